Source: an optimization exercise on an open RTL-to-GDS flow (aim: small area). Production flows keep margins and buffers that such runs may drop. The RTL was checked by simulation tests, not by an equivalence proof against the original design. Order is by start time. A run may have started before the one above it ended, and the first run may already hold edits. The series may have gaps, and a smaller design here may also do less where the tests do not look. Power and IR drop assume default switching activity.

## flow/config.mk

```make
export PLATFORM = sky130hd
export DESIGN_NAME = accel
export DESIGN_NICKNAME = accel
export VERILOG_FILES = /design/flow/design.v
export SDC_FILE = /design/flow/constraint.sdc
export NUM_CORES = 4
export LEC_CHECK = 0
export CAP_MARGIN = 20
export CORE_MARGIN = 2
export CORE_UTILIZATION = 40
export SLEW_MARGIN = 20
```

## flow/constraint.sdc

```tcl
create_clock -name core_clock -period 32.0 [get_ports {clk}]
set_input_delay 6.4000 -clock core_clock [delete_from_list [all_inputs] [get_ports {clk}]]
set_output_delay 6.4000 -clock core_clock [all_outputs]
set_load 0.01 [all_outputs]
```

## flow/design.v

```verilog
module fa(
input a,input b,input ci, output s, output co
);
reg s_out,c_out;
always @(*)
begin
s_out=a^b^ci;
c_out=a&b|a&ci|b&ci;
end
assign s=s_out;
assign co=c_out;
endmodule
module add20bit_2sComp(
   input 		     [19:0]		A,
	input 		     [19:0]		B,
	input 		         		ci,
	output		     [19:0]		calculate_out
);
wire [19:0] s;
wire [19:0] co;
fa fa0(A[0],B[0],ci,s[0],co[0]);
fa fa1(A[1],B[1],co[0],s[1],co[1]);
fa fa2(A[2],B[2],co[1],s[2],co[2]);
fa fa3(A[3],B[3],co[2],s[3],co[3]);
fa fa4(A[4],B[4],co[3],s[4],co[4]);
fa fa5(A[5],B[5],co[4],s[5],co[5]);
fa fa6(A[6],B[6],co[5],s[6],co[6]);
fa fa7(A[7],B[7],co[6],s[7],co[7]);
fa fa8(A[8],B[8],co[7],s[8],co[8]);
fa fa9(A[9],B[9],co[8],s[9],co[9]);
fa fa10(A[10],B[10],co[9],s[10],co[10]);
fa fa11(A[11],B[11],co[10],s[11],co[11]);
fa fa12(A[12],B[12],co[11],s[12],co[12]);
fa fa13(A[13],B[13],co[12],s[13],co[13]);
fa fa14(A[14],B[14],co[13],s[14],co[14]);
fa fa15(A[15],B[15],co[14],s[15],co[15]);
fa fa16(A[16],B[16],co[15],s[16],co[16]);
fa fa17(A[17],B[17],co[16],s[17],co[17]);
fa fa18(A[18],B[18],co[17],s[18],co[18]);
fa fa19(A[19],B[19],co[18],s[19],co[19]);
assign calculate_out[19:0]=s;
endmodule 
module add_12plus1bit(
   input 		     [11:0]		A,
	input 		     [11:0]		B,
	input 		         		ci,
	output		     [12:0]		calculate_out
);
wire [11:0] s;
wire [11:0] co;
fa fa0(A[0],B[0],ci,s[0],co[0]);
fa fa1(A[1],B[1],co[0],s[1],co[1]);
fa fa2(A[2],B[2],co[1],s[2],co[2]);
fa fa3(A[3],B[3],co[2],s[3],co[3]);
fa fa4(A[4],B[4],co[3],s[4],co[4]);
fa fa5(A[5],B[5],co[4],s[5],co[5]);
fa fa6(A[6],B[6],co[5],s[6],co[6]);
fa fa7(A[7],B[7],co[6],s[7],co[7]);
fa fa8(A[8],B[8],co[7],s[8],co[8]);
fa fa9(A[9],B[9],co[8],s[9],co[9]);
fa fa10(A[10],B[10],co[9],s[10],co[10]);
fa fa11(A[11],B[11],co[10],s[11],co[11]);
assign calculate_out[12:0]={co[11],s};
endmodule 
module edge_detection ( 
input clock, 
input rst_n,
input input_signal, 
output reg rising_transition
);
reg n; 
wire rising_transition_c;
assign rising_transition_c = ~n & input_signal;
always @(posedge clock) begin 
if (!rst_n) begin
n                 <= 1'b0;
rising_transition <= 1'b0;
end
else begin
n                 <= input_signal; 
rising_transition <= rising_transition_c; 
end
end
endmodule
module resolution_count(
input reset_timer,
input clk,
input rst_n,
output res0point01_en
);
localparam RES_CYCLES = 25;
reg [4:0] count, count_c;
always @(reset_timer or count) begin
	if (reset_timer == 1'b1 || count == RES_CYCLES - 1) begin
		count_c = 5'd0;
	end
	else begin
		count_c = count + 5'd1;
	end
end
always @ (posedge clk) begin
	if (!rst_n)
		count <= 5'd0;
	else
		count <= count_c;
end
assign res0point01_en = (count == RES_CYCLES - 1);
endmodule
module ring_counter(
input clk,
input rst_n,
input ring_reset,
input ring_en,
output [9:0] mole_posit
);
reg r1, r2, r3, r4, r5, r6, r7, r8, r9, r10;
wire [9:0] content;
always @ (posedge clk) begin
	if (!rst_n) begin
		{r10, r9, r8, r7, r6, r5, r4, r3, r2, r1} <= 10'b0;
	end
	else begin
	if (ring_en == 1'b1) begin
		r1 <= r10;
		r2 <= r1;
		r3 <= r2;
		r4 <= r3;
		r5 <= r4;
		r6 <= r5;
		r7 <= r6;
		r8 <= r7;
		r9 <= r8;
		r10 <= r9;
	end
	if (ring_reset == 1'b1) begin
	   r1 <= 1'b1;
		r2 <= 1'b0;
		r3 <= 1'b0;
		r4 <= 1'b0;
		r5 <= 1'b0;
		r6 <= 1'b0;
		r7 <= 1'b0;
		r8 <= 1'b0;
		r9 <= 1'b0;
		r10 <= 1'b0;
	end
	end
end
assign content = {r10, r9, r8, r7, r6, r5, r4, r3, r2, r1};
assign mole_posit = content;
endmodule
module small_mem (
input clk,
input [9:0] data_in,
input write_enable,
input [1:0] addr_wr,
input [1:0] addr_rd,
output [9:0] data_out
);
reg [9:0]    mem [0:3];
always @(posedge clk) begin
  if (write_enable == 1'b1) begin 
   mem[addr_wr] <= data_in;
  end 
end
assign data_out = mem[addr_rd];
endmodule 
module timers (
input reset_timer,
input clk,
input rst_n,
input whack,
output [9:0] display_timer,
output reg [9:0] timer_stop,
output timer_0point2_edge,
output timer_1_edge,
output timer_3_edge,
output timer_9point99_edge
);
reg [9:0] count_c, count;
wire res0point01_en;
always @ (*) begin
   count_c = count + 10'd00_01;
	timer_stop = count;
	if (count == 10'd09_99 || whack == 1'b1) begin
		count_c = count;
	end	
end
always @ (posedge clk) begin
   if (!rst_n) begin
		count <= 10'd00_00;
	end
	else begin
   if (res0point01_en == 1'b1) begin
		count <= count_c;
	end
	if (reset_timer == 1'b1) begin
		count <= 10'd00_00;
	end
	end
end
wire timer_0point2, timer_1, timer_3, timer_9point99;
assign timer_0point2 = (count == 10'd00_20);
assign timer_1 = (count == 10'd01_00);
assign timer_3 = (count == 10'd03_00);
assign timer_9point99 = (count == 10'd09_99);
assign display_timer = count;
resolution_count my_res(.reset_timer(reset_timer),.clk(clk),.rst_n(rst_n),.res0point01_en(res0point01_en));
edge_detection edge1(.clock(clk),.rst_n(rst_n),.input_signal(timer_0point2),.rising_transition(timer_0point2_edge));
edge_detection edge2(.clock(clk),.rst_n(rst_n),.input_signal(timer_1),.rising_transition(timer_1_edge));
edge_detection edge3(.clock(clk),.rst_n(rst_n),.input_signal(timer_3),.rising_transition(timer_3_edge));
edge_detection edge4(.clock(clk),.rst_n(rst_n),.input_signal(timer_9point99),.rising_transition(timer_9point99_edge));
endmodule
module remapper(
input [15:0] in,
output reg [9:0] board_posit
);
reg [15:0] abs_in;
reg neg;
always @(*) begin
   board_posit = 10'b00_0000_0000;
	if (in[15] == 1'b1) begin 
		abs_in = (~in) + 16'b0000_0000_0000_0001;
		neg = 1'b1;
	end
	else begin
		abs_in = in;
		neg = 1'b0;
	end
	if (neg == 1'b1 && abs_in >= 16'd00_080) begin
		board_posit = 10'b00_0000_0001;
	end
	if (neg == 1'b1 && abs_in >= 16'd00_060 && abs_in < 16'd00_080) begin
		board_posit = 10'b00_0000_0010;
	end
	if (neg == 1'b1 && abs_in >= 16'd00_040 && abs_in < 16'd00_060) begin
		board_posit = 10'b00_0000_0100;
	end
	if (neg == 1'b1 && abs_in >= 16'd00_020 && abs_in < 16'd00_040) begin
		board_posit = 10'b00_0000_1000;
	end
	if (neg == 1'b1 && abs_in > 16'd00_000 && abs_in < 16'd00_020) begin
		board_posit = 10'b00_0001_0000;
	end
	if (neg == 1'b0 && abs_in >= 16'd00_000 && abs_in <= 16'd00_020) begin
		board_posit = 10'b00_0010_0000;
	end
	if (neg == 1'b0 && abs_in > 16'd00_020 && abs_in <= 16'd00_040) begin
		board_posit = 10'b00_0100_0000;
	end
	if (neg == 1'b0 && abs_in > 16'd00_040 && abs_in <= 16'd00_060) begin
		board_posit = 10'b00_1000_0000;
	end
	if (neg == 1'b0 && abs_in > 16'd00_060 && abs_in <= 16'd00_080) begin
		board_posit = 10'b01_0000_0000;
	end
	if (neg == 1'b0 && abs_in > 16'd00_080) begin
		board_posit = 10'b10_0000_0000;
	end
end
endmodule 
module control7(
input clk,
input rst_n,
input [1:0] KEY,
input [15:0] smooth_out,
output reg init,
output [9:0] LEDR,
output reg [3:0] FSM_state,  
output reg [3:0] game_number,  
output reg [9:0] BCD_in
);
reg [9:0] source1, source2, source3, source4;
reg [9:0] source1_q, source2_q, source3_q, source4_q;
reg [9:0] target_q;
wire [11:0] num1, num2, num3, num4;
reg [12:0] sum;
wire [12:0] calculate_out1, calculate_out2, calculate_out3;
wire [9:0] mole_posit;
reg ring_reset, ring_en;
reg reset_timer;
wire whack;
wire [9:0] time_of_game;
wire timer_0point2, timer_1, timer_3, timer_9point99;
wire [9:0] data_out;
reg [9:0] data_in;
reg [1:0] addr_rd, addr_wr;
reg write_enable;
wire [9:0] board_posit;
wire [9:0] display_timer;
wire reset, bang; 
wire reset_edge, bang_edge;
reg [9:0] LED;
assign reset = ~KEY[1];
assign bang = ~KEY[0];
assign LEDR = LED;
edge_detection my_edge1(.clock(clk),.rst_n(rst_n),.input_signal(reset),.rising_transition(reset_edge));
edge_detection my_edge2(.clock(clk),.rst_n(rst_n),.input_signal(bang),.rising_transition(bang_edge));
reg [3:0] state_c, state;
reg [1:0] count_c, count;  
reg [9:0] target;  
parameter start = 4'h0;
parameter mole = 4'h1;
parameter hammer = 4'h2;
parameter game_ends = 4'h3;
parameter A = 4'h4;
parameter B = 4'h5;
parameter C = 4'h6;
parameter D = 4'h7;
parameter E = 4'h8;
always @(*) begin
	state_c = state;
	count_c  = count;
	reset_timer = 1'b0;
	ring_reset = 1'b0;
	LED = 10'b00_0000_0000;
	init = 1'b0;
	ring_en = 1'b1;
	write_enable = 1'b0;
	game_number = {2'b00, count};
	FSM_state = state;
	target = target_q;
	addr_wr = count;
	addr_rd = count;
	data_in = time_of_game;
	source1 = source1_q;
	source2 = source2_q;
	source3 = source3_q;
	source4 = source4_q;
	BCD_in = display_timer;
	case (state)
		start: begin
			LED = 10'b00_0000_0000;
			init = 1'b1;
			FSM_state = start;
			game_number = count;
			BCD_in = display_timer;
			if (timer_3 == 1'b1) begin
				state_c = mole;
				reset_timer = 1'b1;
			end
		end
		mole: begin
		   ring_en = 1'b0;
			LED = mole_posit[9:0];
			target = mole_posit[9:0];
			FSM_state = mole;
			game_number = count;
			BCD_in = display_timer;
			if (timer_0point2 == 1'b1) begin
				state_c = hammer;
			end		
		end
		hammer: begin
			LED = board_posit;
			FSM_state = hammer;
			game_number = count;
			BCD_in = display_timer;
			if (timer_9point99 == 1'b1 || whack == 1'b1) begin
			   write_enable = 1'b1;
				addr_wr = count;
				data_in = time_of_game;
				state_c = game_ends;
				reset_timer = 1'b1;
			end
		end
		game_ends: begin
			LED = 10'b00_0000_0000;
			FSM_state = game_ends;
			game_number = count;
         addr_rd = count;
         BCD_in = data_out;
			if (timer_3 == 1'b1) begin
				count_c = count + 2'b01;
				reset_timer = 1'b1;
			   if (count == 2'b11) begin
					state_c = A;
				end
				else begin
					state_c = start;
			   end
			end
		end
		A: begin
		   addr_rd = 2'b00;
         game_number = A;
			BCD_in = data_out;
			source1 = data_out;
			FSM_state = A;
			if (timer_3 == 1'b1) begin
				state_c = B;
				reset_timer = 1'b1;
			end		 
		end
		B: begin
			addr_rd = 2'b01;
			game_number = B;
			BCD_in = data_out;
			source2 = data_out;
			FSM_state = B;
			if (timer_3 == 1'b1) begin
				state_c = C;
				reset_timer = 1'b1;
			end
		end
		C: begin
			addr_rd = 2'b10;
			game_number = C;
			BCD_in = data_out;
			source3 = data_out;
			FSM_state = C;
			if (timer_3 == 1'b1) begin
				state_c = D;
				reset_timer = 1'b1;
			end
		end
		D: begin
			addr_rd = 2'b11;
			game_number = D;
			BCD_in = data_out;
			source4 = data_out;
			FSM_state = D;
			if (timer_3 == 1'b1) begin
            state_c = E;
				reset_timer = 1'b1;
			end
		end
		E: begin
			game_number = E;
			BCD_in = sum[9:0];
			FSM_state = E;
			if (timer_3 == 1'b1) begin
				state_c = A;
				reset_timer = 1'b1;
			end		
		end
	endcase
	if (reset == 1'b1) begin
		state_c = start;
		count_c = 2'b00;
		reset_timer = 1'b1;
		ring_reset = 1'b1;
	end
end
assign whack = ((target == board_posit[9:0]) && (bang_edge == 1'b1) );
always @(posedge clk) begin
	if (!rst_n) begin
		state <= start;
		count <= 2'b00;
		target_q <= 10'd0;
		source1_q <= 10'd0;
		source2_q <= 10'd0;
		source3_q <= 10'd0;
		source4_q <= 10'd0;
	end
	else begin
		state <= state_c;
		count <= count_c;
		target_q <= target;
		source1_q <= source1;
		source2_q <= source2;
		source3_q <= source3;
		source4_q <= source4;
	end
end
assign num1 = {{2{1'b0}},source1};
assign num2 = {{2{1'b0}},source2};
assign num3 = {{2{1'b0}},source3};
assign num4 = {{2{1'b0}},source4};
add_12plus1bit my_add1(.A(num1), .B(num2), .ci(1'b0), .calculate_out(calculate_out1));
add_12plus1bit my_add2(.A(calculate_out1), .B(num3), .ci(1'b0), .calculate_out(calculate_out2));
add_12plus1bit my_add3(.A(calculate_out2), .B(num4), .ci(1'b0), .calculate_out(calculate_out3));
always @(*) begin
sum = calculate_out3;
sum = sum >> 2;
end
ring_counter my_ring (.clk(clk),.rst_n(rst_n),.ring_reset(ring_reset),.ring_en(ring_en),.mole_posit(mole_posit));
timers my_timers(.reset_timer(reset_timer),.clk(clk),.rst_n(rst_n),.whack(whack),
.display_timer(display_timer),.timer_stop(time_of_game),.timer_0point2_edge(timer_0point2),
.timer_1_edge(timer_1),.timer_3_edge(timer_3),.timer_9point99_edge(timer_9point99));
small_mem my_mem(.clk(clk),.data_in(data_in),.write_enable(write_enable),.addr_wr(addr_wr),.addr_rd(addr_rd),.data_out(data_out));
remapper my_remapper(.in(smooth_out),.board_posit(board_posit));
endmodule 
module bin2bcd
(
	input wire [9:0] bin,
	output wire [3:0] bcd2,bcd1,bcd0
);
reg [9:0] rem, ones;
reg [3:0] tens, honds;
always @ (*) begin
	if (bin >= 10'd0999)
		begin
		honds = 4'h9;
		rem = 10'd0099; 
		end
	else if (bin >= 10'd0900 && bin < 10'd0999)
	   begin
		honds = 4'h9;
		rem = bin - 10'd0900;
		end
	else if (bin >= 10'd0800 && bin < 10'd0900)
	   begin
		honds = 4'h8;
		rem = bin - 10'd0800;
		end
	else if (bin >= 10'd0700 && bin < 10'd0800)
	   begin
		honds = 4'h7;
		rem = bin - 10'd0700;
		end
	else if (bin >= 10'd0600 && bin < 10'd0700)
	   begin
		honds = 4'h6;
		rem = bin - 10'd0600;
		end
	else if (bin >= 10'd0500 && bin < 10'd0600)
	   begin
		honds = 4'h5;
		rem = bin - 10'd0500;
		end	
	else if (bin >= 10'd0400 && bin < 10'd0500)
	   begin
		honds = 4'h4;
		rem = bin - 10'd0400;
		end
	else if (bin >= 10'd0300 && bin < 10'd0400)
	   begin
		honds = 4'h3;
		rem = bin - 10'd0300;
		end
	else if (bin >= 10'd0200 && bin < 10'd0300)
	   begin
		honds = 4'h2;
		rem = bin - 10'd0200;
		end
	else if (bin >= 10'd0100 && bin < 10'd0200)
	   begin
		honds = 4'h1;
		rem = bin - 10'd0100;
		end
	else 
	   begin
		honds = 4'h0;
		rem = bin;
		end
	if (rem >= 10'd0090)
		begin
		tens = 4'h9;
		ones = rem - 10'd0090;
		end
	else if (rem >= 10'd0080 && rem < 10'd0090)
		begin
		tens = 4'h8;
		ones = rem - 10'd0080;
		end
	else if (rem >= 10'd0070 && rem < 10'd0080)
		begin
		tens = 4'h7;
		ones = rem - 10'd0070;
		end
	else if (rem >= 10'd0060 && rem < 10'd0070)
		begin
		tens = 4'h6;
		ones = rem - 10'd0060;
		end
	else if (rem >= 10'd0050 && rem < 10'd0060)
		begin
		tens = 4'h5;
		ones = rem - 10'd0050;
		end
	else if (rem >= 10'd0040 && rem < 10'd0050)
		begin
		tens = 4'h4;
		ones = rem - 10'd0040;
		end
	else if (rem >= 10'd0030 && rem < 10'd0040)
		begin
		tens = 4'h3;
		ones = rem - 10'd0030;
		end
	else if (rem >= 10'd0020 && rem < 10'd0030)
		begin
		tens = 4'h2;
		ones = rem - 10'd0020;
		end
	else if (rem >= 10'd0010 && rem < 10'd0020)
		begin
		tens = 4'h1;
		ones = rem - 10'd0010;
		end
	else 
		begin
		tens = 4'h0;
		ones = rem;
		end
end
assign bcd0 = ones [3:0];
assign bcd1 = tens;
assign bcd2 = honds;
endmodule 
module seg7(
	output		     [7:0]		HEX0,
	output		     [7:0]		HEX1,
	output		     [7:0]		HEX2,
	output		     [7:0]		HEX3,
	output		     [7:0]		HEX4,
	output		     [7:0]		HEX5,
	input            [9:0]     SW,
	input                      clk,
	input                      init,
	input            [3:0]     FSM_state,  
	input            [3:0]     game_number,  
   input 		     [11:0]		display
);
reg [47:0] out;   
always @(*) begin
	 out [31:24]= 8'b11111111; 
	 case (display [3:0])  
	 4'b0000: begin 
	 out [7:0] = 8'b11000000; 
	 end 
	 4'b0001: begin 
	 out [7:0] = 8'b11111001; 
	 end 
	 4'b0010: begin 
	 out [7:0] = 8'b10100100; 
	 end 
	 4'b0011: begin 
	 out [7:0] = 8'b10110000; 
	 end 
	 4'b0100: begin 
	 out [7:0] = 8'b10011001; 
	 end 
	 4'b0101: begin 
	 out [7:0]= 8'b10010010; 
	 end 
	 4'b0110: begin 
	 out [7:0]= 8'b10000010; 
	 end 
	 4'b0111: begin 
	 out [7:0]= 8'b11111000; 
	 end
	 4'b1000: begin 
	 out [7:0]= 8'b10000000; 
	 end 
	 4'b1001: begin 
	 out [7:0]= 8'b10010000; 
	 end 
	 4'b1010: begin 
	 out [7:0]= 8'b10001000; 
	 end 
	 4'b1011: begin 
	 out [7:0]= 8'b10000011; 
	 end
	 4'b1100: begin 
	 out [7:0]= 8'b11000110; 
	 end 
	 4'b1101: begin 
	 out [7:0]= 8'b10100001; 
	 end 
	 4'b1110: begin 
	 out [7:0]= 8'b10000110; 
	 end 
	 4'b1111: begin 
	 out [7:0]= 8'b10001110; 
	 end
	 default: begin 
	 out [7:0]= 8'b11111111; 
	 end 
	 endcase 
	 case (display [7:4])  
	 4'b0000: begin 
	 out [15:8]= 8'b11000000; 
	 end 
	 4'b0001: begin 
	 out [15:8]= 8'b11111001; 
	 end 
	 4'b0010: begin 
	 out [15:8]= 8'b10100100; 
	 end 
	 4'b0011: begin 
	 out [15:8]= 8'b10110000; 
	 end 
	 4'b0100: begin 
	 out [15:8]= 8'b10011001; 
	 end 
	 4'b0101: begin 
	 out [15:8]= 8'b10010010; 
	 end 
	 4'b0110: begin 
	 out [15:8]= 8'b10000010; 
	 end 
	 4'b0111: begin 
	 out [15:8]= 8'b11111000; 
	 end
	 4'b1000: begin 
	 out [15:8]= 8'b10000000; 
	 end 
	 4'b1001: begin 
	 out [15:8]= 8'b10010000; 
	 end 
	 4'b1010: begin 
	 out [15:8]= 8'b10001000; 
	 end 
	 4'b1011: begin 
	 out [15:8]= 8'b10000011; 
	 end
	 4'b1100: begin 
	 out [15:8]= 8'b11000110; 
	 end 
	 4'b1101: begin 
	 out [15:8]= 8'b10100001; 
	 end 
	 4'b1110: begin 
	 out [15:8]= 8'b10000110; 
	 end 
	 4'b1111: begin 
	 out [15:8]= 8'b10001110; 
	 end
	 default: begin 
	 out [15:8]= 8'b11111111; 
	 end 
	 endcase 
	 case (display [11:8])  
	 4'b0000: begin 
	 out [23:16]= 8'b01000000; 
	 end 
	 4'b0001: begin 
	 out [23:16]= 8'b01111001; 
	 end 
	 4'b0010: begin 
	 out [23:16]= 8'b00100100; 
	 end 
	 4'b0011: begin 
	 out [23:16]= 8'b00110000; 
	 end 
	 4'b0100: begin 
	 out [23:16]= 8'b00011001; 
	 end 
	 4'b0101: begin 
	 out [23:16]= 8'b00010010; 
	 end 
	 4'b0110: begin 
	 out [23:16]= 8'b00000010; 
	 end 
	 4'b0111: begin 
	 out [23:16]= 8'b01111000; 
	 end
	 4'b1000: begin 
	 out [23:16]= 8'b00000000; 
	 end 
	 4'b1001: begin 
	 out [23:16]= 8'b00010000; 
	 end 
	 4'b1010: begin 
	 out [23:16]= 8'b00001000; 
	 end 
	 4'b1011: begin 
	 out [23:16]= 8'b00000011; 
	 end
	 4'b1100: begin 
	 out [23:16]= 8'b01000110; 
	 end 
	 4'b1101: begin 
	 out [23:16]= 8'b00100001; 
	 end 
	 4'b1110: begin 
	 out [23:16]= 8'b00000110; 
	 end 
	 4'b1111: begin 
	 out [23:16]= 8'b00001110; 
	 end
	 default: begin 
	 out [23:16]= 8'b11111111; 
	 end 
	 endcase 
	 case (FSM_state)
	 4'h0: begin out[47:40] = 8'b1111_1001; end
	 4'h1: begin out[47:40] = 8'b1010_0100; end
	 4'h2: begin out[47:40] = 8'b1011_0000; end
	 4'h3: begin out[47:40] = 8'b1001_1001; end
	 4'h4: begin out[47:40] = 8'b1000_1000; end
	 4'h5: begin out[47:40] = 8'b1000_0011; end
	 4'h6: begin out[47:40] = 8'b1100_0110; end
	 4'h7: begin out[47:40] = 8'b1010_0001; end
	 4'h8: begin out[47:40] = 8'b1000_0110; end
	 default: begin out[47:40] = 8'b1111_1111; end
	 endcase
	 case (game_number)
	 4'h0: begin out[39:32] = 8'b1111_1001; end
	 4'h1: begin out[39:32] = 8'b1010_0100; end
	 4'h2: begin out[39:32] = 8'b1011_0000; end
	 4'h3: begin out[39:32] = 8'b1001_1001; end
	 4'h4: begin out[39:32] = 8'b1000_1000; end
	 4'h5: begin out[39:32] = 8'b1000_0011; end
	 4'h6: begin out[39:32] = 8'b1100_0110; end
	 4'h7: begin out[39:32] = 8'b1010_0001; end
	 4'h8: begin out[39:32] = 8'b1000_0110; end
	 default: begin out[39:32] = 8'b1111_1111; end
	 endcase
    if (init == 1'b1) begin 
	 out [7:0] = 8'b1011_1111;
	 out[15:8] = 8'b1011_1111;
	 out[23:16] = 8'b0011_1111;
	 out[31:24] = 8'b1111_1111; 
	 end 	 
	 if (SW[9] == 1'b1) begin
	 out[47:40] = 8'b1111_1111;
	 end
 end 
assign HEX0[7:0]=out[7:0];
assign HEX1[7:0]=out[15:8];
assign HEX2[7:0]=out[23:16];
assign HEX3[7:0]=out[31:24];
assign HEX5[7:0]= out[39:32];
assign HEX4[7:0]= out[47:40];
endmodule
module smooth_filter(
input clk,
input rst_n,
input reset,
input [15:0] in,
input [1:0] SW,
output [15:0] out
);
localparam FILTER_CYCLES = 50;
reg [5:0] count, count_c;
wire en;
always @(reset or count) begin
	if (reset == 1'b1 || count == FILTER_CYCLES - 1) begin
		count_c = 6'd0;
	end
	else begin
		count_c = count + 6'd1;
	end
end
assign en = (count == FILTER_CYCLES - 1);
reg [15:0] r1, r2, r3, r4, r5, r6, r7, r8, r9, r10, r11, r12, r13, r14, r15, r16;
always @ (posedge clk) begin
	if (!rst_n) begin
		count <= 6'd0;
		{r1, r2, r3, r4, r5, r6, r7, r8} <= 128'd0;
		{r9, r10, r11, r12, r13, r14, r15, r16} <= 128'd0;
	end
	else begin
	count <= count_c;
	if (en == 1'b1) begin
		r1 <= in;
		r2 <= r1;
		r3 <= r2;
		r4 <= r3;
		r5 <= r4;
		r6 <= r5;
		r7 <= r6;
		r8 <= r7;
		r9 <= r8;
		r10 <= r9;
		r11 <= r10;
		r12 <= r11;
		r13 <= r12;
		r14 <= r13;
		r15 <= r14;
		r16 <= r15;
	end
	end
end
reg [19:0] sum;
wire [19:0] num1, num2, num3, num4, num5, num6, num7, num8;
wire [19:0] num9, num10, num11, num12, num13, num14, num15, num16;
wire ci=1'b0;
wire [19:0] calculate_out1, calculate_out2, calculate_out3, calculate_out4,
            calculate_out5, calculate_out6, calculate_out7, calculate_out8,
				calculate_out9, calculate_out10, calculate_out11, calculate_out12,
				calculate_out13, calculate_out14, calculate_out15;
assign num1 = {{4{r1[15]}},r1};
assign num2 = {{4{r2[15]}},r2};
assign num3 = {{4{r3[15]}},r3};
assign num4 = {{4{r4[15]}},r4};
assign num5 = {{4{r5[15]}},r5};
assign num6 = {{4{r6[15]}},r6};
assign num7 = {{4{r7[15]}},r7};
assign num8 = {{4{r8[15]}},r8};
assign num9 = {{4{r9[15]}},r9};
assign num10 = {{4{r10[15]}},r10};
assign num11 = {{4{r11[15]}},r11};
assign num12 = {{4{r12[15]}},r12};
assign num13 = {{4{r13[15]}},r13};
assign num14 = {{4{r14[15]}},r14};
assign num15 = {{4{r15[15]}},r15};
assign num16 = {{4{r16[15]}},r16};
always @(*) begin
	sum = num1;
	case (SW[1:0]) 
	2'b00:begin 
		sum = num1;
	end
	2'b01:begin
		sum = calculate_out1;
		sum = sum >> 1; 
	end
	2'b10:begin
		sum = calculate_out3;
		sum = sum >> 2;  
	end
	2'b11:begin
		sum = calculate_out15;
		sum = sum >> 4;  
	end
	endcase 
end
assign out = sum[15:0];
add20bit_2sComp my_adder1 (.A(num1),.B(num2),.ci(ci),.calculate_out(calculate_out1));
add20bit_2sComp my_adder2 (.A(calculate_out1),.B(num3),.ci(ci),.calculate_out(calculate_out2));
add20bit_2sComp my_adder3(.A(calculate_out2),.B(num4),.ci(ci),.calculate_out(calculate_out3));
add20bit_2sComp my_adder4(.A(calculate_out3),.B(num5),.ci(ci),.calculate_out(calculate_out4));
add20bit_2sComp my_adder5 (.A(calculate_out4),.B(num6),.ci(ci),.calculate_out(calculate_out5));
add20bit_2sComp my_adder6(.A(calculate_out5),.B(num7),.ci(ci),.calculate_out(calculate_out6));
add20bit_2sComp my_adder7(.A(calculate_out6),.B(num8),.ci(ci),.calculate_out(calculate_out7));
add20bit_2sComp my_adder8 (.A(calculate_out7),.B(num9),.ci(ci),.calculate_out(calculate_out8));
add20bit_2sComp my_adder9(.A(calculate_out8),.B(num10),.ci(ci),.calculate_out(calculate_out9));
add20bit_2sComp my_adder10(.A(calculate_out9),.B(num11),.ci(ci),.calculate_out(calculate_out10));
add20bit_2sComp my_adder11(.A(calculate_out10),.B(num12),.ci(ci),.calculate_out(calculate_out11));
add20bit_2sComp my_adder12(.A(calculate_out11),.B(num13),.ci(ci),.calculate_out(calculate_out12));
add20bit_2sComp my_adder13(.A(calculate_out12),.B(num14),.ci(ci),.calculate_out(calculate_out13));
add20bit_2sComp my_adder14(.A(calculate_out13),.B(num15),.ci(ci),.calculate_out(calculate_out14));
add20bit_2sComp my_adder15(.A(calculate_out14),.B(num16),.ci(ci),.calculate_out(calculate_out15));
endmodule 
module spi_serdes(
        input                       rst_n,
        input                       reset_n,
        input                       spi_clk,
        input                       spi_clk_out,
        input       [15:0]          data_tx,
        input                       start,
        output                      done,
        output reg  [7:0]           data_rx,
        output                      SPI_SDI,
        input                       SPI_SDO,
        output                      SPI_CSN,
        output                      SPI_CLK
    );
localparam  IDLE = 0;  
localparam WRITE = 1;  
localparam  READ = 2;  
localparam STALL = 3;  
reg [1:0]  state;
reg [3:0]  count;
reg [15:0] data_tx_reg;
reg read;
wire spi_active;
assign spi_active = (state == READ || state == WRITE);
assign SPI_CSN = ~(spi_active || start);
assign SPI_CLK = spi_active ? spi_clk_out : 1'b1;
assign SPI_SDI = (state == WRITE) ? data_tx_reg[count] : 1'b1;
assign done    = (state == STALL);
always @(posedge spi_clk) begin
    if (rst_n == 1'b0) begin
        state       <= IDLE;
        count       <= 4'h0;
        data_tx_reg <= 16'h0;
        read        <= 1'b0;
        data_rx     <= 8'h0;
    end else if (reset_n == 1'b0) begin
        state <= IDLE;
    end else begin
        case (state)
            IDLE : begin
                count <= 4'hf;
                if (start) begin
                    read        <= data_tx[15];
                    data_tx_reg <= data_tx;
                    state       <= WRITE;
                end
            end
            WRITE : begin
                count <= count - 4'b0001;
                if (read && (count == 8)) begin
                    state <= READ;
                end else if (count == 0) begin
                    state <= STALL;
                end
            end
            READ : begin
                count <= count - 4'b0001;
                data_rx <= {data_rx[6:0],SPI_SDO};
                if (count == 0) begin
                    state <= STALL;
                end
            end
            STALL: state <= IDLE;
        endcase
    end
end
endmodule
module spi_control#(
        parameter SPI_CLK_FREQ  = 2_000_000,
        parameter UPDATE_FREQ   = 50
    )(
        input                   rst_n,
        input                   reset_n,
        input                   clk,
        input                   spi_clk,  
        input                   spi_clk_out,
        output                  data_update,
        output [15:0]           data_x,
        output [15:0]           data_y,
        output                  SPI_SDI,
        input                   SPI_SDO,
        output                  SPI_CSN,
        output                  SPI_CLK,
        input [1:0]             interrupt  
    );
localparam TIMECOUNT = SPI_CLK_FREQ / UPDATE_FREQ;
localparam SDI_WIDTH = 16;
localparam SDO_WIDTH = 8;
localparam WRITE_MODE      = 2'b00;
localparam READ_MODE       = 2'b10;
localparam INI_NUMBER      = 4'd11;
localparam   IDLE            = 0;
localparam   TRANSFER        = 1;
localparam   INTERACT        = 2;
localparam   BW_RATE         = 6'h2c;
localparam   POWER_CONTROL   = 6'h2d;
localparam   DATA_FORMAT     = 6'h31;
localparam   INT_ENABLE      = 6'h2E;
localparam   INT_MAP         = 6'h2F;
localparam   THRESH_ACT      = 6'h24;
localparam   THRESH_INACT    = 6'h25;
localparam   TIME_INACT      = 6'h26;
localparam   ACT_INACT_CTL   = 6'h27;
localparam   THRESH_FF       = 6'h28;
localparam   TIME_FF         = 6'h29;
localparam   INT_SOURCE      = 6'h30;  
localparam   X_LB            = 6'h32;  
localparam   X_HB            = 6'h33;  
localparam   Y_LB            = 6'h34;  
localparam   Y_HB            = 6'h35;  
localparam   Z_LB            = 6'h36;  
localparam   Z_HB            = 6'h37;  
reg  [3:0]              init_index;
reg  [SDI_WIDTH-3:0]    write_data;
reg  [SDI_WIDTH-1:0]    data_tx;
reg                     start;
wire                    done;
wire [SDO_WIDTH-1:0]    data_rx;
reg  [1:0]              spi_state;
reg data_update_internal;
reg [1:0] data_update_shift;
reg  [$clog2(TIMECOUNT)-1:0]   sample_count;  
wire sample;
reg [2:0] read_index;
reg [7:0] read_command;
localparam LAST_READ_COMMAND = 4;
reg [7:0] data_storage [3:0];
assign data_x = {data_storage[1], data_storage[0]};
assign data_y = {data_storage[3], data_storage[2]};
spi_serdes serdes (
        .rst_n          (rst_n),
        .reset_n        (reset_n),
        .spi_clk        (spi_clk),
        .spi_clk_out    (spi_clk_out),
        .data_tx        (data_tx),
        .start          (start),
        .done           (done),
        .data_rx        (data_rx),
        .SPI_SDI        (SPI_SDI),
        .SPI_SDO        (SPI_SDO),
        .SPI_CSN        (SPI_CSN),
        .SPI_CLK        (SPI_CLK)
    );
always @ (*) begin
    case (init_index)
        0       : write_data = {THRESH_ACT,     8'h20};
        1       : write_data = {THRESH_INACT,   8'h03};
        2       : write_data = {TIME_INACT,     8'h01};
        3       : write_data = {ACT_INACT_CTL,  8'h7f};
        4       : write_data = {THRESH_FF,      8'h09};
        5       : write_data = {TIME_FF,        8'h46};
        6       : write_data = {BW_RATE,        8'h09};
        7       : write_data = {INT_ENABLE,     8'h10};
        8       : write_data = {INT_MAP,        8'h10};
        9       : write_data = {DATA_FORMAT,    8'h00};
        default : write_data = {POWER_CONTROL,  8'h08};
    endcase
end
always @(*) begin
    case (read_index)
        0 : read_command = {READ_MODE, X_LB};
        1 : read_command = {READ_MODE, X_HB};
        2 : read_command = {READ_MODE, Y_LB};
        3 : read_command = {READ_MODE, Y_HB};
        default : read_command = {READ_MODE, INT_SOURCE};
    endcase
end
assign sample = (sample_count == TIMECOUNT - 1);
always @(posedge spi_clk) begin
    if (!rst_n || !reset_n) begin
        sample_count <= 0;
    end else begin
        if (sample) begin
            sample_count <= 0;
        end else begin
            sample_count <= sample_count + 1'b1;
        end
    end 
end
always@(posedge spi_clk) begin
    if(!rst_n) begin
        init_index              <= 4'b0;
        start                   <= 1'b0;
        spi_state               <= IDLE;
        read_index              <= 0;
        data_update_internal    <= 1'b0;
        data_tx                 <= 16'h0;
        data_storage[0]         <= 8'h0;
        data_storage[1]         <= 8'h0;
        data_storage[2]         <= 8'h0;
        data_storage[3]         <= 8'h0;
    end else if(!reset_n) begin
        init_index              <= 4'b0;
        start                   <= 1'b0;
        spi_state               <= IDLE;
        read_index              <= 0;
        data_update_internal    <= 1'b0;
    end else if(init_index < INI_NUMBER) begin
        case(spi_state)
            IDLE : begin
                data_tx   <= {WRITE_MODE, write_data};
                start     <= 1'b1;
                spi_state <= TRANSFER;
            end
            TRANSFER : begin
                if (done) begin
                    init_index  <= init_index + 4'b1;
                    start       <= 1'b0;
                    spi_state   <= IDLE;
                end
            end
        endcase
     end else begin
        case(spi_state)
            IDLE : begin
                data_update_internal    <= 1'b0;
                read_index              <= 0;
                start                   <= 1'b0;
                if (sample) begin
                    spi_state <= INTERACT;
                end
            end
            INTERACT : begin
                data_tx[15:8] <= read_command;
                if (read_index > 0) begin
                    data_storage[read_index - 1'b1] <= data_rx;
                end
                start <= 1'b1;
                spi_state <= TRANSFER;
            end
            TRANSFER : begin
                if (done) begin
                    start <= 1'b0;
                    if (read_index == LAST_READ_COMMAND) begin
                        data_update_internal <= 1'b1;
                        spi_state   <= IDLE;
                    end else begin
                        read_index  <= read_index + 1'b1;
                        spi_state   <= INTERACT;
                    end
                end
            end
            default: begin
                spi_state <= IDLE;
            end
        endcase
    end
end
always @(posedge clk) begin
    if (!rst_n)
        data_update_shift <= 2'b00;
    else
        data_update_shift <= {data_update_shift[0], data_update_internal};
end
assign data_update = data_update_shift == 2'b01;
endmodule
module accel (
   input                      clk,
   input                      rst_n,
   input                      spi_clk_out,
   output           [7:0]     HEX0,
   output           [7:0]     HEX1,
   output           [7:0]     HEX2,
   output           [7:0]     HEX3,
   output           [7:0]     HEX4,
   output           [7:0]     HEX5,
   input            [1:0]     KEY,
   output           [9:0]     LEDR,
   input            [9:0]     SW,
   output                     GSENSOR_CS_N,
   output                     GSENSOR_SCLK,
   output                     GSENSOR_SDI,
   input                      GSENSOR_SDO
   );
   localparam SPI_CLK_FREQ  = 200;   
   localparam UPDATE_FREQ   = 1;     
   wire reset_n;
   wire data_update;
   wire [15:0] data_x, data_y;
spi_control #(      
      .SPI_CLK_FREQ   (SPI_CLK_FREQ),
      .UPDATE_FREQ    (UPDATE_FREQ))
   spi_ctrl (       
      .rst_n      (rst_n),
      .reset_n    (reset_n),
      .clk        (clk),
      .spi_clk    (clk),
      .spi_clk_out(spi_clk_out),
      .data_update(data_update),
      .data_x     (data_x),
      .data_y     (data_y),
      .SPI_SDI    (GSENSOR_SDI),
      .SPI_SDO    (GSENSOR_SDO),
      .SPI_CSN    (GSENSOR_CS_N),
      .SPI_CLK    (GSENSOR_SCLK),
      .interrupt  (2'b00)
   );
assign reset_n = KEY[0];
wire [3:0] bcd2,bcd1,bcd0;
wire [15:0] smooth_out;
wire res = 1'b0;
wire init;
wire [9:0] BCD_in;
wire [3:0] FSM_state;  
wire [3:0] game_number;  
smooth_filter my_filter(.clk(clk),.rst_n(rst_n),.reset(res),.in(data_x[15:0]),.SW(SW[1:0]),.out(smooth_out));
bin2bcd my_bin2bcd (.bin(BCD_in),.bcd2(bcd2),.bcd1(bcd1),.bcd0(bcd0));
seg7 my_seg7 (.HEX0(HEX0),.HEX1(HEX1),.HEX2(HEX2),.HEX3(HEX3),.HEX4(HEX4),.HEX5(HEX5),.SW(SW),.clk(clk),.init(init),.FSM_state(FSM_state),.game_number(game_number),.display({bcd2,bcd1,bcd0}));
control7 my_control7(.clk(clk),.rst_n(rst_n),.KEY(KEY),.smooth_out(smooth_out),.init(init),.LEDR(LEDR),.FSM_state(FSM_state),.game_number(game_number),.BCD_in(BCD_in));
endmodule
```

## flow/run.sh

```bash
#!/bin/bash
# synth_recipe.tcl (not shown) runs the flow's synth.tcl, then flattens the netlist and writes it again
# the make line also repeats each setting of config.mk as NAME=value (left out here)
make -C /OpenROAD-flow-scripts/flow DESIGN_CONFIG=/design/flow/config.mk WORK_HOME=/design/flow/orfs CLKGATE_MAP_FILE= SYNTH_SCRIPT=/design/flow/synth_recipe.tcl finish
```

==> flow_summary_export.csv, run 1 <==
group,metric,value,unit
layout,drive_above_1_share,0.05974,
synthesis,synth-edff-count,56,
routing,number_of_iterations_in_the_first_detailed_routing_pass,5,
routing,detail-route-antenna-nets,0,
clock_tree,postCtsSetupBuffers,0,
power_and_ir_drop,power_frac_seq,0.480,
setup_path,critical_path.slowest_cell,"sky130_fd_sc_hd__o21ai_0",
routing,drc,0,
power_and_ir_drop,power.leakage,13.45,nW
clock_tree,htreeDepth,2,
placement,dp.final_hpwl,47920,um
clock_tree,ctsLongestPathBuffers,3,
setup_path,worst_setup_path_start_kind,"flop",
power_and_ir_drop,cellPowerDensity,38.10,nW/um2
routing,drt-total-wl,68400,um
synthesis,yosysTopAreaCell,"sky130_fd_sc_hd__dfxtp_1",
power_and_ir_drop,total_power,1.267,mW
routing,drt-initial-drc-count,1515,
setup_path,critPathArrivalTime,21090,ps
floorplan,io-pin-count,77,
setup_path,critical-path-max-stage-delay,690,ps
setup_path,type_of_element_capturing_the_critical_path,"output port",
synthesis,synth_flop_cell,"sky130_fd_sc_hd__dfxtp_1",
setup_path,critical_path.top_delay_family,"adder cells",
run_status,result_of_the_run,"complete, no violations",
synthesis,synth.top_cells.by_count,"sky130_fd_sc_hd__nand2_1 (717), sky130_fd_sc_hd__dfxtp_1 (420), sky130_fd_sc_hd__a21oi_1 (373)",
placement,place_congestion,0.9363,
global_route,global_route.overflow_total,0,
power_and_ir_drop,sw_frac_of_total,0.2195,
setup_path,cp_num_buf_inv,4,
synthesis,synth-seq-area-share,0.3337,
layout,area_growth,9.992,%
synthesis,synth_largest_type_area_fraction,0.2780,
sta,maxSlewHeadroom,0.2788,
floorplan,die_outline_width,279.0,um
clock_tree,post_cts_hold_buffers,0,
layout,antenna_cells,0,
layout,largest_register_ffs,40,
routing,drt-vias-per-instance,5.239,
sta,timing_max_transition_violations_final,0,
sta,max_freq,0.03638,GHz
power_and_ir_drop,clockPowerShare,0.499,
clock_tree,cts-root-buf,"sky130_fd_sc_hd__clkbuf_16",
sta,skew,38.61,ps
sta,fin_crit_sh,0.8590,
floorplan,design.core.area,74700,um2
sta,period_minus_slack,27490,ps
synthesis,syn_inst,3279,
clock_tree,clock_latency,620,ps
setup_path,critical_path.max_fanout,15,
floorplan,die_y,279.0,um
run,maxCapViolCount,0,
floorplan,row_count,100,
routing,num_vias,22270,
power_and_ir_drop,cell_internal_power,0.9890,mW
sta,fin_tns_setup,0,ps
power_and_ir_drop,pwr-share-comb,0.021,
power_and_ir_drop,net-switching-power,0.2782,mW
synthesis,yosysWarnings,15,
synthesis,synth_top_cells_by_area,"sky130_fd_sc_hd__dfxtp_1 (28%), sky130_fd_sc_hd__fa_1 (20%), sky130_fd_sc_hd__nand2_1 (8.9%)",
synthesis,synthArstFlopShare,0,
sta,hold_viol_final,0,
setup_path,worst-setup-path-type,"reg2out",
routing,per_cell_routed_wire_length,16.09,um
clock_tree,cts-buffers-inserted,55,
synthesis,synth_area_per_cell,9.222,um2
placement,placement.io_buffers,56,
floorplan,start_util,0.4048,
clock_tree,cts.clk_slew.worst_paths,60,ps
layout,layout.filler_cells,7257,
synthesis,ys_ff_latch,476,
sta,rsz0062_at_grt,"false",
sta,timing_worst_slew_pin_value,1068,ps
setup_path,critPathRequiredTime,25600,ps
hold_path,class_of_the_tightest_hold_or_removal_check,"reg2reg",
clock_tree,cts_tree,"done",
power_and_ir_drop,vdd_ir_drop_max,0.03833,mV
floorplan,floorplan.die_area,77820,um2
setup_path,most_repeated_library_cell_on_the_critical_path,"sky130_fd_sc_hd__fa_1",
synthesis,netlist-cell-type-count,110,
global_route,grt_max_degree,241,
global_route,grt_util_all_layers,0.1790,
layout,postLayoutCellArea,33260,um2
synthesis,synth.most_common_cell,"sky130_fd_sc_hd__nand2_1",
sta,setup_violating_endpoint_count_in_the_final_report,0,
layout,final_net_count,3658,
placement,postPlaceCellArea,31400,um2
global_route,grt_pass1_vias,22160,
synthesis,cell_area_after_synthesis,30240,um2
global_route,grt_antenna_before_repair,2,
clock_tree,postCtsResizedCells,0,
clock_tree,cts_sinks,476,
setup_path,regToRegSetupSlack,10350,ps
global_route,global_route_wire_length_before_repair,115700,um
layout,largest_register,"my_control7.my_mem.mem",
metal layers:
metal / vias to the layer above / wire (um) / track usage
met4: 4 / 1193 / 0.04425
met1: 10750 / 31420 / 0.2484
met3: 86 / 3379 / 0.02594
met2: 463 / 32380 / 0.2945
li1: 10970 / - / -
met5: - / 26 / 0
logic make-up after synthesis:
kind of cell | count (synthesis) | share of synthesized area
DFF | 476 | 0.3337
and+or+nand+nor | 1175 | 0.1693
other | 2 | 0.0002483
AOI/OAI and AO/OA | 691 | 0.1404
muxes | 103 | 0.04324
adders and majority gates | 408 | 0.2424
buffers and inverters | 349 | 0.04721
xor gates and xnor gates | 75 | 0.02358
worst paths after layout:
path	endpoint	startpoint	depth (start not counted)
hold reg to reg	my_control7.my_timers.edge4.rising_transition	my_control7.my_timers.edge4.n	1
setup reg to reg	my_control7.my_mem.mem[2][8]	my_filter.r1[0]	52
setup / recovery	LEDR[6]	my_filter.r1[0]	47
hold / removal	my_control7.my_timers.edge4.rising_transition	my_control7.my_timers.edge4.n	1
power groups by stage:
| stage | Clock [mW] | Combinational [mW] | Sequential, mW |
|---|---|---|---|
| after floorplan | 0 | 0.0204 | 0.620 |
| after global placement | 0 | 0.0261 | 0.621 |
| after detailed placement | 0 | 0.0262 | 0.621 |
| after CTS | 0.651 | 0.0263 | 0.608 |
| after global routing | 0.674 | 0.0295 | 0.608 |
| final | 0.633 | 0.0265 | 0.608 |
cell type report:
| class | instances | area (um2) | area share |
|---|---|---|---|
| Clock inverter | 20 | 207.7 | 0.006244 |
| Clock buffer | 82 | 1623 | 0.04879 |
| Tap cell | 969 | 1212 | 0.03645 |
| Inverter | 162 | 615.6 | 0.01851 |
| Sequential cell | 476 | 10090 | 0.3033 |
| Timing Repair Buffer | 76 | 743.2 | 0.02234 |
| Multi-Input combinational cell | 2465 | 18770 | 0.5643 |
cells in the final DEF (no fill, tap or decap), drive strengths merged, types with 19 or more instances in the layout:
cell type	count
nor2	180
xnor2	57
nand2b	19
clkbuf	82
mux2i	63
clkdlybuf4s50	56
edfxtp	56
fa	297
buf	20
inv	164
mux2	21
nand3	50
nand2	719
o211ai	21
mux4	19
dfxtp	420
a211oi	23
a21oi	377
and3	33
and2	40
o21ai	86
nand4	24
nor3	27
a31oi	20
ha	109
stage by stage:
| stage | util | instances | hold WS [ps] | setup WS [ps] |
|---|---|---|---|---|
| finish | 0.4453 | 4250 | 379.2 | 4510 |
| global route | 0.4453 | 4250 | 396.8 | 3621 |
| global placement | 0.4204 | 4147 | 371.5 | 5185 |
| CTS | 0.4449 | 4249 | 387.2 | 4348 |
| floorplan | - | 3290 | 367.3 | 6961 |
| detailed placement | 0.4204 | 4147 | 371.4 | 5013 |
==> inputs of run 2 (changes only) <==
==> flow/design.v (replaced) <==
module rca #(parameter W = 16) (
   input  [W-1:0] a,
   input  [W-1:0] b,
   input          ci,
   output [W-1:0] s,
   output         co
);
wire [W:0] c;
assign c[0] = ci;
genvar i;
generate
   for (i = 0; i < W; i = i + 1) begin : bit_
      assign s[i]   = a[i] ^ b[i] ^ c[i];
      assign c[i+1] = (a[i] & b[i]) | (a[i] & c[i]) | (b[i] & c[i]);
   end
endgenerate
assign co = c[W];
endmodule
module remapper (
   input      [15:0] in,
   output reg [3:0]  board_idx
);
wire signed [15:0] s = in;
always @(*) begin
   if (s <= -16'sd80)      board_idx = 4'd0;
   else if (s <= -16'sd60) board_idx = 4'd1;
   else if (s <= -16'sd40) board_idx = 4'd2;
   else if (s <= -16'sd20) board_idx = 4'd3;
   else if (s < 16'sd0)    board_idx = 4'd4;
   else if (s <= 16'sd20)  board_idx = 4'd5;
   else if (s <= 16'sd40)  board_idx = 4'd6;
   else if (s <= 16'sd60)  board_idx = 4'd7;
   else if (s <= 16'sd80)  board_idx = 4'd8;
   else                    board_idx = 4'd9;
end
endmodule
module control7 (
   input            clk,
   input            rst_n,
   input      [1:0] KEY,
   input      [3:0] board_idx,
   output           init,
   output     [9:0] LEDR,
   output     [3:0] FSM_state,
   output     [3:0] game_number,
   output reg [9:0] BCD_in
);
localparam START = 4'd0, MOLE = 4'd1, HAMMER = 4'd2, GAME_ENDS = 4'd3,
           A = 4'd4, B = 4'd5, C = 4'd6, D = 4'd7, E = 4'd8;
localparam RES_CYCLES = 25;
wire reset = ~KEY[1];
wire bang  = ~KEY[0];
reg [3:0] state, state_c;
reg [1:0] count, count_c;
reg       reset_timer, write_enable;
reg bang_n, bang_edge;
always @(posedge clk) begin
   if (!rst_n) begin
      bang_n    <= 1'b0;
      bang_edge <= 1'b0;
   end else begin
      bang_n    <= bang;
      bang_edge <= bang & ~bang_n;
   end
end
reg [3:0] ring;
always @(posedge clk) begin
   if (!rst_n)
      ring <= 4'd15;
   else if (reset)
      ring <= 4'd0;
   else if (state != MOLE && ring != 4'd15)
      ring <= (ring == 4'd9) ? 4'd0 : ring + 4'd1;
end
reg [3:0] target_q;
always @(posedge clk) begin
   if (!rst_n)
      target_q <= 4'd15;
   else if (state == MOLE)
      target_q <= ring;
end
wire [3:0] target = (state == MOLE) ? ring : target_q;
wire whack = bang_edge & ~(target[3] & target[2]) & (target == board_idx);
reg [4:0] res;
reg [9:0] tcount;
reg inc_q, t0p2, t3, t9p99;
wire tick   = (res == RES_CYCLES - 1);
wire frozen = (tcount == 10'd999) | whack;
always @(posedge clk) begin
   if (!rst_n) begin
      res    <= 5'd0;
      tcount <= 10'd0;
      inc_q  <= 1'b0;
      t0p2   <= 1'b0;
      t3     <= 1'b0;
      t9p99  <= 1'b0;
   end else begin
      res <= (reset_timer | tick) ? 5'd0 : res + 5'd1;
      if (reset_timer)
         tcount <= 10'd0;
      else if (tick & ~frozen)
         tcount <= tcount + 10'd1;
      inc_q <= tick & ~frozen & ~reset_timer;
      t0p2  <= inc_q & (tcount == 10'd20);
      t3    <= inc_q & (tcount == 10'd300);
      t9p99 <= inc_q & (tcount == 10'd999);
   end
end
always @(*) begin
   state_c = state;
   count_c = count;
   reset_timer = 1'b0;
   write_enable = 1'b0;
   case (state)
      START: if (t3) begin state_c = MOLE; reset_timer = 1'b1; end
      MOLE: if (t0p2) state_c = HAMMER;
      HAMMER: if (t9p99 | whack) begin
         write_enable = 1'b1;
         state_c = GAME_ENDS;
         reset_timer = 1'b1;
      end
      GAME_ENDS: if (t3) begin
         count_c = count + 2'd1;
         reset_timer = 1'b1;
         state_c = (count == 2'd3) ? A : START;
      end
      A, B, C, D: if (t3) begin state_c = state + 4'd1; reset_timer = 1'b1; end
      E: if (t3) begin state_c = A; reset_timer = 1'b1; end
      default: ;
   endcase
   if (reset) begin
      state_c = START;
      count_c = 2'd0;
      reset_timer = 1'b1;
   end
end
always @(posedge clk) begin
   if (!rst_n) begin
      state <= START;
      count <= 2'd0;
   end else begin
      state <= state_c;
      count <= count_c;
   end
end
reg [9:0] mem [0:3];
always @(posedge clk) begin
   if (write_enable)
      mem[count] <= tcount;
end
wire [1:0] addr_rd = (state == GAME_ENDS) ? count : state[1:0];
wire [9:0] data_out = mem[addr_rd];
wire [10:0] t01, t23;
wire [11:0] total;
rca #(10) add_01 (.a(mem[0]), .b(mem[1]), .ci(1'b0), .s(t01[9:0]), .co(t01[10]));
rca #(10) add_23 (.a(mem[2]), .b(mem[3]), .ci(1'b0), .s(t23[9:0]), .co(t23[10]));
rca #(11) add_all (.a(t01), .b(t23), .ci(1'b0), .s(total[10:0]), .co(total[11]));
always @(*) begin
   if (state == START || state == MOLE || state == HAMMER)
      BCD_in = tcount;
   else if (state == E)
      BCD_in = total[11:2];
   else
      BCD_in = data_out;
end
assign init = (state == START);
assign FSM_state = state;
assign game_number = (state >= A) ? state : {2'b00, count};
wire [3:0] led_idx = (state == MOLE) ? ring : board_idx;
wire led_on = (state == MOLE) | (state == HAMMER);
genvar g;
generate
   for (g = 0; g < 10; g = g + 1) begin : led
      assign LEDR[g] = led_on & (led_idx == g);
   end
endgenerate
endmodule
module bin2bcd (
   input  [9:0] bin,
   output [3:0] bcd2, bcd1, bcd0
);
wire [11:0] st [0:10];
assign st[0] = 12'd0;
genvar i;
generate
   for (i = 0; i < 10; i = i + 1) begin : stage
      wire [3:0] a0, a1, a2;
      add3 u0 (.d(st[i][3:0]),  .q(a0));
      add3 u1 (.d(st[i][7:4]),  .q(a1));
      add3 u2 (.d(st[i][11:8]), .q(a2));
      assign st[i+1] = {a2[2:0], a1, a0, bin[9-i]};
   end
endgenerate
assign bcd0 = st[10][3:0];
assign bcd1 = st[10][7:4];
assign bcd2 = st[10][11:8];
endmodule
module add3 (
   input  [3:0] d,
   output [3:0] q
);
assign q[3] = d[3] | (d[2] & d[0]) | (d[2] & d[1]);
assign q[2] = (d[3] & d[0]) | (d[2] & ~d[1] & ~d[0]);
assign q[1] = (d[3] & ~d[0]) | (~d[2] & d[1]) | (d[1] & d[0]);
assign q[0] = (d[3] & ~d[0]) | (~d[3] & ~d[2] & d[0]) | (d[2] & d[1] & ~d[0]);
endmodule
module seg7 (
   output [7:0]  HEX0,
   output [7:0]  HEX1,
   output [7:0]  HEX2,
   output [7:0]  HEX3,
   output [7:0]  HEX4,
   output [7:0]  HEX5,
   input         SW9,
   input         init,
   input  [3:0]  FSM_state,
   input  [3:0]  game_number,
   input  [11:0] display
);
wire [6:0] d0, d1, d2;
wire [7:0] s4, s5;
digit7 u_d0 (.d(display[3:0]),  .seg(d0));
digit7 u_d1 (.d(display[7:4]),  .seg(d1));
digit7 u_d2 (.d(display[11:8]), .seg(d2));
code8  u_s4 (.s(FSM_state),     .seg(s4));
code8  u_s5 (.s(game_number),   .seg(s5));
assign HEX0 = init ? 8'b1011_1111 : {1'b1, d0};
assign HEX1 = init ? 8'b1011_1111 : {1'b1, d1};
assign HEX2 = init ? 8'b0011_1111 : {1'b0, d2};
assign HEX3 = 8'b1111_1111;
assign HEX4 = SW9 ? 8'b1111_1111 : s4;
assign HEX5 = s5;
endmodule
module digit7 (
   input  [3:0] d,
   output [6:0] seg
);
assign seg = (d == 4'd0) ? 7'b1000000 :
             (d == 4'd1) ? 7'b1111001 :
             (d == 4'd2) ? 7'b0100100 :
             (d == 4'd3) ? 7'b0110000 :
             (d == 4'd4) ? 7'b0011001 :
             (d == 4'd5) ? 7'b0010010 :
             (d == 4'd6) ? 7'b0000010 :
             (d == 4'd7) ? 7'b1111000 :
             (d == 4'd8) ? 7'b0000000 : 7'b0010000;
endmodule
module code8 (
   input  [3:0] s,
   output [7:0] seg
);
assign seg = (s == 4'h0) ? 8'b1111_1001 :
             (s == 4'h1) ? 8'b1010_0100 :
             (s == 4'h2) ? 8'b1011_0000 :
             (s == 4'h3) ? 8'b1001_1001 :
             (s == 4'h4) ? 8'b1000_1000 :
             (s == 4'h5) ? 8'b1000_0011 :
             (s == 4'h6) ? 8'b1100_0110 :
             (s == 4'h7) ? 8'b1010_0001 :
             (s == 4'h8) ? 8'b1000_0110 : 8'b1111_1111;
endmodule
module smooth_filter (
   input         clk,
   input         rst_n,
   input  [15:0] in,
   input  [1:0]  SW,
   output [15:0] out
);
localparam FILTER_CYCLES = 50;
localparam RING = 196;
localparam [127:0] POS = {8'd188, 8'd176, 8'd164, 8'd152, 8'd149, 8'd140, 8'd137, 8'd128,
                          8'd125, 8'd113, 8'd101, 8'd89,  8'd77,  8'd65,  8'd16,  8'd4};
reg [5:0] count;
wire en = (count == FILTER_CYCLES - 1);
reg [15:0] r1, r2, r3, r4;
reg [RING-1:0] ring;
reg [4:0]  nsamp;            
reg [19:0] sum16;
wire [RING-1:0] moved = {ring[RING-2:0], ring[RING-1]};
reg  [RING-1:0] ring_next;
wire [15:0] h16;
integer j;
always @(*) begin
   ring_next = moved;
   for (j = 0; j < 16; j = j + 1)
      if (en) ring_next[POS[8*j +: 8]] = r4[j];
end
genvar b;
generate
   for (b = 0; b < 16; b = b + 1) begin : rd
      assign h16[b] = ring[(POS[8*b +: 8] + 599) % RING];
   end
endgenerate
always @(posedge clk) begin
   ring <= ring_next;
end
always @(posedge clk) begin
   if (en) begin
      r1 <= in;
      r2 <= r1;
      r3 <= r2;
      r4 <= r3;
   end
end
wire [15:0] oldest_n = ~(h16 & {16{nsamp[4]}});
always @(posedge clk) begin
   if (!rst_n) begin
      count <= 6'd0;
      nsamp <= 5'd0;
      sum16 <= 20'd0;
   end else begin
      count <= en ? 6'd0 : count + 6'd1;
      if (en) begin
         if (!nsamp[4]) nsamp <= nsamp + 5'd1;
         sum16 <= sum16_next;
      end
   end
end
wire [15:0] d_lo;
wire        d_co;
rca #(16) sub_d (.a(in), .b(oldest_n), .ci(1'b1), .s(d_lo), .co(d_co));
wire [16:0] d = {in[15] ^ oldest_n[15] ^ d_co, d_lo};
wire [19:0] sum16_next;
wire        unused_co16;
rca #(20) add_s (.a(sum16), .b({{3{d[16]}}, d}), .ci(1'b0), .s(sum16_next), .co(unused_co16));
wire [16:0] sum2, sum34;
wire [17:0] sum4;
wire        co2, co34, co4;
rca #(16) add_12 (.a(r1), .b(r2), .ci(1'b0), .s(sum2[15:0]), .co(co2));
assign sum2[16] = r1[15] ^ r2[15] ^ co2;
rca #(16) add_34 (.a(r3), .b(r4), .ci(1'b0), .s(sum34[15:0]), .co(co34));
assign sum34[16] = r3[15] ^ r4[15] ^ co34;
rca #(17) add_4 (.a(sum2), .b(sum34), .ci(1'b0), .s(sum4[16:0]), .co(co4));
assign sum4[17] = sum2[16] ^ sum34[16] ^ co4;
assign out = (SW == 2'd0) ? r1 :
             (SW == 2'd1) ? sum2[16:1] :
             (SW == 2'd2) ? sum4[17:2] : sum16[19:4];
endmodule
module spi_control (
   input             clk,
   input             rst_n,
   input             reset_n,
   input             spi_clk_out,
   output reg [15:0] data_x,
   output            SPI_SDI,
   input             SPI_SDO,
   output            SPI_CSN,
   output            SPI_CLK
);
reg [4:0] ph;
reg [3:0] idx;
reg [7:0] sample_count;
reg [7:0] data_rx;
wire rd_mode = (idx > 4'd10);
wire sample  = (sample_count == 8'd199);
wire bitph   = ph[4];
wire [3:0] k = ph[3:0];
wire rx_bit  = bitph & rd_mode & ~k[3];
wire [15:0] word =
   (idx == 4'd0)  ? {2'b00, 6'h24, 8'h20} :
   (idx == 4'd1)  ? {2'b00, 6'h25, 8'h03} :
   (idx == 4'd2)  ? {2'b00, 6'h26, 8'h01} :
   (idx == 4'd3)  ? {2'b00, 6'h27, 8'h7f} :
   (idx == 4'd4)  ? {2'b00, 6'h28, 8'h09} :
   (idx == 4'd5)  ? {2'b00, 6'h29, 8'h46} :
   (idx == 4'd6)  ? {2'b00, 6'h2c, 8'h09} :
   (idx == 4'd7)  ? {2'b00, 6'h2e, 8'h10} :
   (idx == 4'd8)  ? {2'b00, 6'h2f, 8'h10} :
   (idx == 4'd9)  ? {2'b00, 6'h31, 8'h00} :
   (idx == 4'd10) ? {2'b00, 6'h2d, 8'h08} :
   (idx == 4'd11) ? {2'b10, 6'h32, 8'h00} :
   (idx == 4'd12) ? {2'b10, 6'h33, 8'h00} :
   (idx == 4'd13) ? {2'b10, 6'h34, 8'h00} :
   (idx == 4'd14) ? {2'b10, 6'h35, 8'h00} :
                    {2'b10, 6'h30, 8'h00};
assign SPI_CSN = ~(bitph | ph[1]);
assign SPI_CLK = bitph ? spi_clk_out : 1'b1;
assign SPI_SDI = (bitph & ~rx_bit) ? word[k] : 1'b1;
always @(posedge clk) begin
   if (!rst_n || !reset_n)
      sample_count <= 8'd0;
   else if (sample)
      sample_count <= 8'd0;
   else
      sample_count <= sample_count + 8'd1;
end
always @(posedge clk) begin
   if (!rst_n || !reset_n) begin
      ph  <= 5'd0;
      idx <= 4'd0;
   end else if (bitph) begin
      ph <= (k == 4'd0) ? 5'd3 : ph - 5'd1;
   end else begin
      case (ph[1:0])
         2'd0: if (!rd_mode) ph <= 5'd2; else if (sample) ph <= 5'd1;
         2'd1: ph <= 5'd2;
         2'd2: ph <= 5'd31;
         2'd3: begin
            if (idx == 4'd10 || idx == 4'd15) ph <= 5'd0;
            else if (rd_mode) ph <= 5'd1;
            else ph <= 5'd0;
            idx <= (idx == 4'd15) ? 4'd11 : idx + 4'd1;
         end
      endcase
   end
end
always @(posedge clk) begin
   if (rx_bit)
      data_rx <= {data_rx[6:0], SPI_SDO};
end
always @(posedge clk) begin
   if (!rst_n)
      data_x <= 16'd0;
   else if (reset_n && ph == 5'd1 && idx == 4'd12)
      data_x[7:0] <= data_rx;
   else if (reset_n && ph == 5'd1 && idx == 4'd13)
      data_x[15:8] <= data_rx;
end
endmodule
module accel (
   input                      clk,
   input                      rst_n,
   input                      spi_clk_out,
   output           [7:0]     HEX0,
   output           [7:0]     HEX1,
   output           [7:0]     HEX2,
   output           [7:0]     HEX3,
   output           [7:0]     HEX4,
   output           [7:0]     HEX5,
   input            [1:0]     KEY,
   output           [9:0]     LEDR,
   input            [9:0]     SW,
   output                     GSENSOR_CS_N,
   output                     GSENSOR_SCLK,
   output                     GSENSOR_SDI,
   input                      GSENSOR_SDO
   );
wire [15:0] data_x;
wire [15:0] smooth_out;
wire [3:0]  board_idx;
wire        init;
wire [3:0]  FSM_state;
wire [3:0]  game_number;
wire [9:0]  BCD_in;
wire [3:0]  bcd2, bcd1, bcd0;
spi_control spi_ctrl (
   .clk        (clk),
   .rst_n      (rst_n),
   .reset_n    (KEY[0]),
   .spi_clk_out(spi_clk_out),
   .data_x     (data_x),
   .SPI_SDI    (GSENSOR_SDI),
   .SPI_SDO    (GSENSOR_SDO),
   .SPI_CSN    (GSENSOR_CS_N),
   .SPI_CLK    (GSENSOR_SCLK)
);
smooth_filter my_filter (.clk(clk), .rst_n(rst_n), .in(data_x), .SW(SW[1:0]), .out(smooth_out));
remapper my_remapper (.in(smooth_out), .board_idx(board_idx));
control7 my_control7 (.clk(clk), .rst_n(rst_n), .KEY(KEY), .board_idx(board_idx), .init(init),
   .LEDR(LEDR), .FSM_state(FSM_state), .game_number(game_number), .BCD_in(BCD_in));
bin2bcd my_bin2bcd (.bin(BCD_in), .bcd2(bcd2), .bcd1(bcd1), .bcd0(bcd0));
seg7 my_seg7 (.HEX0(HEX0), .HEX1(HEX1), .HEX2(HEX2), .HEX3(HEX3), .HEX4(HEX4), .HEX5(HEX5),
   .SW9(SW[9]), .init(init), .FSM_state(FSM_state), .game_number(game_number),
   .display({bcd2, bcd1, bcd0}));
endmodule
--- a/flow/config.mk
+++ b/flow/config.mk
@@ -7,2 +7,3 @@
 export LEC_CHECK = 0
+export ABC_AREA = 1
 export CAP_MARGIN = 20
==> run 2 against run 1 <==
Against the previous run:
- maximum frequency grew 55%
- combinational power grew 6%
- area after synthesis shrank 39%
- critical path type is now in2out
- register-to-register slack gained 11000 ps
- synthesized cell count shrank 39%
- largest cell class is now registers
- clock power shrank 23%
==> flow_summary_export.csv, run 2 <==
group,metric,value,unit
floorplan,floorplan.die_area,47860,um2
synthesis,cell_area_after_synthesis,18450,um2
sta,maxSlewHeadroom,0.3060,
floorplan,row_count,78,
sta,fin_tns_setup,0,ps
setup_path,type_of_element_capturing_the_critical_path,"output port",
sta,fin_crit_sh,0.5547,
layout,layout.area.seq,9269,um2
setup_path,worst-setup-path-type,"in2out",
clock_tree,cts-buffers-inserted,43,
synthesis,yosysWarnings,5,
synthesis,synth-edff-count,112,
run,maxCapViolCount,0,
sta,skew,29.48,ps
routing,detail-route-antenna-nets,0,
sta,setup_violating_endpoint_count_in_the_final_report,0,
layout,layout.filler_cells,4375,
setup_path,worst_setup_path_start_kind,"input port",
hold_path,class_of_the_tightest_hold_or_removal_check,"reg2reg",
placement,dp.final_hpwl,27520,um
synthesis,syn_inst,1994,
routing,drc,0,
setup_path,critPathArrivalTime,11350,ps
layout,largestRegisters,"my_filter.ring x196, my_control7.mem x40, my_filter.sum16 x20",
layout,layout_common_cells,"sky130_fd_sc_hd__nand2_1 (338), sky130_fd_sc_hd__inv_1 (300), sky130_fd_sc_hd__dfxtp_1 (295), sky130_fd_sc_hd__nor2_1 (186), sky130_fd_sc_hd__o21ai_0 (138)",
setup_path,critical_path.slowest_cell,"sky130_fd_sc_hd__clkdlybuf4s50_1",
clock_tree,cts_tree,"done",
setup_path,most_repeated_library_cell_on_the_critical_path,"sky130_fd_sc_hd__inv_1",
synthesis,ys_ff_latch,407,
layout,antenna_cells,0,
floorplan,die_y,218.8,um
setup_path,critPathRequiredTime,25600,ps
sta,max_freq,0.05634,GHz
synthesis,synth.most_common_cell,"sky130_fd_sc_hd__nand2_1",
routing,number_of_iterations_in_the_first_detailed_routing_pass,5,
clock_tree,clock_latency,580,ps
sta,timing_worst_slew_pin_value,1037,ps
clock_tree,cts-root-buf,"sky130_fd_sc_hd__clkbuf_16",
synthesis,synth.top_cells.by_count,"sky130_fd_sc_hd__nand2_1 (338), sky130_fd_sc_hd__inv_1 (300), sky130_fd_sc_hd__dfxtp_1 (295)",
setup_path,critical_path.max_fanout,16,
clock_tree,htreeDepth,2,
global_route,global_route_wire_length_before_repair,63470,um
sta,rsz0062_at_grt,"false",
global_route,grt_util_all_layers,0.1634,
floorplan,die_outline_width,218.8,um
routing,drt-vias-per-instance,4.873,
synthesis,synth_mux_area_frac,0,
power_and_ir_drop,power.leakage,8.540,nW
layout,multi_input_gate_area_in_the_final_layout,7820,um2
setup_path,worstPathCellList,"clkdlybuf4s50_1, inv_1, nor2_2, inv_1, nand2_1, a22oi_1, o21ai_0, inv_1, nor3_1, nand3_1, o41ai_1, inv_1, nand3_1, nand2_1, inv_1, nand2_1, nor2_1, clkdlybuf4s50_1",
routing,num_vias,13180,
power_and_ir_drop,vdd_ir_drop_max,0.04377,mV
setup_path,critical-path-max-stage-delay,670,ps
synthesis,synth_largest_type_area_fraction,0.3201,
floorplan,start_util,0.4057,
placement,placement.io_buffers,56,
layout,largest_register,"my_filter.ring",
global_route,global_route.overflow_total,0,
synthesis,synth_compound_gate_area_share,0.09209,
layout,largest_register_ffs,196,
floorplan,io-pin-count,77,
layout,drive_above_1_share,0.07842,
clock_tree,postCtsResizedCells,0,
synthesis,synth-seq-area-share,0.5024,
global_route,grt_pass1_vias,12850,
placement,place_congestion,0.8590,
clock_tree,post_cts_hold_buffers,0,
sta,timing_max_transition_violations_final,0,
setup_path,cp_num_buf_inv,7,
synthesis,synth_area_per_cell,9.253,um2
synthesis,yosysTopAreaCell,"sky130_fd_sc_hd__dfxtp_1",
clock_tree,cts.clk_slew.worst_paths,60,ps
synthesis,adder_and_majority_gate_portion_of_the_synthesized_area,0.1345,
global_route,grt_antenna_before_repair,0,
run_status,result_of_the_run,"complete, no violations",
layout,mostFrequentLayoutCell,"sky130_fd_sc_hd__nand2_1",
setup_path,critical_path.top_delay_family,"buffers and inverters",
routing,drt-initial-drc-count,788,
clock_tree,ctsLongestPathBuffers,3,
synthesis,synthArstFlopShare,0,
synthesis,synth_flop_cell,"sky130_fd_sc_hd__dfxtp_1",
clock_tree,postCtsSetupBuffers,0,
synthesis,main_combinational_cell_family_by_area_after_synthesis,"simple AND/OR/NAND/NOR gates",
synthesis,synth-simple-area-share,0.1853,
global_route,grt_max_degree,57,
synthesis,netlist-cell-type-count,59,
sta,hold_viol_final,0,
routing,drt-total-wl,38280,um
routing,per_cell_routed_wire_length,14.15,um
layout,final_util,0.4627,
power_and_ir_drop,cellPowerDensity,49.69,nW/um2
layout,final_net_count,2221,
sta,period_minus_slack,17750,ps
layout,area_growth,14.05,%
synthesis,synth_xor_area_frac,0.009019,
floorplan,design.core.area,45480,um2
synthesis,synth_top_cells_by_area,"sky130_fd_sc_hd__dfxtp_1 (32%), sky130_fd_sc_hd__edfxtp_1 (18%), sky130_fd_sc_hd__fa_1 (11%)",
clock_tree,cts_sinks,407,
[run 2: cell count changes after synthesis, sizes merged, moves of 56 or more]
cell	before	now
nand2	719	375
a21oi	377	89
fa	297	104
inv	161	309
dfxtp	420	295
clkbuf	141	21
ha	109	32
nand3	50	121
mux2i	63	0
o21ai	86	147
edfxtp	56	112
[run 2: worst register-to-register path, delay by kind of cell, from the launching register on]
family / cells / cell delay, ps
compound gates: 3 / 910
fa+ha+maj: 17 / 6840
buf+inv: 3 / 520
flops: 1 / 440
simple gates: 9 / 1920
[run 2: cell type report]
class / instances / area share
Sequential cell: 407 / 0.4405
Multi-Input combinational cell: 1241 / 0.3716
Clock buffer: 59 / 0.05839
Inverter: 313 / 0.05601
Tap cell: 600 / 0.03568
Timing Repair Buffer: 63 / 0.02890
Clock inverter: 21 / 0.008919
[run 2: final timing paths]
check,from,cells after the start,slack (ps),end
hold reg to reg,my_filter.ring[192],0,300,my_filter.ring[193]
setup / recovery,SW[1],18,14250,LEDR[4]
hold / removal,my_filter.ring[192],0,300,my_filter.ring[193]
setup reg to reg,my_filter.r1[0],32,21030,my_control7.mem[0][3]
[run 2: metrics by stage]
step                power [mW]  instances  area [um2]  setup WS [ps]  hold WS, ps
floorplan               0.5618       2005       18490          16670        309.6
global placement        0.5685       2623       19610          14390        310.8
detailed placement      0.5691       2624       19620          14390        312.1
CTS                      1.059       2704       21040          14380        296.3
global route             1.085       2704       21040          13750        310.4
finish                   1.046       2704       21040          14250        300.5
[run 2: cell families after synthesis]
logic type | count (synthesis)
other | 2
and+or+nand+nor | 774
buffers and inverters | 357
AOI/OAI and AO/OA | 299
DFF | 407
adders and majority gates | 136
xor gates and xnor gates | 19
[run 2: where the power goes]
part / switching, mW / total (mW) / internal [mW]
clock network: 0.206 / 0.487 / 0.281
logic: 0.0191 / 0.0280 / 0.00887
registers: 0.00232 / 0.530 / 0.528
[run 2: layer usage]
metal  global-route usage  wire length, um  vias up
met5                    0                0        -
met4              0.04910              909        0
met3              0.02869             1878       62
met2               0.2675            17560      302
met1               0.2216            17930     6238
li1                     -                -     6574
==> inputs of run 3 (changes only) <==
--- a/flow/config.mk
+++ b/flow/config.mk
@@ -10,3 +10,5 @@
 export CORE_MARGIN = 2
-export CORE_UTILIZATION = 40
+export CORE_UTILIZATION = 60
+export CTS_BUF_LIST = sky130_fd_sc_hd__clkbuf_8
+export CTS_CLUSTER_SIZE = 30
 export SLEW_MARGIN = 20
==> run 3 against run 2 <==
Against the previous run:
- clock power is 6.0% lower
- register-to-register slack got worse by 90 ps
- via count increased by 1.2%
- sequential power hardly changed
- flip-flop and latch count unchanged
- routed wire length up 0.42%
- power decreased by 2.7%
- combinational power up 2%
- core utilization grew 22 points
- critical path depth down 1
- area after synthesis stayed put
- hold slack gained 14 ps
==> flow_summary_export.csv, run 3 <==
group,metric,value,unit
placement,dp.final_hpwl,27540,um
floorplan,design.core.area,30430,um2
global_route,global_route.overflow_total,0,
synthesis,yosysTopAreaCell,"sky130_fd_sc_hd__dfxtp_1",
routing,drt-initial-drc-count,802,
layout,area_growth,12.52,%
setup_path,length_in_cells_of_the_worst_reg_to_reg_path,32,
placement,placement.io_buffers,56,
synthesis,yosysWarnings,5,
synthesis,synth_largest_type_area_fraction,0.3201,
global_route,grt_util_all_layers,0.2492,
sta,final.setup.worst_slack,13870,ps
setup_path,crit_path_start,"SW[1]",
synthesis,synthArstFlopShare,0,
synthesis,ys_ff_latch,407,
setup_path,worst_setup_path_start_kind,"input port",
synthesis,synth.most_common_cell,"sky130_fd_sc_hd__nand2_1",
clock_tree,htreeDepth,3,
clock_tree,post_cts_hold_buffers,0,
synthesis,cell_area_after_synthesis,18450,um2
hold_path,class_of_the_tightest_hold_or_removal_check,"reg2reg",
clock_tree,cts_sinks,407,
synthesis,adder_and_majority_gate_portion_of_the_synthesized_area,0.1345,
synthesis,synth-simple-area-share,0.1853,
layout,final_util,0.6822,
placement,place_congestion,0.8863,
setup_path,type_of_element_capturing_the_critical_path,"output port",
routing,detail-route-antenna-nets,0,
layout,mostFrequentLayoutCell,"sky130_fd_sc_hd__nand2_1",
global_route,grt_antenna_before_repair,0,
layout,layout.filler_cells,2447,
sta,timing_max_transition_violations_final,0,
power_and_ir_drop,cellPowerDensity,49.00,nW/um2
global_route,grt_max_degree,73,
floorplan,start_util,0.6063,
hold_path,hold_start,"my_filter.ring[96]",
clock_tree,postCtsResizedCells,0,
sta,maxSlewHeadroom,0.2773,
sta,hold_viol_final,0,
run_status,result_of_the_run,"complete, no violations",
routing,num_vias,13330,
setup_path,worst-setup-path-type,"in2out",
setup_path,critical_path.max_fanout,16,
routing,per_cell_routed_wire_length,15.11,um
clock_tree,cts_tree,"done",
routing,number_of_iterations_in_the_first_detailed_routing_pass,5,
routing,drt-vias-per-instance,5.242,
synthesis,synth-seq-area-share,0.5024,
sta,timing_worst_slew_pin_value,1080,ps
synthesis,netlist-cell-type-count,59,
global_route,grt_pass1_vias,13130,
global_route,global_route_wire_length_before_repair,63120,um
sta,skew,29.49,ps
sta,setup_violating_endpoint_count_in_the_final_report,0,
clock_tree,clock_latency,600,ps
power_and_ir_drop,vdd_ir_drop_max,0.04746,mV
synthesis,synth_area_per_cell,9.253,um2
setup_path,critPathRequiredTime,25600,ps
floorplan,floorplan.die_area,32170,um2
floorplan,die_y,179.4,um
setup_path,regToRegSetupSlack,20940,ps
floorplan,die_outline_width,179.4,um
synthesis,synth.top_cells.by_count,"sky130_fd_sc_hd__nand2_1 (338), sky130_fd_sc_hd__inv_1 (300), sky130_fd_sc_hd__dfxtp_1 (295)",
placement,pre_cts_setup_slack,14070,ps
sta,period_minus_slack,18130,ps
layout,layout_common_cells,"sky130_fd_sc_hd__nand2_1 (338), sky130_fd_sc_hd__inv_1 (322), sky130_fd_sc_hd__dfxtp_1 (295), sky130_fd_sc_hd__nor2_1 (186), sky130_fd_sc_hd__o21ai_0 (138)",
routing,drc,0,
clock_tree,cts-buffers-inserted,66,
synthesis,synth-edff-count,112,
layout,drive_above_1_share,0.08943,
layout,antenna_cells,0,
layout,largest_register,"my_filter.ring",
hold_path,hold_end,"my_filter.ring[97]",
sta,fin_crit_sh,0.5667,
setup_path,critPathArrivalTime,11730,ps
sta,max_freq,0.05514,GHz
routing,drt-total-wl,38430,um
floorplan,row_count,64,
synthesis,syn_inst,1994,
sta,hold_slack,314.2,ps
layout,largestRegisters,"my_filter.ring x196, my_control7.mem x40, my_filter.sum16 x20",
synthesis,synth_xor_area_frac,0.009019,
power_and_ir_drop,power.leakage,8.626,nW
synthesis,synth_top_cells_by_area,"sky130_fd_sc_hd__dfxtp_1 (32%), sky130_fd_sc_hd__edfxtp_1 (18%), sky130_fd_sc_hd__fa_1 (11%)",
synthesis,synth_compound_gate_area_share,0.09209,
sta,fin_tns_setup,0,ps
floorplan,io-pin-count,77,
clock_tree,postCtsSetupBuffers,0,
synthesis,synth_mux_area_frac,0,
layout,largest_register_ffs,196,
synthesis,main_combinational_cell_family_by_area_after_synthesis,"simple AND/OR/NAND/NOR gates",
synthesis,synth_flop_cell,"sky130_fd_sc_hd__dfxtp_1",
layout,final_net_count,2245,
clock_tree,cts.clk_slew.worst_paths,60,ps
clock_tree,cts-root-buf,"sky130_fd_sc_hd__clkbuf_8",
run,maxCapViolCount,0,
hold_path,worst_hold_path_cell_count,0,
setup_path,regToRegEndpoint,"my_control7.mem[2][2]",
sta,rsz0062_at_grt,"false",
clock_tree,ctsLongestPathBuffers,3,
setup_path,rr_startpoint,"my_filter.r1[0]",
[run 3: area by class of cell]
| cell class | count | area, um2 | area share |
|---|---|---|---|
| clock inverter | 44 | 307.8 | 0.01483 |
| sequential | 407 | 9269 | 0.4465 |
| timing repair buffer | 64 | 615.6 | 0.02965 |
| clock buffer | 78 | 1074 | 0.05171 |
| tap | 396 | 495.5 | 0.02387 |
| multi-input combinational | 1241 | 7820 | 0.3767 |
| inverter | 313 | 1179 | 0.05677 |
[run 3: worst max path at each step]
| stage | endpoint | slack (ps) | cells past startpoint |
|---|---|---|---|
| after floorplan | LEDR[0] | 16670 | 21 |
| after global placement | LEDR[7] | 14050 | 17 |
| after detailed placement | LEDR[4] | 14070 | 17 |
| after CTS | LEDR[4] | 14000 | 17 |
| after global routing | LEDR[4] | 13490 | 22 |
| final | LEDR[4] | 13870 | 17 |
[run 3: stage by stage]
stage | area, um2 | total power, mW | instances
6_report | 20760 | 1.017 | 2543
3_3_place_gp | 19370 | 0.5691 | 2421
2_1_floorplan | 18490 | 0.5618 | 2005
5_1_grt | 20760 | 1.056 | 2543
3_5_place_dp | 19370 | 0.5694 | 2421
4_1_cts | 20750 | 1.030 | 2543
[run 3: worst max-delay path: stages]
cell	delay, ps
sky130_fd_sc_hd__clkdlybuf4s50_1	750
sky130_fd_sc_hd__inv_1	310
sky130_fd_sc_hd__nor2_2	580
sky130_fd_sc_hd__inv_1	430
sky130_fd_sc_hd__nand2_1	150
sky130_fd_sc_hd__o211ai_1	90
sky130_fd_sc_hd__nand3_1	80
sky130_fd_sc_hd__o21ai_0	150
sky130_fd_sc_hd__nor3_1	430
sky130_fd_sc_hd__nand4_1	250
sky130_fd_sc_hd__o21ai_0	200
sky130_fd_sc_hd__a21boi_1	360
sky130_fd_sc_hd__nand2_1	110
sky130_fd_sc_hd__o21ai_0	380
sky130_fd_sc_hd__nand2_1	300
sky130_fd_sc_hd__nor2_1	180
sky130_fd_sc_hd__clkdlybuf4s50_1	550
[run 3: cell families (layout without fill, tap and decap cells)]
| kind of cell | Yosys count | count (layout) |
|---|---|---|
| fa+ha+maj | 136 | 136 |
| buf+inv | 357 | 499 |
| flops | 407 | 407 |
| xor+xnor | 19 | 19 |
| other cells | 2 | 13 |
| simple gates | 774 | 774 |
| compound gates | 299 | 299 |
[run 3: routing by layer]
metal  track usage  part of all wire  vias up
li1              -                 -     6629
met1        0.3113              0.43     6246
met2        0.4163              0.48      348
met3       0.04958             0.054      107
met4        0.1213             0.040        0
met5             0                 0        -
[run 3: report_power, final]
part           internal (mW)  switching (mW)  total (mW)
sequential             0.528         0.00234       0.530
combinational        0.00896          0.0195      0.0285
clock                  0.256           0.202       0.458
==> inputs of run 4 (changes only) <==
==> flow/flow/run.sh (new file) <==
#!/bin/bash
# Standard layout with different clock tree options (no dummy loads, smaller
# clock buffers) and the smallest buffer on the ports.
set -euo pipefail
bash standard.sh "CTS_ARGS=-sink_clustering_enable -repair_clock_nets -dont_use_dummy_load -buf_list sky130_fd_sc_hd__clkbuf_8 -sink_clustering_size 20 -sink_clustering_max_diameter 60" "BUFFER_PORTS_ARGS=-buffer_cell sky130_fd_sc_hd__buf_1" finish > standard_flow.log 2>&1
==> flow/standard.sh (new file) <==
#!/bin/bash
# synth_recipe.tcl (not shown) runs the flow's synth.tcl, then flattens the netlist and writes it again
# the make line also repeats each setting of config.mk as NAME=value (left out here)
make -C /OpenROAD-flow-scripts/flow DESIGN_CONFIG=/design/flow/config.mk WORK_HOME=/design/flow/orfs CLKGATE_MAP_FILE= SYNTH_SCRIPT=/design/flow/synth_recipe.tcl "${@:-finish}"
--- a/flow/config.mk
+++ b/flow/config.mk
@@ -11,4 +11,2 @@
 export CORE_UTILIZATION = 60
-export CTS_BUF_LIST = sky130_fd_sc_hd__clkbuf_8
-export CTS_CLUSTER_SIZE = 30
 export SLEW_MARGIN = 20
removed: flow/run.sh
==> run 4 against run 3 <==
Against the previous run:
- register-to-register slack worse by 30 ps
- maximum frequency rose by 3.7%
- critical path depth is the same
- global-route usage down 1.2 points
- hold slack lost 59 ps
- sequential power about the same
- die area is the same
- power fell by 23%
- clock-buffer cell count is 48 lower
- sequential share of layout area increased by 3.0 points
- critical path type unchanged
==> flow_summary_export.csv, run 4 <==
group,metric,value,unit
layout,area_growth,5.486,%
sta,timing_max_transition_violations_final,0,
setup_path,regToRegEndpoint,"my_control7.mem[1][5]",
clock_tree,cts-root-buf,"sky130_fd_sc_hd__clkbuf_8",
layout,layout_common_cells,"sky130_fd_sc_hd__nand2_1 (338), sky130_fd_sc_hd__inv_1 (300), sky130_fd_sc_hd__dfxtp_1 (295), sky130_fd_sc_hd__nor2_1 (188), sky130_fd_sc_hd__o21ai_0 (138)",
power_and_ir_drop,net-switching-power,0.1684,mW
synthesis,synthArstFlopShare,0,
sta,hold_viol_final,0,
power_and_ir_drop,power.leakage,7.919,nW
global_route,met3_usage,0.02785,
global_route,global_route.overflow_total,0,
synthesis,synth_top_cells_by_area,"sky130_fd_sc_hd__dfxtp_1 (32%), sky130_fd_sc_hd__edfxtp_1 (18%), sky130_fd_sc_hd__fa_1 (11%)",
synthesis,cell_area_after_synthesis,18450,um2
hold_path,hold_end,"my_filter.ring[111]",
synthesis,synth_flop_cell,"sky130_fd_sc_hd__dfxtp_1",
clock_tree,cts.clk_slew.worst_paths,110,ps
sta,skew,103.8,ps
power_and_ir_drop,pwr-share-comb,0.035,
power_and_ir_drop,sw_frac_of_total,0.2139,
routing,drt-initial-drc-count,776,
sta,setup_violating_endpoint_count_in_the_final_report,0,
layout,largest_register,"my_filter.ring",
synthesis,netlist-cell-type-count,59,
global_route,global_route_wire_length_before_repair,60840,um
global_route,grt_busiest_layer,"met2",
setup_path,worst-setup-path-type,"in2out",
global_route,gr-usage-met1,0.3049,
sta,fin_tns_setup,0,ps
synthesis,synth_area_per_cell,9.253,um2
power_and_ir_drop,power_frac_seq,0.673,
floorplan,floorplan.die_area,32170,um2
synthesis,yosysTopAreaCell,"sky130_fd_sc_hd__dfxtp_1",
sta,maxSlewHeadroom,0.3066,
setup_path,length_in_cells_of_the_worst_reg_to_reg_path,36,
hold_path,class_of_the_tightest_hold_or_removal_check,"reg2reg",
setup_path,type_of_element_capturing_the_critical_path,"output port",
sta,timing_worst_slew_pin_value,1036,ps
run,maxCapViolCount,0,
layout,drive_above_1_share,0.06220,
global_route,grt_util_all_layers,0.2369,
power_and_ir_drop,clockPowerShare,0.292,
routing,number_of_iterations_in_the_first_detailed_routing_pass,5,
setup_path,critPathArrivalTime,11080,ps
setup_path,critical-path-max-stage-delay,620,ps
clock_tree,cts_tree,"done",
global_route,grt_antenna_before_repair,0,
placement,dp.final_hpwl,27710,um
power_and_ir_drop,cellPowerDensity,40.44,nW/um2
layout,mostFrequentLayoutCell,"sky130_fd_sc_hd__nand2_1",
synthesis,ys_ff_latch,407,
clock_tree,clock_latency,630,ps
hold_path,hold_start,"my_filter.ring[110]",
clock_tree,cts-buffers-inserted,30,
clock_tree,htreeDepth,1,
global_route,grt_pass1_vias,12690,
sta,fin_crit_sh,0.5464,
setup_path,critical_path.slowest_cell,"sky130_fd_sc_hd__nor2_2",
routing,detail-route-antenna-nets,0,
placement,place_congestion,0.8927,
clock_tree,postCtsSetupBuffers,0,
floorplan,row_count,64,
floorplan,die_outline_width,179.4,um
sta,rsz0062_at_grt,"false",
routing,drt-vias-per-instance,5.249,
setup_path,rr_startpoint,"my_filter.r1[0]",
floorplan,design.core.area,30430,um2
floorplan,start_util,0.6063,
run_status,result_of_the_run,"complete, no violations",
sta,period_minus_slack,17480,ps
layout,largestRegisters,"my_filter.ring x196, my_control7.mem x40, my_filter.sum16 x20",
synthesis,synth.most_common_cell,"sky130_fd_sc_hd__nand2_1",
synthesis,synth.top_cells.by_count,"sky130_fd_sc_hd__nand2_1 (338), sky130_fd_sc_hd__inv_1 (300), sky130_fd_sc_hd__dfxtp_1 (295)",
power_and_ir_drop,cell_internal_power,0.6188,mW
clock_tree,postCtsResizedCells,0,
routing,per_cell_routed_wire_length,15.00,um
setup_path,worstPathCellList,"buf_1, inv_1, nor2_2, inv_1, nand2_1, o211ai_1, nand3_1, o21ai_0, nor3_1, nand4_1, o21ai_0, a21boi_1, nand2_1, o21ai_0, nand2_1, nor2_1, buf_1",
power_and_ir_drop,vdd_ir_drop_max,0.04069,mV
routing,drc,0,
synthesis,synth-seq-area-share,0.5024,
layout,final_util,0.6396,
setup_path,worst_setup_path_start_kind,"input port",
synthesis,synth_largest_type_area_fraction,0.3201,
setup_path,critPathRequiredTime,25600,ps
routing,num_vias,12880,
hold_path,worst_hold_path_cell_count,0,
layout,antenna_cells,0,
clock_tree,cts_sinks,407,
layout,final_net_count,2212,
clock_tree,ctsLongestPathBuffers,3,
sta,max_freq,0.05719,GHz
global_route,grtUsageMet2,0.4095,
global_route,grt_max_degree,70,
floorplan,io-pin-count,77,
synthesis,syn_inst,1994,
clock_tree,post_cts_hold_buffers,0,
setup_path,critical_path.max_fanout,16,
floorplan,die_y,179.4,um
layout,largest_register_ffs,196,
synthesis,yosysWarnings,5,
routing,drt-total-wl,36810,um
placement,placement.io_buffers,56,
setup_path,regToRegSetupSlack,20910,ps
synthesis,synth-edff-count,112,
==> run 4: changes by cell type in the layout (fill, tap and decap cells not counted), sizes merged <==
cell | previous run | this run
bufinv | 4 | 0
inv | 334 | 309
clkdlybuf4s50 | 55 | 0
clkinvlp | 4 | 0
clkbuf | 79 | 31
clkinv | 15 | 4
buf | 8 | 66
==> run 4: metal layers <==
| metal | part of all wire | wire (um) |
|---|---|---|
| met3 | 0.040 | 1462 |
| met5 | 0 | 0 |
| met2 | 0.48 | 17520 |
| met4 | 0.045 | 1648 |
| met1 | 0.44 | 16180 |
==> run 4: how the worst max path moves through the flow <==
stage / startpoint / endpoint / cells past startpoint
after floorplan: SW[1] / LEDR[0] / 21
after global placement: SW[1] / LEDR[6] / 17
after detailed placement: SW[1] / LEDR[4] / 17
after CTS: SW[1] / LEDR[4] / 17
after global routing: SW[1] / LEDR[4] / 17
final: SW[1] / LEDR[4] / 17
==> run 4: critical path, delay by kind of cell <==
| family | cells | cell delay, ps |
|---|---|---|
| AND/OR/NAND/NOR | 8 | 2150 |
| buffers and inverters | 4 | 1360 |
| AO/OA/AOI/OAI | 5 | 1150 |
==> run 4: through the flow <==
stage                     cells  hold slack, ps  setup WS (ps)  power (mW)  area [um2]
after floorplan            2005           309.6          16670      0.5618       18490
after detailed placement   2423           312.1          14690      0.5683       19040
final                      2454           255.5          14520      0.7871       19460
after global routing       2454           264.0          14150      0.8155       19460
after global placement     2422           309.9          14660      0.5678       19040
after CTS                  2453           244.0          14670      0.7952       19450
==> run 4: area by class of cell <==
cell class,instances,area [um2]
Fill cell,2633,10970
Sequential cell,407,9269
Multi-Input combinational cell,1241,7815
Inverter,313,1179
Tap cell,396,495.5
Clock buffer,30,412.9
Timing Repair Buffer,67,291.5
==> run 4: cell families (layout without fill, tap and decap cells) <==
group / Yosys count / after routing / share of synthesized area
flip-flops: 407 / 407 / 0.5024
XOR/XNOR: 19 / 19 / 0.009019
adder cells (fa/ha/maj): 136 / 136 / 0.1345
other: 2 / 13 / 0.0004070
AND/OR/NAND/NOR: 774 / 774 / 0.1853
buffers and inverters: 357 / 410 / 0.07629
AO/OA/AOI/OAI: 299 / 299 / 0.09209
==> run 4: power by group through the flow <==
stage          registers (mW)  clock network (mW)  logic [mW]
6_report                0.530               0.230      0.0272
5_1_grt                 0.530               0.254      0.0311
4_1_cts                 0.530               0.238      0.0270
3_5_place_dp            0.541                   0      0.0269
3_3_place_gp            0.541                   0      0.0264
2_1_floorplan           0.541                   0      0.0210
==> inputs of run 5 (changes only) <==
==> flow/flow/run.sh (replaced) <==
#!/bin/bash
# Standard layout with different clock tree options (no dummy loads, smaller
# clock buffers) and the smallest buffer on the ports.
set -euo pipefail
bash standard.sh "CTS_ARGS=-sink_clustering_enable -repair_clock_nets -dont_use_dummy_load -buf_list sky130_fd_sc_hd__clkbuf_16 -sink_clustering_size 30 -sink_clustering_max_diameter 100" "BUFFER_PORTS_ARGS=-buffer_cell sky130_fd_sc_hd__buf_1" finish > standard_flow.log 2>&1
==> run 5 against run 4 <==
Against the previous run:
- non-clock buffer count did not move
- hold slack improved by 55 ps
- die area did not move
- still clean
- largest power group unchanged
- critical path type unchanged
- flip-flop and latch count did not move
- final cell count fell by 0.49%
- power rose by 2.1%
==> flow_summary_export.csv, run 5 <==
group,metric,value,unit
run_status,result_of_the_run,"complete, no violations",
floorplan,start_util,0.6063,
routing,drc,0,
sta,fin_tns_setup,0,ps
setup_path,worst-setup-path-type,"in2out",
layout,antenna_cells,0,
floorplan,die_y,179.4,um
synthesis,netlist-cell-type-count,59,
clock_tree,ctsLongestPathBuffers,3,
power_and_ir_drop,power.leakage,7.925,nW
global_route,global_route.overflow_total,0,
synthesis,adder_and_majority_gate_portion_of_the_synthesized_area,0.1345,
clock_tree,postCtsResizedCells,0,
hold_path,hold_start,"my_filter.ring[109]",
run,maxCapViolCount,0,
synthesis,synth_largest_type_area_fraction,0.3201,
routing,drt-initial-drc-count,832,
synthesis,synth_top_cells_by_area,"sky130_fd_sc_hd__dfxtp_1 (32%), sky130_fd_sc_hd__edfxtp_1 (18%), sky130_fd_sc_hd__fa_1 (11%)",
synthesis,main_combinational_cell_family_by_area_after_synthesis,"simple AND/OR/NAND/NOR gates",
synthesis,synth_mux_area_frac,0,
clock_tree,cts_tree,"done",
placement,placement.io_buffers,56,
routing,number_of_iterations_in_the_first_detailed_routing_pass,5,
clock_tree,post_cts_hold_buffers,0,
global_route,grt_pass1_vias,12600,
floorplan,floorplan.die_area,32170,um2
layout,area_growth,5.690,%
sta,skew,74.59,ps
setup_path,critPathArrivalTime,11060,ps
routing,drt-vias-per-instance,5.249,
global_route,global_route_wire_length_before_repair,60720,um
global_route,grt_antenna_before_repair,0,
sta,max_freq,0.05726,GHz
routing,drt-total-wl,36800,um
synthesis,synthArstFlopShare,0,
setup_path,worst_setup_path_start_kind,"input port",
hold_path,class_of_the_tightest_hold_or_removal_check,"reg2reg",
sta,maxSlewHeadroom,0.3020,
routing,detail-route-antenna-nets,0,
global_route,grt_max_degree,70,
routing,num_vias,12820,
layout,largest_register_ffs,196,
synthesis,synth.most_common_cell,"sky130_fd_sc_hd__nand2_1",
sta,rsz0062_at_grt,"false",
synthesis,yosysTopAreaCell,"sky130_fd_sc_hd__dfxtp_1",
floorplan,design.core.area,30430,um2
floorplan,row_count,64,
layout,largestRegisters,"my_filter.ring x196, my_control7.mem x40, my_filter.sum16 x20",
clock_tree,cts-buffers-inserted,18,
sta,period_minus_slack,17460,ps
setup_path,worstPathCellList,"buf_1, inv_1, nor2_2, inv_1, nand2_1, o211ai_1, nand3_1, o21ai_0, nor3_1, nand4_1, o21ai_0, a21boi_1, nand2_1, o21ai_0, nand2_1, nor2_1, buf_1",
layout,layout.filler_cells,2622,
layout,mostFrequentLayoutCell,"sky130_fd_sc_hd__nand2_1",
power_and_ir_drop,cellPowerDensity,41.23,nW/um2
synthesis,synth-simple-area-share,0.1853,
placement,dp.final_hpwl,27710,um
setup_path,type_of_element_capturing_the_critical_path,"output port",
synthesis,cell_area_after_synthesis,18450,um2
power_and_ir_drop,vdd_ir_drop_max,0.05309,mV
synthesis,synth_xor_area_frac,0.009019,
synthesis,ys_ff_latch,407,
sta,timing_worst_slew_pin_value,1043,ps
floorplan,io-pin-count,77,
clock_tree,clock_latency,530,ps
layout,layout_common_cells,"sky130_fd_sc_hd__nand2_1 (338), sky130_fd_sc_hd__inv_1 (300), sky130_fd_sc_hd__dfxtp_1 (295), sky130_fd_sc_hd__nor2_1 (188), sky130_fd_sc_hd__o21ai_0 (138)",
global_route,grt_util_all_layers,0.2367,
setup_path,critical_path.slowest_cell,"sky130_fd_sc_hd__nor2_2",
synthesis,synth-seq-area-share,0.5024,
setup_path,crit_path_start,"SW[1]",
synthesis,synth_area_per_cell,9.253,um2
layout,final_net_count,2200,
sta,fin_crit_sh,0.5458,
synthesis,synth.top_cells.by_count,"sky130_fd_sc_hd__nand2_1 (338), sky130_fd_sc_hd__inv_1 (300), sky130_fd_sc_hd__dfxtp_1 (295)",
synthesis,synth_compound_gate_area_share,0.09209,
synthesis,yosysWarnings,5,
clock_tree,postCtsSetupBuffers,0,
routing,per_cell_routed_wire_length,15.07,um
clock_tree,cts_sinks,407,
clock_tree,cts.clk_slew.worst_paths,110,ps
synthesis,synth_flop_cell,"sky130_fd_sc_hd__dfxtp_1",
synthesis,syn_inst,1994,
sta,hold_slack,310.7,ps
setup_path,rr_startpoint,"my_filter.r1[0]",
synthesis,synth-edff-count,112,
setup_path,critical-path-max-stage-delay,630,ps
clock_tree,htreeDepth,1,
setup_path,critical_path.max_fanout,16,
sta,timing_max_transition_violations_final,0,
sta,hold_viol_final,0,
layout,drive_above_1_share,0.05670,
clock_tree,cts-root-buf,"sky130_fd_sc_hd__clkbuf_16",
setup_path,critPathRequiredTime,25600,ps
placement,place_congestion,0.8927,
layout,largest_register,"my_filter.ring",
sta,setup_violating_endpoint_count_in_the_final_report,0,
floorplan,die_outline_width,179.4,um
run 5: power breakdown:
group / switching, mW / internal [mW] / leakage (nW)
clock network: 0.145 / 0.102 / 0.222
logic: 0.0194 / 0.00794 / 4.21
registers: 0.00238 / 0.527 / 3.49
run 5: critical path: cells and delay by family:
| kind | cells | cell delay, ps |
|---|---|---|
| AND/OR/NAND/NOR | 8 | 2160 |
| buffers and inverters | 4 | 1330 |
| AO/OA/AOI/OAI | 5 | 1170 |
run 5: logic make-up (layout without fill, tap and decap cells):
| kind of cell | count (synthesis) | after routing |
|---|---|---|
| adder cells (fa/ha/maj) | 136 | 136 |
| AO/OA/AOI/OAI | 299 | 299 |
| XOR/XNOR | 19 | 19 |
| buffers and inverters | 357 | 398 |
| other | 2 | 13 |
| AND/OR/NAND/NOR | 774 | 774 |
| flip-flops | 407 | 407 |
run 5: stage by stage:
stage | instance area (um2) | util | worst slack [ps] | cells | total power, mW
2_1_floorplan | 18490 | - | 16670 | 2005 | 0.5618
3_3_place_gp | 19040 | 0.6256 | 14660 | 2422 | 0.5678
3_5_place_dp | 19040 | 0.6258 | 14690 | 2423 | 0.5683
4_1_cts | 19490 | 0.6406 | 14690 | 2441 | 0.8118
5_1_grt | 19500 | 0.6408 | 14150 | 2442 | 0.8317
6_report | 19500 | 0.6408 | 14540 | 2442 | 0.8040
run 5: final timing paths:
check	to	slack [ps]	cells past startpoint
worst max register to register	my_control7.mem[1][5]	20910	36
worst min register to register	my_filter.ring[110]	310	0
worst min-delay path	my_filter.ring[110]	310	0
worst max-delay path	LEDR[4]	14540	17
run 5: final cells by class:
| type | count | area (um2) | share of cell area |
|---|---|---|---|
| multi-input cells | 1241 | 7815 | 0.4008 |
| clock buffers | 18 | 450.4 | 0.02310 |
| repair buffers | 67 | 291.5 | 0.01495 |
| well taps | 396 | 495.5 | 0.02541 |
| inverters | 313 | 1179 | 0.06044 |
| flip-flops and latches | 407 | 9269 | 0.4753 |
run 5: routing by layer:
| layer | vias to the layer above | global-route usage | share of wire |
|---|---|---|---|
| li1 | 6492 | - | - |
| met3 | 69 | 0.02743 | 0.039 |
| met1 | 6020 | 0.3049 | 0.44 |
| met2 | 237 | 0.4116 | 0.48 |
| met5 | - | 0 | 0 |
| met4 | 0 | 0.09039 | 0.042 |
==> inputs of run 6 (changes only) <==
--- a/flow/design.v
+++ b/flow/design.v
@@ -18,19 +18,68 @@
 endmodule
+module inc #(parameter W = 8) (
+   input  [W-1:0] a,
+   input          ci,
+   output [W-1:0] s
+);
+wire [W:0] c;
+assign c[0] = ci;
+genvar i;
+generate
+   for (i = 0; i < W; i = i + 1) begin : bit_
+      assign s[i]   = a[i] ^ c[i];
+      assign c[i+1] = a[i] & c[i];
+   end
+endgenerate
+endmodule
+module dec #(parameter W = 8) (
+   input  [W-1:0] a,
+   output [W-1:0] s
+);
+wire [W:0] b;
+assign b[0] = 1'b1;
+genvar i;
+generate
+   for (i = 0; i < W; i = i + 1) begin : bit_
+      assign s[i]   = a[i] ^ b[i];
+      assign b[i+1] = ~a[i] & b[i];
+   end
+endgenerate
+endmodule
 module remapper (
-   input      [15:0] in,
-   output reg [3:0]  board_idx
+   input  [15:0] in,
+   output [3:0]  board_idx
 );
-wire signed [15:0] s = in;
-always @(*) begin
-   if (s <= -16'sd80)      board_idx = 4'd0;
-   else if (s <= -16'sd60) board_idx = 4'd1;
-   else if (s <= -16'sd40) board_idx = 4'd2;
-   else if (s <= -16'sd20) board_idx = 4'd3;
-   else if (s < 16'sd0)    board_idx = 4'd4;
-   else if (s <= 16'sd20)  board_idx = 4'd5;
-   else if (s <= 16'sd40)  board_idx = 4'd6;
-   else if (s <= 16'sd60)  board_idx = 4'd7;
-   else if (s <= 16'sd80)  board_idx = 4'd8;
-   else                    board_idx = 4'd9;
-end
+wire neg = in[15];
+wire in_range = neg ? (&in[14:7]) : ~(|in[14:7]);
+wire [7:0] b = {~in[7], in[6:0]};           
+wire le_m80, le_m60, le_m40, le_m20, lt_0, le_20, le_40, le_60, le_80;
+le_const #(.W(8), .C(8'd48))  c0 (.a(b), .le(le_m80));    
+le_const #(.W(8), .C(8'd68))  c1 (.a(b), .le(le_m60));
+le_const #(.W(8), .C(8'd88))  c2 (.a(b), .le(le_m40));
+le_const #(.W(8), .C(8'd108)) c3 (.a(b), .le(le_m20));
+le_const #(.W(8), .C(8'd127)) c4 (.a(b), .le(lt_0));      
+le_const #(.W(8), .C(8'd148)) c5 (.a(b), .le(le_20));
+le_const #(.W(8), .C(8'd168)) c6 (.a(b), .le(le_40));
+le_const #(.W(8), .C(8'd188)) c7 (.a(b), .le(le_60));
+le_const #(.W(8), .C(8'd208)) c8 (.a(b), .le(le_80));
+wire [8:0] above = {~le_80, ~le_60, ~le_40, ~le_20, ~lt_0, ~le_m20, ~le_m40, ~le_m60, ~le_m80};
+wire [3:0] idx_in = above[8] ? 4'd9 : above[7] ? 4'd8 : above[6] ? 4'd7 : above[5] ? 4'd6 :
+                    above[4] ? 4'd5 : above[3] ? 4'd4 : above[2] ? 4'd3 : above[1] ? 4'd2 :
+                    above[0] ? 4'd1 : 4'd0;
+assign board_idx = in_range ? idx_in : (neg ? 4'd0 : 4'd9);
+endmodule
+module le_const #(parameter W = 8, parameter [W-1:0] C = 0) (
+   input  [W-1:0] a,
+   output         le
+);
+wire [W:0] r;
+assign r[0] = 1'b1;
+genvar i;
+generate
+   for (i = 0; i < W; i = i + 1) begin : bit_
+      if (C[i]) assign r[i+1] = ~a[i] | r[i];
+      else      assign r[i+1] = ~a[i] & r[i];
+   end
+endgenerate
+assign le = r[W];
 endmodule
@@ -53,2 +102,4 @@
 reg [3:0] state, state_c;
+wire [3:0] state_inc;
+inc #(4) u_stinc (.a(state), .ci(1'b1), .s(state_inc));
 reg [1:0] count, count_c;
@@ -66,2 +117,4 @@
 reg [3:0] ring;
+wire [3:0] ring_inc;
+inc #(4) u_rinc (.a(ring), .ci(1'b1), .s(ring_inc));
 always @(posedge clk) begin
@@ -72,3 +125,3 @@
    else if (state != MOLE && ring != 4'd15)
-      ring <= (ring == 4'd9) ? 4'd0 : ring + 4'd1;
+      ring <= (ring == 4'd9) ? 4'd0 : ring_inc;
 end
@@ -88,2 +141,6 @@
 wire frozen = (tcount == 10'd999) | whack;
+wire [4:0] res_inc;
+wire [9:0] tcount_inc;
+inc #(5)  u_resinc (.a(res), .ci(1'b1), .s(res_inc));
+inc #(10) u_tinc (.a(tcount), .ci(tick & ~frozen), .s(tcount_inc));
 always @(posedge clk) begin
@@ -97,7 +154,4 @@
    end else begin
-      res <= (reset_timer | tick) ? 5'd0 : res + 5'd1;
-      if (reset_timer)
-         tcount <= 10'd0;
-      else if (tick & ~frozen)
-         tcount <= tcount + 10'd1;
+      res <= (reset_timer | tick) ? 5'd0 : res_inc;
+      tcount <= reset_timer ? 10'd0 : tcount_inc;
       inc_q <= tick & ~frozen & ~reset_timer;
@@ -122,3 +176,3 @@
       GAME_ENDS: if (t3) begin
-         count_c = count + 2'd1;
+         count_c = {count[1] ^ count[0], ~count[0]};
          reset_timer = 1'b1;
@@ -126,3 +180,3 @@
       end
-      A, B, C, D: if (t3) begin state_c = state + 4'd1; reset_timer = 1'b1; end
+      A, B, C, D: if (t3) begin state_c = state_inc; reset_timer = 1'b1; end
       E: if (t3) begin state_c = A; reset_timer = 1'b1; end
@@ -167,3 +221,3 @@
 assign FSM_state = state;
-assign game_number = (state >= A) ? state : {2'b00, count};
+assign game_number = (state[3] | state[2]) ? state : {2'b00, count};
 wire [3:0] led_idx = (state == MOLE) ? ring : board_idx;
@@ -274,2 +328,4 @@
 wire en = (count == FILTER_CYCLES - 1);
+wire [5:0] count_inc;
+inc #(6) u_cinc (.a(count), .ci(1'b1), .s(count_inc));
 reg [15:0] r1, r2, r3, r4;
@@ -278,2 +334,4 @@
 reg [19:0] sum16;
+wire [4:0] nsamp_inc;
+inc #(5) u_ninc (.a(nsamp), .ci(~nsamp[4]), .s(nsamp_inc));
 wire [RING-1:0] moved = {ring[RING-2:0], ring[RING-1]};
@@ -311,5 +369,5 @@
    end else begin
-      count <= en ? 6'd0 : count + 6'd1;
+      count <= en ? 6'd0 : count_inc;
       if (en) begin
-         if (!nsamp[4]) nsamp <= nsamp + 5'd1;
+         nsamp <= nsamp_inc;
          sum16 <= sum16_next;
@@ -353,3 +411,7 @@
 reg [7:0] data_rx;
-wire rd_mode = (idx > 4'd10);
+wire [7:0] sample_inc;
+wire [3:0] idx_inc, k_dec;
+inc #(8) u_sinc (.a(sample_count), .ci(1'b1), .s(sample_inc));
+inc #(4) u_iinc (.a(idx), .ci(1'b1), .s(idx_inc));
+wire rd_mode = idx[3] & (idx[2] | (idx[1] & idx[0]));    
 wire sample  = (sample_count == 8'd199);
@@ -357,2 +419,3 @@
 wire [3:0] k = ph[3:0];
+dec #(4) u_kdec (.a(k), .s(k_dec));
 wire rx_bit  = bitph & rd_mode & ~k[3];
@@ -384,3 +447,3 @@
    else
-      sample_count <= sample_count + 8'd1;
+      sample_count <= sample_inc;
 end
@@ -391,3 +454,3 @@
    end else if (bitph) begin
-      ph <= (k == 4'd0) ? 5'd3 : ph - 5'd1;
+      ph <= (k == 4'd0) ? 5'd3 : {1'b1, k_dec};
    end else begin
@@ -401,3 +464,3 @@
             else ph <= 5'd0;
-            idx <= (idx == 4'd15) ? 4'd11 : idx + 4'd1;
+            idx <= (idx == 4'd15) ? 4'd11 : idx_inc;
          end
==> flow/flow/run.sh (replaced) <==
#!/bin/bash
# 1. the standard synthesis.
# 2. Its combinational logic re-mapped for area by yosys/abc (flow/reopt.ys.in);
#    the flip-flops keep their cells and names.
# 3. the standard layout of that netlist, with no dummy loads in the clock
#    tree, clkbuf_16 clock buffers in larger clusters, and buf_1 port buffers.
# Each tool writes its full output to a log file here.
set -euo pipefail
HERE=$(pwd)
PLAT=$FLOW_HOME/platforms/$FLOW_PLATFORM
LIB=$PLAT/lib/sky130_fd_sc_hd__tt_025C_1v80.lib
RES=$HERE/orfs/results/$FLOW_PLATFORM/accel/base
YOSYS=$FLOW_HOME/../tools/install/yosys/bin/yosys
[[ -x $YOSYS ]] || YOSYS=yosys

bash standard.sh synth > 1_standard_synth.log 2>&1
cp "$RES/1_2_yosys.v" std_synth.v

python3 flow/genmap.py "$LIB" > cellmap.v 2> 2_genmap.log
DONTUSE=$(sed -n '/DONT_USE_CELLS +=/,/^#/p' "$PLAT/config.mk" | grep -oE 'sky130_fd_sc_hd__[A-Za-z0-9_]+' | sed 's/^/-dont_use /' | tr '\n' ' ')
sed -e "s#@LIB@#$LIB#g" -e "s#@PLAT@#$PLAT#g" -e "s#@TOP@#$FLOW_TOP#g" \
    -e "s#@ABC@#$HERE/flow/area.abc#g" -e "s#@DONTUSE@#$DONTUSE#g" flow/reopt.ys.in > reopt.ys
"$YOSYS" -s reopt.ys > 3_reopt_yosys.log 2>&1

bash standard.sh clean_synth > 4_clean_synth.log 2>&1
bash standard.sh SYNTH_NETLIST_FILES="$HERE/reopt.v" \
   "CTS_ARGS=-sink_clustering_enable -repair_clock_nets -dont_use_dummy_load -buf_list sky130_fd_sc_hd__clkbuf_16 -sink_clustering_size 30 -sink_clustering_max_diameter 100" \
   "BUFFER_PORTS_ARGS=-buffer_cell sky130_fd_sc_hd__buf_1" \
   finish > 5_standard_layout.log 2>&1
==> flow/flow/area.abc (new file) <==
strash; dc2; dch -f; amap; strash; dch -f; amap; topo
==> flow/flow/genmap.py (new file) <==
# Writes a yosys techmap file that turns every combinational cell of a liberty
# file into plain logic, from the liberty "function" attributes. Full and half
# adders get XOR forms so that extract_fa can find them again.
import re, sys

lib = open(sys.argv[1]).read()
starts = [(m.group(1), m.start())
          for m in re.finditer(r'\n\s*cell\s*\(\s*"?(\w+)"?\s*\)\s*\{', lib)]
out = []


def conv(f):
    f = f.replace('!', '~').replace('+', '|').replace('*', '&')
    f = re.sub(r'\b1\b', "1'b1", f)
    f = re.sub(r'\b0\b', "1'b0", f)
    return re.sub(r'(\w|\))\s+(?=[\w~(])', r'\1 & ', f)


for i, (name, st) in enumerate(starts):
    end = starts[i + 1][1] if i + 1 < len(starts) else len(lib)
    body = lib[st:end]
    if re.search(r'\b(ff|latch|statetable)\s*\(', body):
        continue
    pins = []
    for m in re.finditer(r'(?<!pg_)pin\s*\(\s*"?(\w+)"?\s*\)\s*\{', body):
        seg = body[m.end():m.end() + 4000]
        seg = seg.split('pin (')[0] if 'pin (' in seg else seg
        d = re.search(r'direction\s*:\s*"?(\w+)"?', seg)
        f = re.search(r'function\s*:\s*"([^"]*)"', seg)
        pins.append((m.group(1), d.group(1) if d else None, f.group(1) if f else None))
    ins = [p for p, d, f in pins if d == 'input']
    outs = [(p, f) for p, d, f in pins if d == 'output']
    if not outs or any(f is None for _, f in outs):
        continue
    short = name.replace('sky130_fd_sc_hd__', '')
    fn = dict(outs)
    if re.fullmatch(r'fa_\d+', short):
        fn = {'COUT': '(A&B)|(A&CIN)|(B&CIN)', 'SUM': 'A^B^CIN'}
    elif re.fullmatch(r'ha_\d+', short):
        fn = {'COUT': 'A&B', 'SUM': 'A^B'}
    else:
        fn = {p: conv(f) for p, f in outs}
    out.append(f"module {name} ({', '.join(ins + [p for p, _ in outs])});")
    out += [f"  input {p};" for p in ins]
    for p, _ in outs:
        out.append(f"  output {p};")
        out.append(f"  assign {p} = {fn[p]};")
    out.append("endmodule\n")
print("\n".join(out))
==> flow/flow/reopt.ys.in (new file) <==
# Re-map the combinational logic of the standard synthesis for area. The
# flip-flops (and every other cell with state) are left as they are, with
# their names.
read_liberty -lib @LIB@
read_verilog -noblackbox std_synth.v
hierarchy -top @TOP@
techmap -map cellmap.v
techmap
opt -purge
extract_fa -fa
techmap -map @PLAT@/cells_adders_hd.v
techmap
opt -fast -purge
abc -liberty @LIB@ -script @ABC@ @DONTUSE@
opt_clean -purge
hilomap -singleton -hicell sky130_fd_sc_hd__conb_1 HI -locell sky130_fd_sc_hd__conb_1 LO
insbuf -buf sky130_fd_sc_hd__buf_1 A X
opt_clean -purge
check
tee -o reopt_stat.txt stat -liberty @LIB@
write_verilog -noattr -nohex -nodec reopt.v
==> run 6 against run 5 <==
Against the previous run:
- clock skew shrank 40 ps
- core utilization grew 1.5 points
- synthesized cell count shrank 28%
- routed wire length shrank 18%
- worst setup slack lost 380 ps
- power shrank 2.5%
- sequential power is essentially flat
- first-iteration DRC count shrank 4.3%
- sequential share of layout area grew 6.7 points
- largest cell class unchanged
- global-route usage shrank 1.5 points
- clock power shrank 4%
- still clean on timing, DRC and antenna
- die area shrank 13%
- highest routed layer unchanged
==> flow_summary_export.csv, run 6 <==
group,metric,value,unit
setup_path,worst-setup-path-type,"reg2out",
setup_path,type_of_element_capturing_the_critical_path,"output port",
placement,placement.io_buffers,56,
sta,maxSlewHeadroom,0.3230,
setup_path,critical-path-max-stage-delay,640,ps
sta,setup_violating_endpoint_count_in_the_final_report,0,
setup_path,critical_path.max_fanout,4,
setup_path,regToRegSetupSlack,19210,ps
routing,drt-vias-per-instance,5.671,
global_route,grt_util_all_layers,0.2217,
sta,fin_tns_setup,0,ps
setup_path,crit_path_start,"my_filter.r1[0]",
clock_tree,post_cts_hold_buffers,0,
layout,largest_register_ffs,196,
clock_tree,postCtsSetupBuffers,0,
global_route,global_route.overflow_total,0,
run_status,result_of_the_run,"complete, no violations",
setup_path,critPathRequiredTime,25600,ps
synthesis,yosysWarnings,0,
layout,final_net_count,1636,
clock_tree,postCtsResizedCells,0,
setup_path,crit_cells,34,
layout,area_growth,7.354,%
setup_path,cp_num_buf_inv,4,
clock_tree,cts-buffers-inserted,17,
run,maxCapViolCount,0,
layout,layout_common_cells,"sky130_fd_sc_hd__dfxtp_1 (295), sky130_fd_sc_hd__nor2_1 (207), sky130_fd_sc_hd__clkinv_1 (155), sky130_fd_sc_hd__edfxtp_1 (112), sky130_fd_sc_hd__fa_1 (103)",
global_route,grt_pass1_vias,10280,
layout,antenna_cells,0,
setup_path,worst_setup_path_endpoint,"LEDR[7]",
floorplan,design.core.area,26060,um2
synthesis,syn_inst,1433,
setup_path,critical_path.slowest_cell,"sky130_fd_sc_hd__o41ai_1",
sta,rsz0062_at_grt,"false",
clock_tree,cts.clk_slew.worst_paths,110,ps
hold_path,class_of_the_tightest_hold_or_removal_check,"reg2reg",
floorplan,io-pin-count,77,
power_and_ir_drop,net-switching-power,0.1554,mW
synthesis,synth_area_per_cell,11.11,um2
floorplan,die_y,166.9,um
power_and_ir_drop,cellPowerDensity,45.86,nW/um2
clock_tree,ctsLongestPathBuffers,3,
power_and_ir_drop,sw_frac_of_total,0.1983,
floorplan,die_outline_width,166.9,um
sta,timing_worst_slew_pin_value,1010,ps
global_route,grt_antenna_before_repair,0,
setup_path,rr_startpoint,"my_filter.r1[0]",
power_and_ir_drop,vdd_ir_drop_max,0.07218,mV
global_route,global_route_wire_length_before_repair,50930,um
sta,period_minus_slack,17840,ps
power_and_ir_drop,power_frac_seq,0.674,
routing,drt-initial-drc-count,796,
setup_path,worst_setup_path_start_kind,"flop",
floorplan,start_util,0.6111,
floorplan,row_count,59,
floorplan,floorplan.die_area,27860,um2
sta,hold_viol_final,0,
sta,fin_crit_sh,0.5576,
clock_tree,htreeDepth,1,
placement,place_congestion,0.8651,
global_route,grt_max_degree,91,
routing,number_of_iterations_in_the_first_detailed_routing_pass,5,
sta,max_freq,0.05604,GHz
setup_path,critPathArrivalTime,11440,ps
clock_tree,cts_sinks,407,
setup_path,critical_path.top_delay_family,"adder cells",
routing,detail-route-antenna-nets,0,
placement,dp.final_hpwl,22050,um
sta,skew,34.22,ps
sta,timing_max_transition_violations_final,0,
clock_tree,cts-root-buf,"sky130_fd_sc_hd__clkbuf_16",
sta,hold_slack,319.2,ps
routing,per_cell_routed_wire_length,16.27,um
setup_path,most_repeated_library_cell_on_the_critical_path,"sky130_fd_sc_hd__fa_1",
layout,largest_register,"my_filter.ring",
synthesis,cell_area_after_synthesis,15930,um2
power_and_ir_drop,clockPowerShare,0.303,
clock_tree,cts_tree,"done",
routing,drt-total-wl,30100,um
clock_tree,clock_latency,520,ps
setup_path,regToRegEndpoint,"my_control7.mem[2][1]",
layout,mostFrequentLayoutCell,"sky130_fd_sc_hd__dfxtp_1",
power_and_ir_drop,cell_internal_power,0.6285,mW
setup_path,length_in_cells_of_the_worst_reg_to_reg_path,37,
layout,largestRegisters,"my_filter.ring x196, my_control7.mem x40, my_filter.sum16 x20",
layout,drive_above_1_share,0.02178,
power_and_ir_drop,pwr-share-comb,0.023,
power_and_ir_drop,power.leakage,5.927,nW
routing,num_vias,10490,
routing,drc,0,
==> run 6: power by group through the flow <==
stage | clock (mW) | combinational [mW] | sequential, mW
floorplan | 0 | 0.0126 | 0.540
global placement | 0 | 0.0173 | 0.540
detailed placement | 0 | 0.0176 | 0.541
CTS | 0.246 | 0.0177 | 0.529
global route | 0.264 | 0.0203 | 0.529
finish | 0.237 | 0.0179 | 0.529
==> run 6: metrics by stage <==
step           utilization  cell area [um2]  instances  worst slack, ps  total power [mW]
6_report            0.6561            17100       1850            14160            0.7840
5_1_grt             0.6561            17100       1850            13370            0.8133
4_1_cts             0.6550            17070       1849            14100            0.7923
3_5_place_dp        0.6387            16640       1832            14700            0.5581
3_3_place_gp        0.6387            16640       1832            14740            0.5578
2_1_floorplan            -            15970       1444            15570            0.5526
==> run 6: worst min-delay path by stage <==
stage	to	depth (start not counted)	startpoint	slack, ps
floorplan	my_filter.ring[0]	0	my_filter.ring[195]	310
global placement	my_filter.ring[162]	0	my_filter.ring[161]	310
detailed placement	my_filter.ring[170]	0	my_filter.ring[169]	310
CTS	my_filter.ring[135]	0	my_filter.ring[134]	310
global route	my_filter.ring[144]	0	my_filter.ring[143]	330
finish	my_filter.ring[135]	0	my_filter.ring[134]	320
==> run 6: layer usage <==
layer  share of wire  track usage
met1            0.47       0.3222
met2            0.47       0.3652
met3           0.047      0.02567
met4           0.016      0.04498
met5               0            0
==> run 6: final cells by class <==
class	instances	area, um2
timing repair buffer	67	312.8
multi-input combinational	868	6083
inverter	156	586.8
sequential	407	9269
fill	1998	8962
tap	335	419.2
clock buffer	17	425.4
==> inputs of run 7 (changes only) <==
--- a/flow/flow/run.sh
+++ b/flow/flow/run.sh
@@ -26,3 +26,3 @@
 bash standard.sh SYNTH_NETLIST_FILES="$HERE/reopt.v" \
-   "CTS_ARGS=-sink_clustering_enable -repair_clock_nets -dont_use_dummy_load -buf_list sky130_fd_sc_hd__clkbuf_16 -sink_clustering_size 30 -sink_clustering_max_diameter 100" \
+   "CTS_ARGS=-sink_clustering_enable -repair_clock_nets -dont_use_dummy_load -buf_list sky130_fd_sc_hd__clkbuf_16 -sink_clustering_size 25 -sink_clustering_max_diameter 80" \
    "BUFFER_PORTS_ARGS=-buffer_cell sky130_fd_sc_hd__buf_1" \
--- a/flow/config.mk
+++ b/flow/config.mk
@@ -10,3 +10,3 @@
 export CORE_MARGIN = 2
-export CORE_UTILIZATION = 60
+export CORE_UTILIZATION = 75
 export SLEW_MARGIN = 20
==> run 7 against run 6 <==
Against the previous run:
- still clean on timing, DRC and antenna
- combinational power grew 7%
- first-iteration DRC count rose by 41%
- routed wire length is 24% higher
- sequential share of layout area rose by 0.068 points
- critical endpoint is now HEX1[3]
- largest cell class unchanged
==> flow_summary_export.csv, run 7 <==
group,metric,value,unit
run_status,result_of_the_run,"complete, no violations",
clock_tree,ctsLongestPathBuffers,3,
setup_path,critical-path-max-stage-delay,550,ps
placement,place_inst,1772,
global_route,global_route_wire_length_before_repair,59160,um
sta,fin_crit_sh,0.5742,
setup_path,regToRegEndpoint,"my_control7.mem[1][1]",
clock_tree,clock_latency,550,ps
setup_path,most_repeated_library_cell_on_the_critical_path,"sky130_fd_sc_hd__fa_1",
sta,fin_tns_setup,0,ps
setup_path,worst-setup-path-type,"reg2out",
routing,number_of_iterations_in_the_first_detailed_routing_pass,8,
floorplan,start_util,0.7600,
clock_tree,htreeDepth,1,
layout,area_growth,7.220,%
placement,postPlaceCellArea,16570,um2
power_and_ir_drop,cellPowerDensity,47.42,nW/um2
layout,largestRegisters,"my_filter.ring x196, my_control7.mem x40, my_filter.sum16 x20",
power_and_ir_drop,power.leakage,5.969,nW
sta,period_minus_slack,18370,ps
sta,timing_max_transition_violations_final,0,
sta,setup_violating_endpoint_count_in_the_final_report,0,
clock_tree,cts-buffers-inserted,20,
hold_path,hold_end,"my_filter.ring[159]",
synthesis,yosysWarnings,0,
layout,postLayoutCellArea,17080,um2
sta,timing_worst_slew_pin_value,1085,ps
layout,layout_common_cells,"sky130_fd_sc_hd__dfxtp_1 (295), sky130_fd_sc_hd__nor2_1 (207), sky130_fd_sc_hd__clkinv_1 (155), sky130_fd_sc_hd__edfxtp_1 (112), sky130_fd_sc_hd__fa_1 (103)",
setup_path,worst_setup_path_start_kind,"flop",
floorplan,die_outline_width,149.7,um
routing,drt-initial-drc-count,1123,
layout,layout.area.seq,9269,um2
routing,per_cell_routed_wire_length,20.77,um
synthesis,cell_area_after_synthesis,15930,um2
sta,rsz0062_at_grt,"false",
floorplan,row_count,53,
setup_path,cp_num_buf_inv,9,
layout,final_util,0.8148,
layout,drive_above_1_share,0.02307,
routing,detail-route-antenna-nets,0,
synthesis,syn_inst,1433,
sta,hold_viol_final,0,
clock_tree,cts-root-buf,"sky130_fd_sc_hd__clkbuf_16",
layout,mostFrequentLayoutCell,"sky130_fd_sc_hd__dfxtp_1",
clock_tree,post_cts_hold_buffers,0,
setup_path,rr_startpoint,"my_filter.r1[0]",
clock_tree,cts_sinks,407,
layout,antenna_cells,0,
floorplan,floorplan.die_area,22410,um2
power_and_ir_drop,total_power,0.8097,mW
floorplan,io-pin-count,77,
floorplan,die_y,149.7,um
layout,layout.filler_cells,1168,
clock_tree,cts_tree,"done",
clock_tree,cts.clk_slew.worst_paths,100,ps
setup_path,critical_path.slowest_cell,"sky130_fd_sc_hd__fa_1",
global_route,grt_max_degree,71,
sta,hold_slack,280.9,ps
layout,largest_register_ffs,196,
layout,final-instance-count-excl-fill,1792,
power_and_ir_drop,vdd_ir_drop_max,0.05319,mV
setup_path,critical_path.max_fanout,6,
global_route,grt_pass1_vias,11420,
routing,drt-vias-per-instance,6.452,
run,maxCapViolCount,0,
setup_path,critical_path.top_delay_family,"adder cells",
layout,final_net_count,1638,
hold_path,hold_start,"my_filter.ring[158]",
setup_path,type_of_element_capturing_the_critical_path,"output port",
placement,place_congestion,0.8824,
sta,final.setup.worst_slack,13630,ps
synthesis,synth_area_per_cell,11.11,um2
sta,maxSlewHeadroom,0.2726,
clock_tree,postCtsSetupBuffers,0,
sta,max_freq,0.05443,GHz
setup_path,regToRegSetupSlack,18770,ps
clock_tree,postCtsResizedCells,0,
hold_path,worst_hold_path_cell_count,0,
hold_path,class_of_the_tightest_hold_or_removal_check,"reg2reg",
layout,multi_input_gate_area_in_the_final_layout,6090,um2
global_route,grt_antenna_before_repair,0,
routing,drc,0,
floorplan,design.core.area,20960,um2
placement,pre_cts_setup_slack,14470,ps
placement,dp.final_hpwl,25140,um
global_route,global_route.overflow_total,0,
setup_path,critPathRequiredTime,25600,ps
routing,num_vias,11560,
placement,placement.io_buffers,56,
setup_path,critPathArrivalTime,11970,ps
sta,skew,79.63,ps
setup_path,crit_cells,40,
routing,drt-total-wl,37220,um
layout,largest_register,"my_filter.ring",
global_route,grt_util_all_layers,0.3426,
setup_path,length_in_cells_of_the_worst_reg_to_reg_path,37,
run 7: layout make-up:
type                    instances  share of cell area
inverters                     156             0.03437
repair buffers                 66             0.01671
clock buffers                  20             0.02931
multi-input cells             868              0.3566
flip-flops and latches        407              0.5428
well taps                     275             0.02015
run 7: how the worst max path moves through the flow:
stage / startpoint / to
3_5_place_dp: my_filter.r1[0] / LEDR[7]
6_report: my_control7.mem[1][0] / HEX1[3]
2_1_floorplan: my_filter.r1[0] / LEDR[6]
3_3_place_gp: my_filter.r1[0] / LEDR[6]
4_1_cts: my_filter.r1[0] / LEDR[7]
5_1_grt: my_control7.mem[1][0] / HEX1[3]
run 7: report_power, final:
part	switching, mW	internal [mW]	total [mW]
sequential	0.00158	0.527	0.529
clock	0.150	0.112	0.262
combinational	0.0140	0.00514	0.0191
run 7: layer usage:
metal  global-route usage  vias to the layer above  share of wire
li1                     -                     5149              -
met1               0.4241                     5475           0.36
met2               0.5814                      735           0.49
met3              0.06677                      203          0.088
met4               0.1693                        0          0.058
met5                    0                        -              0
==> inputs of run 8 (changes only) <==
--- a/flow/flow/run.sh
+++ b/flow/flow/run.sh
@@ -4,4 +4,7 @@
 #    the flip-flops keep their cells and names.
-# 3. the standard layout of that netlist, with no dummy loads in the clock
-#    tree, clkbuf_16 clock buffers in larger clusters, and buf_1 port buffers.
+# 3. Full-adder polarities chosen to need fewer inverters (flow/fafix.py); the
+#    result is used only if a SAT proof shows it equivalent to step 2's.
+# 4. the standard layout of that netlist, with no dummy loads in the clock
+#    tree, clkbuf_16 clock buffers in clusters of up to 30 sinks, and buf_1
+#    port buffers.
 # Each tool writes its full output to a log file here.
@@ -24,6 +27,17 @@
 
-bash standard.sh clean_synth > 4_clean_synth.log 2>&1
-bash standard.sh SYNTH_NETLIST_FILES="$HERE/reopt.v" \
-   "CTS_ARGS=-sink_clustering_enable -repair_clock_nets -dont_use_dummy_load -buf_list sky130_fd_sc_hd__clkbuf_16 -sink_clustering_size 25 -sink_clustering_max_diameter 80" \
+NETLIST=$HERE/reopt.v
+if python3 flow/fafix.py reopt.v fafix.v > 4_fafix.log 2>&1 &&
+   python3 flow/cutflops.py reopt.v reopt_cut.v >> 4_fafix.log 2>&1 &&
+   python3 flow/cutflops.py fafix.v fafix_cut.v >> 4_fafix.log 2>&1 &&
+   sed -e "s#@TOP@#$FLOW_TOP#g" flow/eq.ys.in > eq.ys &&
+   "$YOSYS" -s eq.ys > 5_fafix_equiv_yosys.log 2>&1 &&
+   grep -q "SAT proof finished - no model found: SUCCESS" 5_fafix_equiv_yosys.log; then
+  NETLIST=$HERE/fafix.v
+fi
+echo "netlist for the layout: $NETLIST" > 6_netlist_choice.log
+
+bash standard.sh clean_synth > 7_clean_synth.log 2>&1
+bash standard.sh SYNTH_NETLIST_FILES="$NETLIST" \
+   "CTS_ARGS=-sink_clustering_enable -repair_clock_nets -dont_use_dummy_load -buf_list sky130_fd_sc_hd__clkbuf_16 -sink_clustering_size 30 -sink_clustering_max_diameter 100" \
    "BUFFER_PORTS_ARGS=-buffer_cell sky130_fd_sc_hd__buf_1" \
-   finish > 5_standard_layout.log 2>&1
+   finish > 8_standard_layout.log 2>&1
==> flow/flow/cutflops.py (new file) <==
# Turn every flip-flop instance of a flat netlist into cut points: its Q becomes
# a module input and its data/enable pins module outputs, for a combinational
# equivalence check.
import re, sys
src = open(sys.argv[1]).read()
m = re.search(r'\bmodule\s+(\S+)\s*\((.*?)\);', src, re.S)
inst_re = re.compile(r'^\s*(sky130_fd_sc_hd__\w*df\w+)\s+(\S+)\s*\((.*?)\);', re.S | re.M)
pin_re = re.compile(r'\.(\w+)\(\s*(.*?)\s*\)\s*(?:,|$)', re.S)
newports = []; decl = []; assigns = []
k = 0
def repl(mm):
    global k
    pm = dict((p, n.strip()) for p, n in pin_re.findall(mm.group(3)))
    key = re.sub(r'[^A-Za-z0-9_]', '_', mm.group(2))
    for p, n in sorted(pm.items()):
        if p == 'CLK': continue
        port = f'ff_{key}_{p}'
        newports.append(port)
        if p in ('Q', 'Q_N'):
            decl.append(f'  input {port};'); assigns.append(f'  assign {n} = {port} ;')
        else:
            decl.append(f'  output {port};'); assigns.append(f'  assign {port} = {n} ;')
    return ''
body = inst_re.sub(repl, src[m.end():])
hdr = src[:m.start()] + f'module {m.group(1)}({m.group(2)}, ' + ', '.join(newports) + ');'
i = body.rindex('endmodule')
open(sys.argv[2], 'w').write(hdr + '\n' + '\n'.join(decl) + '\n' + body[:i] + '\n'.join(assigns) + '\n' + body[i:])
==> flow/flow/eq.ys.in (new file) <==
# Combinational equivalence of two netlists with the same flip-flops, which
# cutflops.py has turned into module ports.
read_verilog cellmap.v
read_verilog reopt_cut.v
rename @TOP@ gold
read_verilog fafix_cut.v
rename @TOP@ gate
flatten
techmap
opt -purge
miter -equiv -flatten -make_assert gold gate miter
sat -verify -prove-asserts -set-init-zero miter
==> flow/flow/fafix.py (new file) <==
# Choose the polarity of each full-adder cell so that the fewest inverters are
# needed, then rebuild the inverters. A full adder with all three inputs
# inverted gives both outputs inverted (sum and majority are self-dual).
# Reads and writes a flat yosys netlist of sky130 cells.
import re, sys, collections, random

src = open(sys.argv[1]).read()
m = re.search(r'\bmodule\s+(\S+)\s*\((.*?)\);', src, re.S)
head_end = m.end()
body_end = src.rindex('endmodule')
body = src[head_end:body_end]
inst_re = re.compile(r'^\s*(sky130_fd_sc_hd__\w+)\s+(\S+)\s*\((.*?)\);', re.S | re.M)
pin_re = re.compile(r'\.(\w+)\(\s*(.*?)\s*\)\s*(?:,|$)', re.S)
cells = {}
order = []
for mm in inst_re.finditer(body):
    cells[mm.group(2)] = [mm.group(1), dict((p, n.strip()) for p, n in pin_re.findall(mm.group(3)))]
    order.append(mm.group(2))
rest = inst_re.sub('', body)
special = set()
for a in re.findall(r'assign\s+(.*?);', rest, re.S):
    special.update(t for t in re.split(r'[=\s{},]+', a) if t)
ports = set(re.findall(r'\b(?:input|output)\s+(?:\[[^\]]*\]\s*)?(\w+)', rest))
def is_special(n):
    return n in special or n.split('[')[0].strip() in ports or n.split('[')[0].strip() in special

OUTP = {'X', 'Y', 'Q', 'Q_N', 'COUT', 'SUM', 'HI', 'LO'}
def is_inv(nm):
    t, pm = cells[nm]
    return re.fullmatch(r'sky130_fd_sc_hd__(clk)?inv_\d+', t) is not None and not is_special(pm['Y'])
def is_fa(nm): return cells[nm][0] == 'sky130_fd_sc_hd__fa_1'

drv = {}
for nm in order:
    for p, n in cells[nm][1].items():
        if p in OUTP: drv[n] = (nm, p)

def root(n):
    """(source net, parity): follow removable inverters back to their source."""
    par = 0
    while n in drv and is_inv(drv[n][0]):
        n = cells[drv[n][0]][1]['A']; par ^= 1
    return n, par

# consumers: every input pin of a non-inverter cell, and every special net
# driven through inverters.
cons = []   # (cell or None, pin, source net, parity)
for nm in order:
    if is_inv(nm): continue
    for p, n in cells[nm][1].items():
        if p in OUTP: continue
        r, par = root(n)
        cons.append((nm, p, r, par))
for n in list(drv):
    if is_special(n) and drv[n][0] in cells and is_inv(drv[n][0]):
        pass  # not removable by construction (is_inv false for special outputs)
fas = [nm for nm in order if is_fa(nm)]
fa_idx = {f: i for i, f in enumerate(fas)}
src_fa = {}
for f in fas:
    for p in ('COUT', 'SUM'):
        src_fa[cells[f][1][p]] = f

def cost(flip):
    need = set()
    for c, p, r, par in cons:
        q = par ^ (flip[fa_idx[c]] if c in fa_idx else 0) ^ (flip[fa_idx[src_fa[r]]] if r in src_fa else 0)
        if q: need.add(r)
    # special nets (ports) that are fa outputs directly
    for r, f in src_fa.items():
        if is_special(r) and flip[fa_idx[f]]: need.add(r)
    return len(need)

random.seed(1)
flip = [0] * len(fas)
best = cost(flip); start = best
cur = best
T = 1.0
for it in range(20000):
    i = random.randrange(len(fas))
    flip[i] ^= 1
    c = cost(flip)
    if c <= cur or random.random() < pow(2.718, (cur - c) / T):
        cur = c
        if c < best: best = c; bestflip = list(flip)
    else:
        flip[i] ^= 1
    T = max(0.05, T * 0.9995)
if best == start: bestflip = [0] * len(fas)
sys.stderr.write(f'fafix: inverted sources {start} -> {best}\n')
flip = bestflip

# rebuild: drop removable inverters, reconnect consumers, add one inverter per
# source that needs one.
removed = {nm for nm in order if is_inv(nm)}
inv_of = {}
k = [0]
new_wires = []
def get_inv(r):
    if r not in inv_of:
        k[0] += 1
        y = f'_fafix_{k[0]}_'
        new_wires.append(y)
        nm = f'_fafix_inv_{k[0]}_'
        cells[nm] = ['sky130_fd_sc_hd__clkinv_1', {'A': r, 'Y': y}]
        order.append(nm)
        inv_of[r] = y
    return inv_of[r]
for c, p, r, par in cons:
    q = par ^ (flip[fa_idx[c]] if c in fa_idx else 0) ^ (flip[fa_idx[src_fa[r]]] if r in src_fa else 0)
    cells[c][1][p] = get_inv(r) if q else r
# fa outputs that are special nets: keep the net's logical value
for r, f in list(src_fa.items()):
    if is_special(r) and flip[fa_idx[f]]:
        raise SystemExit('fa drives a port directly; not handled')
for nm in removed:
    del cells[nm]
# a flipped fa keeps its pin names; its output nets now carry the inverted
# value, which the consumers above already account for.
out = [src[:head_end], rest.rstrip() + '\n']
out += [f'  wire {w};\n' for w in new_wires]
for nm in order:
    if nm not in cells: continue
    t, pm = cells[nm]
    out.append(f'  {t} {nm} (\n' + ',\n'.join(f'    .{p}({n} )' for p, n in pm.items()) + '\n  );\n')
out.append(src[body_end:])
open(sys.argv[2], 'w').write(''.join(out))
n_inv = sum(1 for nm in cells if re.search(r'__(clk)?inv_', cells[nm][0]))
sys.stderr.write(f'fafix: {sum(flip)} adders flipped, {n_inv} inverters\n')
--- a/flow/config.mk
+++ b/flow/config.mk
@@ -10,3 +10,3 @@
 export CORE_MARGIN = 2
-export CORE_UTILIZATION = 75
+export CORE_UTILIZATION = 60
 export SLEW_MARGIN = 20
==> run 8 against run 7 <==
Against the previous run:
- clock skew is 53 ps lower
- first-iteration DRC count is 34% lower
- largest power group unchanged
- critical path depth down 8
- die area up 24%
- still clean
- flip-flop and latch count did not move
- worst setup slack gained 590 ps
==> flow_summary_export.csv, run 8 <==
group,metric,value,unit
power_and_ir_drop,net-switching-power,0.1572,mW
setup_path,worst_setup_path_start_kind,"flop",
sta,timing_max_transition_violations_final,0,
power_and_ir_drop,cell_internal_power,0.6286,mW
global_route,global_route_wire_length_before_repair,50740,um
synthesis,yosysWarnings,0,
power_and_ir_drop,clockPowerShare,0.304,
hold_path,worst_hold_path_cell_count,0,
clock_tree,cts-root-buf,"sky130_fd_sc_hd__clkbuf_16",
synthesis,cell_area_after_synthesis,15870,um2
setup_path,type_of_element_capturing_the_critical_path,"output port",
layout,final_net_count,1620,
global_route,grt_max_degree,83,
setup_path,critical_path.max_fanout,4,
layout,layout_common_cells,"sky130_fd_sc_hd__dfxtp_1 (295), sky130_fd_sc_hd__nor2_1 (207), sky130_fd_sc_hd__clkinv_1 (140), sky130_fd_sc_hd__edfxtp_1 (112), sky130_fd_sc_hd__fa_1 (103)",
run,maxCapViolCount,0,
routing,detail-route-antenna-nets,0,
placement,placement.io_buffers,56,
synthesis,syn_inst,1418,
clock_tree,clock_latency,520,ps
layout,largestRegisters,"my_filter.ring x196, my_control7.mem x40, my_filter.sum16 x20",
setup_path,critPathArrivalTime,11380,ps
clock_tree,postCtsResizedCells,0,
power_and_ir_drop,power_frac_seq,0.673,
global_route,grt_pass1_vias,10190,
clock_tree,post_cts_hold_buffers,0,
sta,final.setup.worst_slack,14220,ps
layout,drive_above_1_share,0.02135,
sta,hold_viol_final,0,
power_and_ir_drop,vdd_ir_drop_max,0.07199,mV
layout,antenna_cells,0,
sta,period_minus_slack,17780,ps
global_route,grt_util_all_layers,0.2205,
global_route,global_route.overflow_total,0,
floorplan,io-pin-count,77,
run_status,result_of_the_run,"complete, no violations",
clock_tree,cts_tree,"done",
layout,largest_register,"my_filter.ring",
placement,place_inst,1817,
clock_tree,cts-buffers-inserted,17,
layout,largest_register_ffs,196,
setup_path,length_in_cells_of_the_worst_reg_to_reg_path,35,
setup_path,critPathRequiredTime,25600,ps
layout,layout.filler_cells,2069,
layout,multi_input_gate_area_in_the_final_layout,6083,um2
layout,layout.area.seq,9269,um2
power_and_ir_drop,sw_frac_of_total,0.2000,
clock_tree,cts.clk_slew.worst_paths,110,ps
hold_path,class_of_the_tightest_hold_or_removal_check,"reg2reg",
global_route,grt_antenna_before_repair,0,
layout,final-instance-count-excl-fill,1834,
sta,max_freq,0.05625,GHz
power_and_ir_drop,total_power,0.7858,mW
sta,setup_violating_endpoint_count_in_the_final_report,0,
placement,postPlaceCellArea,16590,um2
clock_tree,htreeDepth,1,
floorplan,floorplan.die_area,27770,um2
routing,drt-total-wl,29660,um
sta,fin_tns_setup,0,ps
power_and_ir_drop,power.leakage,5.922,nW
floorplan,die_y,166.6,um
routing,drc,0,
routing,per_cell_routed_wire_length,16.17,um
placement,pre_cts_setup_slack,14710,ps
floorplan,row_count,59,
clock_tree,ctsLongestPathBuffers,3,
setup_path,worst-setup-path-type,"reg2out",
setup_path,critical_path.slowest_cell,"sky130_fd_sc_hd__o41ai_1",
floorplan,start_util,0.6107,
setup_path,most_repeated_library_cell_on_the_critical_path,"sky130_fd_sc_hd__fa_1",
sta,rsz0062_at_grt,"false",
routing,drt-initial-drc-count,746,
power_and_ir_drop,cellPowerDensity,46.19,nW/um2
sta,skew,26.48,ps
sta,timing_worst_slew_pin_value,1032,ps
synthesis,synth_area_per_cell,11.19,um2
layout,mostFrequentLayoutCell,"sky130_fd_sc_hd__dfxtp_1",
sta,maxSlewHeadroom,0.3080,
sta,fin_crit_sh,0.5556,
routing,num_vias,10510,
clock_tree,cts_sinks,407,
power_and_ir_drop,pwr-share-comb,0.023,
layout,area_growth,7.207,%
setup_path,critical-path-max-stage-delay,580,ps
clock_tree,postCtsSetupBuffers,0,
routing,number_of_iterations_in_the_first_detailed_routing_pass,5,
layout,postLayoutCellArea,17010,um2
floorplan,die_outline_width,166.6,um
routing,drt-vias-per-instance,5.731,
placement,place_congestion,0.8748,
floorplan,design.core.area,25980,um2
placement,dp.final_hpwl,21600,um
## run 8: changes by cell type in the layout (fill, tap and decap cells not counted), sizes merged
cell	before	now
clkinv	156	141
clkbuf	20	17
## run 8: per-layer routing
metal / up-vias / track usage / part of all wire / wire (um)
li1: 5117 / - / - / -
met1: 5099 / 0.3177 / 0.46 / 13700
met2: 253 / 0.3699 / 0.48 / 14130
met3: 42 / 0.02258 / 0.044 / 1299
met4: 0 / 0.04273 / 0.018 / 527
met5: - / 0 / 0 / 0
## run 8: path summary, 6_finish.rpt
path                            start                    end  slack, ps
setup reg to reg      my_filter.r1[0]  my_control7.mem[2][2]      19240
setup / recovery      my_filter.r1[0]                LEDR[7]      14220
hold / removal    my_filter.ring[189]    my_filter.ring[190]        330
hold reg to reg   my_filter.ring[189]    my_filter.ring[190]        330
## run 8: metrics by stage
stage | hold WS [ps] | utilization
after global routing | 340.1 | 0.6547
after floorplan | 309.6 | -
final | 325.4 | 0.6547
after CTS | 335.4 | 0.6547
after detailed placement | 312.1 | 0.6383
after global placement | 309.9 | 0.6383
## run 8: worst max-delay path, delay by kind of cell (launching register included)
| family | cells | cell delay [ps] |
|---|---|---|
| AND/OR/NAND/NOR | 6 | 1060 |
| adder cells (fa/ha/maj) | 16 | 7310 |
| flip-flops | 1 | 480 |
| buffers and inverters | 3 | 330 |
| AO/OA/AOI/OAI | 7 | 1680 |
## run 8: power by group through the flow
stage               clock network [mW]  registers (mW)  logic (mW)
detailed placement                   0           0.541      0.0176
global route                     0.263           0.529      0.0203
CTS                              0.247           0.529      0.0177
global placement                     0           0.540      0.0173
finish                           0.239           0.529      0.0179
floorplan                            0           0.540      0.0126
## run 8: final cells by class
cell class                 instances  share of cell area
timing repair buffer              66             0.01677
sequential                       407              0.5448
tap                              335             0.02464
clock buffer                      17             0.02501
inverter                         141             0.03118
multi-input combinational        868              0.3576
==> inputs of run 9 (changes only) <==
==> flow/flow/run.sh (replaced) <==
#!/bin/bash
# 1. the standard synthesis.
# 2. Its combinational logic re-mapped for area by yosys/abc with four abc
#    scripts (flow/abc_*.abc), in parallel; the flip-flops keep their cells
#    and names. The smallest result that a SAT proof shows equivalent to the
#    standard synthesis is kept (else the standard synthesis itself).
# 3. Full-adder polarities chosen to need fewer inverters (flow/fafix.py),
#    kept only if a SAT proof shows it equivalent too.
# 4. the standard layout of that netlist, with no dummy loads in the clock
#    tree, clkbuf_16 clock buffers in clusters of up to 30 sinks, and buf_1
#    port buffers.
# Each tool writes its full output to a log file here.
set -euo pipefail
HERE=$(pwd)
PLAT=$FLOW_HOME/platforms/$FLOW_PLATFORM
LIB=$PLAT/lib/sky130_fd_sc_hd__tt_025C_1v80.lib
RES=$HERE/orfs/results/$FLOW_PLATFORM/accel/base
YOSYS=$FLOW_HOME/../tools/install/yosys/bin/yosys
[[ -x $YOSYS ]] || YOSYS=yosys

bash standard.sh synth > 1_standard_synth.log 2>&1
cp "$RES/1_2_yosys.v" std_synth.v

python3 flow/genmap.py "$LIB" > cellmap.v 2> 2_genmap.log
DONTUSE=$(sed -n '/DONT_USE_CELLS +=/,/^#/p' "$PLAT/config.mk" | grep -oE 'sky130_fd_sc_hd__[A-Za-z0-9_]+' | sed 's/^/-dont_use /' | tr '\n' ' ')

# equiv GOLD GATE LOG: SAT proof that two netlists are equivalent
equiv() {
  python3 flow/cutflops.py "$1" "${1%.v}_cut.v" >> "$3" 2>&1 &&
  python3 flow/cutflops.py "$2" "${2%.v}_cut.v" >> "$3" 2>&1 &&
  sed -e "s#@TOP@#$FLOW_TOP#g" -e "s#@GOLD@#${1%.v}_cut.v#g" -e "s#@GATE@#${2%.v}_cut.v#g" \
      flow/eq.ys.in > "${3%.log}.ys" &&
  timeout 600 "$YOSYS" -s "${3%.log}.ys" >> "$3" 2>&1 &&
  grep -q "SAT proof finished - no model found: SUCCESS" "$3"
}

for v in a b c d; do
  sed -e "s#@LIB@#$LIB#g" -e "s#@PLAT@#$PLAT#g" -e "s#@TOP@#$FLOW_TOP#g" \
      -e "s#@ABC@#$HERE/flow/abc_$v.abc#g" -e "s#@DONTUSE@#$DONTUSE#g" \
      -e "s#@NAME@#reopt_$v#g" flow/reopt.ys.in > reopt_$v.ys
  ( timeout 900 "$YOSYS" -s reopt_$v.ys > 3_reopt_${v}_yosys.log 2>&1 || true ) &
done
wait

NETLIST=$HERE/std_synth.v
for v in $(for v in a b c d; do
             a=$(grep -oE "Chip area for module .*: [0-9.]+" reopt_${v}_stat.txt 2>/dev/null | awk '{print $NF}')
             [[ -n "$a" && -s reopt_$v.v ]] && echo "$a $v"
           done | sort -g | awk '{print $2}'); do
  if equiv std_synth.v reopt_$v.v 4_equiv_reopt_$v.log; then
    NETLIST=$HERE/reopt_$v.v
    break
  fi
done
echo "after re-mapping: $NETLIST" > 5_netlist_choice.log

if python3 flow/fafix.py "$NETLIST" fafix.v > 6_fafix.log 2>&1 &&
   equiv "$NETLIST" fafix.v 7_equiv_fafix.log; then
  NETLIST=$HERE/fafix.v
fi
echo "for the layout: $NETLIST" >> 5_netlist_choice.log

bash standard.sh clean_synth > 8_clean_synth.log 2>&1
bash standard.sh SYNTH_NETLIST_FILES="$NETLIST" \
   "CTS_ARGS=-sink_clustering_enable -repair_clock_nets -dont_use_dummy_load -buf_list sky130_fd_sc_hd__clkbuf_16 -sink_clustering_size 30 -sink_clustering_max_diameter 100" \
   "BUFFER_PORTS_ARGS=-buffer_cell sky130_fd_sc_hd__buf_1" \
   finish > 9_standard_layout.log 2>&1
==> flow/flow/abc_a.abc (new file) <==
strash; dc2; dch -f; amap; strash; dch -f; amap; topo
==> flow/flow/abc_b.abc (new file) <==
strash; dc2; &get -n; &deepsyn -T 20; &put; dc2; dch -f; amap; topo
==> flow/flow/abc_c.abc (new file) <==
strash; dc2; &get -n; &deepsyn -T 20 -S 1; &put; dc2; dch -f; amap; topo
==> flow/flow/abc_d.abc (new file) <==
strash; dc2; &get -n; &deepsyn -T 20; &put; dc2; &get -n; &deepsyn -T 20 -S 5; &put; dc2; dch -f; amap; topo
--- a/flow/flow/eq.ys.in
+++ b/flow/flow/eq.ys.in
@@ -3,5 +3,5 @@
 read_verilog cellmap.v
-read_verilog reopt_cut.v
+read_verilog @GOLD@
 rename @TOP@ gold
-read_verilog fafix_cut.v
+read_verilog @GATE@
 rename @TOP@ gate
--- a/flow/flow/reopt.ys.in
+++ b/flow/flow/reopt.ys.in
@@ -19,3 +19,3 @@
 check
-tee -o reopt_stat.txt stat -liberty @LIB@
-write_verilog -noattr -nohex -nodec reopt.v
+tee -o @NAME@_stat.txt stat -liberty @LIB@
+write_verilog -noattr -nohex -nodec @NAME@.v
removed: flow/flow/area.abc
==> run 9 against run 8 <==
Against the previous run:
- sequential share of layout area rose by 1.2 points
- combinational power rose by 16%
- non-clock buffer count fell by 2
- maximum frequency fell by 1.3%
- clock-buffer cell count did not move
- sequential power barely moved
- critical path depth fell by 1
- clock power barely moved
- area after synthesis fell by 2.3%
- hold slack got worse by 21 ps
- synthesized cell count fell by 7.5%
- global-route usage barely moved
- critical endpoint is now LEDR[1]
- largest power group unchanged
- highest routed layer unchanged
==> flow_summary_export.csv, run 9 <==
group,metric,value,unit
layout,mostFrequentLayoutCell,"sky130_fd_sc_hd__dfxtp_1",
setup_path,type_of_element_capturing_the_critical_path,"output port",
clock_tree,ctsLongestPathBuffers,3,
floorplan,design.core.area,25250,um2
placement,pre_cts_setup_slack,14450,ps
clock_tree,cts.clk_slew.worst_paths,110,ps
floorplan,die_outline_width,164.8,um
power_and_ir_drop,clockPowerShare,0.302,
sta,setup_violating_endpoint_count_in_the_final_report,0,
sta,fin_tns_setup,0,ps
floorplan,start_util,0.6140,
run_status,result_of_the_run,"complete, no violations",
setup_path,most_repeated_library_cell_on_the_critical_path,"sky130_fd_sc_hd__fa_1",
synthesis,cell_area_after_synthesis,15510,um2
synthesis,yosysWarnings,0,
placement,placement.io_buffers,56,
synthesis,synth_area_per_cell,11.82,um2
setup_path,critical_path.max_fanout,4,
clock_tree,cts_sinks,407,
global_route,grt_pass1_vias,9413,
sta,maxSlewHeadroom,0.3147,
floorplan,row_count,58,
layout,largestRegisters,"my_filter.ring x196, my_control7.mem x40, my_filter.sum16 x20",
setup_path,critical_path.slowest_cell,"sky130_fd_sc_hd__or4_1",
setup_path,critPathRequiredTime,25600,ps
setup_path,cp_num_buf_inv,4,
routing,detail-route-antenna-nets,0,
run,maxCapViolCount,0,
global_route,global_route.overflow_total,0,
sta,timing_worst_slew_pin_value,1024,ps
synthesis,syn_inst,1312,
sta,max_freq,0.05553,GHz
sta,fin_crit_sh,0.5628,
sta,final.setup.worst_slack,13990,ps
floorplan,floorplan.die_area,27150,um2
power_and_ir_drop,cell_internal_power,0.6307,mW
routing,per_cell_routed_wire_length,17.01,um
hold_path,class_of_the_tightest_hold_or_removal_check,"reg2reg",
layout,final_net_count,1512,
setup_path,critical-path-max-stage-delay,570,ps
routing,num_vias,9816,
layout,layout.area.seq,9269,um2
setup_path,worst_setup_path_start_kind,"flop",
layout,postLayoutCellArea,16630,um2
global_route,grt_max_degree,75,
clock_tree,clock_latency,520,ps
floorplan,io-pin-count,77,
global_route,global_route_wire_length_before_repair,47490,um
routing,number_of_iterations_in_the_first_detailed_routing_pass,7,
sta,hold_viol_final,0,
power_and_ir_drop,cellPowerDensity,47.45,nW/um2
setup_path,worst-setup-path-type,"reg2out",
placement,postPlaceCellArea,16190,um2
routing,drt-vias-per-instance,5.704,
power_and_ir_drop,vdd_ir_drop_max,0.06155,mV
setup_path,critical_path.top_delay_family,"adder cells",
layout,layout.filler_cells,1942,
sta,skew,43.90,ps
setup_path,crit_path_start,"my_filter.r1[0]",
routing,drt-initial-drc-count,820,
clock_tree,cts-buffers-inserted,17,
sta,period_minus_slack,18010,ps
power_and_ir_drop,power_frac_seq,0.672,
power_and_ir_drop,power.leakage,5.807,nW
layout,largest_register,"my_filter.ring",
layout,layout_common_cells,"sky130_fd_sc_hd__dfxtp_1 (295), sky130_fd_sc_hd__nor2_1 (173), sky130_fd_sc_hd__clkinv_1 (130), sky130_fd_sc_hd__edfxtp_1 (112), sky130_fd_sc_hd__fa_1 (103)",
layout,drive_above_1_share,0.02157,
setup_path,rr_startpoint,"my_filter.r1[0]",
placement,dp.final_hpwl,21370,um
layout,antenna_cells,0,
routing,drt-total-wl,29280,um
layout,final_util,0.6587,
global_route,grt_util_all_layers,0.2206,
layout,area_growth,7.278,%
clock_tree,postCtsSetupBuffers,0,
clock_tree,cts-root-buf,"sky130_fd_sc_hd__clkbuf_16",
clock_tree,htreeDepth,1,
clock_tree,post_cts_hold_buffers,0,
layout,largest_register_ffs,196,
global_route,grt_antenna_before_repair,0,
layout,multi_input_gate_area_in_the_final_layout,5763,um2
power_and_ir_drop,sw_frac_of_total,0.2010,
power_and_ir_drop,net-switching-power,0.1587,mW
clock_tree,postCtsResizedCells,0,
sta,timing_max_transition_violations_final,0,
floorplan,die_y,164.8,um
clock_tree,cts_tree,"done",
sta,rsz0062_at_grt,"false",
setup_path,critPathArrivalTime,11610,ps
power_and_ir_drop,pwr-share-comb,0.026,
hold_path,hold_start,"my_filter.ring[0]",
placement,place_congestion,0.8862,
routing,drc,0,
run 9: cell count changes in the layout (fill, tap and decap cells not counted), moves of 8 or more:
cell and change:
sky130_fd_sc_hd__o22ai_1 -16, sky130_fd_sc_hd__a22oi_1 -17, sky130_fd_sc_hd__nand2_1 -18, sky130_fd_sc_hd__nor2_1 -34, sky130_fd_sc_hd__nand3_1 +10, sky130_fd_sc_hd__clkinv_1 -10, sky130_fd_sc_hd__o21ai_0 -33, sky130_fd_sc_hd__nor3_1 -11
sky130_fd_sc_hd__a32o_1 +34, sky130_fd_sc_hd__a21oi_1 -11, sky130_fd_sc_hd__a211oi_1 +8
run 9: worst paths after layout:
kind | to | slack, ps | cells past startpoint
worst max register to register | my_control7.mem[3][6] | 18720 | 32
worst max-delay path | LEDR[1] | 13990 | 31
worst min-delay path | my_filter.ring[1] | 300 | 0
worst min register to register | my_filter.ring[1] | 300 | 0
run 9: cell type report:
| cell class | count | share of cell area |
|---|---|---|
| tap | 330 | 0.02482 |
| multi-input combinational | 772 | 0.3464 |
| clock buffer | 17 | 0.02557 |
| timing repair buffer | 64 | 0.01632 |
| sequential | 407 | 0.5572 |
| inverter | 131 | 0.02964 |
run 9: metal layers:
metal,routed length [um],up-vias,global-route usage
li1,-,4759,-
met1,13670,4807,0.3134
met2,13890,220,0.3692
met3,1239,30,0.02863
met4,476,0,0.04466
met5,0,-,0
run 9: stage by stage:
stage / cells / hold slack [ps] / power, mW
2_1_floorplan: 1323 / 309.6 / 0.5561
3_3_place_gp: 1704 / 309.5 / 0.5620
3_5_place_dp: 1704 / 312.1 / 0.5626
4_1_cts: 1721 / 304.6 / 0.7967
5_1_grt: 1721 / 330.3 / 0.8165
6_report: 1721 / 304.9 / 0.7894
run 9: power by group through the flow:
| stage | combinational (mW) | sequential [mW] | clock (mW) |
|---|---|---|---|
| 2_1_floorplan | 0.0145 | 0.542 | 0 |
| 3_3_place_gp | 0.0198 | 0.542 | 0 |
| 3_5_place_dp | 0.0204 | 0.542 | 0 |
| 4_1_cts | 0.0204 | 0.530 | 0.246 |
| 5_1_grt | 0.0234 | 0.531 | 0.262 |
| 6_report | 0.0208 | 0.530 | 0.238 |
run 9: worst register-to-register path: cells and delay by family (launching register included):
kind	cells	cell delay, ps
xor gates and xnor gates	1	180
and+or+nand+nor	7	2300
AOI/OAI and AO/OA	6	2320
adders and majority gates	16	7480
buffers and inverters	2	180
DFF	1	450
==> inputs of run 10 (changes only) <==
--- a/flow/flow/run.sh
+++ b/flow/flow/run.sh
@@ -64,3 +64,3 @@
 bash standard.sh SYNTH_NETLIST_FILES="$NETLIST" \
-   "CTS_ARGS=-sink_clustering_enable -repair_clock_nets -dont_use_dummy_load -buf_list sky130_fd_sc_hd__clkbuf_16 -sink_clustering_size 30 -sink_clustering_max_diameter 100" \
+   "CTS_ARGS=-sink_clustering_enable -repair_clock_nets -dont_use_dummy_load -buf_list sky130_fd_sc_hd__clkbuf_16 -sink_clustering_size 34 -sink_clustering_max_diameter 80" \
    "BUFFER_PORTS_ARGS=-buffer_cell sky130_fd_sc_hd__buf_1" \
==> run 10 against run 9 <==
Against the previous run:
- still clean
- sequential power is essentially flat
- clock-buffer cell count is the same
- area after synthesis is the same
- hold slack gained 6.0 ps
- clock power is essentially flat
- design area is the same
- routed wire length grew 0.80%
- non-clock buffer count is the same
- core utilization is the same
- critical path type unchanged
- critical endpoint unchanged
- largest power group unchanged
==> flow_summary_export.csv, run 10 <==
group,metric,value,unit
clock_tree,cts-root-buf,"sky130_fd_sc_hd__clkbuf_16",
sta,fin_tns_setup,0,ps
global_route,grt_pass1_vias,9462,
setup_path,most_repeated_library_cell_on_the_critical_path,"sky130_fd_sc_hd__fa_1",
sta,timing_max_transition_violations_final,0,
sta,skew,71.95,ps
global_route,global_route_wire_length_before_repair,47600,um
layout,final_net_count,1512,
power_and_ir_drop,cellPowerDensity,47.49,nW/um2
layout,antenna_cells,0,
synthesis,syn_inst,1312,
clock_tree,clock_latency,530,ps
floorplan,io-pin-count,77,
global_route,grtUsageMet2,0.3695,
setup_path,critPathRequiredTime,25600,ps
power_and_ir_drop,power_frac_seq,0.672,
layout,drive_above_1_share,0.02157,
clock_tree,htreeDepth,1,
routing,per_cell_routed_wire_length,17.15,um
synthesis,yosysWarnings,0,
floorplan,die_y,164.8,um
layout,layout_common_cells,"sky130_fd_sc_hd__dfxtp_1 (295), sky130_fd_sc_hd__nor2_1 (173), sky130_fd_sc_hd__clkinv_1 (130), sky130_fd_sc_hd__edfxtp_1 (112), sky130_fd_sc_hd__fa_1 (103)",
clock_tree,cts.clk_slew.worst_paths,110,ps
power_and_ir_drop,vdd_ir_drop_max,0.05977,mV
sta,setup_violating_endpoint_count_in_the_final_report,0,
clock_tree,cts-buffers-inserted,17,
global_route,met3_usage,0.03114,
sta,period_minus_slack,18010,ps
layout,mostFrequentLayoutCell,"sky130_fd_sc_hd__dfxtp_1",
setup_path,worst-setup-path-type,"reg2out",
sta,timing_worst_slew_pin_value,986.1,ps
setup_path,regToRegEndpoint,"my_control7.mem[3][9]",
routing,drt-total-wl,29510,um
layout,largest_register,"my_filter.ring",
sta,rsz0062_at_grt,"false",
layout,final_util,0.6587,
hold_path,hold_end,"my_filter.ring[18]",
power_and_ir_drop,sw_frac_of_total,0.2014,
placement,place_inst,1704,
setup_path,length_in_cells_of_the_worst_reg_to_reg_path,32,
sta,hold_slack,310.9,ps
layout,final-instance-count-excl-fill,1721,
sta,hold_viol_final,0,
setup_path,critPathArrivalTime,11610,ps
floorplan,floorplan.die_area,27150,um2
routing,num_vias,9789,
routing,drt-vias-per-instance,5.688,
power_and_ir_drop,power.leakage,5.807,nW
run_status,result_of_the_run,"complete, no violations",
floorplan,start_util,0.6140,
clock_tree,cts_sinks,407,
hold_path,hold_start,"my_filter.ring[17]",
routing,number_of_iterations_in_the_first_detailed_routing_pass,5,
power_and_ir_drop,net-switching-power,0.1591,mW
global_route,grt_max_degree,75,
setup_path,critical_path.slowest_cell,"sky130_fd_sc_hd__or4_1",
floorplan,die_outline_width,164.8,um
routing,detail-route-antenna-nets,0,
layout,layout.filler_cells,1944,
routing,drc,0,
setup_path,rr_startpoint,"my_filter.r1[0]",
global_route,gr-usage-met1,0.3126,
setup_path,critical_path.max_fanout,4,
clock_tree,postCtsResizedCells,0,
layout,area_growth,7.278,%
power_and_ir_drop,pwr-share-comb,0.026,
layout,largest_register_ffs,196,
sta,maxSlewHeadroom,0.3402,
setup_path,critical-path-max-stage-delay,570,ps
hold_path,class_of_the_tightest_hold_or_removal_check,"reg2reg",
clock_tree,postCtsSetupBuffers,0,
routing,drt-initial-drc-count,746,
hold_path,worst_hold_path_cell_count,0,
global_route,grt_util_all_layers,0.2212,
floorplan,design.core.area,25250,um2
clock_tree,post_cts_hold_buffers,0,
layout,largestRegisters,"my_filter.ring x196, my_control7.mem x40, my_filter.sum16 x20",
sta,fin_crit_sh,0.5628,
power_and_ir_drop,cell_internal_power,0.6308,mW
placement,dp.final_hpwl,21370,um
sta,max_freq,0.05553,GHz
setup_path,regToRegSetupSlack,18810,ps
clock_tree,ctsLongestPathBuffers,3,
global_route,grt_busiest_layer,"met2",
clock_tree,cts_tree,"done",
synthesis,synth_area_per_cell,11.82,um2
synthesis,cell_area_after_synthesis,15510,um2
setup_path,worst_setup_path_start_kind,"flop",
placement,placement.io_buffers,56,
global_route,grt_antenna_before_repair,0,
placement,place_congestion,0.8862,
power_and_ir_drop,clockPowerShare,0.302,
floorplan,row_count,58,
global_route,global_route.overflow_total,0,
setup_path,type_of_element_capturing_the_critical_path,"output port",
run,maxCapViolCount,0,
## run 10: cell counts in the layout (fill, tap and decap cells not counted)
Identical to the previous run, type by type.
## run 10: how the worst max path moves through the flow
stage	to	slack (ps)	cells past startpoint	startpoint
2_1_floorplan	LEDR[1]	15320	30	my_filter.r1[0]
3_3_place_gp	LEDR[5]	14610	31	my_filter.r1[0]
3_5_place_dp	LEDR[1]	14450	31	my_filter.r1[0]
4_1_cts	LEDR[1]	13890	31	my_filter.r1[0]
5_1_grt	LEDR[5]	13340	31	my_filter.r2[0]
6_report	LEDR[1]	13990	31	my_filter.r1[0]
## run 10: stage by stage
stage / total power [mW] / worst slack, ps / area (um2)
final: 0.7899 / 13990 / 16630
after global routing: 0.8157 / 13340 / 16630
after CTS: 0.7971 / 13890 / 16620
after detailed placement: 0.5626 / 14450 / 16190
after global placement: 0.5620 / 14610 / 16190
after floorplan: 0.5561 / 15320 / 15550
## run 10: critical path: cells and delay by family, from the launching register on
kind                       cells  cell delay, ps
and+or+nand+nor                6            1350
adders and majority gates     16            7450
DFF                            1             450
buffers and inverters          4             450
AOI/OAI and AO/OA              5            1400
## run 10: power groups by stage
stage / Combinational (mW) / Sequential [mW] / Clock [mW]
2_1_floorplan: 0.0145 / 0.542 / 0
3_3_place_gp: 0.0198 / 0.542 / 0
3_5_place_dp: 0.0204 / 0.542 / 0
4_1_cts: 0.0204 / 0.531 / 0.246
5_1_grt: 0.0234 / 0.531 / 0.261
6_report: 0.0208 / 0.531 / 0.239
## run 10: final cells by class
class / count / area, um2 / share of cell area
Clock buffer: 17 / 425.4 / 0.02557
Inverter: 131 / 493.0 / 0.02964
Multi-Input combinational cell: 772 / 5763 / 0.3464
Sequential cell: 407 / 9269 / 0.5572
Tap cell: 330 / 412.9 / 0.02482
Timing Repair Buffer: 64 / 271.5 / 0.01632
## run 10: routing by layer
layer	wire length [um]	up-vias
li1	-	4759
met1	13760	4769
met2	13940	227
met3	1303	34
met4	507	0
met5	0	-
==> inputs of run 11 (changes only) <==
--- a/flow/flow/run.sh
+++ b/flow/flow/run.sh
@@ -64,3 +64,3 @@
 bash standard.sh SYNTH_NETLIST_FILES="$NETLIST" \
-   "CTS_ARGS=-sink_clustering_enable -repair_clock_nets -dont_use_dummy_load -buf_list sky130_fd_sc_hd__clkbuf_16 -sink_clustering_size 34 -sink_clustering_max_diameter 80" \
+   "CTS_ARGS=-sink_clustering_enable -repair_clock_nets -dont_use_dummy_load -buf_list {sky130_fd_sc_hd__clkbuf_8 sky130_fd_sc_hd__clkbuf_16} -sink_clustering_size 30 -sink_clustering_max_diameter 100" \
    "BUFFER_PORTS_ARGS=-buffer_cell sky130_fd_sc_hd__buf_1" \
==> run 11 against run 10 <==
Against the previous run:
- critical path depth is the same
- hold slack lost 6.0 ps
- combinational power is essentially flat
- routed wire length shrank 0.79%
- first-iteration DRC count grew 9.9%
- design area is the same
- area after synthesis is the same
- final cell count is the same
==> flow_summary_export.csv, run 11 <==
group,metric,value,unit
setup_path,worst_setup_path_start_kind,"flop",
routing,per_cell_routed_wire_length,17.01,um
placement,place_congestion,0.8862,
synthesis,syn_inst,1312,
sta,timing_max_transition_violations_final,0,
setup_path,critical-path-max-stage-delay,570,ps
setup_path,critical_path.max_fanout,4,
routing,drc,0,
layout,largestRegisters,"my_filter.ring x196, my_control7.mem x40, my_filter.sum16 x20",
layout,final-instance-count-excl-fill,1721,
sta,fin_tns_setup,0,ps
routing,drt-total-wl,29280,um
setup_path,critical_path.slowest_cell,"sky130_fd_sc_hd__or4_1",
run,maxCapViolCount,0,
floorplan,start_util,0.6140,
power_and_ir_drop,cellPowerDensity,47.45,nW/um2
routing,num_vias,9816,
synthesis,synth_area_per_cell,11.82,um2
setup_path,critical_path.top_delay_family,"adder cells",
sta,timing_worst_slew_pin_value,1024,ps
setup_path,most_repeated_library_cell_on_the_critical_path,"sky130_fd_sc_hd__fa_1",
global_route,grt_util_all_layers,0.2206,
hold_path,class_of_the_tightest_hold_or_removal_check,"reg2reg",
sta,final.setup.worst_slack,13990,ps
floorplan,io-pin-count,77,
layout,layout.area.seq,9269,um2
layout,multi_input_gate_area_in_the_final_layout,5763,um2
clock_tree,htreeDepth,1,
floorplan,die_outline_width,164.8,um
layout,largest_register,"my_filter.ring",
power_and_ir_drop,power_frac_seq,0.672,
floorplan,die_y,164.8,um
sta,skew,43.90,ps
sta,hold_viol_final,0,
placement,pre_cts_setup_slack,14450,ps
clock_tree,clock_latency,520,ps
sta,period_minus_slack,18010,ps
global_route,grt_antenna_before_repair,0,
global_route,global_route.overflow_total,0,
sta,rsz0062_at_grt,"false",
power_and_ir_drop,clockPowerShare,0.302,
clock_tree,ctsLongestPathBuffers,3,
synthesis,cell_area_after_synthesis,15510,um2
clock_tree,postCtsSetupBuffers,0,
power_and_ir_drop,total_power,0.7894,mW
power_and_ir_drop,pwr-share-comb,0.026,
power_and_ir_drop,vdd_ir_drop_max,0.06155,mV
layout,area_growth,7.278,%
global_route,grt_pass1_vias,9413,
floorplan,design.core.area,25250,um2
clock_tree,cts-buffers-inserted,17,
layout,antenna_cells,0,
setup_path,critPathArrivalTime,11610,ps
setup_path,critPathRequiredTime,25600,ps
clock_tree,post_cts_hold_buffers,0,
floorplan,row_count,58,
layout,largest_register_ffs,196,
setup_path,worst-setup-path-type,"reg2out",
routing,drt-vias-per-instance,5.704,
layout,final_net_count,1512,
clock_tree,cts_tree,"done",
routing,number_of_iterations_in_the_first_detailed_routing_pass,7,
sta,max_freq,0.05553,GHz
layout,layout_common_cells,"sky130_fd_sc_hd__dfxtp_1 (295), sky130_fd_sc_hd__nor2_1 (173), sky130_fd_sc_hd__clkinv_1 (130), sky130_fd_sc_hd__edfxtp_1 (112), sky130_fd_sc_hd__fa_1 (103)",
sta,maxSlewHeadroom,0.3147,
sta,setup_violating_endpoint_count_in_the_final_report,0,
sta,fin_crit_sh,0.5628,
clock_tree,cts.clk_slew.worst_paths,110,ps
layout,drive_above_1_share,0.02157,
layout,layout.filler_cells,1942,
routing,detail-route-antenna-nets,0,
global_route,grt_max_degree,75,
clock_tree,cts_sinks,407,
clock_tree,cts-root-buf,"sky130_fd_sc_hd__clkbuf_16",
placement,placement.io_buffers,56,
run_status,result_of_the_run,"complete, no violations",
layout,mostFrequentLayoutCell,"sky130_fd_sc_hd__dfxtp_1",
power_and_ir_drop,net-switching-power,0.1587,mW
floorplan,floorplan.die_area,27150,um2
synthesis,yosysWarnings,0,
layout,postLayoutCellArea,16630,um2
power_and_ir_drop,cell_internal_power,0.6307,mW
placement,place_inst,1704,
routing,drt-initial-drc-count,820,
placement,postPlaceCellArea,16190,um2
clock_tree,postCtsResizedCells,0,
setup_path,cp_num_buf_inv,4,
placement,dp.final_hpwl,21370,um
power_and_ir_drop,sw_frac_of_total,0.2010,
power_and_ir_drop,power.leakage,5.807,nW
global_route,global_route_wire_length_before_repair,47490,um
setup_path,type_of_element_capturing_the_critical_path,"output port",
==> run 11: through the flow <==
stage          hold WS [ps]    util
3_3_place_gp          309.5  0.6412
6_report              304.9  0.6587
2_1_floorplan         309.6       -
4_1_cts               304.6  0.6580
3_5_place_dp          312.1  0.6412
5_1_grt               330.3  0.6587
==> run 11: layer usage <==
| metal | track usage | vias up | wire, um |
|---|---|---|---|
| met3 | 0.02863 | 30 | 1239 |
| met5 | 0 | - | 0 |
| met4 | 0.04466 | 0 | 476 |
| met2 | 0.3692 | 220 | 13890 |
| li1 | - | 4759 | - |
| met1 | 0.3134 | 4807 | 13670 |
==> run 11: power groups by stage <==
stage / sequential, mW / clock, mW / combinational, mW
finish: 0.530 / 0.238 / 0.0208
global route: 0.531 / 0.262 / 0.0234
CTS: 0.530 / 0.246 / 0.0204
detailed placement: 0.542 / 0 / 0.0204
global placement: 0.542 / 0 / 0.0198
floorplan: 0.542 / 0 / 0.0145
==> run 11: worst paths after layout <==
path | start | endpoint | slack [ps] | cells past startpoint
worst max-delay path | my_filter.r1[0] | LEDR[1] | 13990 | 31
worst min-delay path | my_filter.ring[0] | my_filter.ring[1] | 300 | 0
worst max register to register | my_filter.r1[0] | my_control7.mem[3][6] | 18720 | 32
worst min register to register | my_filter.ring[0] | my_filter.ring[1] | 300 | 0
==> run 11: area by class of cell <==
class,instances,area share
Inverter,131,0.02964
Tap cell,330,0.02482
Timing Repair Buffer,64,0.01632
Multi-Input combinational cell,772,0.3464
Clock buffer,17,0.02557
Sequential cell,407,0.5572
==> inputs of run 12 (changes only) <==
--- a/flow/flow/run.sh
+++ b/flow/flow/run.sh
@@ -2,4 +2,4 @@
 # 1. the standard synthesis.
-# 2. Its combinational logic re-mapped for area by yosys/abc with four abc
-#    scripts (flow/abc_*.abc), in parallel; the flip-flops keep their cells
+# 2. Its combinational logic re-mapped for area by yosys/abc with eight abc
+#    scripts (flow/abc_*.abc), four at a time; the flip-flops keep their cells
 #    and names. The smallest result that a SAT proof shows equivalent to the
@@ -36,8 +36,12 @@
 
-for v in a b c d; do
+VARIANTS="a b c d L0 L6 L8 L9"
+run_variant() {
   sed -e "s#@LIB@#$LIB#g" -e "s#@PLAT@#$PLAT#g" -e "s#@TOP@#$FLOW_TOP#g" \
-      -e "s#@ABC@#$HERE/flow/abc_$v.abc#g" -e "s#@DONTUSE@#$DONTUSE#g" \
-      -e "s#@NAME@#reopt_$v#g" flow/reopt.ys.in > reopt_$v.ys
-  ( timeout 900 "$YOSYS" -s reopt_$v.ys > 3_reopt_${v}_yosys.log 2>&1 || true ) &
-done
+      -e "s#@ABC@#$HERE/flow/abc_$1.abc#g" -e "s#@DONTUSE@#$DONTUSE#g" \
+      -e "s#@NAME@#reopt_$1#g" flow/reopt.ys.in > reopt_$1.ys
+  timeout 900 "$YOSYS" -s reopt_$1.ys > 3_reopt_$1_yosys.log 2>&1 || true
+}
+for v in a b c d; do run_variant $v & done
+wait
+for v in L0 L6 L8 L9; do run_variant $v & done
 wait
@@ -45,3 +49,3 @@
 NETLIST=$HERE/std_synth.v
-for v in $(for v in a b c d; do
+for v in $(for v in $VARIANTS; do
              a=$(grep -oE "Chip area for module .*: [0-9.]+" reopt_${v}_stat.txt 2>/dev/null | awk '{print $NF}')
@@ -64,3 +68,3 @@
 bash standard.sh SYNTH_NETLIST_FILES="$NETLIST" \
-   "CTS_ARGS=-sink_clustering_enable -repair_clock_nets -dont_use_dummy_load -buf_list {sky130_fd_sc_hd__clkbuf_8 sky130_fd_sc_hd__clkbuf_16} -sink_clustering_size 30 -sink_clustering_max_diameter 100" \
+   "CTS_ARGS=-sink_clustering_enable -repair_clock_nets -dont_use_dummy_load -buf_list sky130_fd_sc_hd__clkbuf_16 -sink_clustering_size 30 -sink_clustering_max_diameter 100" \
    "BUFFER_PORTS_ARGS=-buffer_cell sky130_fd_sc_hd__buf_1" \
==> flow/flow/abc_L0.abc (new file) <==
strash; dc2; &get -n; &deepsyn -T 60 -S 0; &put; dc2; &get -n; &deepsyn -T 60 -S 20; &put; dc2; dch -f; amap; topo
==> flow/flow/abc_L6.abc (new file) <==
strash; dc2; &get -n; &deepsyn -T 60 -S 6; &put; dc2; &get -n; &deepsyn -T 60 -S 26; &put; dc2; dch -f; amap; topo
==> flow/flow/abc_L8.abc (new file) <==
strash; dc2; &get -n; &deepsyn -T 60 -S 8; &put; dc2; &get -n; &deepsyn -T 60 -S 28; &put; dc2; dch -f; amap; topo
==> flow/flow/abc_L9.abc (new file) <==
strash; dc2; &get -n; &deepsyn -T 60 -S 9; &put; dc2; &get -n; &deepsyn -T 60 -S 29; &put; dc2; dch -f; amap; topo
==> run 12 against run 11 <==
Against the previous run:
- clock power is essentially flat
- synthesized cell count shrank 0.99%
- final cell count shrank 0.70%
- via count grew 0.64%
- flip-flop and latch count is the same
- clock-buffer cell count is the same
==> flow_summary_export.csv, run 12 <==
group,metric,value,unit
power_and_ir_drop,pwr-share-comb,0.022,
global_route,grt_pass1_vias,9280,
synthesis,cell_area_after_synthesis,15440,um2
layout,largest_register_ffs,196,
setup_path,length_in_cells_of_the_worst_reg_to_reg_path,34,
layout,area_growth,7.267,%
sta,hold_slack,314.8,ps
sta,setup_violating_endpoint_count_in_the_final_report,0,
power_and_ir_drop,total_power,0.7854,mW
sta,skew,27.13,ps
clock_tree,post_cts_hold_buffers,0,
floorplan,die_outline_width,164.4,um
placement,postPlaceCellArea,16140,um2
layout,antenna_cells,0,
floorplan,floorplan.die_area,27040,um2
power_and_ir_drop,cellPowerDensity,47.41,nW/um2
setup_path,worst-setup-path-type,"reg2out",
setup_path,critPathRequiredTime,25600,ps
floorplan,design.core.area,25250,um2
synthesis,yosysWarnings,0,
setup_path,critical_path.top_delay_family,"adder cells",
floorplan,row_count,58,
setup_path,critical-path-max-stage-delay,710,ps
clock_tree,cts-root-buf,"sky130_fd_sc_hd__clkbuf_16",
placement,dp.final_hpwl,21250,um
global_route,grt_util_all_layers,0.2221,
sta,fin_tns_setup,0,ps
routing,drc,0,
sta,rsz0062_at_grt,"false",
sta,maxSlewHeadroom,0.3125,
routing,drt-initial-drc-count,756,
setup_path,cp_num_buf_inv,4,
setup_path,rr_startpoint,"my_filter.r1[0]",
sta,timing_max_transition_violations_final,0,
global_route,grt_antenna_before_repair,0,
power_and_ir_drop,net-switching-power,0.1569,mW
sta,timing_worst_slew_pin_value,1027,ps
run,maxCapViolCount,0,
power_and_ir_drop,clockPowerShare,0.305,
clock_tree,htreeDepth,1,
power_and_ir_drop,cell_internal_power,0.6285,mW
floorplan,io-pin-count,77,
layout,final-instance-count-excl-fill,1709,
routing,per_cell_routed_wire_length,17.08,um
layout,largestRegisters,"my_filter.ring x196, my_control7.mem x40, my_filter.sum16 x20",
routing,number_of_iterations_in_the_first_detailed_routing_pass,6,
setup_path,regToRegSetupSlack,19240,ps
placement,place_inst,1692,
run_status,result_of_the_run,"complete, no violations",
hold_path,class_of_the_tightest_hold_or_removal_check,"reg2reg",
global_route,global_route.overflow_total,0,
sta,period_minus_slack,17810,ps
clock_tree,cts_sinks,407,
setup_path,worst_setup_path_start_kind,"flop",
floorplan,die_y,164.4,um
setup_path,type_of_element_capturing_the_critical_path,"output port",
setup_path,critical_path.slowest_cell,"sky130_fd_sc_hd__o41ai_1",
sta,max_freq,0.05615,GHz
power_and_ir_drop,sw_frac_of_total,0.1998,
clock_tree,cts_tree,"done",
power_and_ir_drop,vdd_ir_drop_max,0.06381,mV
layout,layout_common_cells,"sky130_fd_sc_hd__dfxtp_1 (295), sky130_fd_sc_hd__nor2_1 (176), sky130_fd_sc_hd__clkinv_1 (124), sky130_fd_sc_hd__edfxtp_1 (112), sky130_fd_sc_hd__fa_1 (103)",
clock_tree,cts.clk_slew.worst_paths,110,ps
floorplan,start_util,0.6115,
clock_tree,clock_latency,520,ps
layout,postLayoutCellArea,16570,um2
placement,place_congestion,0.9011,
hold_path,hold_start,"my_filter.ring[182]",
synthesis,synth_area_per_cell,11.89,um2
layout,drive_above_1_share,0.02175,
sta,hold_viol_final,0,
clock_tree,ctsLongestPathBuffers,3,
power_and_ir_drop,power.leakage,5.939,nW
routing,num_vias,9879,
synthesis,syn_inst,1299,
global_route,global_route_wire_length_before_repair,47690,um
hold_path,hold_end,"my_filter.ring[183]",
clock_tree,postCtsResizedCells,0,
layout,mostFrequentLayoutCell,"sky130_fd_sc_hd__dfxtp_1",
layout,final_net_count,1500,
clock_tree,postCtsSetupBuffers,0,
routing,drt-total-wl,29190,um
layout,largest_register,"my_filter.ring",
sta,fin_crit_sh,0.5566,
global_route,grt_max_degree,58,
hold_path,worst_hold_path_cell_count,0,
setup_path,critical_path.max_fanout,4,
routing,detail-route-antenna-nets,0,
routing,drt-vias-per-instance,5.781,
setup_path,regToRegEndpoint,"my_control7.mem[2][5]",
setup_path,critPathArrivalTime,11410,ps
power_and_ir_drop,power_frac_seq,0.673,
clock_tree,cts-buffers-inserted,17,
placement,placement.io_buffers,56,
setup_path,most_repeated_library_cell_on_the_critical_path,"sky130_fd_sc_hd__fa_1",
==> run 12: cell types whose count changed in the layout (fill, tap and decap cells not counted), moves of 3 or more <==
cell / previous run / this run
sky130_fd_sc_hd__o211ai_1: 2 / 6
sky130_fd_sc_hd__or3_1: 9 / 4
sky130_fd_sc_hd__a221oi_1: 9 / 5
sky130_fd_sc_hd__a21o_1: 4 / 0
sky130_fd_sc_hd__clkinv_1: 130 / 124
sky130_fd_sc_hd__a31oi_1: 8 / 11
sky130_fd_sc_hd__o22ai_1: 32 / 36
sky130_fd_sc_hd__nor4_1: 9 / 4
sky130_fd_sc_hd__nor2_1: 173 / 176
sky130_fd_sc_hd__o31ai_1: 5 / 2
sky130_fd_sc_hd__nand3_1: 19 / 10
sky130_fd_sc_hd__nor3_1: 43 / 47
==> run 12: final cells by class <==
class / count / area [um2]
clock buffers: 17 / 425.4
multi-input cells: 765 / 5709
flip-flops and latches: 407 / 9269
well taps: 330 / 412.9
repair buffers: 65 / 279.0
fillers: 1943 / 8688
inverters: 125 / 470.5
==> run 12: worst max-delay path by stage <==
| stage | start | to | depth (start not counted) |
|---|---|---|---|
| 2_1_floorplan | my_filter.r1[0] | LEDR[1] | 33 |
| 3_5_place_dp | my_filter.r1[0] | LEDR[1] | 34 |
| 6_report | my_filter.r1[0] | LEDR[1] | 34 |
| 5_1_grt | my_filter.r1[0] | LEDR[9] | 34 |
| 3_3_place_gp | my_filter.r1[0] | LEDR[5] | 34 |
| 4_1_cts | my_filter.r1[0] | LEDR[1] | 34 |
==> run 12: worst register-to-register path, delay by kind of cell (launching register included) <==
kind,cells,cell delay (ps)
adders and majority gates,16,7450
AOI/OAI and AO/OA,10,2580
and+or+nand+nor,6,1720
DFF,1,460
buffers and inverters,2,160
==> run 12: metrics by stage <==
stage                 util  worst slack [ps]
global route        0.6560             13500
finish              0.6560             14190
floorplan                -             15700
global placement    0.6391             14870
detailed placement  0.6391             14740
CTS                 0.6559             14140
==> run 12: layer usage <==
layer,track usage,part of all wire,vias to the layer above
met1,0.3343,0.47,4804
met5,0,0,-
met2,0.3545,0.45,302
met3,0.02762,0.057,39
met4,0.04071,0.016,0
li1,-,-,4734
==> run 12: power by group through the flow <==
stage	clock network (mW)	registers (mW)	logic [mW]
2_1_floorplan	0	0.540	0.0119
4_1_cts	0.247	0.529	0.0170
6_report	0.240	0.529	0.0173
3_5_place_dp	0	0.540	0.0169
5_1_grt	0.262	0.529	0.0194
3_3_place_gp	0	0.540	0.0167

re-timing with driven ports:
How much do the figures lean on ideal ports? The routed layouts below were timed once more, with nothing changed but the port constraints. Step 1, drivers: a clkbuf_16 drives clk and a buf_2 each remaining input, both assumed. Step 2 also shifts input and output timing later by t, the mid clock arrival at the registers, as if the neighbouring blocks saw the same clock. a / b / c = no drivers / after step 1 / after step 2; a / b = the first two.
run	shift t [ns]	setup WS [ns]	hold slack, ns	worst register clock-pin slew, ns	worst slew at a driven data input, ns
run 1	0.663	4.510 / 4.448 / 5.112	0.379 / 0.379 / 0.379	0.06 / 0.06	0.05
run 2	0.609	14.250 / 14.151 / 14.151	0.301 / 0.301 / 0.301	0.06 / 0.06	0.10
run 3	0.631	13.866 / 13.832 / 13.832	0.314 / 0.314 / 0.314	0.06 / 0.06	0.04
run 4	0.631	14.516 / 14.484 / 14.484	0.255 / 0.255 / 0.255	0.12 / 0.12	0.04
run 5	0.548	14.536 / 14.503 / 14.503	0.311 / 0.311 / 0.311	0.11 / 0.11	0.04
run 6	0.554	14.157 / 14.103 / 14.658	0.319 / 0.319 / 0.319	0.11 / 0.11	0.05
run 7	0.555	13.627 / 13.581 / 14.136	0.281 / 0.281 / 0.281	0.10 / 0.10	0.05
run 8	0.553	14.221 / 14.172 / 14.725	0.325 / 0.325 / 0.325	0.12 / 0.12	0.05
run 9	0.547	13.991 / 13.942 / 14.489	0.305 / 0.305 / 0.305	0.11 / 0.11	0.04
run 10	0.545	13.990 / 13.941 / 14.486	0.311 / 0.311 / 0.311	0.12 / 0.12	0.04
run 11	0.547	13.991 / 13.942 / 14.489	0.305 / 0.305 / 0.305	0.11 / 0.11	0.04
run 12	0.558	14.190 / 14.137 / 14.695	0.315 / 0.315 / 0.315	0.11 / 0.11	0.06
After both steps every run listed still meets setup and hold. For run 2, which loses most, drivers alone change the setup slack by -0.099 ns; drivers and shift together by -0.099 ns.
